This is an optimization exercise on Yosys and OpenROAD, whose aim is small area, not a production implementation.
RTL that was checked went through simulation tests only; none was proved equivalent to the original.
Order is by start time. A run may have started before the one above it ended, and the first run may already hold edits.
Some runs may be left out. An edit can pass the tests and still lose a function that they never use.
No functional check of the RTL was part of runs 16 and 17.

==> flow/design.v <==
module video_uut (
    input  wire         clk_i           , 
    input  wire         cen_i           , 
    input  wire         rst_i           , 
    input  wire         vid_sel_i       , 
    input  wire [23:0]  vid_rgb_i       , 
    input  wire [1:0]   vh_blank_i      , 
    input  wire [2:0]   dvh_sync_i      , 
    output wire [2:0]   dvh_sync_o      , 
    output wire [23:0]  vid_rgb_o         
); 
reg HD, VD;   
wire HR, HF, VR, VF;   
reg [11:0] HCNT;   
reg [10:0] VCNT;   
assign HR = ~HD && vh_blank_i[0];   
assign HF = HD && ~vh_blank_i[0];   
assign VR = ~VD && vh_blank_i[1];   
assign VF = VD && ~vh_blank_i[1];   
reg [25:0] frame_counter;
localparam NUM_SNOWFLAKES = 12;
localparam SNOWFLAKE_SIZE = 16;   
reg [10:0] snowflake_x [0:NUM_SNOWFLAKES-1];   
reg [10:0] snowflake_y [0:NUM_SNOWFLAKES-1];   
reg [7:0]  snowflake_rot [0:NUM_SNOWFLAKES-1];   
reg [3:0]  snowflake_speed [0:NUM_SNOWFLAKES-1];   
localparam [23:0] COLOR_SNOWFLAKE = 24'hFF_FF_FF;   
localparam [23:0] COLOR_BG_DARK  = 24'h00_00_20;   
localparam [23:0] COLOR_BG       = 24'h00_00_40;   
localparam [23:0] COLOR_MAZE      = 24'h00_40_80;   
localparam [23:0] COLOR_LETTER_R      = 24'h00_00_FF;   
localparam [23:0] COLOR_LETTER_O      = 24'hFF_A5_00;   
localparam [23:0] COLOR_LETTER_S1     = 24'hFF_00_00;   
localparam [23:0] COLOR_LETTER_S2     = 24'h00_FF_00;   
localparam [23:0] COLOR_GHOST_BLUE   = 24'h00_80_FF;   
localparam [23:0] COLOR_GHOST_RED    = 24'hFF_00_00;   
localparam [23:0] COLOR_GHOST_PINK   = 24'hFF_B0_FF;   
localparam [23:0] COLOR_GHOST_GREEN  = 24'h00_FF_00;   
localparam [23:0] COLOR_GHOST_PURPLE = 24'h80_00_FF;   
localparam [23:0] COLOR_PACMAN    = 24'hFF_FF_00;   
reg [10:0] pixel_x, pixel_y;
reg [10:0] box_x, box_y;
reg        box_dir_x, box_dir_y;   
reg [23:0]  vid_rgb_d1;
reg [2:0]   dvh_sync_d1;
function [23:0] draw_snowflake;
    input [10:0] px, py;   
    input [10:0] sx, sy;   
    input [7:0]  rot;      
    reg [10:0] rel_x, rel_y;
    reg [10:0] abs_x, abs_y;
    begin
        if (px >= sx) begin
            rel_x = px - sx;
            abs_x = px - sx;
        end else begin
            rel_x = sx - px;
            abs_x = sx - px;
        end
        if (py >= sy) begin
            rel_y = py - sy;
            abs_y = py - sy;
        end else begin
            rel_y = sy - py;
            abs_y = sy - py;
        end
        if (abs_x > SNOWFLAKE_SIZE/2 || abs_y > SNOWFLAKE_SIZE/2) begin
            draw_snowflake = 24'h0;   
        end else begin
            if (abs_x < 2 && abs_y < 2) begin
                draw_snowflake = COLOR_SNOWFLAKE;
            end
            else if (abs_y < 2 && abs_x < SNOWFLAKE_SIZE/2) begin
                draw_snowflake = COLOR_SNOWFLAKE;
            end
            else if (abs_x < 2 && abs_y < SNOWFLAKE_SIZE/2) begin
                draw_snowflake = COLOR_SNOWFLAKE;
            end
            else if (abs_x == abs_y && abs_x < SNOWFLAKE_SIZE/2) begin
                draw_snowflake = COLOR_SNOWFLAKE;
            end
            else if ((abs_x + abs_y < 3) && (abs_x > 1 || abs_y > 1)) begin
                draw_snowflake = COLOR_SNOWFLAKE;
            end
            else begin
                draw_snowflake = 24'h0;   
            end
        end
    end
endfunction
wire [23:0] snowflake_color [0:NUM_SNOWFLAKES-1];
genvar i;
generate
    for (i = 0; i < NUM_SNOWFLAKES; i = i + 1) begin : gen_snowflakes
        assign snowflake_color[i] = draw_snowflake(HCNT, VCNT, snowflake_x[i], snowflake_y[i], snowflake_rot[i]);
    end
endgenerate
function [23:0] draw_maze;
    input [10:0] px, py;   
    input signed [10:0] offset_y;   
    reg [10:0] center_x, center_y;
    reg [10:0] letter_start_x;
    reg [10:0] letter_width, letter_height;
    reg [10:0] thickness_outer, thickness_inner, thickness_gap;
    reg [10:0] border_thickness;
    reg [10:0] corner_size;
    begin
        center_x = 960;   
        center_y = 540;   
        draw_maze = 24'h0;   
        border_thickness = 15;   
        corner_size = 30;   
        if (py < border_thickness && px >= corner_size && px < 1920 - corner_size) begin
            draw_maze = COLOR_MAZE;
        end
        if (py >= 1080 - border_thickness && px >= corner_size && px < 1920 - corner_size) begin
            draw_maze = COLOR_MAZE;
        end
        if (px < border_thickness && py >= corner_size && py < 1080 - corner_size) begin
            draw_maze = COLOR_MAZE;
        end
        if (px >= 1920 - border_thickness && py >= corner_size && py < 1080 - corner_size) begin
            draw_maze = COLOR_MAZE;
        end
        if (py >= border_thickness + 10 && py < border_thickness + 15 && px >= corner_size + 10 && px < 1920 - corner_size - 10) begin
            draw_maze = COLOR_MAZE;
        end
        if (py >= 1080 - border_thickness - 15 && py < 1080 - border_thickness - 10 && px >= corner_size + 10 && px < 1920 - corner_size - 10) begin
            draw_maze = COLOR_MAZE;
        end
        if (px >= border_thickness + 10 && px < border_thickness + 15 && py >= corner_size + 10 && py < 1080 - corner_size - 10) begin
            draw_maze = COLOR_MAZE;
        end
        if (px >= 1920 - border_thickness - 15 && px < 1920 - border_thickness - 10 && py >= corner_size + 10 && py < 1080 - corner_size - 10) begin
            draw_maze = COLOR_MAZE;
        end
        if ((px < corner_size && py < border_thickness) || (px < border_thickness && py < corner_size)) begin
            draw_maze = COLOR_MAZE;
        end
        if ((px >= border_thickness + 10 && px < corner_size + 10 && py >= border_thickness + 10 && py < border_thickness + 15) ||
            (px >= border_thickness + 10 && px < border_thickness + 15 && py >= border_thickness + 10 && py < corner_size + 10)) begin
            draw_maze = COLOR_MAZE;
        end
        if ((px >= 1920 - corner_size && py < border_thickness) || (px >= 1920 - border_thickness && py < corner_size)) begin
            draw_maze = COLOR_MAZE;
        end
        if ((px >= 1920 - corner_size - 10 && px < 1920 - border_thickness - 10 && py >= border_thickness + 10 && py < border_thickness + 15) ||
            (px >= 1920 - border_thickness - 15 && px < 1920 - border_thickness - 10 && py >= border_thickness + 10 && py < corner_size + 10)) begin
            draw_maze = COLOR_MAZE;
        end
        if ((px < corner_size && py >= 1080 - border_thickness) || (px < border_thickness && py >= 1080 - corner_size)) begin
            draw_maze = COLOR_MAZE;
        end
        if ((px >= border_thickness + 10 && px < corner_size + 10 && py >= 1080 - border_thickness - 15 && py < 1080 - border_thickness - 10) ||
            (px >= border_thickness + 10 && px < border_thickness + 15 && py >= 1080 - corner_size - 10 && py < 1080 - border_thickness - 10)) begin
            draw_maze = COLOR_MAZE;
        end
        if ((px >= 1920 - corner_size && py >= 1080 - border_thickness) || (px >= 1920 - border_thickness && py >= 1080 - corner_size)) begin
            draw_maze = COLOR_MAZE;
        end
        if ((px >= 1920 - corner_size - 10 && px < 1920 - border_thickness - 10 && py >= 1080 - border_thickness - 15 && py < 1080 - border_thickness - 10) ||
            (px >= 1920 - border_thickness - 15 && px < 1920 - border_thickness - 10 && py >= 1080 - corner_size - 10 && py < 1080 - border_thickness - 10)) begin
            draw_maze = COLOR_MAZE;
        end
        letter_start_x = 200;   
        letter_width = 350;   
        letter_height = 450;   
        thickness_outer = 16;   
        thickness_inner = 16;    
        thickness_gap = 20;      
        if (px >= letter_start_x && px < letter_start_x + letter_width && py >= center_y - letter_height/2 && py < center_y + letter_height/2) begin
            if (((px >= letter_start_x && px < letter_start_x + thickness_outer) ||  
                 (px >= letter_start_x + thickness_outer + thickness_gap && px < letter_start_x + thickness_outer + thickness_gap + thickness_inner)) &&
                (py >= center_y - letter_height/2 && py < center_y + letter_height/2)) begin
                draw_maze = COLOR_LETTER_R;
            end
            if (((py >= center_y - letter_height/2 && py < center_y - letter_height/2 + thickness_outer) ||  
                 (py >= center_y - letter_height/2 + thickness_outer + thickness_gap && py < center_y - letter_height/2 + thickness_outer + thickness_gap + thickness_inner)) &&
                (px >= letter_start_x && px < letter_start_x + letter_width)) begin
                draw_maze = COLOR_LETTER_R;
            end
            if (((px >= letter_start_x + letter_width - thickness_outer && px < letter_start_x + letter_width) ||  
                 (px >= letter_start_x + letter_width - thickness_outer - thickness_gap - thickness_inner && px < letter_start_x + letter_width - thickness_outer - thickness_gap)) &&
                (py >= center_y - letter_height/2 + thickness_outer && py < center_y)) begin
                draw_maze = COLOR_LETTER_R;
            end
            if (((py >= center_y && py < center_y + thickness_outer) ||  
                 (py >= center_y + thickness_outer + thickness_gap && py < center_y + thickness_outer + thickness_gap + thickness_inner)) &&
                (px >= letter_start_x && px < letter_start_x + letter_width)) begin
                draw_maze = COLOR_LETTER_R;
            end
            if (((px >= letter_start_x + letter_width - thickness_outer && px < letter_start_x + letter_width) ||  
                 (px >= letter_start_x + letter_width - thickness_outer - thickness_gap - thickness_inner && px < letter_start_x + letter_width - thickness_outer - thickness_gap)) &&
                (py >= center_y + thickness_outer && py < center_y + letter_height/2)) begin
                draw_maze = COLOR_LETTER_R;
            end
        end
        if (px >= letter_start_x + 430 && px < letter_start_x + 430 + letter_width && py >= center_y - letter_height/2 && py < center_y + letter_height/2) begin
            if (((px >= letter_start_x + 430 && px < letter_start_x + 430 + thickness_outer) ||  
                 (px >= letter_start_x + 430 + thickness_outer + thickness_gap && px < letter_start_x + 430 + thickness_outer + thickness_gap + thickness_inner)) &&
                (py >= center_y - letter_height/2 && py < center_y + letter_height/2)) begin
                draw_maze = COLOR_LETTER_O;
            end
            if (((px >= letter_start_x + 430 + letter_width - thickness_outer && px < letter_start_x + 430 + letter_width) ||  
                 (px >= letter_start_x + 430 + letter_width - thickness_outer - thickness_gap - thickness_inner && px < letter_start_x + 430 + letter_width - thickness_outer - thickness_gap)) &&
                (py >= center_y - letter_height/2 && py < center_y + letter_height/2)) begin
                draw_maze = COLOR_LETTER_O;
            end
            if (((py >= center_y - letter_height/2 && py < center_y - letter_height/2 + thickness_outer) ||  
                 (py >= center_y - letter_height/2 + thickness_outer + thickness_gap && py < center_y - letter_height/2 + thickness_outer + thickness_gap + thickness_inner)) &&
                (px >= letter_start_x + 430 + thickness_outer && px < letter_start_x + 430 + letter_width - thickness_outer)) begin
                draw_maze = COLOR_LETTER_O;
            end
            if (((py >= center_y + letter_height/2 - thickness_outer && py < center_y + letter_height/2) ||  
                 (py >= center_y + letter_height/2 - thickness_outer - thickness_gap - thickness_inner && py < center_y + letter_height/2 - thickness_outer - thickness_gap)) &&
                (px >= letter_start_x + 430 + thickness_outer && px < letter_start_x + 430 + letter_width - thickness_outer)) begin
                draw_maze = COLOR_LETTER_O;
            end
        end
        if (px >= letter_start_x + 860 && px < letter_start_x + 860 + letter_width && py >= center_y - letter_height/2 && py < center_y + letter_height/2) begin
            if (((px >= letter_start_x + 860 && px < letter_start_x + 860 + thickness_outer) ||  
                 (px >= letter_start_x + 860 + thickness_outer + thickness_gap && px < letter_start_x + 860 + thickness_outer + thickness_gap + thickness_inner)) &&
                (py >= center_y - letter_height/2 + thickness_outer && py < center_y)) begin
                draw_maze = COLOR_LETTER_S1;
            end
            if (((py >= center_y - letter_height/2 && py < center_y - letter_height/2 + thickness_outer) ||  
                 (py >= center_y - letter_height/2 + thickness_outer + thickness_gap && py < center_y - letter_height/2 + thickness_outer + thickness_gap + thickness_inner)) &&
                (px >= letter_start_x + 860 + thickness_outer && px < letter_start_x + 860 + letter_width - thickness_outer)) begin
                draw_maze = COLOR_LETTER_S1;
            end
            if (((px >= letter_start_x + 860 + letter_width - thickness_outer && px < letter_start_x + 860 + letter_width) ||  
                 (px >= letter_start_x + 860 + letter_width - thickness_outer - thickness_gap - thickness_inner && px < letter_start_x + 860 + letter_width - thickness_outer - thickness_gap)) &&
                (py >= center_y - letter_height/2 + thickness_outer && py < center_y - letter_height/2 + 60)) begin
                draw_maze = COLOR_LETTER_S1;
            end
            if (((py >= center_y && py < center_y + thickness_outer) ||  
                 (py >= center_y + thickness_outer + thickness_gap && py < center_y + thickness_outer + thickness_gap + thickness_inner)) &&
                (px >= letter_start_x + 860 && px < letter_start_x + 860 + letter_width)) begin
                draw_maze = COLOR_LETTER_S1;
            end
            if (((px >= letter_start_x + 860 + letter_width - thickness_outer && px < letter_start_x + 860 + letter_width) ||  
                 (px >= letter_start_x + 860 + letter_width - thickness_outer - thickness_gap - thickness_inner && px < letter_start_x + 860 + letter_width - thickness_outer - thickness_gap)) &&
                (py >= center_y + thickness_outer && py < center_y + letter_height/2)) begin
                draw_maze = COLOR_LETTER_S1;
            end
            if (((py >= center_y + letter_height/2 - thickness_outer && py < center_y + letter_height/2) ||  
                 (py >= center_y + letter_height/2 - thickness_outer - thickness_gap - thickness_inner && py < center_y + letter_height/2 - thickness_outer - thickness_gap)) &&
                (px >= letter_start_x + 860 && px < letter_start_x + 860 + letter_width - thickness_outer)) begin
                draw_maze = COLOR_LETTER_S1;
            end
        end
        if (px >= letter_start_x + 1290 && px < letter_start_x + 1290 + letter_width && py >= center_y - letter_height/2 && py < center_y + letter_height/2) begin
            if (((px >= letter_start_x + 1290 && px < letter_start_x + 1290 + thickness_outer) ||  
                 (px >= letter_start_x + 1290 + thickness_outer + thickness_gap && px < letter_start_x + 1290 + thickness_outer + thickness_gap + thickness_inner)) &&
                (py >= center_y - letter_height/2 + thickness_outer && py < center_y)) begin
                draw_maze = COLOR_LETTER_S2;
            end
            if (((py >= center_y - letter_height/2 && py < center_y - letter_height/2 + thickness_outer) ||  
                 (py >= center_y - letter_height/2 + thickness_outer + thickness_gap && py < center_y - letter_height/2 + thickness_outer + thickness_gap + thickness_inner)) &&
                (px >= letter_start_x + 1290 + thickness_outer && px < letter_start_x + 1290 + letter_width - thickness_outer)) begin
                draw_maze = COLOR_LETTER_S2;
            end
            if (((px >= letter_start_x + 1290 + letter_width - thickness_outer && px < letter_start_x + 1290 + letter_width) ||  
                 (px >= letter_start_x + 1290 + letter_width - thickness_outer - thickness_gap - thickness_inner && px < letter_start_x + 1290 + letter_width - thickness_outer - thickness_gap)) &&
                (py >= center_y - letter_height/2 + thickness_outer && py < center_y - letter_height/2 + 60)) begin
                draw_maze = COLOR_LETTER_S2;
            end
            if (((py >= center_y && py < center_y + thickness_outer) ||  
                 (py >= center_y + thickness_outer + thickness_gap && py < center_y + thickness_outer + thickness_gap + thickness_inner)) &&
                (px >= letter_start_x + 1290 && px < letter_start_x + 1290 + letter_width)) begin
                draw_maze = COLOR_LETTER_S2;
            end
            if (((px >= letter_start_x + 1290 + letter_width - thickness_outer && px < letter_start_x + 1290 + letter_width) ||  
                 (px >= letter_start_x + 1290 + letter_width - thickness_outer - thickness_gap - thickness_inner && px < letter_start_x + 1290 + letter_width - thickness_outer - thickness_gap)) &&
                (py >= center_y + thickness_outer && py < center_y + letter_height/2)) begin
                draw_maze = COLOR_LETTER_S2;
            end
            if (((py >= center_y + letter_height/2 - thickness_outer && py < center_y + letter_height/2) ||  
                 (py >= center_y + letter_height/2 - thickness_outer - thickness_gap - thickness_inner && py < center_y + letter_height/2 - thickness_outer - thickness_gap)) &&
                (px >= letter_start_x + 1290 && px < letter_start_x + 1290 + letter_width - thickness_outer)) begin
                draw_maze = COLOR_LETTER_S2;
            end
        end
    end
endfunction
function [23:0] draw_pacman;
    input [10:0] px, py;   
    input [10:0] pac_x, pac_y;   
    input [7:0]  mouth_angle;   
    reg signed [11:0] rel_x, rel_y;
    reg [10:0] abs_x, abs_y;
    reg [13:0] dist_sq;
    reg signed [11:0] mouth_slope;   
    begin
        rel_x = px - pac_x;
        rel_y = py - pac_y;
        if (rel_x >= 0) begin
            abs_x = rel_x;
        end else begin
            abs_x = -rel_x;
        end
        if (rel_y >= 0) begin
            abs_y = rel_y;
        end else begin
            abs_y = -rel_y;
        end
        dist_sq = rel_x * rel_x + rel_y * rel_y;
        if (dist_sq < 900) begin   
            if (rel_x > 0) begin
                if ((abs_y << 6) < (rel_x * mouth_angle)) begin   
                    draw_pacman = 24'h0;   
                end else begin
                    draw_pacman = COLOR_PACMAN;
                end
            end else begin
                draw_pacman = COLOR_PACMAN;
            end
        end else begin
            draw_pacman = 24'h0;   
        end
    end
endfunction
function [23:0] draw_ghost;
    input [10:0] px, py;   
    input [10:0] gx, gy;   
    input [23:0] ghost_color;   
    reg [10:0] rel_x, rel_y;
    reg [10:0] abs_x, abs_y;
    reg signed [10:0] signed_rel_x, signed_rel_y;
    reg [11:0] dist_sq;
    begin
        if (px >= gx) begin
            rel_x = px - gx;
            abs_x = px - gx;
            signed_rel_x = px - gx;
        end else begin
            rel_x = gx - px;
            abs_x = gx - px;
            signed_rel_x = -(gx - px);
        end
        if (py >= gy) begin
            rel_y = py - gy;
            abs_y = py - gy;
            signed_rel_y = py - gy;
        end else begin
            rel_y = gy - py;
            abs_y = gy - py;
            signed_rel_y = -(gy - py);
        end
        draw_ghost = 24'h0;   
        if (abs_x <= 20 && abs_y <= 25) begin
            if (signed_rel_y < -5) begin
                dist_sq = abs_x * abs_x + (signed_rel_y + 5) * (signed_rel_y + 5);
                if (dist_sq < 400) begin   
                    draw_ghost = ghost_color;
                end
            end
            else if (signed_rel_y >= -5 && signed_rel_y < 20) begin
                if (abs_x <= 20) begin
                    draw_ghost = ghost_color;
                end
            end
            else if (signed_rel_y >= 20 && signed_rel_y <= 25) begin
                if ((signed_rel_x >= -20 && signed_rel_x < -12 && signed_rel_y >= 20 && signed_rel_y < 22) ||
                    (signed_rel_x >= -12 && signed_rel_x < -4 && signed_rel_y >= 20 && signed_rel_y < 24) ||
                    (signed_rel_x >= -4 && signed_rel_x < 4 && signed_rel_y >= 20 && signed_rel_y < 25) ||
                    (signed_rel_x >= 4 && signed_rel_x < 12 && signed_rel_y >= 20 && signed_rel_y < 24) ||
                    (signed_rel_x >= 12 && signed_rel_x < 20 && signed_rel_y >= 20 && signed_rel_y < 22)) begin
                    draw_ghost = ghost_color;
                end
            end
            if (((signed_rel_x >= -12 && signed_rel_x <= -6) && (signed_rel_y >= -10 && signed_rel_y <= -4)) ||
                ((signed_rel_x >= 6 && signed_rel_x <= 12) && (signed_rel_y >= -10 && signed_rel_y <= -4))) begin
                draw_ghost = 24'hFF_FF_FF;   
            end
            if (((signed_rel_x >= -10 && signed_rel_x <= -8) && (signed_rel_y >= -8 && signed_rel_y <= -6)) ||
                ((signed_rel_x >= 8 && signed_rel_x <= 10) && (signed_rel_y >= -8 && signed_rel_y <= -6))) begin
                draw_ghost = 24'h00_00_00;   
            end
        end
    end
endfunction
wire [10:0] ghost_x [0:4];
wire [10:0] ghost_y_static;
wire [23:0] maze_color;
wire [23:0] ghost_color [0:4];
assign ghost_x[0] = 150;    
assign ghost_x[1] = 550;    
assign ghost_x[2] = 960;    
assign ghost_x[3] = 1180;   
assign ghost_x[4] = 1650;   
assign ghost_y_static = 150;   
assign maze_color = draw_maze(HCNT, VCNT, 0);   
assign ghost_color[0] = draw_ghost(HCNT, VCNT, ghost_x[0], ghost_y_static, COLOR_GHOST_PINK);    
assign ghost_color[1] = draw_ghost(HCNT, VCNT, ghost_x[1], ghost_y_static, COLOR_GHOST_RED);     
assign ghost_color[2] = draw_ghost(HCNT, VCNT, ghost_x[2], ghost_y_static, COLOR_GHOST_BLUE);    
assign ghost_color[3] = draw_ghost(HCNT, VCNT, ghost_x[3], ghost_y_static, COLOR_GHOST_GREEN);   
assign ghost_color[4] = draw_ghost(HCNT, VCNT, ghost_x[4], ghost_y_static, COLOR_GHOST_PURPLE);  
wire [10:0] pacman_x_static;
wire [10:0] pacman_y_static;
wire [7:0]  pacman_mouth_static;
wire [23:0] pacman_color_static;
assign pacman_x_static = 960;         
assign pacman_y_static = 250;         
assign pacman_mouth_static = 8'd45;   
assign pacman_color_static = draw_pacman(HCNT, VCNT, pacman_x_static, pacman_y_static, pacman_mouth_static);
function [23:0] draw_dots;
    input [10:0] px, py;   
    input [23:0] maze_pixel;   
    begin
        if (maze_pixel == 24'h0 &&   
            px >= 80 && px < 1840 &&   
            py >= 80 && py < 1000 &&
            (px % 50 >= 22 && px % 50 < 28) &&   
            (py % 50 >= 22 && py % 50 < 28)) begin   
            draw_dots = 24'hFF_FF_FF;   
        end else begin
            draw_dots = 24'h0;   
        end
    end
endfunction
wire [23:0] dot_color;
assign dot_color = draw_dots(HCNT, VCNT, maze_color);
integer j;
always @(posedge clk_i) begin
    if (rst_i) begin
        HD <= 1'b0;
        VD <= 1'b0;
        HCNT <= 12'd0;
        VCNT <= 11'd0;
        frame_counter <= 26'd0;
        for (j = 0; j < NUM_SNOWFLAKES; j = j + 1) begin
            snowflake_x[j] <= (j * 160) % 1920;   
            snowflake_y[j] <= (j * 90) % 1080;    
            snowflake_rot[j] <= j * 21;            
            snowflake_speed[j] <= (j % 8) + 1;     
        end
        vid_rgb_d1 <= 24'h00_00_00;
        dvh_sync_d1 <= 3'b000;
    end else if(cen_i) begin
        HD <= vh_blank_i[0];   
        VD <= vh_blank_i[1];   
        if (HF) begin   
            HCNT <= 12'd0;
        end else if (!vh_blank_i[0]) begin   
            HCNT <= HCNT + 1;
        end
        if (VF) begin   
            VCNT <= 11'd0;
            frame_counter <= frame_counter + 1;
            for (j = 0; j < NUM_SNOWFLAKES; j = j + 1) begin
                if (snowflake_y[j] + snowflake_speed[j] >= 1080) begin
                    snowflake_y[j] <= 11'd0;
                    snowflake_x[j] <= (snowflake_x[j] + 137) % 1920;   
                end else begin
                    snowflake_y[j] <= snowflake_y[j] + snowflake_speed[j];
                end
                snowflake_rot[j] <= snowflake_rot[j] + (j % 4) + 1;   
            end
        end else if (HR) begin   
            VCNT <= VCNT + 1;
        end
        vid_rgb_d1 <= 24'h00_00_00;   
        if (dot_color != 24'h0) begin
            vid_rgb_d1 <= dot_color;
        end
        if (maze_color != 24'h0) begin
            vid_rgb_d1 <= maze_color;
        end
        for (j = 0; j < 5; j = j + 1) begin
            if (ghost_color[j] != 24'h0) begin
                vid_rgb_d1 <= ghost_color[j];
            end
        end
        if (pacman_color_static != 24'h0) begin
            vid_rgb_d1 <= pacman_color_static;
        end
        for (j = 0; j < NUM_SNOWFLAKES; j = j + 1) begin
            if (snowflake_color[j] != 24'h0) begin
                vid_rgb_d1 <= snowflake_color[j];
            end
        end
        dvh_sync_d1 <= dvh_sync_i;
    end
end
assign dvh_sync_o  = dvh_sync_d1;
assign vid_rgb_o   = vid_rgb_d1;
endmodule
==> flow/run.sh <==
#!/bin/bash
# synth_recipe.tcl (not shown) runs the flow's synth.tcl, then flattens the netlist and writes it again
# the make line also repeats each setting of config.mk as NAME=value (left out here)
make -C /OpenROAD-flow-scripts/flow DESIGN_CONFIG=/design/flow/config.mk WORK_HOME=/design/flow/orfs CLKGATE_MAP_FILE= SYNTH_SCRIPT=/design/flow/synth_recipe.tcl finish
==> flow/config.mk <==
export PLATFORM = sky130hd
export DESIGN_NAME = video_uut
export DESIGN_NICKNAME = video_uut
export VERILOG_FILES = /design/flow/design.v
export SDC_FILE = /design/flow/constraint.sdc
export NUM_CORES = 4
export LEC_CHECK = 0
export CAP_MARGIN = 20
export CORE_MARGIN = 2
export CORE_UTILIZATION = 40
export SLEW_MARGIN = 20
==> flow/constraint.sdc <==
create_clock -name core_clock -period 13.0 [get_ports {clk_i}]
set_input_delay 2.6000 -clock core_clock [delete_from_list [all_inputs] [get_ports {clk_i}]]
set_output_delay 2.6000 -clock core_clock [all_outputs]
set_load 0.01 [all_outputs]
==> results of run 1 <==
worst max-delay path by stage:
stage	cells after the start	from	end
after floorplan	42	VCNT[1]	vid_rgb_d1[23]
after global placement	41	VCNT[1]	vid_rgb_d1[23]
after detailed placement	41	VCNT[1]	vid_rgb_d1[23]
after CTS	41	VCNT[1]	vid_rgb_d1[23]
after global routing	46	VCNT[1]	vid_rgb_d1[10]
final	44	VCNT[1]	vid_rgb_d1[10]
cell families after synthesis:
| kind of cell | after synthesis | synth area share |
|---|---|---|
| other cells | 1 | 0.0000546 |
| fa+ha+maj | 1392 | 0.300 |
| compound gates | 2460 | 0.232 |
| xor+xnor | 681 | 0.0872 |
| buf+inv | 1457 | 0.0814 |
| simple gates | 2550 | 0.178 |
| mux | 240 | 0.0361 |
| flops | 294 | 0.0857 |
layout by cell type (no fill, tap or decap), types with 84 or more instances in the layout:
master    instances
buf_4           150
o21ai_0         575
xor2_1          145
nor4_1           98
a31oi_1         124
ha_1            963
nand2_1         762
and2_1           84
a21o_1          249
nor3_1          173
nor2_1          684
nand4_1          85
mux2i_1         182
fa_1            427
a21oi_1         631
inv_1          1086
nor2b_1         107
dfxtp_1         272
nand3_1         196
xnor2_1         532
o21bai_1        112
timing repair:
action                                  4_1_cts  5_1_grt
gates resized for setup                       0        2
hold buffers                                  0        0
endpoints found under the setup margin        0        1
layout make-up:
cell class | count | area, sq um | share of cell area
clock buffer | 60 | 1180 | 0.0162
multi-input combinational | 7329 | 57300 | 0.785
antenna | 5 | 12.5 | 0.000171
sequential | 294 | 5950 | 0.0815
clock inverter | 14 | 135 | 0.00185
inverter | 1110 | 4170 | 0.0572
tap | 2233 | 2790 | 0.0383
timing repair buffer | 184 | 1470 | 0.0201
per-layer routing:
metal  vias up  part of all wire  wire length [um]
met1     31689              0.43            103000
met2      2361              0.45            107000
met3       520             0.071             16900
met4         8             0.043             10300
li1      31332                 -                 -
met5         -           0.00025                59
critical path: cells and delay by family (launching register included):
family | cells | cell delay, ns
flip-flops | 1 | 0.36
XOR/XNOR | 4 | 0.87
AO/OA/AOI/OAI | 11 | 3.24
adder cells (fa/ha/maj) | 12 | 4.90
buffers and inverters | 8 | 0.73
AND/OR/NAND/NOR | 9 | 1.78
per-stage QoR:
step                      cells   util
after floorplan            9080      -
after global placement    11150  0.418
after detailed placement  11150  0.418
after CTS                 11224  0.426
after global routing      11224  0.426
final                     11229  0.426
flip-flops by register name (all words and copies together), names as in the netlist:
| name | count |
|---|---|
| dvh_sync_d1 | 3 |
| VD | 1 |
| vid_rgb_d1 | 10 |
| VCNT | 11 |
| snowflake_y | 125 |
| HCNT | 11 |
| HD | 1 |
| snowflake_x | 132 |
==> run notes, run 1 <==
result of the run finished clean; number of register bits inferred by synthesis 294; die span in x 418 um; R2R Setup Slk 0.91 ns; max-cap violation count 0; type of the tightest min-delay check reg -> reg; CTS H-tree lvls 2; Starting Density 0.401; gp weighted congestion 0.959; number of fill cells in the layout 17481; RSZ-0062 raised after global routing no; crit path max-delay cell type o21ai_0; predominant post-synthesis flop cell dfxtp_1; maximum number of pins on one net before global-route repair 60; Worst EP required 13.45 ns; final-report hold violation count 0; mapped cell area 68700 sq um; crit-path max FO 14; vias per cell 5.87; Seq/Total Area, Yosys 0.0857; synthesized instance count 9075; ratio of cells with drive above 1 in the final layout 0.0497; Arrival @ worst endpoint 12.53 ns; met3 Use GR 0.0399; number of global-route vias before repair 63413; mean instance size in the synthesized netlist 7.57 sq um; clock network latency to the later pin of the worst-skew pair 0.62 ns; met1 track demand over resource in global routing 0.346; list of most frequent post-synthesis cells 1095 x inv_1, 963 x ha_1, 764 x nand2_1; layout overhead on the synthesized area 6.27%; sum of overflow across all layers after global routing 0; critical path endpoint category flip-flop; Max Clk Rate 82.7 MHz; Min-Delay Startpoint snowflake_x[10][10]; area of the core 171000 sq um; critical path type reg -> reg; number of synthesized flops with an enable pin 0; most frequent cell after synthesis inv_1; Yosys warning count 5; via count of the routed design 65910; setup bufs post-CTS 0; Num Clock Sinks 294; aggregate global-route resource usage 0.263; worst-case setup margin in the final layout 0.912 ns; most repeated library cell on the critical path fa_1; clock tree from TritonCTS done; library cell with the largest summed area after synthesis ha_1; # setup viols final 0; Post-Place Setup Slack 0.864 ns; post-placement cell area 71600 sq um; area of the die 175000 sq um; Initial DRT Pass Iterations 5; length in cells of the worst reg-to-reg path 44; Async SR Flop Fraction 0; maximum root-to-sink buffer count 3; final instance area 73000 sq um; worst-margin pin slew 1.13 ns; first-iteration detailed-routing DRC count 5918; global routing met2 resource utilization 0.431; Reg2Reg Capture Point vid_rgb_d1[10]; worst hold stages 2; Netlist cell types 128; max-slew violation count 0; TritonCTS Buffers 41; area share of the largest cell type after synthesis 0.175; final worst clock skew 0.0323 ns; # rows 152; minimum clock period after layout 12.09 ns; I/O Pins 60; relative slew slack 0.244; Largest stage delay, worst path 0.69 ns; cell at the root of the clock tree clkbuf_16; fin crit share 0.930; wire length per cell after detailed routing 21.2 um; Min-Delay Endpoint snowflake_x[10][10]; HPWL after DPL 181000 um; hold_ws 0.470 ns; post-route DRC violation count 0; routed wire length 238000 um; source of the worst register-to-register timing path VCNT[1]; main area contributors after synthesis ha_1 18%, fa_1 12%, dfxtp_1 8.6%; most utilized layer in the global route result met2; floorplan die height 418 um; number of antenna violations at the first check in global routing 16; total negative slack for setup checks 0 ns; startpoint type of the worst setup path flip-flop; Worst-path clk slew 0.06 ns; Final ANT Viol Nets 0; Final Net Count 10383; number of buffers inserted by port buffering 34; global-route wire length before repair 365000 um
Power of run 1 is not shown: the default activity estimate is doubtful for this run.
==> inputs of run 2 (changes only) <==
==> flow/design.v (replaced) <==
module video_uut (
    input  wire         clk_i           , 
    input  wire         cen_i           , 
    input  wire         rst_i           , 
    input  wire         vid_sel_i       , 
    input  wire [23:0]  vid_rgb_i       , 
    input  wire [1:0]   vh_blank_i      , 
    input  wire [2:0]   dvh_sync_i      , 
    output wire [2:0]   dvh_sync_o      , 
    output wire [23:0]  vid_rgb_o         
);
localparam [3:0] C_BLACK  = 4'd0;    
localparam [3:0] C_WHITE  = 4'd1;    
localparam [3:0] C_MAZE   = 4'd2;    
localparam [3:0] C_BLUE   = 4'd3;    
localparam [3:0] C_ORANGE = 4'd4;    
localparam [3:0] C_RED    = 4'd5;    
localparam [3:0] C_GREEN  = 4'd6;    
localparam [3:0] C_GBLUE  = 4'd7;    
localparam [3:0] C_PINK   = 4'd8;    
localparam [3:0] C_PURPLE = 4'd9;    
localparam [3:0] C_YELLOW = 4'd10;   
reg         HD, VD;
reg  [10:0] HCNT;      
reg  [10:0] VCNT;
wire HR = ~HD &  vh_blank_i[0];
wire HF =  HD & ~vh_blank_i[0];
wire VR = ~VD &  vh_blank_i[1];
wire VF =  VD & ~vh_blank_i[1];
wire [10:0] px = HCNT;
wire [10:0] py = VCNT;
localparam NSF = 12;
reg [10:0] sf_x [0:NSF-1];
reg [10:0] sf_y [0:NSF-1];
function automatic [10:0] sf_x0(input integer j); sf_x0 = (j * 160) % 1920; endfunction
function automatic [10:0] sf_y0(input integer j); sf_y0 = (j * 90) % 1080; endfunction
function automatic sf_hit(input [10:0] px, input [10:0] py, input [10:0] sx, input [10:0] sy);
    reg [11:0] ux, uy;
    reg [3:0]  tx, ty;
    reg [2:0]  ax, ay;
    begin
        ux = {1'b0, px} + 12'd7 - {1'b0, sx};
        uy = {1'b0, py} + 12'd7 - {1'b0, sy};
        tx = ux[3:0] - 4'd7;
        ty = uy[3:0] - 4'd7;
        ax = tx[3] ? -tx[2:0] : tx[2:0];
        ay = ty[3] ? -ty[2:0] : ty[2:0];
        sf_hit = (ux[11:4] == 8'd0) && (ux[3:0] != 4'd15) &&
                 (uy[11:4] == 8'd0) && (uy[3:0] != 4'd15) &&
                 (ax < 3'd2 || ay < 3'd2 || ax == ay);
    end
endfunction
wire [NSF-1:0] sf_on;
genvar gi;
generate
    for (gi = 0; gi < NSF; gi = gi + 1) begin : g_sf
        assign sf_on[gi] = sf_hit(px, py, sf_x[gi], sf_y[gi]);
    end
endgenerate
reg  [13:0] SX, SY;
localparam [13:0] SX0 = 14'd4096;    
localparam [13:0] SY0 = 14'd13348;   
wire [13:0] dist_sq = SX + SY;
wire signed [11:0] rel_x = {1'b0, px} - 12'd960;
wire signed [11:0] rel_y = {1'b0, py} - 12'd250;
wire [10:0] abs_y = rel_y[11] ? -rel_y : rel_y;
wire [11:0] mouth_r = rel_x * 8'd45;
wire pac_on = (dist_sq < 14'd900) &&
              !((rel_x > 0) && ({abs_y[5:0], 6'd0} < mouth_r));
wire g_row = (py >= 11'd125) && (py <= 11'd175);
wire g0 = (px >= 11'd130)  && (px <= 11'd170);
wire g1 = (px >= 11'd530)  && (px <= 11'd570);
wire g2 = (px >= 11'd940)  && (px <= 11'd980);
wire g3 = (px >= 11'd1160) && (px <= 11'd1200);
wire g4 = (px >= 11'd1650-11'd20) && (px <= 11'd1670);
wire [10:0] gx = g0 ? 11'd150 : g1 ? 11'd550 : g2 ? 11'd960 : g3 ? 11'd1180 : 11'd1650;
wire [3:0]  gcol = g0 ? C_PINK : g1 ? C_RED : g2 ? C_GBLUE : g3 ? C_GREEN : C_PURPLE;
wire signed [6:0] gdx = px[6:0] - gx[6:0];
wire signed [6:0] gdy = py[6:0] - 7'd22;        
wire [1:0] gshape;   
function automatic [1:0] ghost_shape(input signed [6:0] rx, input signed [6:0] ry);
    reg [6:0] ax;
    reg [11:0] d;
    reg [6:0] t;
    begin
        ax = rx[6] ? -rx : rx;
        t  = ry + 7'sd5;
        t  = t[6] ? -t : t;
        d  = ax * ax + t * t;
        ghost_shape = 2'd0;
        if (ry < -7'sd5) begin
            if (d < 12'd400) ghost_shape = 2'd1;
        end else if (ry < 7'sd20) begin
            ghost_shape = 2'd1;
        end else begin
            if ((rx >= -7'sd20 && rx < -7'sd12 && ry < 7'sd22) ||
                (rx >= -7'sd12 && rx < -7'sd4  && ry < 7'sd24) ||
                (rx >= -7'sd4  && rx <  7'sd4  && ry < 7'sd25) ||
                (rx >=  7'sd4  && rx <  7'sd12 && ry < 7'sd24) ||
                (rx >=  7'sd12 && rx <  7'sd20 && ry < 7'sd22))
                ghost_shape = 2'd1;
        end
        if (((rx >= -7'sd12 && rx <= -7'sd6) || (rx >= 7'sd6 && rx <= 7'sd12)) &&
            (ry >= -7'sd10 && ry <= -7'sd4))
            ghost_shape = 2'd2;
        if (((rx >= -7'sd10 && rx <= -7'sd8) || (rx >= 7'sd8 && rx <= 7'sd10)) &&
            (ry >= -7'sd8 && ry <= -7'sd6))
            ghost_shape = 2'd3;
    end
endfunction
assign gshape = (g_row && (g0 | g1 | g2 | g3 | g4)) ? ghost_shape(gdx, gdy) : 2'd0;
function [3:0] draw_maze;
    input [10:0] px, py;   
    input signed [10:0] offset_y;   
    reg [10:0] center_x, center_y;
    reg [10:0] letter_start_x;
    reg [10:0] letter_width, letter_height;
    reg [10:0] thickness_outer, thickness_inner, thickness_gap;
    reg [10:0] border_thickness;
    reg [10:0] corner_size;
    begin
        center_x = 960;   
        center_y = 540;   
        draw_maze = 4'd0;   
        border_thickness = 15;   
        corner_size = 30;   
        if (py < border_thickness && px >= corner_size && px < 1920 - corner_size) begin
            draw_maze = 4'd2;
        end
        if (py >= 1080 - border_thickness && px >= corner_size && px < 1920 - corner_size) begin
            draw_maze = 4'd2;
        end
        if (px < border_thickness && py >= corner_size && py < 1080 - corner_size) begin
            draw_maze = 4'd2;
        end
        if (px >= 1920 - border_thickness && py >= corner_size && py < 1080 - corner_size) begin
            draw_maze = 4'd2;
        end
        if (py >= border_thickness + 10 && py < border_thickness + 15 && px >= corner_size + 10 && px < 1920 - corner_size - 10) begin
            draw_maze = 4'd2;
        end
        if (py >= 1080 - border_thickness - 15 && py < 1080 - border_thickness - 10 && px >= corner_size + 10 && px < 1920 - corner_size - 10) begin
            draw_maze = 4'd2;
        end
        if (px >= border_thickness + 10 && px < border_thickness + 15 && py >= corner_size + 10 && py < 1080 - corner_size - 10) begin
            draw_maze = 4'd2;
        end
        if (px >= 1920 - border_thickness - 15 && px < 1920 - border_thickness - 10 && py >= corner_size + 10 && py < 1080 - corner_size - 10) begin
            draw_maze = 4'd2;
        end
        if ((px < corner_size && py < border_thickness) || (px < border_thickness && py < corner_size)) begin
            draw_maze = 4'd2;
        end
        if ((px >= border_thickness + 10 && px < corner_size + 10 && py >= border_thickness + 10 && py < border_thickness + 15) ||
            (px >= border_thickness + 10 && px < border_thickness + 15 && py >= border_thickness + 10 && py < corner_size + 10)) begin
            draw_maze = 4'd2;
        end
        if ((px >= 1920 - corner_size && py < border_thickness) || (px >= 1920 - border_thickness && py < corner_size)) begin
            draw_maze = 4'd2;
        end
        if ((px >= 1920 - corner_size - 10 && px < 1920 - border_thickness - 10 && py >= border_thickness + 10 && py < border_thickness + 15) ||
            (px >= 1920 - border_thickness - 15 && px < 1920 - border_thickness - 10 && py >= border_thickness + 10 && py < corner_size + 10)) begin
            draw_maze = 4'd2;
        end
        if ((px < corner_size && py >= 1080 - border_thickness) || (px < border_thickness && py >= 1080 - corner_size)) begin
            draw_maze = 4'd2;
        end
        if ((px >= border_thickness + 10 && px < corner_size + 10 && py >= 1080 - border_thickness - 15 && py < 1080 - border_thickness - 10) ||
            (px >= border_thickness + 10 && px < border_thickness + 15 && py >= 1080 - corner_size - 10 && py < 1080 - border_thickness - 10)) begin
            draw_maze = 4'd2;
        end
        if ((px >= 1920 - corner_size && py >= 1080 - border_thickness) || (px >= 1920 - border_thickness && py >= 1080 - corner_size)) begin
            draw_maze = 4'd2;
        end
        if ((px >= 1920 - corner_size - 10 && px < 1920 - border_thickness - 10 && py >= 1080 - border_thickness - 15 && py < 1080 - border_thickness - 10) ||
            (px >= 1920 - border_thickness - 15 && px < 1920 - border_thickness - 10 && py >= 1080 - corner_size - 10 && py < 1080 - border_thickness - 10)) begin
            draw_maze = 4'd2;
        end
        letter_start_x = 200;   
        letter_width = 350;   
        letter_height = 450;   
        thickness_outer = 16;   
        thickness_inner = 16;    
        thickness_gap = 20;      
        if (px >= letter_start_x && px < letter_start_x + letter_width && py >= center_y - letter_height/2 && py < center_y + letter_height/2) begin
            if (((px >= letter_start_x && px < letter_start_x + thickness_outer) ||  
                 (px >= letter_start_x + thickness_outer + thickness_gap && px < letter_start_x + thickness_outer + thickness_gap + thickness_inner)) &&
                (py >= center_y - letter_height/2 && py < center_y + letter_height/2)) begin
                draw_maze = 4'd3;
            end
            if (((py >= center_y - letter_height/2 && py < center_y - letter_height/2 + thickness_outer) ||  
                 (py >= center_y - letter_height/2 + thickness_outer + thickness_gap && py < center_y - letter_height/2 + thickness_outer + thickness_gap + thickness_inner)) &&
                (px >= letter_start_x && px < letter_start_x + letter_width)) begin
                draw_maze = 4'd3;
            end
            if (((px >= letter_start_x + letter_width - thickness_outer && px < letter_start_x + letter_width) ||  
                 (px >= letter_start_x + letter_width - thickness_outer - thickness_gap - thickness_inner && px < letter_start_x + letter_width - thickness_outer - thickness_gap)) &&
                (py >= center_y - letter_height/2 + thickness_outer && py < center_y)) begin
                draw_maze = 4'd3;
            end
            if (((py >= center_y && py < center_y + thickness_outer) ||  
                 (py >= center_y + thickness_outer + thickness_gap && py < center_y + thickness_outer + thickness_gap + thickness_inner)) &&
                (px >= letter_start_x && px < letter_start_x + letter_width)) begin
                draw_maze = 4'd3;
            end
            if (((px >= letter_start_x + letter_width - thickness_outer && px < letter_start_x + letter_width) ||  
                 (px >= letter_start_x + letter_width - thickness_outer - thickness_gap - thickness_inner && px < letter_start_x + letter_width - thickness_outer - thickness_gap)) &&
                (py >= center_y + thickness_outer && py < center_y + letter_height/2)) begin
                draw_maze = 4'd3;
            end
        end
        if (px >= letter_start_x + 430 && px < letter_start_x + 430 + letter_width && py >= center_y - letter_height/2 && py < center_y + letter_height/2) begin
            if (((px >= letter_start_x + 430 && px < letter_start_x + 430 + thickness_outer) ||  
                 (px >= letter_start_x + 430 + thickness_outer + thickness_gap && px < letter_start_x + 430 + thickness_outer + thickness_gap + thickness_inner)) &&
                (py >= center_y - letter_height/2 && py < center_y + letter_height/2)) begin
                draw_maze = 4'd4;
            end
            if (((px >= letter_start_x + 430 + letter_width - thickness_outer && px < letter_start_x + 430 + letter_width) ||  
                 (px >= letter_start_x + 430 + letter_width - thickness_outer - thickness_gap - thickness_inner && px < letter_start_x + 430 + letter_width - thickness_outer - thickness_gap)) &&
                (py >= center_y - letter_height/2 && py < center_y + letter_height/2)) begin
                draw_maze = 4'd4;
            end
            if (((py >= center_y - letter_height/2 && py < center_y - letter_height/2 + thickness_outer) ||  
                 (py >= center_y - letter_height/2 + thickness_outer + thickness_gap && py < center_y - letter_height/2 + thickness_outer + thickness_gap + thickness_inner)) &&
                (px >= letter_start_x + 430 + thickness_outer && px < letter_start_x + 430 + letter_width - thickness_outer)) begin
                draw_maze = 4'd4;
            end
            if (((py >= center_y + letter_height/2 - thickness_outer && py < center_y + letter_height/2) ||  
                 (py >= center_y + letter_height/2 - thickness_outer - thickness_gap - thickness_inner && py < center_y + letter_height/2 - thickness_outer - thickness_gap)) &&
                (px >= letter_start_x + 430 + thickness_outer && px < letter_start_x + 430 + letter_width - thickness_outer)) begin
                draw_maze = 4'd4;
            end
        end
        if (px >= letter_start_x + 860 && px < letter_start_x + 860 + letter_width && py >= center_y - letter_height/2 && py < center_y + letter_height/2) begin
            if (((px >= letter_start_x + 860 && px < letter_start_x + 860 + thickness_outer) ||  
                 (px >= letter_start_x + 860 + thickness_outer + thickness_gap && px < letter_start_x + 860 + thickness_outer + thickness_gap + thickness_inner)) &&
                (py >= center_y - letter_height/2 + thickness_outer && py < center_y)) begin
                draw_maze = 4'd5;
            end
            if (((py >= center_y - letter_height/2 && py < center_y - letter_height/2 + thickness_outer) ||  
                 (py >= center_y - letter_height/2 + thickness_outer + thickness_gap && py < center_y - letter_height/2 + thickness_outer + thickness_gap + thickness_inner)) &&
                (px >= letter_start_x + 860 + thickness_outer && px < letter_start_x + 860 + letter_width - thickness_outer)) begin
                draw_maze = 4'd5;
            end
            if (((px >= letter_start_x + 860 + letter_width - thickness_outer && px < letter_start_x + 860 + letter_width) ||  
                 (px >= letter_start_x + 860 + letter_width - thickness_outer - thickness_gap - thickness_inner && px < letter_start_x + 860 + letter_width - thickness_outer - thickness_gap)) &&
                (py >= center_y - letter_height/2 + thickness_outer && py < center_y - letter_height/2 + 60)) begin
                draw_maze = 4'd5;
            end
            if (((py >= center_y && py < center_y + thickness_outer) ||  
                 (py >= center_y + thickness_outer + thickness_gap && py < center_y + thickness_outer + thickness_gap + thickness_inner)) &&
                (px >= letter_start_x + 860 && px < letter_start_x + 860 + letter_width)) begin
                draw_maze = 4'd5;
            end
            if (((px >= letter_start_x + 860 + letter_width - thickness_outer && px < letter_start_x + 860 + letter_width) ||  
                 (px >= letter_start_x + 860 + letter_width - thickness_outer - thickness_gap - thickness_inner && px < letter_start_x + 860 + letter_width - thickness_outer - thickness_gap)) &&
                (py >= center_y + thickness_outer && py < center_y + letter_height/2)) begin
                draw_maze = 4'd5;
            end
            if (((py >= center_y + letter_height/2 - thickness_outer && py < center_y + letter_height/2) ||  
                 (py >= center_y + letter_height/2 - thickness_outer - thickness_gap - thickness_inner && py < center_y + letter_height/2 - thickness_outer - thickness_gap)) &&
                (px >= letter_start_x + 860 && px < letter_start_x + 860 + letter_width - thickness_outer)) begin
                draw_maze = 4'd5;
            end
        end
        if (px >= letter_start_x + 1290 && px < letter_start_x + 1290 + letter_width && py >= center_y - letter_height/2 && py < center_y + letter_height/2) begin
            if (((px >= letter_start_x + 1290 && px < letter_start_x + 1290 + thickness_outer) ||  
                 (px >= letter_start_x + 1290 + thickness_outer + thickness_gap && px < letter_start_x + 1290 + thickness_outer + thickness_gap + thickness_inner)) &&
                (py >= center_y - letter_height/2 + thickness_outer && py < center_y)) begin
                draw_maze = 4'd6;
            end
            if (((py >= center_y - letter_height/2 && py < center_y - letter_height/2 + thickness_outer) ||  
                 (py >= center_y - letter_height/2 + thickness_outer + thickness_gap && py < center_y - letter_height/2 + thickness_outer + thickness_gap + thickness_inner)) &&
                (px >= letter_start_x + 1290 + thickness_outer && px < letter_start_x + 1290 + letter_width - thickness_outer)) begin
                draw_maze = 4'd6;
            end
            if (((px >= letter_start_x + 1290 + letter_width - thickness_outer && px < letter_start_x + 1290 + letter_width) ||  
                 (px >= letter_start_x + 1290 + letter_width - thickness_outer - thickness_gap - thickness_inner && px < letter_start_x + 1290 + letter_width - thickness_outer - thickness_gap)) &&
                (py >= center_y - letter_height/2 + thickness_outer && py < center_y - letter_height/2 + 60)) begin
                draw_maze = 4'd6;
            end
            if (((py >= center_y && py < center_y + thickness_outer) ||  
                 (py >= center_y + thickness_outer + thickness_gap && py < center_y + thickness_outer + thickness_gap + thickness_inner)) &&
                (px >= letter_start_x + 1290 && px < letter_start_x + 1290 + letter_width)) begin
                draw_maze = 4'd6;
            end
            if (((px >= letter_start_x + 1290 + letter_width - thickness_outer && px < letter_start_x + 1290 + letter_width) ||  
                 (px >= letter_start_x + 1290 + letter_width - thickness_outer - thickness_gap - thickness_inner && px < letter_start_x + 1290 + letter_width - thickness_outer - thickness_gap)) &&
                (py >= center_y + thickness_outer && py < center_y + letter_height/2)) begin
                draw_maze = 4'd6;
            end
            if (((py >= center_y + letter_height/2 - thickness_outer && py < center_y + letter_height/2) ||  
                 (py >= center_y + letter_height/2 - thickness_outer - thickness_gap - thickness_inner && py < center_y + letter_height/2 - thickness_outer - thickness_gap)) &&
                (px >= letter_start_x + 1290 && px < letter_start_x + 1290 + letter_width - thickness_outer)) begin
                draw_maze = 4'd6;
            end
        end
    end
endfunction
wire [3:0] maze_c = draw_maze(px, py, 11'd0);
wire dot_on = (maze_c == 4'd0) &&
              px >= 80 && px < 1840 && py >= 80 && py < 1000 &&
              (px % 50 >= 22 && px % 50 < 28) && (py % 50 >= 22 && py % 50 < 28);
reg [3:0] pix_c;
always @* begin
    pix_c = C_BLACK;
    if (dot_on)               pix_c = C_WHITE;
    if (maze_c != 4'd0)       pix_c = maze_c;
    if (gshape == 2'd1)       pix_c = gcol;
    if (gshape == 2'd2)       pix_c = C_WHITE;
    if (pac_on)               pix_c = C_YELLOW;
    if (|sf_on)               pix_c = C_WHITE;
end
reg [3:0] col_q;
reg [2:0] dvh_sync_d1;
integer j;
always @(posedge clk_i) begin
    if (rst_i) begin
        HD <= 1'b0;
        VD <= 1'b0;
        HCNT <= 11'd0;
        VCNT <= 11'd0;
        SX <= SX0;
        SY <= SY0;
        for (j = 0; j < NSF; j = j + 1) begin
            sf_x[j] <= sf_x0(j);
            sf_y[j] <= sf_y0(j);
        end
        col_q <= C_BLACK;
        dvh_sync_d1 <= 3'b000;
    end else if (cen_i) begin
        HD <= vh_blank_i[0];
        VD <= vh_blank_i[1];
        if (HF || (!vh_blank_i[0] && HCNT == 11'd2047)) begin
            HCNT <= 11'd0;
            SX <= SX0;
        end else if (!vh_blank_i[0]) begin
            HCNT <= HCNT + 11'd1;
            SX <= SX + {2'b0, HCNT, 1'b0} - 14'd1919;
        end
        if (VF || (HR && VCNT == 11'd2047)) begin
            VCNT <= 11'd0;
            SY <= SY0;
        end else if (HR) begin
            VCNT <= VCNT + 11'd1;
            SY <= SY + {2'b0, VCNT, 1'b0} - 14'd499;
        end
        if (VF) begin
            for (j = 0; j < NSF; j = j + 1) begin
                if (sf_y[j] + ((j % 8) + 1) >= 1080) begin
                    sf_y[j] <= 11'd0;
                    sf_x[j] <= ({1'b0, sf_x[j]} + 12'd137 >= 12'd1920) ? sf_x[j] - 11'd1783 : sf_x[j] + 11'd137;
                end else begin
                    sf_y[j] <= sf_y[j] + ((j % 8) + 1);
                end
            end
        end
        col_q <= pix_c;
        dvh_sync_d1 <= dvh_sync_i;
    end
end
reg [23:0] rgb;
always @* begin
    case (col_q)
        C_WHITE:  rgb = 24'hFF_FF_FF;
        C_MAZE:   rgb = 24'h00_40_80;
        C_BLUE:   rgb = 24'h00_00_FF;
        C_ORANGE: rgb = 24'hFF_A5_00;
        C_RED:    rgb = 24'hFF_00_00;
        C_GREEN:  rgb = 24'h00_FF_00;
        C_GBLUE:  rgb = 24'h00_80_FF;
        C_PINK:   rgb = 24'hFF_B0_FF;
        C_PURPLE: rgb = 24'h80_00_FF;
        C_YELLOW: rgb = 24'hFF_FF_00;
        default:  rgb = 24'h00_00_00;
    endcase
end
assign dvh_sync_o = dvh_sync_d1;
assign vid_rgb_o  = rgb;
endmodule
--- a/flow/config.mk
+++ b/flow/config.mk
@@ -5,6 +5,7 @@
 export SDC_FILE = /design/flow/constraint.sdc
 export NUM_CORES = 4
 export LEC_CHECK = 0
+export ABC_AREA = 1
 export CAP_MARGIN = 20
 export CORE_MARGIN = 2
 export CORE_UTILIZATION = 40
==> run 2 against run 1 <==
  * Setup slack gained 0.32 ns
  * Die area down 40%
  * Register-to-register slack improved by 0.32 ns
  * Synthesized area fell by 41%
  * Via count decreased by 41%
  * Cell area decreased by 39%
  * Sequential share of layout area rose by 6.5 points
  * Still clean on timing, DRC and antenna
  * Critical path depth rose by 12
==> run notes, run 2 <==
result of the run finished clean; flip-flop count of the largest register after layout 132; max-cap violation count 0; # rows 117; clock network latency to the later pin of the worst-skew pair 0.65 ns; number of antenna violations at the first check in global routing 0; number of register bits inferred by synthesis 326; ratio of cells with drive above 1 in the final layout 0.0493; Num Clock Sinks 326; maximum number of pins on one net before global-route repair 101; xor/xnor share of the synthesized area 0.106; final-report hold violation count 0; relative slew slack 0.359; mean instance size in the synthesized netlist 6.63 sq um; area of the die 104000 sq um; final worst clock skew 0.0243 ns; global-route wire length before repair 193000 um; TritonCTS Buffers 43; number of synthesized flops with an enable pin 0; largest registers sf_x: 132 flops, sf_y: 125 flops; number of buffers inserted by port buffering 34; fin crit share 0.905; area of the core 101000 sq um; Final Net Count 6813; crit-path max FO 13; synthesized instance count 6143; startpoint type of the worst setup path flip-flop; sum of overflow across all layers after global routing 0; most repeated library cell on the critical path nand2_1; I/O Pins 60; max-slew violation count 0; Netlist cell types 67; routed wire length 122000 um; Diodes inserted 0; CTS hold repair buffers 0; first-iteration detailed-routing DRC count 2349; wire length per cell after detailed routing 16.1 um; commonest cells after routing, fill and taps aside 1050 x nand2_1, 1046 x inv_1, 566 x nor2_1; main area contributors after synthesis ha_1 16%, dfxtp_1 16%, nand2_1 9.7%; worst-margin pin slew 0.962 ns; gp weighted congestion 0.945; aggregate global-route resource usage 0.230; most frequent cell after synthesis nand2_1; most frequent standard cell in the layout excluding fill and tap cells nand2_1; mapped cell area 40700 sq um; die span in x 323 um; Initial DRT Pass Iterations 6; cell at the root of the clock tree clkbuf_16; maximum root-to-sink buffer count 3; simple-gate share of the synthesized area 0.250; floorplan die height 323 um; Top reg by flops sf_x; vias per cell 5.16; Worst-path clk slew 0.06 ns; via count of the routed design 39138; Max Clk Rate 85.0 MHz; mux contribution to synthesized area 0.000246; crit path max-delay cell type dfxtp_1; library cell with the largest summed area after synthesis ha_1; RSZ-0062 raised after global routing no; Seq/Total Area, Yosys 0.160; Starting Density 0.402; critical path type reg -> reg; Async SR Flop Fraction 0; Worst EP required 13.51 ns; # setup viols final 0; predominant post-synthesis flop cell dfxtp_1; HPWL after DPL 89700 um; number of fill cells in the layout 10606; setup bufs post-CTS 0; main combinational cell family by area after synthesis simple AND/OR/NAND/NOR gates; Largest stage delay, worst path 0.79 ns; area share of the largest cell type after synthesis 0.160; quantity of gates resized following cts 0; clock tree from TritonCTS done; critical path endpoint category flip-flop; Final ANT Viol Nets 0; Yosys warning count 3; fraction of the mapped netlist area in adder cells 0.200; Compound-Gate Fraction of Synth Area 0.172; minimum clock period after layout 11.77 ns; post-route DRC violation count 0; CTS H-tree lvls 2; total negative slack for setup checks 0 ns; type of the tightest min-delay check reg -> reg; Arrival @ worst endpoint 12.28 ns; layout overhead on the synthesized area 9.15%; number of global-route vias before repair 37221; list of most frequent post-synthesis cells 1050 x nand2_1, 1047 x inv_1, 567 x nor2_1
run 2: cell count changes in the layout (fill, tap and decap cells not counted), moves of 90 or more:
cell | before | now
xnor2_1 | 532 | 144
ha_1 | 963 | 520
nor2b_1 | 107 | 0
nand2_1 | 762 | 1050
xor2_1 | 145 | 336
fa_1 | 427 | 80
mux2i_1 | 182 | 1
a31oi_1 | 124 | 34
a21o_1 | 249 | 13
nor2_1 | 684 | 566
o21ai_0 | 575 | 322
run 2: path summary, 6_finish.rpt:
path                            cells past startpoint    start            end  slack [ns]
worst max-delay path                               56  HCNT[8]  vid_rgb_o[23]        1.23
worst min-delay path                                2       VD             VD        0.46
worst min register to register                      2       VD             VD        0.46
worst max register to register                     56  HCNT[8]  vid_rgb_o[23]        1.23
run 2: logic make-up after synthesis:
logic type / count (synthesis)
other cells: 2
fa+ha+maj: 602
mux: 1
xor+xnor: 493
flops: 326
compound gates: 1218
simple gates: 2318
buf+inv: 1183
run 2: critical path: cells and delay by family (launching register included):
family	cells	cell delay, ns
adder cells (fa/ha/maj)	9	3.75
AND/OR/NAND/NOR	21	2.91
AO/OA/AOI/OAI	14	2.77
buffers and inverters	9	1.05
flip-flops	1	0.79
XOR/XNOR	3	0.38
run 2: area by class of cell:
| class | count | area (sq um) | share of cell area |
|---|---|---|---|
| inverters | 1069 | 4020 | 0.0904 |
| well taps | 1368 | 1710 | 0.0385 |
| clock buffers | 56 | 1160 | 0.0262 |
| multi-input cells | 4638 | 29900 | 0.672 |
| repair buffers | 100 | 833 | 0.0187 |
| flip-flops and latches | 326 | 6530 | 0.147 |
| clock inverters | 23 | 343 | 0.00771 |
run 2: metal layers:
layer,vias to the layer above,part of all wire,global-route usage,wire length [um]
li1,20241,-,-,-
met1,17982,0.45,0.294,55200
met2,733,0.47,0.403,57300
met3,182,0.042,0.0227,5060
met4,0,0.033,0.0774,4070
met5,-,0,0,0
run 2: stage by stage:
step                      instance area, sq um  hold slack (ns)  setup slack (ns)   util  instances
after floorplan                          40800            0.435              2.68      -       6147
after global placement                   43000            0.446              1.38  0.423       7501
after detailed placement                 43000            0.452              1.35  0.423       7501
after CTS                                44500            0.459              1.33  0.438       7580
after global routing                     44500            0.471             0.332  0.438       7580
final                                    44500            0.455              1.23  0.438       7580
Power of run 2 is not shown: the default activity estimate is doubtful for this run.
==> inputs of run 3 (changes only) <==
--- a/flow/design.v
+++ b/flow/design.v
@@ -30,31 +30,72 @@
 wire [10:0] px = HCNT;
 wire [10:0] py = VCNT;
 localparam NSF = 12;
-reg [10:0] sf_x [0:NSF-1];
-reg [10:0] sf_y [0:NSF-1];
-function automatic [10:0] sf_x0(input integer j); sf_x0 = (j * 160) % 1920; endfunction
-function automatic [10:0] sf_y0(input integer j); sf_y0 = (j * 90) % 1080; endfunction
-function automatic sf_hit(input [10:0] px, input [10:0] py, input [10:0] sx, input [10:0] sy);
-    reg [11:0] ux, uy;
-    reg [3:0]  tx, ty;
-    reg [2:0]  ax, ay;
+function automatic [3:0] sf_win(input [11:0] u);
+    reg [3:0] t;
     begin
-        ux = {1'b0, px} + 12'd7 - {1'b0, sx};
-        uy = {1'b0, py} + 12'd7 - {1'b0, sy};
-        tx = ux[3:0] - 4'd7;
-        ty = uy[3:0] - 4'd7;
-        ax = tx[3] ? -tx[2:0] : tx[2:0];
-        ay = ty[3] ? -ty[2:0] : ty[2:0];
-        sf_hit = (ux[11:4] == 8'd0) && (ux[3:0] != 4'd15) &&
-                 (uy[11:4] == 8'd0) && (uy[3:0] != 4'd15) &&
-                 (ax < 3'd2 || ay < 3'd2 || ax == ay);
+        t = u[3:0] - 4'd7;
+        sf_win[3]   = (u[11:4] == 8'd0) && (u[3:0] != 4'd15);
+        sf_win[2:0] = t[3] ? -t[2:0] : t[2:0];
     end
 endfunction
+function automatic sf_pat(input [3:0] wx, input [3:0] wy);
+    sf_pat = wx[3] && wy[3] && (wx[2:0] < 3'd2 || wy[2:0] < 3'd2 || wx[2:0] == wy[2:0]);
+endfunction
+wire [11:0] px7 = {1'b0, px} + 12'd7;
+wire [11:0] py7 = {1'b0, py} + 12'd7;
 wire [NSF-1:0] sf_on;
+wire [11:0] sf_ux [0:NSF-1];
+wire [11:0] sf_uy [0:NSF-1];
+wire [10:0] sf_xv [0:NSF-1];
+wire [10:0] sf_yv [0:NSF-1];
 genvar gi;
 generate
     for (gi = 0; gi < NSF; gi = gi + 1) begin : g_sf
-        assign sf_on[gi] = sf_hit(px, py, sf_x[gi], sf_y[gi]);
+        localparam integer S  = (gi % 8) + 1;
+        localparam [10:0]  X0 = (gi * 160) % 1920;
+        localparam [10:0]  Y0 = (gi * 90) % 1080;
+        if (gi >= 8) begin : g_derived
+            wire [10:0] xb = sf_xv[gi-8];
+            wire [10:0] yb = sf_yv[gi-8];
+            wire c = (yb >= 11'd360);
+            wire w = c ? (xb >= 11'd503) : (xb >= 11'd640);
+            wire [11:0] uyb = sf_uy[gi-8];
+            wire [11:0] uxb = sf_ux[gi-8];
+            wire [11:0] uy_lo = uyb - 12'd720;
+            wire [11:0] uy_hi = (gi == 11 && yb[1]) ? uyb + 12'd362 : uyb + 12'd360;
+            wire [11:0] ux_00 = uxb - 12'd1280;
+            wire [11:0] ux_01 = uxb + 12'd640;
+            wire [11:0] ux_10 = uxb - 12'd1417;
+            wire [11:0] ux_11 = uxb + 12'd503;
+            wire [3:0] wy = c ? sf_win(uy_hi) : sf_win(uy_lo);
+            wire [3:0] wx = c ? (w ? sf_win(ux_11) : sf_win(ux_10)) : (w ? sf_win(ux_01) : sf_win(ux_00));
+            assign sf_on[gi] = sf_pat(wx, wy);
+            assign sf_ux[gi] = 12'd0;
+            assign sf_uy[gi] = 12'd0;
+            assign sf_xv[gi] = 11'd0;
+            assign sf_yv[gi] = 11'd0;
+        end else begin : g_stored
+            reg [10:0] x, y;
+            wire [10:0] yv = (S % 2 == 0 && Y0[0] == 1'b0) ? {y[10:1], 1'b0} : y;
+            always @(posedge clk_i) begin
+                if (rst_i) begin
+                    x <= X0;
+                    y <= Y0;
+                end else if (cen_i && VF) begin
+                    if (yv >= 11'd1080 - S) begin
+                        y <= 11'd0;
+                        x <= (x >= 11'd1783) ? x - 11'd1783 : x + 11'd137;
+                    end else begin
+                        y <= yv + S;
+                    end
+                end
+            end
+            assign sf_xv[gi] = x;
+            assign sf_yv[gi] = yv;
+            assign sf_ux[gi] = px7 - {1'b0, x};
+            assign sf_uy[gi] = py7 - {1'b0, yv};
+            assign sf_on[gi] = sf_pat(sf_win(sf_ux[gi]), sf_win(sf_uy[gi]));
+        end
     end
 endgenerate
 reg  [13:0] SX, SY;
@@ -313,7 +354,6 @@
 end
 reg [3:0] col_q;
 reg [2:0] dvh_sync_d1;
-integer j;
 always @(posedge clk_i) begin
     if (rst_i) begin
         HD <= 1'b0;
@@ -322,10 +362,6 @@
         VCNT <= 11'd0;
         SX <= SX0;
         SY <= SY0;
-        for (j = 0; j < NSF; j = j + 1) begin
-            sf_x[j] <= sf_x0(j);
-            sf_y[j] <= sf_y0(j);
-        end
         col_q <= C_BLACK;
         dvh_sync_d1 <= 3'b000;
     end else if (cen_i) begin
@@ -345,16 +381,6 @@
             VCNT <= VCNT + 11'd1;
             SY <= SY + {2'b0, VCNT, 1'b0} - 14'd499;
         end
-        if (VF) begin
-            for (j = 0; j < NSF; j = j + 1) begin
-                if (sf_y[j] + ((j % 8) + 1) >= 1080) begin
-                    sf_y[j] <= 11'd0;
-                    sf_x[j] <= ({1'b0, sf_x[j]} + 12'd137 >= 12'd1920) ? sf_x[j] - 11'd1783 : sf_x[j] + 11'd137;
-                end else begin
-                    sf_y[j] <= sf_y[j] + ((j % 8) + 1);
-                end
-            end
-        end
         col_q <= pix_c;
         dvh_sync_d1 <= dvh_sync_i;
     end
==> flow/flow/run.sh (new file) <==
#!/bin/bash
# The standard layout (standard.sh), with one change to synthesis: adders are
# left to ABC as plain logic (no full/half-adder cell extraction, no
# Kogge-Stone carry network), mapped with ABC's area script. Registers, their
# names and cell types are those of the standard synthesis.
set -euo pipefail
bash standard.sh ABC_AREA=1 ADDER_MAP_FILE= SYNTH_OPERATIONS_ARGS=-nofsm finish > make_finish.log 2>&1
==> flow/standard.sh (new file) <==
#!/bin/bash
# synth_recipe.tcl (not shown) runs the flow's synth.tcl, then flattens the netlist and writes it again
# the make line also repeats each setting of config.mk as NAME=value (left out here)
make -C /OpenROAD-flow-scripts/flow DESIGN_CONFIG=/design/flow/config.mk WORK_HOME=/design/flow/orfs CLKGATE_MAP_FILE= SYNTH_SCRIPT=/design/flow/synth_recipe.tcl "${@:-finish}"
removed: flow/run.sh
==> run 3 against run 2 <==
  * Die area is 33% lower
  * Register-to-register slack better by 4.0 ns
  * Synthesized cell count is 21% lower
  * Clock skew is 0.010 ns lower
  * Via count is 23% lower
  * Utilization is 0.25 points lower
  * Setup slack better by 4.0 ns
  * Cell area is 34% lower
==> run notes, run 3 <==
hold_ws 0.458 ns; floorplan die height 264 um; most repeated library cell on the critical path nand2_1; number of antenna violations at the first check in global routing 4; area of the die 69800 sq um; clock network latency to the later pin of the worst-skew pair 0.61 ns; Worst-path clk slew 0.06 ns; post-route DRC violation count 0; clock tree from TritonCTS done; Critical path origin HCNT[1]; number of register bits inferred by synthesis 240; area of the core 67000 sq um; worst-case setup margin in the final layout 5.24 ns; Arrival @ worst endpoint 8.30 ns; post-placement cell area 28200 sq um; area taken by flip-flops and latches 4810 sq um; area share of the largest cell type after synthesis 0.182; layout overhead on the synthesized area 7.97%; relative slew slack 0.275; gp weighted congestion 0.972; mapped cell area 27100 sq um; Min-Delay Startpoint VD; flip-flop count of the largest register after layout 88; setup bufs post-CTS 0; most frequent cell after synthesis nand2_1; first-iteration detailed-routing DRC count 2435; critical path endpoint category flip-flop; cell at the root of the clock tree clkbuf_16; commonest cells after routing, fill and taps aside 1314 x nand2_1, 717 x inv_1, 658 x nor2_1; via count of the routed design 30050; predominant post-synthesis flop cell dfxtp_1; Num Clock Sinks 240; largest registers g_sf.g_stored.x: 88 flops, g_sf.g_stored.y: 83 flops; quantity of gates resized following cts 0; # rows 95; result of the run finished clean; mean instance size in the synthesized netlist 5.57 sq um; Largest stage delay, worst path 0.72 ns; Async SR Flop Fraction 0; fin crit share 0.597; Max Clk Rate 129 MHz; Post-Place Setup Slack 5.48 ns; max-slew violation count 0; crit path max-delay cell type nand2_1; # setup viols final 0; critical path type reg -> reg; minimum clock period after layout 7.76 ns; Worst EP required 13.54 ns; Final ANT Viol Nets 0; vias per cell 5.22; routed wire length 92400 um; I/O Pins 60; area taken by multi-input logic gates 18800 sq um; Netlist cell types 83; list of most frequent post-synthesis cells 1314 x nand2_1, 718 x inv_1, 661 x nor2_1; global-route wire length before repair 144000 um; crit-path max FO 12; number of synthesized flops with an enable pin 0; Top reg by flops g_sf.g_stored.x; ratio of cells with drive above 1 in the final layout 0.0682; number of fill cells in the layout 7381; most frequent standard cell in the layout excluding fill and tap cells nand2_1; sum of overflow across all layers after global routing 0; final instance area 29200 sq um; source of the worst register-to-register timing path HCNT[1]; CTS H-tree lvls 1; type of the tightest min-delay check reg -> reg; maximum root-to-sink buffer count 3; die span in x 264 um; max-cap violation count 0; Initial DRT Pass Iterations 6; final-report hold violation count 0; wire length per cell after detailed routing 16.0 um; final worst clock skew 0.0140 ns; Yosys warning count 1; CTS hold repair buffers 0; synthesized instance count 4857; RSZ-0062 raised after global routing no; library cell with the largest summed area after synthesis nand2_1; aggregate global-route resource usage 0.257; total negative slack for setup checks 0 ns; Diodes inserted 0; startpoint type of the worst setup path flip-flop; number of global-route vias before repair 26685; Final Net Count 4893; number of buffers inserted by port buffering 34; worst-margin pin slew 1.09 ns; main area contributors after synthesis nand2_1 18%, dfxtp_1 18%, inv_1 10%; Seq/Total Area, Yosys 0.178; maximum number of pins on one net before global-route repair 43; TritonCTS Buffers 31; Starting Density 0.404; HPWL after DPL 68700 um
==> run 3: logic make-up after synthesis <==
logic type / after synthesis / share of synthesized area
and+or+nand+nor: 2678 / 0.429
buffers and inverters: 862 / 0.127
AOI/OAI and AO/OA: 811 / 0.178
xor gates and xnor gates: 261 / 0.0864
DFF: 240 / 0.178
adders and majority gates: 4 / 0.00148
muxes: 1 / 0.000416
==> run 3: routing by layer <==
metal	up-vias	global-route usage	routed length [um]
li1	15649	-	-
met1	13459	0.353	43300
met2	812	0.427	40900
met3	130	0.0265	5520
met4	0	0.0713	2740
met5	-	0	0
==> run 3: metrics by stage <==
| stage | instances | util |
|---|---|---|
| global placement | 5700 | 0.421 |
| global route | 5757 | 0.436 |
| finish | 5757 | 0.436 |
| CTS | 5757 | 0.436 |
| floorplan | 4857 | - |
| detailed placement | 5700 | 0.421 |
==> run 3: area by class of cell <==
type,count,area share
clock buffers,43,0.0301
clock inverters,14,0.00501
inverters,769,0.0994
multi-input cells,3755,0.645
flip-flops and latches,240,0.165
well taps,873,0.0374
repair buffers,63,0.0189
==> run 3: critical path: cells and delay by family, from the launching register on <==
family | cells | cell delay [ns]
AO/OA/AOI/OAI | 7 | 2.35
flip-flops | 1 | 0.68
AND/OR/NAND/NOR | 22 | 3.44
buffers and inverters | 5 | 1.18
==> run 3: worst paths after layout <==
| check | to | slack [ns] | depth (start not counted) |
|---|---|---|---|
| worst max-delay path | vid_rgb_o[11] | 5.24 | 34 |
| worst max register to register | vid_rgb_o[11] | 5.24 | 34 |
| worst min-delay path | VD | 0.46 | 2 |
| worst min register to register | VD | 0.46 | 2 |
Power of run 3 is not shown: the default activity estimate is doubtful for this run.
==> inputs of run 4 (changes only) <==
==> flow/flow/run.sh (replaced) <==
#!/bin/bash
# The standard layout (standard.sh) with a different combinational mapping in
# synthesis:
#  - adders are left to ABC as plain logic (no full/half-adder cell
#    extraction, no Kogge-Stone carry network);
#  - ABC runs flow/deep.abc (deepsyn restructuring, then area-recovering
#    mapping) instead of ORFS's abc script.
# flow/synth.tcl is synth_recipe.tcl with an abc wrapper that swaps the script;
# registers, their names and cell types are those of the standard synthesis.
set -euo pipefail
export MY_ABC_SCRIPT="$PWD/flow/deep.abc"
bash standard.sh SYNTH_SCRIPT="$PWD/flow/synth.tcl" ADDER_MAP_FILE= SYNTH_OPERATIONS_ARGS=-nofsm finish > make_finish.log 2>&1
==> flow/flow/deep.abc (new file) <==
strash
&get -n
&fraig -x
&deepsyn -T 100
&deepsyn -T 100
&put
strash
&get -n
&dch -f
&nf -R 1000
&put
==> flow/flow/synth.tcl (new file) <==
# synth_recipe.tcl with an abc wrapper: the ABC script is replaced by $MY_ABC_SCRIPT
proc synth {args} { yosys synth -nofsm -noshare {*}$args }
proc abc {args} {
  set out {}
  set skip 0
  foreach a $args {
    if {$skip} { set skip 0; continue }
    if {$a eq "-script"} { set skip 1; continue }
    lappend out $a
  }
  if {[info exists ::env(MY_ABC_SCRIPT)] && $::env(MY_ABC_SCRIPT) ne ""} {
    set out [linsert $out 0 -script $::env(MY_ABC_SCRIPT)]
  }
  yosys abc {*}$out
}
source $::env(SCRIPTS_DIR)/synth.tcl
# left out here: clear keep_hierarchy, flatten, clean up, hide names made inside functions, write 1_2_yosys.v
--- a/flow/config.mk
+++ b/flow/config.mk
@@ -5,7 +5,6 @@
 export SDC_FILE = /design/flow/constraint.sdc
 export NUM_CORES = 4
 export LEC_CHECK = 0
-export ABC_AREA = 1
 export CAP_MARGIN = 20
 export CORE_MARGIN = 2
 export CORE_UTILIZATION = 40
==> run 4 against run 3 <==
  * Non-clock buffer count increased by 26
  * Highest routed layer unchanged
  * Via count decreased by 27%
  * Fmax decreased by 12%
  * Wire length decreased by 23%
==> run notes, run 4 <==
wire length per cell after detailed routing 19.2 um; most frequent cell after synthesis nand2_1; Worst EP required 13.45 ns; number of buffers inserted by port buffering 34; Largest stage delay, worst path 0.67 ns; most frequent standard cell in the layout excluding fill and tap cells nand2_1; global-route wire length before repair 112000 um; fin crit share 0.681; commonest cells after routing, fill and taps aside 353 x nand2_1, 341 x nor2_1, 332 x a21oi_1; critical path type reg -> reg; synthesized instance count 2883; number of synthesized flops with an enable pin 0; Final ANT Viol Nets 0; Initial DRT Pass Iterations 6; number of fill cells in the layout 5041; area share of the largest cell type after synthesis 0.236; library cell with the largest summed area after synthesis dfxtp_1; Max Clk Rate 113 MHz; die span in x 230 um; Worst-path clk slew 0.06 ns; maximum root-to-sink buffer count 3; Critical Path End vid_rgb_o[13]; result of the run finished clean; Diodes inserted 0; source of the worst register-to-register timing path HCNT[6]; maximum number of pins on one net before global-route repair 50; gp weighted congestion 0.952; minimum clock period after layout 8.85 ns; RSZ-0062 raised after global routing no; HPWL after DPL 50300 um; area of the core 50200 sq um; clock tree from TritonCTS done; list of most frequent post-synthesis cells 353 x nand2_1, 341 x nor2_1, 332 x a21oi_1; main area contributors after synthesis dfxtp_1 24%, xnor2_1 12%, a21oi_1 8.2%; Final Net Count 3022; relative slew slack 0.269; most repeated library cell on the critical path nor2_1; vias per cell 5.95; TritonCTS Buffers 29; routed wire length 70900 um; worst-case setup margin in the final layout 4.15 ns; via count of the routed design 21902; Post-Place Setup Slack 4.45 ns; CTS hold repair buffers 0; Seq/Total Area, Yosys 0.236; post-route DRC violation count 0; number of register bits inferred by synthesis 240; Critical path origin HCNT[6]; worst-margin pin slew 1.09 ns; ratio of cells with drive above 1 in the final layout 0.0402; Reg2Reg Capture Point vid_rgb_o[13]; quantity of gates resized following cts 0; max-cap violation count 0; clock network latency to the later pin of the worst-skew pair 0.58 ns; total negative slack for setup checks 0 ns; Starting Density 0.406; max-slew violation count 0; length in cells of the worst reg-to-reg path 37; Yosys warning count 1; crit path max-delay cell type nor3_1; number of global-route vias before repair 20908; layout overhead on the synthesized area 12.4%; R2R Setup Slk 4.15 ns; Top reg by flops g_sf.g_stored.x; I/O Pins 60; setup bufs post-CTS 0; # setup viols final 0; mapped cell area 20400 sq um; crit-path max FO 28; number of antenna violations at the first check in global routing 0; final worst clock skew 0.0155 ns; cell at the root of the clock tree clkbuf_16; # rows 82; area of the die 52700 sq um; flip-flop count of the largest register after layout 88; Num Clock Sinks 240; Netlist cell types 68; type of the tightest min-delay check reg -> reg; first-iteration detailed-routing DRC count 1639; Async SR Flop Fraction 0; aggregate global-route resource usage 0.261; sum of overflow across all layers after global routing 0; Arrival @ worst endpoint 9.30 ns; mean instance size in the synthesized netlist 7.06 sq um; CTS H-tree lvls 1; floorplan die height 230 um; startpoint type of the worst setup path flip-flop; largest registers g_sf.g_stored.x: 88 flops, g_sf.g_stored.y: 83 flops; final-report hold violation count 0; predominant post-synthesis flop cell dfxtp_1; critical path endpoint category flip-flop
-- run 4: changes by cell type in the layout (fill, tap and decap cells not counted), moves of 44 or more --
cell      change
nand2_1     -961
xor2_1       -46
nor2_1      -317
and3_1       +56
nand2b_1     +48
inv_1       -717
xnor2_1     +214
or2_2        -57
a21oi_1     +109
nand3_1     -222
and2_0       +44
o21ai_0      -61
nand2_2      -53
-- run 4: metal layers --
layer / part of all wire / track usage / routed length [um] / up-vias
met2: 0.46 / 0.440 / 32700 / 737
met1: 0.43 / 0.330 / 30300 / 10321
met5: 0 / 0 / 0 / -
met4: 0.046 / 0.114 / 3230 / 0
met3: 0.065 / 0.0385 / 4640 / 184
li1: - / - / - / 10660
-- run 4: cell families (layout without fill, tap and decap cells) --
kind of cell / count (synthesis) / in the layout / share of synthesized area
muxes: 17 / 17 / 0.00854
DFF: 240 / 240 / 0.236
AOI/OAI and AO/OA: 862 / 862 / 0.254
buffers and inverters: 72 / 199 / 0.0159
adders and majority gates: 34 / 34 / 0.0167
xor gates and xnor gates: 433 / 433 / 0.186
and+or+nand+nor: 1225 / 1225 / 0.283
-- run 4: how the worst min path moves through the flow --
| stage | start | slack [ns] | depth (start not counted) | endpoint |
|---|---|---|---|---|
| floorplan | HD | 0.44 | 1 | HD |
| global placement | HD | 0.46 | 1 | HD |
| detailed placement | dvh_sync_d1[1] | 0.47 | 1 | dvh_sync_d1[1] |
| CTS | dvh_sync_d1[2] | 0.49 | 1 | dvh_sync_d1[2] |
| global route | HD | 0.51 | 1 | HD |
| finish | dvh_sync_d1[2] | 0.48 | 1 | dvh_sync_d1[2] |
-- run 4: layout make-up --
type,count,area [sq um],share of cell area
well taps,672,841,0.0367
multi-input cells,2571,15300,0.670
inverters,58,218,0.00951
flip-flops and latches,240,4810,0.210
repair buffers,89,752,0.0328
clock buffers,39,823,0.0360
clock inverters,13,125,0.00546
-- run 4: worst max-delay path, delay by kind of cell, from the launching register on --
| kind | cells | cell delay (ns) |
|---|---|---|
| compound gates | 14 | 3.86 |
| simple gates | 16 | 3.12 |
| xor+xnor | 4 | 0.86 |
| buf+inv | 3 | 0.56 |
| flops | 1 | 0.30 |
-- run 4: through the flow --
stage | instance area (sq um) | cells | hold slack (ns) | util
6_report | 22900 | 3682 | 0.485 | 0.456
4_1_cts | 22900 | 3682 | 0.487 | 0.456
3_3_place_gp | 21900 | 3629 | 0.461 | 0.437
5_1_grt | 22900 | 3682 | 0.509 | 0.456
2_1_floorplan | 20400 | 2883 | 0.442 | -
3_5_place_dp | 21900 | 3630 | 0.470 | 0.438
Power of run 4 is not shown: the default activity estimate is doubtful for this run.
==> inputs of run 5 (changes only) <==
--- a/flow/flow/run.sh
+++ b/flow/flow/run.sh
@@ -9,4 +9,4 @@
 # registers, their names and cell types are those of the standard synthesis.
 set -euo pipefail
 export MY_ABC_SCRIPT="$PWD/flow/deep.abc"
-bash standard.sh SYNTH_SCRIPT="$PWD/flow/synth.tcl" ADDER_MAP_FILE= SYNTH_OPERATIONS_ARGS=-nofsm finish > make_finish.log 2>&1
+bash standard.sh SYNTH_SCRIPT="$PWD/flow/synth.tcl" ADDER_MAP_FILE= SYNTH_OPERATIONS_ARGS=-nofsm CTS_ARGS="-sink_clustering_enable -repair_clock_nets -dont_use_dummy_load -sink_clustering_size 25 -sink_clustering_max_diameter 60" finish > make_finish.log 2>&1
==> run 5 against run 4 <==
  * Sequential cell count stayed put
  * Synthesized area is the same
  * Sequential share of layout area is 0.18 points higher
  * Wire length barely moved
  * Highest routed layer unchanged
  * Largest cell class unchanged
  * Still clean
  * Die area stayed put
  * Global-route usage about the same
  * Critical endpoint unchanged
  * First-iteration DRC count grew 6.1%
  * Setup slack worse by 0.044 ns
==> run notes, run 5 <==
Worst-path clk slew 0.07 ns; CP delay by family, top compound AO/OA/AOI/OAI gates; result of the run finished clean; Num Clock Sinks 240; setup bufs post-CTS 0; maximum number of pins on one net before global-route repair 50; CTS H-tree lvls 1; critical path endpoint category flip-flop; Largest stage delay, worst path 0.65 ns; synthesized instance count 2883; final-report hold violation count 0; area of the die 52700 sq um; Reg2Reg Capture Point vid_rgb_o[13]; Async SR Flop Fraction 0; sum of overflow across all layers after global routing 0; fin crit share 0.684; top layer reached by signal wires met4; source of the worst register-to-register timing path HCNT[6]; Final Net Count 3023; wire length the detailed router placed on met1 30300 um; list of most frequent post-synthesis cells 353 x nand2_1, 341 x nor2_1, 332 x a21oi_1; global-route wire length before repair 112000 um; R2R Setup Slk 4.11 ns; Max Clk Rate 112 MHz; main area contributors after synthesis dfxtp_1 24%, xnor2_1 12%, a21oi_1 8.2%; layout overhead on the synthesized area 11.5%; most frequent cell after synthesis nand2_1; crit path max-delay cell type nor3_1; TritonCTS Buffers 30; routed wire length 70900 um; relative slew slack 0.283; mapped cell area 20400 sq um; area share of the largest cell type after synthesis 0.236; post-route DRC violation count 0; clock tree from TritonCTS done; cell at the root of the clock tree clkbuf_16; vias per cell 5.99; crit-path max FO 28; Final ANT Viol Nets 0; flip-flop count of the largest register after layout 88; worst hold stages 1; minimum clock period after layout 8.89 ns; routed wl met3 4710 um; Top reg by flops g_sf.g_stored.x; CTS hold repair buffers 0; final worst clock skew 0.0457 ns; post-layout instance count excluding filler cells 3660; number of register bits inferred by synthesis 240; type of the tightest min-delay check reg -> reg; floorplan die height 230 um; critical path type reg -> reg; RSZ-0062 raised after global routing no; largest registers g_sf.g_stored.x: 88 flops, g_sf.g_stored.y: 83 flops; Arrival @ worst endpoint 9.34 ns; area of the core 50200 sq um; mean instance size in the synthesized netlist 7.06 sq um; # setup viols final 0; number of antenna violations at the first check in global routing 0; library cell with the largest summed area after synthesis dfxtp_1; number of buffers inserted by port buffering 34; Final Core Density 0.452; Starting Density 0.406; clock network latency to the later pin of the worst-skew pair 0.61 ns; total negative slack for setup checks 0 ns; I/O Pins 60; worst-margin pin slew 1.07 ns; met2 routed WL 32600 um; ratio of cells with drive above 1 in the final layout 0.0345; wire length per cell after detailed routing 19.4 um; number of global-route vias before repair 20781; first-iteration detailed-routing DRC count 1739; CP bufs+invs 3; maximum root-to-sink buffer count 3; most repeated library cell on the critical path nor2_1; via count of the routed design 21915; quantity of gates resized following cts 0; startpoint type of the worst setup path flip-flop; max-cap violation count 0; number of synthesized flops with an enable pin 0; commonest cells after routing, fill and taps aside 353 x nand2_1, 341 x nor2_1, 332 x a21oi_1; # rows 82; max-slew violation count 0; die span in x 230 um; Min-Delay Startpoint dvh_sync_d1[2]; Min-Delay Endpoint dvh_sync_d1[2]; Yosys warning count 1; most frequent standard cell in the layout excluding fill and tap cells nand2_1; Inst Count DP 3630; HPWL after DPL 50300 um; Worst EP required 13.45 ns; Seq/Total Area, Yosys 0.236; hold_ws 0.488 ns; predominant post-synthesis flop cell dfxtp_1; Diodes inserted 0; aggregate global-route resource usage 0.261; gp weighted congestion 0.952; Netlist cell types 68; length in cells of the worst reg-to-reg path 37; Initial DRT Pass Iterations 5
run 5: cell counts after synthesis:
No cell type changed its count.
run 5: area by class of cell:
type	instances	area [sq um]
fill	5047	27500
multi-input combinational	2571	15300
sequential	240	4810
tap	672	841
timing repair buffer	89	752
clock buffer	30	751
inverter	58	218
run 5: metal layers:
| layer | global-route usage | vias up |
|---|---|---|
| met4 | 0.118 | 0 |
| met1 | 0.331 | 10337 |
| met2 | 0.439 | 760 |
| li1 | - | 10646 |
| met5 | 0 | - |
| met3 | 0.0356 | 172 |
run 5: kinds of logic after synthesis:
family	Yosys count	synth area share
DFF	240	0.236
xor gates and xnor gates	433	0.186
AOI/OAI and AO/OA	862	0.254
buffers and inverters	72	0.0159
adders and majority gates	34	0.0167
muxes	17	0.00854
and+or+nand+nor	1225	0.283
run 5: worst register-to-register path, delay by kind of cell (launching register included):
| kind | cells | cell delay (ns) |
|---|---|---|
| and+or+nand+nor | 16 | 3.14 |
| xor gates and xnor gates | 4 | 0.86 |
| DFF | 1 | 0.30 |
| buffers and inverters | 3 | 0.56 |
| AOI/OAI and AO/OA | 14 | 3.91 |
run 5: how the worst max path moves through the flow:
stage / startpoint / endpoint / slack [ns] / cells past startpoint
after global routing: HCNT[6] / vid_rgb_o[10] / 3.49 / 37
after detailed placement: HCNT[6] / vid_rgb_o[10] / 4.45 / 37
after floorplan: HCNT[8] / vid_rgb_o[10] / 5.59 / 35
final: HCNT[6] / vid_rgb_o[13] / 4.11 / 37
after CTS: HCNT[6] / vid_rgb_o[10] / 4.38 / 37
after global placement: HCNT[6] / vid_rgb_o[10] / 4.49 / 37
run 5: metrics by stage:
step	cell area, sq um	setup WS, ns
2_1_floorplan	20400	5.59
3_3_place_gp	21900	4.49
3_5_place_dp	21900	4.45
4_1_cts	22700	4.38
5_1_grt	22700	3.49
6_report	22700	4.11
Power of run 5 is not shown: the default activity estimate is doubtful for this run.
==> inputs of run 6 (changes only) <==
--- a/flow/design.v
+++ b/flow/design.v
@@ -48,6 +48,7 @@
 wire [11:0] sf_uy [0:NSF-1];
 wire [10:0] sf_xv [0:NSF-1];
 wire [10:0] sf_yv [0:NSF-1];
+wire [10:0] sf_yg [0:NSF-1];    
 genvar gi;
 generate
     for (gi = 0; gi < NSF; gi = gi + 1) begin : g_sf
@@ -74,6 +75,38 @@
             assign sf_uy[gi] = 12'd0;
             assign sf_xv[gi] = 11'd0;
             assign sf_yv[gi] = 11'd0;
+            assign sf_yg[gi] = 11'd0;
+        end else if (gi == 1 || gi == 3 || gi == 5 || gi == 7) begin : g_double
+            localparam integer B  = (gi - 1) / 2;
+            localparam [11:0]  K  = (gi == 1 || gi == 5) ? 12'd90 : 12'd88;
+            localparam [10:0]  PH = (gi == 3) ? 11'd2 : (gi == 7) ? 11'd6 : 11'd0;
+            localparam [10:0]  WR = (gi == 3) ? 11'd1076 : 11'd1072;
+            wire [10:0] xb = sf_xv[B];
+            wire [10:0] yb = sf_yg[B];
+            wire [11:0] ys = {yb, 1'b0} + K;
+            wire [1:0]  e  = (ys >= 12'd2160) ? 2'd2 : (ys >= 12'd1080) ? 2'd1 : 2'd0;
+            wire [10:0] yg = (e == 2'd2) ? ys - 12'd2160 : (e == 2'd1) ? ys - 12'd1080 : ys;
+            wire [12:0] xs = {1'b0, xb, 1'b0} + 13'd160 + ((e == 2'd2) ? 13'd274 : (e == 2'd1) ? 13'd137 : 13'd0);
+            wire [10:0] xd = (xs >= 13'd3840) ? xs - 13'd3840 : (xs >= 13'd1920) ? xs - 13'd1920 : xs;
+            wire [10:0] yd;
+            if (PH != 0) begin : g_phase
+                reg p;
+                always @(posedge clk_i) begin
+                    if (rst_i)
+                        p <= 1'b1;
+                    else if (cen_i && VF && yd >= WR)
+                        p <= 1'b0;
+                end
+                assign yd = p ? yg + PH : yg;
+            end else begin : g_nophase
+                assign yd = yg;
+            end
+            assign sf_xv[gi] = xd;
+            assign sf_yv[gi] = yd;
+            assign sf_yg[gi] = yg;
+            assign sf_ux[gi] = px7 - {1'b0, xd};
+            assign sf_uy[gi] = py7 - {1'b0, yd};
+            assign sf_on[gi] = sf_pat(sf_win(sf_ux[gi]), sf_win(sf_uy[gi]));
         end else begin : g_stored
             reg [10:0] x, y;
             wire [10:0] yv = (S % 2 == 0 && Y0[0] == 1'b0) ? {y[10:1], 1'b0} : y;
@@ -92,20 +125,37 @@
             end
             assign sf_xv[gi] = x;
             assign sf_yv[gi] = yv;
+            assign sf_yg[gi] = yv;
             assign sf_ux[gi] = px7 - {1'b0, x};
             assign sf_uy[gi] = py7 - {1'b0, yv};
             assign sf_on[gi] = sf_pat(sf_win(sf_ux[gi]), sf_win(sf_uy[gi]));
         end
     end
 endgenerate
-reg  [13:0] SX, SY;
+reg  [13:6] SXh, SYh;
 localparam [13:0] SX0 = 14'd4096;    
 localparam [13:0] SY0 = 14'd13348;   
+function automatic [5:0] sq_lo(input [4:0] r);
+    reg [9:0] q;
+    begin
+        q = r * r;
+        sq_lo = q[5:0];
+    end
+endfunction
+wire [4:0]  ry5 = py[4:0] - 5'd26;    
+wire [13:0] SX = {SXh, sq_lo(px[4:0])};
+wire [13:0] SY = {SYh, sq_lo(ry5)};
+wire [13:0] SX_inc = SX + {2'b0, HCNT, 1'b0} - 14'd1919;
+wire [13:0] SY_inc = SY + {2'b0, VCNT, 1'b0} - 14'd499;
 wire [13:0] dist_sq = SX + SY;
 wire signed [11:0] rel_x = {1'b0, px} - 12'd960;
 wire signed [11:0] rel_y = {1'b0, py} - 12'd250;
 wire [10:0] abs_y = rel_y[11] ? -rel_y : rel_y;
-wire [11:0] mouth_r = rel_x * 8'd45;
+reg  [11:6] MRh;
+localparam [11:0] MR0 = 12'd1856;
+wire [11:0] mr_lo = {6'd0, px[5:0]} * 12'd45 + MR0;
+wire [11:0] mouth_r = {MRh, mr_lo[5:0]};
+wire [11:0] mouth_inc = mouth_r + 12'd45;
 wire pac_on = (dist_sq < 14'd900) &&
               !((rel_x > 0) && ({abs_y[5:0], 6'd0} < mouth_r));
 wire g_row = (py >= 11'd125) && (py <= 11'd175);
@@ -360,8 +410,9 @@
         VD <= 1'b0;
         HCNT <= 11'd0;
         VCNT <= 11'd0;
-        SX <= SX0;
-        SY <= SY0;
+        SXh <= SX0[13:6];
+        SYh <= SY0[13:6];
+        MRh <= MR0[11:6];
         col_q <= C_BLACK;
         dvh_sync_d1 <= 3'b000;
     end else if (cen_i) begin
@@ -369,17 +420,19 @@
         VD <= vh_blank_i[1];
         if (HF || (!vh_blank_i[0] && HCNT == 11'd2047)) begin
             HCNT <= 11'd0;
-            SX <= SX0;
+            SXh <= SX0[13:6];
+            MRh <= MR0[11:6];
         end else if (!vh_blank_i[0]) begin
             HCNT <= HCNT + 11'd1;
-            SX <= SX + {2'b0, HCNT, 1'b0} - 14'd1919;
+            SXh <= SX_inc[13:6];
+            MRh <= mouth_inc[11:6];
         end
         if (VF || (HR && VCNT == 11'd2047)) begin
             VCNT <= 11'd0;
-            SY <= SY0;
+            SYh <= SY0[13:6];
         end else if (HR) begin
             VCNT <= VCNT + 11'd1;
-            SY <= SY + {2'b0, VCNT, 1'b0} - 14'd499;
+            SYh <= SY_inc[13:6];
         end
         col_q <= pix_c;
         dvh_sync_d1 <= dvh_sync_i;
--- a/flow/flow/run.sh
+++ b/flow/flow/run.sh
@@ -9,4 +9,4 @@
 # registers, their names and cell types are those of the standard synthesis.
 set -euo pipefail
 export MY_ABC_SCRIPT="$PWD/flow/deep.abc"
-bash standard.sh SYNTH_SCRIPT="$PWD/flow/synth.tcl" ADDER_MAP_FILE= SYNTH_OPERATIONS_ARGS=-nofsm CTS_ARGS="-sink_clustering_enable -repair_clock_nets -dont_use_dummy_load -sink_clustering_size 25 -sink_clustering_max_diameter 60" finish > make_finish.log 2>&1
+bash standard.sh SYNTH_SCRIPT="$PWD/flow/synth.tcl" ADDER_MAP_FILE= SYNTH_OPERATIONS_ARGS=-nofsm CTS_ARGS="-sink_clustering_enable -repair_clock_nets -dont_use_dummy_load -sink_clustering_size 20 -sink_clustering_max_diameter 60 -buf_list {sky130_fd_sc_hd__clkbuf_8}" finish > make_finish.log 2>&1
==> run 6 against run 5 <==
  * Still clean
  * Fmax decreased by 26%
  * Via count down 5.6%
  * Sequential cell count decreased by 87
  * Non-clock buffer count is 24 higher
  * Register-to-register slack worse by 3.1 ns
  * Critical path depth increased by 28
  * Clock skew increased by 0.0038 ns
  * Die area down 11%
  * Cell area fell by 11%
  * Setup slack got worse by 3.1 ns
  * Clock-buffer cell count fell by 13
==> run notes, run 6 <==
wire length per cell after detailed routing 21.6 um; commonest cells after routing, fill and taps aside 380 x nor2_1, 306 x nand2_1, 294 x xnor2_1; synthesized instance count 2692; clock tree from TritonCTS done; predominant post-synthesis flop cell dfxtp_1; critical path endpoint category flip-flop; relative slew slack 0.309; CTS hold repair buffers 0; crit path max-delay cell type or4_1; cell at the root of the clock tree clkbuf_8; # rows 78; sum of overflow across all layers after global routing 0; Largest stage delay, worst path 0.55 ns; post-placement cell area 19800 sq um; mean instance size in the synthesized netlist 6.75 sq um; Num Clock Sinks 153; vias per cell 6.07; xor/xnor share of the synthesized area 0.210; crit-path max FO 12; number of buffers inserted by port buffering 34; CTS H-tree lvls 4; post-route DRC violation count 0; largest registers g_sf.genblk1.g_stored.x: 44 flops, g_sf.genblk1.g_stored.y: 44 flops; number of register bits inferred by synthesis 153; most frequent cell after synthesis nor2_1; Max Clk Rate 83.2 MHz; area share of the largest cell type after synthesis 0.168; fraction of the mapped netlist area in adder cells 0.0171; max-slew violation count 0; routed wire length 73700 um; maximum number of pins on one net before global-route repair 46; clock network latency to the later pin of the worst-skew pair 0.59 ns; Seq/Total Area, Yosys 0.168; Worst-path clk slew 0.09 ns; Compound-Gate Fraction of Synth Area 0.260; critical path type reg -> reg; layout overhead on the synthesized area 10.6%; number of global-route vias before repair 19256; Final Net Count 2843; aggregate global-route resource usage 0.310; mapped cell area 18200 sq um; number of fill cells in the layout 4709; most repeated library cell on the critical path nor2_1; Final ANT Viol Nets 0; area taken by flip-flops and latches 3060 sq um; main area contributors after synthesis dfxtp_1 17%, xnor2_1 14%, nor2_1 7.8%; worst-margin pin slew 1.02 ns; maximum root-to-sink buffer count 2; simple-gate share of the synthesized area 0.307; via count of the routed design 20696; area taken by multi-input logic gates 14900 sq um; I/O Pins 60; final-report hold violation count 0; list of most frequent post-synthesis cells 380 x nor2_1, 307 x nand2_1, 299 x xnor2_1; gp weighted congestion 0.947; Worst EP required 13.47 ns; final worst clock skew 0.0496 ns; main combinational cell family by area after synthesis simple AND/OR/NAND/NOR gates; number of synthesized flops with an enable pin 0; mux contribution to synthesized area 0.0186; area of the core 45100 sq um; Async SR Flop Fraction 0; minimum clock period after layout 12.02 ns; HPWL after DPL 55300 um; max-cap violation count 0; final instance area 20100 sq um; first-iteration detailed-routing DRC count 1924; TritonCTS Buffers 17; most frequent standard cell in the layout excluding fill and tap cells nor2_1; library cell with the largest summed area after synthesis dfxtp_1; Initial DRT Pass Iterations 6; floorplan die height 217 um; Starting Density 0.403; startpoint type of the worst setup path flip-flop; Arrival @ worst endpoint 12.48 ns; fin crit share 0.924; die span in x 217 um; # setup viols final 0; Netlist cell types 64; type of the tightest min-delay check reg -> reg; result of the run finished clean; Yosys warning count 1; global-route wire length before repair 113000 um; ratio of cells with drive above 1 in the final layout 0.0410; area of the die 47200 sq um; number of antenna violations at the first check in global routing 0
[run 6: repair_timing]
item / 4_1_cts / 5_1_grt
gates resized for setup: 0 / 16
endpoints found under the setup margin: 0 / 13
buffers inserted: 0 / 2
[run 6: worst paths after layout]
| check | slack, ns | cells after the start | start | endpoint |
|---|---|---|---|---|
| hold / removal | 0.48 | 1 | SXh[13] | SXh[13] |
| hold reg to reg | 0.48 | 1 | SXh[13] | SXh[13] |
| setup / recovery | 0.98 | 65 | g_sf[0].genblk1.g_stored.y[1] | vid_rgb_o[7] |
| setup reg to reg | 0.98 | 65 | g_sf[0].genblk1.g_stored.y[1] | vid_rgb_o[7] |
[run 6: logic make-up (layout without fill, tap and decap cells)]
family / Yosys count / after routing
simple gates: 1192 / 1192
compound gates: 770 / 770
xor+xnor: 435 / 435
flops: 153 / 153
buf+inv: 78 / 194
mux: 33 / 33
fa+ha+maj: 31 / 31
other cells: 0 / 1
[run 6: final cells by class]
type | instances | share of cell area
diodes | 1 | 0.000124
clock buffers | 17 | 0.0116
inverters | 64 | 0.0119
multi-input cells | 2461 | 0.740
flip-flops and latches | 153 | 0.152
well taps | 600 | 0.0373
repair buffers | 113 | 0.0462
[run 6: stage by stage]
step | std cells | util | TNS [ns] | hold WS (ns) | worst slack (ns)
floorplan | 2692 | - | 0 | 0.442 | 0.0551
global placement | 3389 | 0.439 | 0 | 0.461 | 0.687
detailed placement | 3389 | 0.439 | 0 | 0.475 | 0.532
CTS | 3406 | 0.444 | 0 | 0.487 | 0.412
global route | 3408 | 0.446 | -0.0437 | 0.546 | -0.0437
finish | 3409 | 0.446 | 0 | 0.478 | 0.984
[run 6: per-layer routing]
layer | routed length (um) | track usage
met1 | 31700 | 0.401
met2 | 32500 | 0.490
met3 | 5090 | 0.0467
met4 | 4420 | 0.177
met5 | 0 | 0
[run 6: critical path, delay by kind of cell, from the launching register on]
family                 cells  cell delay (ns)
multiplexers               3             0.91
AND/OR/NAND/NOR           30             5.02
XOR/XNOR                   6             1.23
AO/OA/AOI/OAI             20             3.54
flip-flops                 1             0.32
buffers and inverters      6             0.89
Power of run 6 is not shown: the default activity estimate is doubtful for this run.
==> inputs of run 7 (changes only) <==
--- a/flow/flow/run.sh
+++ b/flow/flow/run.sh
@@ -9,4 +9,4 @@
 # registers, their names and cell types are those of the standard synthesis.
 set -euo pipefail
 export MY_ABC_SCRIPT="$PWD/flow/deep.abc"
-bash standard.sh SYNTH_SCRIPT="$PWD/flow/synth.tcl" ADDER_MAP_FILE= SYNTH_OPERATIONS_ARGS=-nofsm CTS_ARGS="-sink_clustering_enable -repair_clock_nets -dont_use_dummy_load -sink_clustering_size 20 -sink_clustering_max_diameter 60 -buf_list {sky130_fd_sc_hd__clkbuf_8}" finish > make_finish.log 2>&1
+bash standard.sh SYNTH_SCRIPT="$PWD/flow/synth.tcl" ADDER_MAP_FILE= SYNTH_OPERATIONS_ARGS=-nofsm CTS_ARGS="-sink_clustering_enable -repair_clock_nets -dont_use_dummy_load -sink_clustering_size 16 -sink_clustering_max_diameter 60 -buf_list {sky130_fd_sc_hd__clkbuf_8}" finish > make_finish.log 2>&1
--- a/flow/config.mk
+++ b/flow/config.mk
@@ -8,4 +8,5 @@
 export CAP_MARGIN = 20
 export CORE_MARGIN = 2
 export CORE_UTILIZATION = 40
+export GPL_TIMING_DRIVEN = 0
 export SLEW_MARGIN = 20
==> run 7 against run 6 <==
  * Still clean
  * Global-route usage shrank 1.7 points
  * Wire length shrank 4.6%
  * Synthesized cell count is the same
  * Sequential share of layout area shrank 0.14 points
  * Cell area grew 1.5%
  * Sequential cell count is the same
  * Synthesized area is the same
  * Clock skew shrank 0.0088 ns
  * Utilization grew 0.68 points
  * Critical path depth shrank 5
  * Non-clock buffer count shrank 21
  * Critical path type unchanged
==> run notes, run 7 <==
result of the run finished clean; routed wl met3 5150 um; hold_ws 0.473 ns; global-route wire length before repair 107000 um; Max Clk Rate 79.9 MHz; most frequent standard cell in the layout excluding fill and tap cells nor2_1; Yosys warning count 1; TritonCTS Buffers 17; most repeated library cell on the critical path nand2_1; wire length the detailed router placed on met1 30500 um; Num Clock Sinks 153; maximum root-to-sink buffer count 2; layout overhead on the synthesized area 12.3%; cell at the root of the clock tree clkbuf_8; total negative slack for setup checks 0 ns; Async SR Flop Fraction 0; sum of overflow across all layers after global routing 0; startpoint type of the worst setup path flip-flop; largest registers g_sf.genblk1.g_stored.x: 44 flops, g_sf.genblk1.g_stored.y: 44 flops; wire length per cell after detailed routing 20.8 um; R2R Setup Slk 0.48 ns; Worst EP required 13.47 ns; gp weighted congestion 0.929; final worst clock skew 0.0408 ns; Post-Place Setup Slack -2.87 ns; worst-margin pin slew 1.19 ns; Netlist cell types 64; post-route DRC violation count 0; crit path max-delay cell type dfxtp_4; number of synthesized flops with an enable pin 0; HPWL after DPL 52800 um; final instance area 20400 sq um; main area contributors after synthesis dfxtp_1 17%, xnor2_1 14%, nor2_1 7.8%; Min-Delay Startpoint SXh[13]; commonest cells after routing, fill and taps aside 372 x nor2_1, 305 x nand2_1, 286 x xnor2_1; die span in x 217 um; via count of the routed design 20589; routed wire length 70300 um; Arrival @ worst endpoint 13.00 ns; synthesized instance count 2692; number of global-route vias before repair 18635; Reg2Reg Capture Point vid_rgb_o[11]; list of most frequent post-synthesis cells 380 x nor2_1, 307 x nand2_1, 299 x xnor2_1; worst hold stages 1; CTS H-tree lvls 4; top layer reached by signal wires met4; I/O Pins 60; maximum number of pins on one net before global-route repair 46; Final ANT Viol Nets 0; mapped cell area 18200 sq um; number of fill cells in the layout 4688; floorplan die height 217 um; ratio of cells with drive above 1 in the final layout 0.0527; post-placement cell area 19800 sq um; most frequent cell after synthesis nor2_1; # setup viols final 0; Final Net Count 2822; # rows 78; area of the die 47200 sq um; number of antenna violations at the first check in global routing 0; Initial DRT Pass Iterations 6; minimum clock period after layout 12.52 ns; Min-Delay Endpoint SXh[13]; vias per cell 6.08; Worst-path clk slew 0.09 ns; clock tree from TritonCTS done; fin crit share 0.963; crit-path max FO 14; length in cells of the worst reg-to-reg path 60; met2 routed WL 31600 um; CTS hold repair buffers 0; Starting Density 0.403; final-report hold violation count 0; source of the worst register-to-register timing path g_sf[0].genblk1.g_stored.y[0]; type of the tightest min-delay check reg -> reg; critical path type reg -> reg; predominant post-synthesis flop cell dfxtp_1; max-cap violation count 0; relative slew slack 0.202; library cell with the largest summed area after synthesis dfxtp_1; critical path endpoint category flip-flop; Largest stage delay, worst path 0.43 ns; mean instance size in the synthesized netlist 6.75 sq um; area share of the largest cell type after synthesis 0.168; max-slew violation count 0; clock network latency to the later pin of the worst-skew pair 0.58 ns; number of buffers inserted by port buffering 34; worst-case setup margin in the final layout 0.479 ns; Seq/Total Area, Yosys 0.168; aggregate global-route resource usage 0.292; number of register bits inferred by synthesis 153; area of the core 45100 sq um; first-iteration detailed-routing DRC count 1880
==> run 7: cell type report <==
type | count | area [sq um] | area share
clock buffers | 17 | 234 | 0.0115
multi-input cells | 2461 | 15100 | 0.741
diodes | 1 | 2.50 | 0.000123
plain buffers | 14 | 105 | 0.00515
well taps | 600 | 751 | 0.0368
inverters | 64 | 243 | 0.0119
repair buffers | 78 | 861 | 0.0422
flip-flops and latches | 153 | 3080 | 0.151
==> run 7: worst max path at each step <==
stage                                  startpoint       endpoint  cells past startpoint
floorplan           g_sf[0].genblk1.g_stored.y[0]  vid_rgb_o[10]                     59
global placement    g_sf[0].genblk1.g_stored.y[0]  vid_rgb_o[10]                     59
detailed placement  g_sf[0].genblk1.g_stored.y[0]   vid_rgb_o[7]                     62
CTS                 g_sf[0].genblk1.g_stored.y[1]   vid_rgb_o[7]                     63
global route        g_sf[0].genblk1.g_stored.y[0]   vid_rgb_o[7]                     64
finish              g_sf[0].genblk1.g_stored.y[0]  vid_rgb_o[11]                     60
==> run 7: kinds of logic (layout without fill, tap and decap cells) <==
kind of cell | count (synthesis) | count (layout) | synth area share
compound gates | 770 | 770 | 0.260
mux | 33 | 33 | 0.0186
fa+ha+maj | 31 | 31 | 0.0171
other cells | 0 | 1 | 0
flops | 153 | 153 | 0.168
simple gates | 1192 | 1192 | 0.307
xor+xnor | 435 | 435 | 0.210
buf+inv | 78 | 173 | 0.0190
==> run 7: metal layers <==
metal / vias up / global-route usage
met3: 158 / 0.0460
met1: 9698 / 0.386
met5: - / 0
met2: 817 / 0.469
met4: 0 / 0.128
li1: 9916 / -
==> run 7: timing repair <==
| action | in CTS | in global routing |
|---|---|---|
| buffers inserted | 6 | 13 |
| pin swaps | 3 | 7 |
| gates resized for setup | 32 | 29 |
| endpoints found under the setup margin | 14 | 14 |
==> run 7: critical path, delay by kind of cell (launching register included) <==
kind,cells,cell delay (ns)
and+or+nand+nor,28,5.27
AOI/OAI and AO/OA,21,4.12
muxes,2,0.62
DFF,1,0.43
xor gates and xnor gates,6,1.24
buffers and inverters,2,0.40
adders and majority gates,1,0.33
==> run 7: per-stage QoR <==
step | utilization | cells
global placement | 0.427 | 3326
CTS | 0.448 | 3374
global route | 0.453 | 3387
detailed placement | 0.439 | 3351
floorplan | - | 2692
finish | 0.453 | 3388
Power of run 7 is not shown: the default activity estimate is doubtful for this run.
==> inputs of run 8 (changes only) <==
--- a/flow/config.mk
+++ b/flow/config.mk
@@ -5,8 +5,8 @@
 export SDC_FILE = /design/flow/constraint.sdc
 export NUM_CORES = 4
 export LEC_CHECK = 0
-export CAP_MARGIN = 20
+export CAP_MARGIN = 0
 export CORE_MARGIN = 2
 export CORE_UTILIZATION = 40
 export GPL_TIMING_DRIVEN = 0
-export SLEW_MARGIN = 20
+export SLEW_MARGIN = 0
==> run 8 against run 7 <==
  * Now fails the layout checks on max-capacitance violations, max-slew violations
  * Sequential share of layout area increased by 0.053 points
  * Sequential cell count unchanged
  * Critical path depth is 1 lower
  * Critical path type unchanged
  * Largest cell class unchanged
  * Wire length hardly changed
==> run notes, run 8 <==
result of the run failed layout checks; Layout Check Fails max-capacitance violations, max-slew violations; type of the tightest min-delay check reg -> reg; crit path max-delay cell type dfxtp_4; Inst Count DP 3344; Diodes inserted 0; vias per cell 6.10; most repeated library cell on the critical path o21ai_0; mapped cell area 18200 sq um; # setup viols final 0; Worst-path clk slew 0.09 ns; number of register bits inferred by synthesis 153; synthesized instance count 2692; predominant post-synthesis flop cell dfxtp_1; Seq/Total Area, Yosys 0.168; max-slew violation count 7; number of global-route vias before repair 18747; area of the die 47200 sq um; wire length per cell after detailed routing 20.8 um; area of the core 45100 sq um; most frequent cell after synthesis nor2_1; Worst EP required 13.48 ns; critical path endpoint category flip-flop; post-layout instance count excluding filler cells 3379; HPWL after DPL 52600 um; max-cap violation count 1; routed wl met3 4770 um; Final ANT Viol Nets 0; largest registers g_sf.genblk1.g_stored.x: 44 flops, g_sf.genblk1.g_stored.y: 44 flops; mean instance size in the synthesized netlist 6.75 sq um; commonest cells after routing, fill and taps aside 372 x nor2_1, 305 x nand2_1, 286 x xnor2_1; aggregate global-route resource usage 0.293; ratio of cells with drive above 1 in the final layout 0.0439; Arrival @ worst endpoint 12.79 ns; post-route DRC violation count 0; maximum number of pins on one net before global-route repair 37; startpoint type of the worst setup path flip-flop; number of synthesized flops with an enable pin 0; Largest stage delay, worst path 0.43 ns; Final Net Count 2814; library cell with the largest summed area after synthesis dfxtp_1; sum of overflow across all layers after global routing 0; clock tree from TritonCTS done; first-iteration detailed-routing DRC count 1884; worst-margin pin slew 1.52 ns; cell at the root of the clock tree clkbuf_8; number of fill cells in the layout 4704; Num Clock Sinks 153; die span in x 217 um; routed wire length 70300 um; list of most frequent post-synthesis cells 380 x nor2_1, 307 x nand2_1, 299 x xnor2_1; number of antenna violations at the first check in global routing 0; floorplan die height 217 um; area share of the largest cell type after synthesis 0.168; most frequent standard cell in the layout excluding fill and tap cells nor2_1; layout overhead on the synthesized area 11.6%; final worst clock skew 0.0489 ns; global-route wire length before repair 108000 um; top layer reached by signal wires met4; critical path type reg -> reg; gp weighted congestion 0.929; maximum root-to-sink buffer count 2; Max Clk Rate 81.2 MHz; minimum clock period after layout 12.32 ns; Final Core Density 0.450; CTS hold repair buffers 0; # rows 78; crit-path max FO 14; Netlist cell types 64; final-report hold violation count 0; Async SR Flop Fraction 0; met2 routed WL 31400 um; clock network latency to the later pin of the worst-skew pair 0.59 ns; wire length the detailed router placed on met1 31000 um; number of buffers inserted by port buffering 34; TritonCTS Buffers 17; via count of the routed design 20598; Initial DRT Pass Iterations 6; main area contributors after synthesis dfxtp_1 17%, xnor2_1 14%, nor2_1 7.8%; Starting Density 0.403; I/O Pins 60; fin crit share 0.947; relative slew slack -0.0226; CTS H-tree lvls 4; Yosys warning count 1
[run 8: cell types whose count changed in the layout (fill, tap and decap cells not counted), sizes merged]
cell / delta
buf: -8
diode: -1
[run 8: routing by layer]
metal | up-vias | track usage
met3 | 172 | 0.0435
met2 | 787 | 0.469
met5 | - | 0
met4 | 0 | 0.133
li1 | 9881 | -
met1 | 9758 | 0.389
[run 8: worst paths after layout]
path	start	end	slack, ns	cells past startpoint
hold reg to reg	SXh[13]	SXh[13]	0.47	1
setup / recovery	g_sf[0].genblk1.g_stored.y[0]	vid_rgb_o[11]	0.68	59
setup reg to reg	g_sf[0].genblk1.g_stored.y[0]	vid_rgb_o[11]	0.68	59
hold / removal	SXh[13]	SXh[13]	0.47	1
[run 8: stage by stage]
stage | setup slack, ns | setup TNS (ns) | cell area [sq um] | hold WS, ns
2_1_floorplan | 0.0551 | 0 | 18200 | 0.442
3_3_place_gp | -3.84 | -47.86 | 19300 | 0.462
3_5_place_dp | -2.79 | -34.04 | 19700 | 0.462
4_1_cts | 0.0382 | 0 | 20100 | 0.475
5_1_grt | -0.0722 | -0.175 | 20300 | 0.503
6_report | 0.683 | 0 | 20300 | 0.474
[run 8: repair_timing]
action	in CTS	in global routing
setup endpoints to repair	14	14
buffers inserted	6	12
cloned	0	0
pin swaps	3	6
gates resized for setup	31	24
[run 8: cell families (layout without fill, tap and decap cells)]
family | after synthesis | count (layout) | synth area share
flip-flops | 153 | 153 | 0.168
buffers and inverters | 78 | 165 | 0.0190
XOR/XNOR | 435 | 435 | 0.210
multiplexers | 33 | 33 | 0.0186
AND/OR/NAND/NOR | 1192 | 1192 | 0.307
adder cells (fa/ha/maj) | 31 | 31 | 0.0171
AO/OA/AOI/OAI | 770 | 770 | 0.260
[run 8: cell type report]
cell class / count / area, sq um / share of cell area
plain buffers: 14 / 105 / 0.00518
clock buffers: 17 / 234 / 0.0115
inverters: 64 / 241 / 0.0119
multi-input cells: 2461 / 15100 / 0.744
flip-flops and latches: 153 / 3080 / 0.152
well taps: 600 / 751 / 0.0370
repair buffers: 70 / 791 / 0.0390
[run 8: critical path: cells and delay by family, from the launching register on]
family	cells	cell delay [ns]
AO/OA/AOI/OAI	21	4.27
XOR/XNOR	7	1.55
adder cells (fa/ha/maj)	1	0.33
buffers and inverters	3	0.54
flip-flops	1	0.43
multiplexers	2	0.60
AND/OR/NAND/NOR	25	4.47
Power of run 8 is not shown: the default activity estimate is doubtful for this run.
==> inputs of run 9 (changes only) <==
==> flow/flow/run.sh (replaced) <==
#!/bin/bash
# The standard layout (standard.sh) with a different clock tree (clkbuf_8 only,
# clusters of up to 20 sinks within 60 um, no dummy loads) and a different
# combinational mapping in
# synthesis:
#  - adders are left to ABC as plain logic (no full/half-adder cell
#    extraction, no Kogge-Stone carry network);
#  - ABC runs flow/deep.abc (deepsyn restructuring, then area-recovering
#    mapping) instead of ORFS's abc script.
# flow/synth.tcl is synth_recipe.tcl with an abc wrapper that swaps the script;
# registers, their names and cell types are those of the standard synthesis.
set -euo pipefail
export MY_ABC_SCRIPT="$PWD/flow/deep.abc"
bash standard.sh SYNTH_SCRIPT="$PWD/flow/synth.tcl" ADDER_MAP_FILE= SYNTH_OPERATIONS_ARGS=-nofsm CTS_ARGS="-sink_clustering_enable -repair_clock_nets -dont_use_dummy_load -sink_clustering_size 20 -sink_clustering_max_diameter 60 -buf_list {sky130_fd_sc_hd__clkbuf_8}" finish > make_finish.log 2>&1
==> flow/config.mk (replaced) <==
export PLATFORM = sky130hd
export DESIGN_NAME = video_uut
export DESIGN_NICKNAME = video_uut
export VERILOG_FILES = /design/flow/design.v
export SDC_FILE = /design/flow/constraint.sdc
export NUM_CORES = 4
export LEC_CHECK = 0
export CAP_MARGIN = 20
export CORE_MARGIN = 2
export CORE_UTILIZATION = 40
export SLEW_MARGIN = 20
==> run 9 against run 8 <==
  * The run now finishes clean
  * Sequential share of layout area up 0.085 points
  * Setup slack gained 0.30 ns
  * Via count is 0.48% higher
  * Synthesized cell count stayed put
  * Clock skew grew 0.00070 ns
  * Register-to-register slack improved by 0.30 ns
  * Critical path depth grew 6
  * Clock-buffer cell count unchanged
  * Fmax is 2.5% higher
  * Global-route usage increased by 1.6 points
  * Hold slack better by 0.0041 ns
  * Non-clock buffer count is 29 higher
  * Largest cell class unchanged
==> run notes, run 9 <==
most frequent cell after synthesis nor2_1; area of the die 47200 sq um; clock tree from TritonCTS done; ratio of cells with drive above 1 in the final layout 0.0410; Worst EP required 13.47 ns; most repeated library cell on the critical path nor2_1; Compound-Gate Fraction of Synth Area 0.260; area of the core 45100 sq um; list of most frequent post-synthesis cells 380 x nor2_1, 307 x nand2_1, 299 x xnor2_1; Netlist cell types 64; wire length per cell after detailed routing 21.6 um; routed wl met3 5090 um; synthesized instance count 2692; predominant post-synthesis flop cell dfxtp_1; Async SR Flop Fraction 0; maximum root-to-sink buffer count 2; Worst-path clk slew 0.09 ns; # setup viols final 0; Post-Place Setup Slack 0.532 ns; Max Clk Rate 83.2 MHz; post-route DRC violation count 0; routed wire length 73700 um; type of the tightest min-delay check reg -> reg; number of synthesized flops with an enable pin 0; max-cap violation count 0; global-route wire length before repair 113000 um; top layer reached by signal wires met4; number of global-route vias before repair 19256; gp weighted congestion 0.947; maximum number of pins on one net before global-route repair 46; max-slew violation count 0; Initial DRT Pass Iterations 6; I/O Pins 60; path length in cells of the critical path 65; clock network latency to the later pin of the worst-skew pair 0.59 ns; Num Clock Sinks 153; area share of the largest cell type after synthesis 0.168; critical path type reg -> reg; Final ANT Viol Nets 0; minimum clock period after layout 12.02 ns; Final Net Count 2843; startpoint type of the worst setup path flip-flop; CTS H-tree lvls 4; mux contribution to synthesized area 0.0186; mapped cell area 18200 sq um; Critical Path End vid_rgb_o[7]; Largest stage delay, worst path 0.55 ns; Reg2Reg Capture Point vid_rgb_o[7]; length in cells of the worst reg-to-reg path 65; wire length the detailed router placed on met1 31700 um; Yosys warning count 1; worst-case setup margin in the final layout 0.984 ns; largest registers g_sf.genblk1.g_stored.x: 44 flops, g_sf.genblk1.g_stored.y: 44 flops; source of the worst register-to-register timing path g_sf[0].genblk1.g_stored.y[1]; fraction of the mapped netlist area in adder cells 0.0171; mean instance size in the synthesized netlist 6.75 sq um; main combinational cell family by area after synthesis simple AND/OR/NAND/NOR gates; CP delay by family, top simple AND/OR/NAND/NOR gates; number of antenna violations at the first check in global routing 0; main area contributors after synthesis dfxtp_1 17%, xnor2_1 14%, nor2_1 7.8%; number of register bits inferred by synthesis 153; HPWL after DPL 55300 um; floorplan die height 217 um; via count of the routed design 20696; met2 routed WL 32500 um; vias per cell 6.07; Seq/Total Area, Yosys 0.168; CP bufs+invs 6; xor/xnor share of the synthesized area 0.210; TritonCTS Buffers 17; first-iteration detailed-routing DRC count 1924; worst-margin pin slew 1.02 ns; die span in x 217 um; layout overhead on the synthesized area 10.6%; simple-gate share of the synthesized area 0.307; aggregate global-route resource usage 0.310; sum of overflow across all layers after global routing 0; area taken by multi-input logic gates 14900 sq um; cell at the root of the clock tree clkbuf_8; most frequent standard cell in the layout excluding fill and tap cells nor2_1; final-report hold violation count 0; area taken by flip-flops and latches 3060 sq um; result of the run finished clean; fin crit share 0.924; Starting Density 0.403; # rows 78; Arrival @ worst endpoint 12.48 ns; crit-path max FO 12; library cell with the largest summed area after synthesis dfxtp_1; number of buffers inserted by port buffering 34; commonest cells after routing, fill and taps aside 380 x nor2_1, 306 x nand2_1, 294 x xnor2_1; relative slew slack 0.309; number of fill cells in the layout 4709; Critical path origin g_sf[0].genblk1.g_stored.y[1]; critical path endpoint category flip-flop; crit path max-delay cell type or4_1; R2R Setup Slk 0.98 ns; final worst clock skew 0.0496 ns
## run 9: cell count changes in the layout (fill, tap and decap cells not counted), sizes merged
cell	delta
buf	+29
diode	+1
inv	-1
clkinv	+1
## run 9: worst reg2reg max path, delay by kind of cell (launching register included)
| family | cells | cell delay [ns] |
|---|---|---|
| multiplexers | 3 | 0.92 |
| flip-flops | 1 | 0.32 |
| AO/OA/AOI/OAI | 20 | 3.54 |
| XOR/XNOR | 6 | 1.23 |
| buffers and inverters | 6 | 0.89 |
| AND/OR/NAND/NOR | 30 | 5.05 |
## run 9: logic make-up after synthesis
logic type | count (synthesis)
DFF | 153
muxes | 33
buffers and inverters | 78
AOI/OAI and AO/OA | 770
adders and majority gates | 31
and+or+nand+nor | 1192
xor gates and xnor gates | 435
## run 9: repair_timing
item	in CTS	in global routing
gates resized for setup	0	16
hold buffers	0	0
setup buffers	0	2
setup endpoints to repair	0	13
## run 9: per-layer routing
| layer | vias up | global-route usage |
|---|---|---|
| met5 | - | 0 |
| met4 | 0 | 0.177 |
| met3 | 189 | 0.0467 |
| met2 | 829 | 0.490 |
| met1 | 9743 | 0.401 |
| li1 | 9935 | - |
## run 9: cell type report
type | count | share of cell area
Antenna cell | 1 | 0.000124
Clock buffer | 17 | 0.0116
Tap cell | 600 | 0.0373
Sequential cell | 153 | 0.152
Inverter | 64 | 0.0119
Multi-Input combinational cell | 2461 | 0.740
Timing Repair Buffer | 113 | 0.0462
## run 9: worst min-delay path by stage
stage | to | depth (start not counted) | slack [ns] | startpoint
final | SXh[13] | 1 | 0.48 | SXh[13]
after global routing | SXh[13] | 1 | 0.55 | SXh[13]
after CTS | SXh[13] | 1 | 0.49 | SXh[13]
after floorplan | SXh[13] | 1 | 0.44 | SXh[13]
after global placement | SXh[13] | 1 | 0.46 | SXh[13]
after detailed placement | SXh[13] | 1 | 0.47 | SXh[13]
## run 9: through the flow
| stage | hold slack [ns] | cell area, sq um | setup TNS [ns] | std cells | util |
|---|---|---|---|---|---|
| 3_5_place_dp | 0.475 | 19800 | 0 | 3389 | 0.439 |
| 4_1_cts | 0.487 | 20000 | 0 | 3406 | 0.444 |
| 6_report | 0.478 | 20100 | 0 | 3409 | 0.446 |
| 3_3_place_gp | 0.461 | 19800 | 0 | 3389 | 0.439 |
| 5_1_grt | 0.546 | 20100 | -0.0437 | 3408 | 0.446 |
| 2_1_floorplan | 0.442 | 18200 | 0 | 2692 | - |
Power of run 9 is not shown: the default activity estimate is doubtful for this run.
==> inputs of run 10 (changes only) <==
--- a/flow/config.mk
+++ b/flow/config.mk
@@ -7,5 +7,5 @@
 export LEC_CHECK = 0
 export CAP_MARGIN = 20
 export CORE_MARGIN = 2
-export CORE_UTILIZATION = 40
+export CORE_UTILIZATION = 60
 export SLEW_MARGIN = 20
==> run 10 against run 9 <==
  * Critical endpoint unchanged
  * Critical path depth did not move
  * Final cell count fell by 6.4%
  * Synthesized cell count did not move
  * First-iteration DRC count rose by 23%
  * Still clean on timing, DRC and antenna
  * Non-clock buffer count fell by 8
  * Setup slack got worse by 0.012 ns
==> run notes, run 10 <==
result of the run finished clean; crit-path max FO 7; most repeated library cell on the critical path nand2_1; critical path endpoint category flip-flop; main area contributors after synthesis dfxtp_1 17%, xnor2_1 14%, nor2_1 7.8%; global-route wire length before repair 106000 um; Diodes inserted 0; Starting Density 0.612; die span in x 178 um; # rows 63; Worst EP required 13.40 ns; Seq/Total Area, Yosys 0.168; sum of overflow across all layers after global routing 0; wire length per cell after detailed routing 21.7 um; Yosys warning count 1; maximum root-to-sink buffer count 2; Num Clock Sinks 153; number of antenna violations at the first check in global routing 0; aggregate global-route resource usage 0.429; predominant post-synthesis flop cell dfxtp_1; number of global-route vias before repair 19409; startpoint type of the worst setup path flip-flop; HPWL after DPL 50600 um; Netlist cell types 64; Async SR Flop Fraction 0; first-iteration detailed-routing DRC count 2370; Max Clk Rate 83.1 MHz; most frequent cell after synthesis nor2_1; list of most frequent post-synthesis cells 380 x nor2_1, 307 x nand2_1, 299 x xnor2_1; ratio of cells with drive above 1 in the final layout 0.0400; type of the tightest min-delay check reg -> reg; max-slew violation count 0; number of buffers inserted by port buffering 34; # setup viols final 0; Final Core Density 0.666; Arrival @ worst endpoint 12.43 ns; via count of the routed design 21186; worst-margin pin slew 1.16 ns; TritonCTS Buffers 17; hold_ws 0.495 ns; library cell with the largest summed area after synthesis dfxtp_1; fin crit share 0.925; routed wire length 69200 um; clock network latency to the later pin of the worst-skew pair 0.53 ns; CTS H-tree lvls 4; critical path type reg -> reg; Worst-path clk slew 0.08 ns; final worst clock skew 0.0339 ns; synthesized instance count 2692; post-layout instance count excluding filler cells 3190; Final ANT Viol Nets 0; largest registers g_sf.genblk1.g_stored.x: 44 flops, g_sf.genblk1.g_stored.y: 44 flops; CTS hold repair buffers 0; Inst Count DP 3169; mean instance size in the synthesized netlist 6.75 sq um; mapped cell area 18200 sq um; minimum clock period after layout 12.03 ns; area of the die 31700 sq um; commonest cells after routing, fill and taps aside 378 x nor2_1, 307 x nand2_1, 294 x xnor2_1; gp weighted congestion 1.02; crit path max-delay cell type or4_1; layout overhead on the synthesized area 8.92%; area of the core 29700 sq um; relative slew slack 0.220; Final Net Count 2835; Largest stage delay, worst path 0.55 ns; floorplan die height 178 um; max-cap violation count 0; Initial DRT Pass Iterations 8; number of synthesized flops with an enable pin 0; number of fill cells in the layout 2681; maximum number of pins on one net before global-route repair 47; clock tree from TritonCTS done; I/O Pins 60; cell at the root of the clock tree clkbuf_8; area share of the largest cell type after synthesis 0.168; post-route DRC violation count 0; vias per cell 6.64; most frequent standard cell in the layout excluding fill and tap cells nor2_1; final-report hold violation count 0; number of register bits inferred by synthesis 153
[run 10: metrics by stage]
| stage | TNS, ns | worst slack (ns) | cell area [sq um] |
|---|---|---|---|
| after detailed placement | 0 | 0.406 | 19400 |
| after global routing | -0.379 | -0.122 | 19800 |
| after CTS | 0 | 0.317 | 19700 |
| after global placement | 0 | 0.670 | 19400 |
| final | 0 | 0.972 | 19800 |
| after floorplan | 0 | 0.0551 | 18200 |
[run 10: cells by family after synthesis]
family	count (synthesis)	share of synthesized area
and+or+nand+nor	1192	0.307
AOI/OAI and AO/OA	770	0.260
xor gates and xnor gates	435	0.210
DFF	153	0.168
buffers and inverters	78	0.0190
muxes	33	0.0186
adders and majority gates	31	0.0171
[run 10: cell type report]
class / count / area, sq um / share of cell area
clock buffer: 17 / 234 / 0.0118
inverter: 64 / 240 / 0.0121
multi-input combinational: 2461 / 14900 / 0.753
sequential: 153 / 3060 / 0.155
tap: 390 / 488 / 0.0246
timing repair buffer: 105 / 868 / 0.0438
[run 10: critical path: cells and delay by family (launching register included)]
kind / cells / cell delay (ns)
AOI/OAI and AO/OA: 20 / 3.45
xor gates and xnor gates: 7 / 1.44
buffers and inverters: 6 / 0.90
DFF: 1 / 0.31
muxes: 3 / 0.87
and+or+nand+nor: 29 / 4.93
[run 10: what timing repair did]
action                     in CTS  in global routing
buffers inserted                0                  4
setup endpoints to repair       0                 14
resized for setup               0                 24
[run 10: worst paths after layout]
path                                 startpoint            to  slack, ns  depth (start not counted)
setup / recovery  g_sf[0].genblk1.g_stored.y[1]  vid_rgb_o[7]       0.97                         65
hold / removal                               VD            VD       0.49                          2
setup reg to reg  g_sf[0].genblk1.g_stored.y[1]  vid_rgb_o[7]       0.97                         65
hold reg to reg                              VD            VD       0.49                          2
[run 10: metal layers]
layer,GRT usage,share of wire,vias to the layer above
met5,0,0,-
met2,0.648,0.42,1172
met1,0.535,0.39,9798
met3,0.0963,0.11,286
met4,0.317,0.078,0
li1,-,-,9930
Power of run 10 is not shown: the default activity estimate is doubtful for this run.
==> inputs of run 11 (changes only) <==
--- a/flow/flow/run.sh
+++ b/flow/flow/run.sh
@@ -11,4 +11,4 @@
 # registers, their names and cell types are those of the standard synthesis.
 set -euo pipefail
 export MY_ABC_SCRIPT="$PWD/flow/deep.abc"
-bash standard.sh SYNTH_SCRIPT="$PWD/flow/synth.tcl" ADDER_MAP_FILE= SYNTH_OPERATIONS_ARGS=-nofsm CTS_ARGS="-sink_clustering_enable -repair_clock_nets -dont_use_dummy_load -sink_clustering_size 20 -sink_clustering_max_diameter 60 -buf_list {sky130_fd_sc_hd__clkbuf_8}" finish > make_finish.log 2>&1
+bash standard.sh SYNTH_SCRIPT="$PWD/flow/synth.tcl" ADDER_MAP_FILE= SYNTH_OPERATIONS_ARGS=-nofsm BUFFER_PORTS_ARGS="-buffer_cell sky130_fd_sc_hd__buf_1" CTS_ARGS="-sink_clustering_enable -repair_clock_nets -dont_use_dummy_load -sink_clustering_size 20 -sink_clustering_max_diameter 60 -buf_list {sky130_fd_sc_hd__clkbuf_8}" finish > make_finish.log 2>&1
--- a/flow/config.mk
+++ b/flow/config.mk
@@ -7,5 +7,5 @@
 export LEC_CHECK = 0
 export CAP_MARGIN = 20
 export CORE_MARGIN = 2
-export CORE_UTILIZATION = 60
+export CORE_UTILIZATION = 40
 export SLEW_MARGIN = 20
==> run 11 against run 10 <==
  * Still clean on timing, DRC and antenna
  * Register-to-register slack improved by 0.12 ns
  * Synthesized cell count unchanged
  * Clock-buffer cell count unchanged
  * First-iteration DRC count shrank 15%
  * Clock skew up 0.032 ns
  * Final cell count is 6.6% higher
  * Wire length is 5.1% higher
  * Utilization decreased by 22 points
  * Non-clock buffer count is the same
  * Critical path depth fell by 2
==> run notes, run 11 <==
die span in x 217 um; main area contributors after synthesis dfxtp_1 17%, xnor2_1 14%, nor2_1 7.8%; post-placement cell area 19500 sq um; mean instance size in the synthesized netlist 6.75 sq um; Netlist cell types 64; number of antenna violations at the first check in global routing 1; CP bufs+invs 3; ratio of cells with drive above 1 in the final layout 0.0429; top layer reached by signal wires met4; number of global-route vias before repair 19057; mapped cell area 18200 sq um; cell at the root of the clock tree clkbuf_8; Max Clk Rate 84.0 MHz; Num Clock Sinks 153; max-cap violation count 0; via count of the routed design 20709; crit-path max FO 7; area of the die 47200 sq um; most frequent cell after synthesis nor2_1; post-layout instance count excluding filler cells 3401; type of the tightest min-delay check reg -> reg; critical path type reg -> reg; fin crit share 0.916; minimum clock period after layout 11.91 ns; list of most frequent post-synthesis cells 380 x nor2_1, 307 x nand2_1, 299 x xnor2_1; Initial DRT Pass Iterations 5; final-report hold violation count 0; aggregate global-route resource usage 0.304; synthesized instance count 2692; final worst clock skew 0.0655 ns; number of register bits inferred by synthesis 153; Async SR Flop Fraction 0; area share of the largest cell type after synthesis 0.168; critical path endpoint category flip-flop; maximum number of pins on one net before global-route repair 36; largest registers g_sf.genblk1.g_stored.x: 44 flops, g_sf.genblk1.g_stored.y: 44 flops; CTS hold repair buffers 0; Starting Density 0.403; most frequent standard cell in the layout excluding fill and tap cells nor2_1; post-route DRC violation count 0; CP delay by family, top simple AND/OR/NAND/NOR gates; area taken by flip-flops and latches 3060 sq um; clock network latency to the later pin of the worst-skew pair 0.56 ns; Final Net Count 2835; Yosys warning count 1; floorplan die height 217 um; vias per cell 6.09; gp weighted congestion 0.989; Inst Count DP 3381; area of the core 45100 sq um; maximum root-to-sink buffer count 2; wire length per cell after detailed routing 21.4 um; Worst EP required 13.41 ns; global-route wire length before repair 111000 um; # rows 78; TritonCTS Buffers 17; routed wl met3 5140 um; Worst-path clk slew 0.08 ns; layout overhead on the synthesized area 9.61%; met2 routed WL 32900 um; wire length the detailed router placed on met1 31900 um; commonest cells after routing, fill and taps aside 377 x nor2_1, 306 x nand2_1, 293 x xnor2_1; library cell with the largest summed area after synthesis dfxtp_1; final instance area 19900 sq um; crit path max-delay cell type or4_1; number of synthesized flops with an enable pin 0; result of the run finished clean; I/O Pins 60; total negative slack for setup checks 0 ns; number of buffers inserted by port buffering 34; startpoint type of the worst setup path flip-flop; Final ANT Viol Nets 0; CTS H-tree lvls 4; Largest stage delay, worst path 0.55 ns; Arrival @ worst endpoint 12.32 ns; number of fill cells in the layout 4761; HPWL after DPL 54400 um; sum of overflow across all layers after global routing 0; max-slew violation count 0; first-iteration detailed-routing DRC count 2019; routed wire length 72700 um; worst-margin pin slew 1.17 ns; Seq/Total Area, Yosys 0.168; # setup viols final 0; area taken by multi-input logic gates 15000 sq um; clock tree from TritonCTS done; hold_ws 0.474 ns; relative slew slack 0.215; predominant post-synthesis flop cell dfxtp_1
run 11: cell types whose count changed in the layout (fill, tap and decap cells not counted), sizes merged:
cell,change
buf,+32
clkbuf,+1
clkdlybuf4s50,-33
diode,+1
run 11: logic make-up (layout without fill, tap and decap cells):
kind of cell    count (synthesis)  after routing  synth area share
flops                         153            153             0.168
mux                            33             33            0.0186
buf+inv                        78            186            0.0190
fa+ha+maj                      31             31            0.0171
xor+xnor                      435            435             0.210
compound gates                770            770             0.260
simple gates                 1192           1192             0.307
other cells                     0              1                 0
run 11: cell type report:
| cell class | count | area share |
|---|---|---|
| inverter | 64 | 0.0121 |
| sequential | 153 | 0.154 |
| tap | 600 | 0.0377 |
| antenna | 1 | 0.000126 |
| multi-input combinational | 2461 | 0.751 |
| clock buffer | 17 | 0.0117 |
| timing repair buffer | 105 | 0.0332 |
run 11: final timing paths:
check	start	endpoint	slack (ns)	cells after the start
worst max-delay path	g_sf[0].genblk1.g_stored.y[1]	vid_rgb_o[7]	1.09	63
worst min-delay path	SXh[13]	SXh[13]	0.47	1
worst max register to register	g_sf[0].genblk1.g_stored.y[1]	vid_rgb_o[7]	1.09	63
worst min register to register	SXh[13]	SXh[13]	0.47	1
run 11: metal layers:
| metal | track usage | vias to the layer above |
|---|---|---|
| met2 | 0.490 | 796 |
| met3 | 0.0447 | 145 |
| met4 | 0.134 | 0 |
| met1 | 0.401 | 9855 |
| met5 | 0 | - |
| li1 | - | 9913 |
run 11: what timing repair did:
item                                   4_1_cts  5_1_grt
gates resized for setup                      3       27
endpoints found under the hold margin        0        0
buffers inserted                             0        2
setup endpoints to repair                    1       14
cloned                                       0        0
pin swaps                                    0        3
run 11: worst reg2reg max path: cells and delay by family, from the launching register on:
| family | cells | cell delay [ns] |
|---|---|---|
| compound gates | 21 | 3.84 |
| xor+xnor | 6 | 1.26 |
| buf+inv | 3 | 0.31 |
| flops | 1 | 0.31 |
| mux | 3 | 0.95 |
| simple gates | 30 | 5.13 |
run 11: metrics by stage:
step                utilization  setup WS [ns]
global route              0.442        -0.0685
detailed placement        0.433        -0.0146
CTS                       0.439          0.178
floorplan                     -         0.0551
finish                    0.442           1.09
global placement          0.433          0.386
Power of run 11 is not shown: the default activity estimate is doubtful for this run.
==> inputs of run 12 (changes only) <==
--- a/flow/flow/run.sh
+++ b/flow/flow/run.sh
@@ -11,4 +11,4 @@
 # registers, their names and cell types are those of the standard synthesis.
 set -euo pipefail
 export MY_ABC_SCRIPT="$PWD/flow/deep.abc"
-bash standard.sh SYNTH_SCRIPT="$PWD/flow/synth.tcl" ADDER_MAP_FILE= SYNTH_OPERATIONS_ARGS=-nofsm BUFFER_PORTS_ARGS="-buffer_cell sky130_fd_sc_hd__buf_1" CTS_ARGS="-sink_clustering_enable -repair_clock_nets -dont_use_dummy_load -sink_clustering_size 20 -sink_clustering_max_diameter 60 -buf_list {sky130_fd_sc_hd__clkbuf_8}" finish > make_finish.log 2>&1
+bash standard.sh SYNTH_SCRIPT="$PWD/flow/synth.tcl" ADDER_MAP_FILE= SYNTH_OPERATIONS_ARGS=-nofsm CTS_ARGS="-sink_clustering_enable -repair_clock_nets -dont_use_dummy_load -sink_clustering_size 20 -sink_clustering_max_diameter 60 -buf_list {sky130_fd_sc_hd__clkbuf_8}" finish > make_finish.log 2>&1
==> flow/config.mk (replaced) <==
export PLATFORM = sky130hd
export DESIGN_NAME = video_uut
export DESIGN_NICKNAME = video_uut
export VERILOG_FILES = /design/flow/design.v
export SDC_FILE = /design/flow/constraint.sdc
export NUM_CORES = 4
export LEC_CHECK = 0
export CAP_MARGIN = 10
export CORE_MARGIN = 2
export CORE_UTILIZATION = 60
export SLEW_MARGIN = 10
==> run 12 against run 11 <==
  * Wire length shrank 4.8%
  * Synthesized area is the same
  * Hold slack gained 0.021 ns
  * Final cell count shrank 6.2%
  * Synthesized cell count is the same
  * Non-clock buffer count is the same
  * Global-route usage grew 13 points
  * Utilization grew 22 points
==> run notes, run 12 <==
result of the run finished clean; fin crit share 0.925; top layer reached by signal wires met4; cell at the root of the clock tree clkbuf_8; Netlist cell types 64; final-report hold violation count 0; wire length the detailed router placed on met1 27100 um; area of the die 31700 sq um; clock network latency to the later pin of the worst-skew pair 0.53 ns; number of global-route vias before repair 19409; wire length per cell after detailed routing 21.7 um; sum of overflow across all layers after global routing 0; Min-Delay Startpoint VD; Initial DRT Pass Iterations 8; crit path max-delay cell type or4_1; Reg2Reg Capture Point vid_rgb_o[7]; main area contributors after synthesis dfxtp_1 17%, xnor2_1 14%, nor2_1 7.8%; mapped cell area 18200 sq um; area of the core 29700 sq um; library cell with the largest summed area after synthesis dfxtp_1; number of buffers inserted by port buffering 34; CTS H-tree lvls 4; vias per cell 6.64; synthesized instance count 2692; maximum number of pins on one net before global-route repair 47; # setup viols final 0; number of synthesized flops with an enable pin 0; Min-Delay Endpoint VD; die span in x 178 um; clock tree from TritonCTS done; most frequent cell after synthesis nor2_1; number of antenna violations at the first check in global routing 0; startpoint type of the worst setup path flip-flop; Final Net Count 2835; Final ANT Viol Nets 0; Diodes inserted 0; critical path type reg -> reg; number of register bits inferred by synthesis 153; Worst-path clk slew 0.08 ns; most repeated library cell on the critical path nand2_1; Arrival @ worst endpoint 12.43 ns; met2 routed WL 29300 um; Inst Count DP 3169; hold_ws 0.495 ns; post-layout instance count excluding filler cells 3190; Yosys warning count 1; relative slew slack 0.220; Worst EP required 13.40 ns; routed wl met3 7370 um; commonest cells after routing, fill and taps aside 378 x nor2_1, 307 x nand2_1, 294 x xnor2_1; final worst clock skew 0.0339 ns; worst hold stages 2; HPWL after DPL 50600 um; length in cells of the worst reg-to-reg path 65; max-slew violation count 0; Seq/Total Area, Yosys 0.168; via count of the routed design 21186; crit-path max FO 7; Max Clk Rate 83.1 MHz; # rows 63; type of the tightest min-delay check reg -> reg; floorplan die height 178 um; critical path endpoint category flip-flop; first-iteration detailed-routing DRC count 2370; largest registers g_sf.genblk1.g_stored.x: 44 flops, g_sf.genblk1.g_stored.y: 44 flops; Async SR Flop Fraction 0; predominant post-synthesis flop cell dfxtp_1; worst-margin pin slew 1.16 ns; post-route DRC violation count 0; Starting Density 0.612; area share of the largest cell type after synthesis 0.168; source of the worst register-to-register timing path g_sf[0].genblk1.g_stored.y[1]; gp weighted congestion 1.02; Largest stage delay, worst path 0.55 ns; most frequent standard cell in the layout excluding fill and tap cells nor2_1; routed wire length 69200 um; mean instance size in the synthesized netlist 6.75 sq um; I/O Pins 60; layout overhead on the synthesized area 8.92%; minimum clock period after layout 12.03 ns; Num Clock Sinks 153; ratio of cells with drive above 1 in the final layout 0.0400; TritonCTS Buffers 17; maximum root-to-sink buffer count 2; R2R Setup Slk 0.97 ns; list of most frequent post-synthesis cells 380 x nor2_1, 307 x nand2_1, 299 x xnor2_1; aggregate global-route resource usage 0.429; global-route wire length before repair 106000 um; max-cap violation count 0
## run 12: cell counts after synthesis
Identical to the previous run, type by type.
## run 12: worst max path at each step
stage                                              from       endpoint  cells past startpoint
after global placement    g_sf[0].genblk1.g_stored.y[1]  vid_rgb_o[10]                     61
after floorplan           g_sf[0].genblk1.g_stored.y[0]  vid_rgb_o[10]                     59
after CTS                 g_sf[0].genblk1.g_stored.y[1]   vid_rgb_o[7]                     63
after global routing      g_sf[0].genblk1.g_stored.y[1]   vid_rgb_o[7]                     66
after detailed placement  g_sf[0].genblk1.g_stored.y[1]   vid_rgb_o[7]                     63
final                     g_sf[0].genblk1.g_stored.y[1]   vid_rgb_o[7]                     65
## run 12: area by class of cell
cell class	instances	area, sq um
sequential	153	3060
inverter	64	240
fill	2681	9910
timing repair buffer	105	868
multi-input combinational	2461	14900
clock buffer	17	234
tap	390	488
## run 12: cell families (layout without fill, tap and decap cells)
group | Yosys count | after routing | share of synthesized area
and+or+nand+nor | 1192 | 1192 | 0.307
DFF | 153 | 153 | 0.168
muxes | 33 | 33 | 0.0186
xor gates and xnor gates | 435 | 435 | 0.210
AOI/OAI and AO/OA | 770 | 770 | 0.260
buffers and inverters | 78 | 186 | 0.0190
adders and majority gates | 31 | 31 | 0.0171
## run 12: repair_timing
action / 4_1_cts / 5_1_grt
setup endpoints to repair: 0 / 14
hold buffers: 0 / 0
buffers inserted: 0 / 4
gates resized for setup: 0 / 24
hold endpoints to repair: 0 / 0
## run 12: critical path, delay by kind of cell (launching register included)
| family | cells | cell delay (ns) |
|---|---|---|
| compound gates | 20 | 3.45 |
| flops | 1 | 0.31 |
| buf+inv | 6 | 0.90 |
| mux | 3 | 0.87 |
| simple gates | 29 | 4.93 |
| xor+xnor | 7 | 1.44 |
## run 12: layer usage
layer | vias up | global-route usage
met5 | - | 0
met4 | 0 | 0.317
met3 | 286 | 0.0963
met2 | 1172 | 0.648
met1 | 9798 | 0.535
li1 | 9930 | -
## run 12: per-stage QoR
| stage | setup slack, ns | setup TNS, ns | cell area, sq um | util |
|---|---|---|---|---|
| 2_1_floorplan | 0.0551 | 0 | 18200 | - |
| 3_3_place_gp | 0.670 | 0 | 19400 | 0.654 |
| 3_5_place_dp | 0.406 | 0 | 19400 | 0.654 |
| 4_1_cts | 0.317 | 0 | 19700 | 0.662 |
| 5_1_grt | -0.122 | -0.379 | 19800 | 0.666 |
| 6_report | 0.972 | 0 | 19800 | 0.666 |
Power of run 12 is not shown: the default activity estimate is doubtful for this run.
==> inputs of run 13 (changes only) <==
--- a/flow/flow/run.sh
+++ b/flow/flow/run.sh
@@ -11,4 +11,6 @@
 # registers, their names and cell types are those of the standard synthesis.
 set -euo pipefail
 export MY_ABC_SCRIPT="$PWD/flow/deep.abc"
-bash standard.sh SYNTH_SCRIPT="$PWD/flow/synth.tcl" ADDER_MAP_FILE= SYNTH_OPERATIONS_ARGS=-nofsm CTS_ARGS="-sink_clustering_enable -repair_clock_nets -dont_use_dummy_load -sink_clustering_size 20 -sink_clustering_max_diameter 60 -buf_list {sky130_fd_sc_hd__clkbuf_8}" finish > make_finish.log 2>&1
+# appended to the platform's own DONT_USE_CELLS by its "+="
+export DONT_USE_CELLS="sky130_fd_sc_hd__buf_4 sky130_fd_sc_hd__buf_6 sky130_fd_sc_hd__buf_8 sky130_fd_sc_hd__buf_12 sky130_fd_sc_hd__buf_16"
+bash standard.sh SYNTH_SCRIPT="$PWD/flow/synth.tcl" ADDER_MAP_FILE= SYNTH_OPERATIONS_ARGS=-nofsm MIN_BUF_CELL_AND_PORTS="sky130_fd_sc_hd__buf_2 A X" BUFFER_PORTS_ARGS="-buffer_cell sky130_fd_sc_hd__buf_1" CTS_ARGS="-sink_clustering_enable -repair_clock_nets -dont_use_dummy_load -sink_clustering_size 20 -sink_clustering_max_diameter 60 -buf_list {sky130_fd_sc_hd__clkbuf_8}" finish > make_finish.log 2>&1
--- a/flow/config.mk
+++ b/flow/config.mk
@@ -5,7 +5,7 @@
 export SDC_FILE = /design/flow/constraint.sdc
 export NUM_CORES = 4
 export LEC_CHECK = 0
-export CAP_MARGIN = 10
+export CAP_MARGIN = 20
 export CORE_MARGIN = 2
 export CORE_UTILIZATION = 60
-export SLEW_MARGIN = 10
+export SLEW_MARGIN = 20
==> run 13 against run 12 <==
  * Global-route usage is 0.79 points lower
  * Critical path depth is 6 lower
  * Via count about the same
  * Clock skew shrank 0.0014 ns
  * Sequential cell count unchanged
  * Utilization is 0.67 points lower
  * Cell area is 1.0% lower
  * Final cell count is essentially flat
==> run notes, run 13 <==
post-route DRC violation count 0; vias per cell 6.63; Min-Delay Endpoint VD; max-cap violation count 0; number of antenna violations at the first check in global routing 2; mapped cell area 18100 sq um; type of the tightest min-delay check reg -> reg; Largest stage delay, worst path 0.54 ns; Post-Place Setup Slack 0.405 ns; most frequent standard cell in the layout excluding fill and tap cells nor2_1; minimum clock period after layout 12.08 ns; cell at the root of the clock tree clkbuf_8; commonest cells after routing, fill and taps aside 379 x nor2_1, 306 x nand2_1, 292 x xnor2_1; Starting Density 0.611; post-layout instance count excluding filler cells 3192; # setup viols final 0; critical path type reg -> reg; largest registers g_sf.genblk1.g_stored.x: 44 flops, g_sf.genblk1.g_stored.y: 44 flops; Final ANT Viol Nets 0; Reg2Reg Capture Point vid_rgb_o[10]; first-iteration detailed-routing DRC count 2700; clock network latency to the later pin of the worst-skew pair 0.51 ns; predominant post-synthesis flop cell dfxtp_1; fin crit share 0.929; mean instance size in the synthesized netlist 6.74 sq um; main area contributors after synthesis dfxtp_1 17%, xnor2_1 14%, nor2_1 7.9%; met2 routed WL 28700 um; floorplan die height 178 um; length in cells of the worst reg-to-reg path 59; routed wire length 67400 um; Seq/Total Area, Yosys 0.169; top layer reached by signal wires met5; list of most frequent post-synthesis cells 380 x nor2_1, 307 x nand2_1, 299 x xnor2_1; # rows 63; worst-margin pin slew 1.05 ns; aggregate global-route resource usage 0.421; R2R Setup Slk 0.92 ns; sum of overflow across all layers after global routing 0; CTS hold repair buffers 0; Worst EP required 13.43 ns; library cell with the largest summed area after synthesis dfxtp_1; final-report hold violation count 0; clock tree from TritonCTS done; crit-path max FO 12; max-slew violation count 0; critical path endpoint category flip-flop; most repeated library cell on the critical path nor2_1; number of synthesized flops with an enable pin 0; gp weighted congestion 1.02; global-route wire length before repair 104000 um; I/O Pins 60; area of the die 31700 sq um; crit path max-delay cell type xnor2_1; wire length per cell after detailed routing 21.1 um; area of the core 29700 sq um; Num Clock Sinks 153; Async SR Flop Fraction 0; number of global-route vias before repair 19093; maximum number of pins on one net before global-route repair 47; Netlist cell types 64; synthesized instance count 2692; CTS H-tree lvls 4; Min-Delay Startpoint VD; Critical path origin g_sf[0].genblk1.g_stored.y[1]; most frequent cell after synthesis nor2_1; number of buffers inserted by port buffering 34; HPWL after DPL 50200 um; worst-case setup margin in the final layout 0.920 ns; wire length the detailed router placed on met1 26700 um; relative slew slack 0.300; startpoint type of the worst setup path flip-flop; Worst-path clk slew 0.09 ns; via count of the routed design 21176; result of the run finished clean; Final Net Count 2835; ratio of cells with drive above 1 in the final layout 0.0396; Final Core Density 0.660; die span in x 178 um; Arrival @ worst endpoint 12.51 ns; final worst clock skew 0.0325 ns; Initial DRT Pass Iterations 8; Yosys warning count 1; worst hold stages 2; source of the worst register-to-register timing path g_sf[0].genblk1.g_stored.y[1]; area share of the largest cell type after synthesis 0.169; routed wl met3 7410 um; Max Clk Rate 82.8 MHz; layout overhead on the synthesized area 8.04%; number of register bits inferred by synthesis 153; maximum root-to-sink buffer count 2; Inst Count DP 3172; TritonCTS Buffers 17
[run 13: routing by layer]
layer | up-vias | GRT usage
met5 | - | 0
met4 | 2 | 0.269
met3 | 279 | 0.0863
met2 | 1198 | 0.648
met1 | 9770 | 0.536
li1 | 9927 | -
[run 13: cell families (layout without fill, tap and decap cells)]
| logic type | after synthesis | count (layout) | synth area share |
|---|---|---|---|
| buffers and inverters | 78 | 186 | 0.0171 |
| XOR/XNOR | 435 | 435 | 0.210 |
| other | 0 | 2 | 0 |
| flip-flops | 153 | 153 | 0.169 |
| AO/OA/AOI/OAI | 770 | 770 | 0.261 |
| AND/OR/NAND/NOR | 1192 | 1192 | 0.308 |
| adder cells (fa/ha/maj) | 31 | 31 | 0.0171 |
| multiplexers | 33 | 33 | 0.0186 |
[run 13: layout make-up]
class | count | area [sq um]
Multi-Input combinational cell | 2461 | 14900
Fill cell | 2716 | 10100
Sequential cell | 153 | 3060
Timing Repair Buffer | 105 | 662
Tap cell | 390 | 488
Inverter | 64 | 240
Clock buffer | 17 | 234
Antenna cell | 2 | 5.00
[run 13: critical path: cells and delay by family, from the launching register on]
family          cells  cell delay, ns
mux                 2            0.48
compound gates     19            4.10
fa+ha+maj           1            0.34
simple gates       25            4.32
buf+inv             5            0.81
xor+xnor            7            1.59
flops               1            0.32
[run 13: what timing repair did]
item | CTS | global route
gates resized for setup | 0 | 22
setup endpoints to repair | 0 | 14
setup buffers | 0 | 1
endpoints found under the hold margin | 0 | 0
[run 13: per-stage QoR]
step                instance area (sq um)  TNS, ns  hold slack (ns)
CTS                                 19500        0            0.494
detailed placement                  19300        0            0.475
global route                        19600  -0.0374            0.529
finish                              19600        0            0.492
global placement                    19300        0            0.462
floorplan                           18100        0            0.442
[run 13: worst max-delay path by stage]
stage                     slack (ns)  cells after the start       endpoint
final                           0.92                     59  vid_rgb_o[10]
after global routing           -0.04                     65   vid_rgb_o[7]
after CTS                       0.34                     64  vid_rgb_o[11]
after detailed placement        0.41                     64  vid_rgb_o[11]
after global placement          0.81                     64  vid_rgb_o[11]
after floorplan                 0.06                     59  vid_rgb_o[10]
Power of run 13 is not shown: the default activity estimate is doubtful for this run.
==> inputs of run 14 (changes only) <==
==> flow/flow/run.sh (replaced) <==
#!/bin/bash
# The standard layout (standard.sh) with a different clock tree (clkbuf_8 only,
# clusters of up to 20 sinks within 60 um, no dummy loads) and a different
# combinational mapping in
# synthesis:
#  - adders are left to ABC as plain logic (no full/half-adder cell
#    extraction, no Kogge-Stone carry network);
#  - ABC runs flow/deep.abc (deepsyn restructuring, then area-recovering
#    mapping) instead of ORFS's abc script.
# flow/synth.tcl is synth_recipe.tcl with an abc wrapper that swaps the script;
# registers, their names and cell types are those of the standard synthesis.
set -euo pipefail
export MY_ABC_SCRIPT="$PWD/flow/deep.abc"
bash standard.sh SYNTH_SCRIPT="$PWD/flow/synth.tcl" ADDER_MAP_FILE= SYNTH_OPERATIONS_ARGS=-nofsm BUFFER_PORTS_ARGS="-buffer_cell sky130_fd_sc_hd__buf_1" CTS_ARGS="-sink_clustering_enable -repair_clock_nets -dont_use_dummy_load -sink_clustering_size 20 -sink_clustering_max_diameter 60 -buf_list {sky130_fd_sc_hd__clkbuf_8}" finish > make_finish.log 2>&1
==> run 14 against run 13 <==
  * Sequential cell count is the same
  * Cell area grew 0.57%
  * Wire length grew 0.43%
  * Utilization grew 0.37 points
  * Die area grew 0.19%
==> run notes, run 14 <==
result of the run finished clean; area of the die 31700 sq um; aggregate global-route resource usage 0.424; post-route DRC violation count 0; list of most frequent post-synthesis cells 380 x nor2_1, 307 x nand2_1, 299 x xnor2_1; Netlist cell types 64; Compound-Gate Fraction of Synth Area 0.260; fraction of the mapped netlist area in adder cells 0.0171; number of buffers inserted by port buffering 34; Final Net Count 2843; Worst-path clk slew 0.08 ns; global routing met2 resource utilization 0.652; Num Clock Sinks 153; most utilized layer in the global route result met2; number of antenna violations at the first check in global routing 0; Min-Delay Endpoint SXh[13]; commonest cells after routing, fill and taps aside 378 x nor2_1, 306 x nand2_1, 292 x xnor2_1; R2R Setup Slk 1.05 ns; mux contribution to synthesized area 0.0186; Diodes inserted 0; vias per cell 6.65; worst hold stages 1; relative slew slack 0.283; Starting Density 0.612; layout overhead on the synthesized area 8.44%; met3 Use GR 0.0725; length in cells of the worst reg-to-reg path 61; global-route wire length before repair 105000 um; HPWL after DPL 50100 um; Reg2Reg Capture Point vid_rgb_o[11]; CTS hold repair buffers 0; maximum root-to-sink buffer count 2; type of the tightest min-delay check reg -> reg; clock tree from TritonCTS done; max-cap violation count 0; synthesized instance count 2692; gp weighted congestion 1.05; final worst clock skew 0.0241 ns; met1 track demand over resource in global routing 0.539; final-report hold violation count 0; Final ANT Viol Nets 0; wire length per cell after detailed routing 21.2 um; xor/xnor share of the synthesized area 0.210; Worst EP required 13.40 ns; startpoint type of the worst setup path flip-flop; source of the worst register-to-register timing path g_sf[0].genblk1.g_stored.y[1]; Arrival @ worst endpoint 12.35 ns; worst-margin pin slew 1.07 ns; number of global-route vias before repair 19395; I/O Pins 60; TritonCTS Buffers 17; max-slew violation count 0; crit-path max FO 9; critical path type reg -> reg; floorplan die height 178 um; crit path max-delay cell type a2111oi_0; library cell with the largest summed area after synthesis dfxtp_1; Async SR Flop Fraction 0; Yosys warning count 1; clock network latency to the later pin of the worst-skew pair 0.49 ns; number of register bits inferred by synthesis 153; hold_ws 0.473 ns; sum of overflow across all layers after global routing 0; number of synthesized flops with an enable pin 0; number of fill cells in the layout 2743; most frequent cell after synthesis nor2_1; main combinational cell family by area after synthesis simple AND/OR/NAND/NOR gates; first-iteration detailed-routing DRC count 2558; # setup viols final 0; Min-Delay Startpoint SXh[13]; most frequent standard cell in the layout excluding fill and tap cells nor2_1; main area contributors after synthesis dfxtp_1 17%, xnor2_1 14%, nor2_1 7.8%; area of the core 29700 sq um; die span in x 178 um; mean instance size in the synthesized netlist 6.75 sq um; Seq/Total Area, Yosys 0.168; Initial DRT Pass Iterations 6; CTS H-tree lvls 4; ratio of cells with drive above 1 in the final layout 0.0449; maximum number of pins on one net before global-route repair 47; fin crit share 0.919; routed wire length 67700 um; simple-gate share of the synthesized area 0.307; Max Clk Rate 83.7 MHz; via count of the routed design 21282; # rows 63; cell at the root of the clock tree clkbuf_8; critical path endpoint category flip-flop; most repeated library cell on the critical path nor2_1; area share of the largest cell type after synthesis 0.168; largest registers g_sf.genblk1.g_stored.x: 44 flops, g_sf.genblk1.g_stored.y: 44 flops; minimum clock period after layout 11.95 ns; predominant post-synthesis flop cell dfxtp_1; Largest stage delay, worst path 0.49 ns; mapped cell area 18200 sq um
-- run 14: final cells by class --
| class | instances | area (sq um) | share of cell area |
|---|---|---|---|
| clock buffer | 17 | 234 | 0.0119 |
| inverter | 64 | 240 | 0.0122 |
| multi-input combinational | 2461 | 15000 | 0.759 |
| sequential | 153 | 3060 | 0.155 |
| tap | 390 | 488 | 0.0247 |
| timing repair buffer | 113 | 722 | 0.0366 |
-- run 14: stage by stage --
| step | setup WS [ns] | util | setup TNS (ns) | cell area [sq um] | std cells |
|---|---|---|---|---|---|
| floorplan | 0.0551 | - | 0 | 18200 | 2692 |
| global placement | 0.420 | 0.649 | 0 | 19300 | 3173 |
| detailed placement | -0.122 | 0.649 | -0.131 | 19300 | 3173 |
| CTS | 0.0467 | 0.657 | 0 | 19500 | 3190 |
| global route | -0.0528 | 0.664 | -0.120 | 19700 | 3198 |
| finish | 1.05 | 0.664 | 0 | 19700 | 3198 |
-- run 14: routing by layer --
| metal | wire [um] | part of all wire |
|---|---|---|
| met3 | 7180 | 0.11 |
| met4 | 5340 | 0.079 |
| met1 | 26400 | 0.39 |
| met2 | 28700 | 0.42 |
| met5 | 0 | 0 |
-- run 14: cells by family (layout without fill, tap and decap cells) --
logic type,Yosys count,after routing
compound gates,770,770
xor+xnor,435,435
fa+ha+maj,31,31
buf+inv,78,194
flops,153,153
mux,33,33
simple gates,1192,1192
-- run 14: timing repair --
item,in CTS,in global routing
pin swaps,0,4
gates resized for setup,1,28
setup endpoints to repair,2,14
setup buffers,0,8
endpoints found under the hold margin,0,0
gates cloned,0,0
-- run 14: how the worst max path moves through the flow --
stage | start | to | slack (ns) | cells past startpoint
2_1_floorplan | g_sf[0].genblk1.g_stored.y[0] | vid_rgb_o[10] | 0.06 | 59
3_3_place_gp | g_sf[0].genblk1.g_stored.y[1] | vid_rgb_o[10] | 0.42 | 62
3_5_place_dp | g_sf[0].genblk1.g_stored.y[1] | vid_rgb_o[10] | -0.12 | 62
4_1_cts | g_sf[0].genblk1.g_stored.y[1] | vid_rgb_o[10] | 0.05 | 62
5_1_grt | g_sf[0].genblk1.g_stored.y[1] | vid_rgb_o[7] | -0.05 | 65
6_report | g_sf[0].genblk1.g_stored.y[1] | vid_rgb_o[11] | 1.05 | 61
-- run 14: critical path, delay by kind of cell, from the launching register on --
family	cells	cell delay [ns]
AOI/OAI and AO/OA	22	4.42
xor gates and xnor gates	6	1.14
adders and majority gates	1	0.35
buffers and inverters	3	0.50
DFF	1	0.31
muxes	2	0.53
and+or+nand+nor	27	4.60
Power of run 14 is not shown: the default activity estimate is doubtful for this run.
==> inputs of run 15 (changes only) <==
--- a/flow/flow/run.sh
+++ b/flow/flow/run.sh
@@ -1,5 +1,6 @@
 #!/bin/bash
-# The standard layout (standard.sh) with a different clock tree (clkbuf_8 only,
+# The standard layout (standard.sh) with buf_1 port buffers, a different clock
+# tree (clkbuf_8 only,
 # clusters of up to 20 sinks within 60 um, no dummy loads) and a different
 # combinational mapping in
 # synthesis:
--- a/flow/config.mk
+++ b/flow/config.mk
@@ -7,5 +7,5 @@
 export LEC_CHECK = 0
 export CAP_MARGIN = 20
 export CORE_MARGIN = 2
-export CORE_UTILIZATION = 60
+export CORE_UTILIZATION = 40
 export SLEW_MARGIN = 20
==> run 15 against run 14 <==
  * Still clean on timing, DRC and antenna
  * Cell area is 1.1% higher
  * Wire length grew 7.4%
  * Utilization is 22 points lower
  * Non-clock buffer count fell by 8
  * Synthesized area unchanged
  * Critical path depth up 2
  * Sequential share of layout area shrank 0.16 points
  * Global-route usage decreased by 12 points
  * Clock skew up 0.041 ns
  * Hold slack is essentially flat
  * Final cell count is 6.3% higher
  * Clock-buffer cell count is the same
==> run notes, run 15 <==
hold_ws 0.474 ns; maximum root-to-sink buffer count 2; crit-path max FO 7; vias per cell 6.09; # setup viols final 0; aggregate global-route resource usage 0.304; post-placement cell area 19500 sq um; global-route wire length before repair 111000 um; # rows 78; TritonCTS Buffers 17; area of the die 47200 sq um; maximum number of pins on one net before global-route repair 36; ratio of cells with drive above 1 in the final layout 0.0429; worst hold stages 1; final instance area 19900 sq um; Seq/Total Area, Yosys 0.168; main area contributors after synthesis dfxtp_1 17%, xnor2_1 14%, nor2_1 7.8%; length in cells of the worst reg-to-reg path 63; wire length per cell after detailed routing 21.4 um; result of the run finished clean; predominant post-synthesis flop cell dfxtp_1; mean instance size in the synthesized netlist 6.75 sq um; layout overhead on the synthesized area 9.61%; max-slew violation count 0; area of the core 45100 sq um; Final ANT Viol Nets 0; Initial DRT Pass Iterations 5; final worst clock skew 0.0655 ns; Final Net Count 2835; most frequent standard cell in the layout excluding fill and tap cells nor2_1; critical path type reg -> reg; first-iteration detailed-routing DRC count 2019; gp weighted congestion 0.989; floorplan die height 217 um; die span in x 217 um; clock network latency to the later pin of the worst-skew pair 0.56 ns; fin crit share 0.916; max-cap violation count 0; commonest cells after routing, fill and taps aside 377 x nor2_1, 306 x nand2_1, 293 x xnor2_1; minimum clock period after layout 11.91 ns; number of register bits inferred by synthesis 153; type of the tightest min-delay check reg -> reg; worst-margin pin slew 1.17 ns; number of global-route vias before repair 19057; CTS H-tree lvls 4; most frequent cell after synthesis nor2_1; mapped cell area 18200 sq um; Async SR Flop Fraction 0; Starting Density 0.403; Arrival @ worst endpoint 12.32 ns; Num Clock Sinks 153; total negative slack for setup checks 0 ns; Largest stage delay, worst path 0.55 ns; area share of the largest cell type after synthesis 0.168; Final Core Density 0.442; Worst EP required 13.41 ns; critical path endpoint category flip-flop; Max Clk Rate 84.0 MHz; via count of the routed design 20709; cell at the root of the clock tree clkbuf_8; routed wire length 72700 um; number of synthesized flops with an enable pin 0; HPWL after DPL 54400 um; sum of overflow across all layers after global routing 0; post-route DRC violation count 0; synthesized instance count 2692; list of most frequent post-synthesis cells 380 x nor2_1, 307 x nand2_1, 299 x xnor2_1; library cell with the largest summed area after synthesis dfxtp_1; I/O Pins 60; startpoint type of the worst setup path flip-flop; Yosys warning count 1; crit path max-delay cell type or4_1; Netlist cell types 64; relative slew slack 0.215; number of buffers inserted by port buffering 34; largest registers g_sf.genblk1.g_stored.x: 44 flops, g_sf.genblk1.g_stored.y: 44 flops; final-report hold violation count 0; Worst-path clk slew 0.08 ns; number of antenna violations at the first check in global routing 1; clock tree from TritonCTS done
-- run 15: cell counts after synthesis --
No cell type changed its count.
-- run 15: through the flow --
stage	cells	setup slack, ns
after floorplan	2692	0.0551
after global placement	3381	0.386
after detailed placement	3381	-0.0146
after CTS	3398	0.178
after global routing	3401	-0.0685
final	3401	1.09
-- run 15: area by class of cell --
class	instances	area, sq um
diodes	1	2.50
inverters	64	240
clock buffers	17	234
flip-flops and latches	153	3060
fillers	4761	25200
repair buffers	105	662
well taps	600	751
multi-input cells	2461	15000
-- run 15: cells by family after synthesis --
logic type                 count (synthesis)  synth area share
and+or+nand+nor                         1192             0.307
adders and majority gates                 31            0.0171
buffers and inverters                     78            0.0190
xor gates and xnor gates                 435             0.210
muxes                                     33            0.0186
AOI/OAI and AO/OA                        770             0.260
DFF                                      153             0.168
-- run 15: what timing repair did --
action | in CTS | in global routing
gates resized for setup | 3 | 27
pin swaps | 0 | 3
setup endpoints to repair | 1 | 14
buffers inserted | 0 | 2
hold buffers | 0 | 0
endpoints found under the hold margin | 0 | 0
-- run 15: critical path, delay by kind of cell (launching register included) --
kind	cells	cell delay (ns)
multiplexers	3	0.95
AO/OA/AOI/OAI	21	3.83
flip-flops	1	0.31
AND/OR/NAND/NOR	30	5.13
XOR/XNOR	6	1.25
buffers and inverters	3	0.31
-- run 15: metal layers --
| layer | up-vias | part of all wire | GRT usage |
|---|---|---|---|
| li1 | 9913 | - | - |
| met1 | 9855 | 0.44 | 0.401 |
| met2 | 796 | 0.45 | 0.490 |
| met3 | 145 | 0.071 | 0.0447 |
| met4 | 0 | 0.038 | 0.134 |
| met5 | - | 0 | 0 |
-- run 15: final timing paths --
path / slack, ns / to / start
min reg2reg: 0.47 / SXh[13] / SXh[13]
max: 1.09 / vid_rgb_o[7] / g_sf[0].genblk1.g_stored.y[1]
max reg2reg: 1.09 / vid_rgb_o[7] / g_sf[0].genblk1.g_stored.y[1]
min: 0.47 / SXh[13] / SXh[13]
Power of run 15 is not shown: the default activity estimate is doubtful for this run.
==> inputs of run 16 (changes only) <==
--- a/flow/design.v
+++ b/flow/design.v
@@ -76,8 +76,8 @@
             assign sf_xv[gi] = 11'd0;
             assign sf_yv[gi] = 11'd0;
             assign sf_yg[gi] = 11'd0;
-        end else if (gi == 1 || gi == 3 || gi == 5 || gi == 7) begin : g_double
-            localparam integer B  = (gi - 1) / 2;
+        end else if (gi == 1 || gi == 5 || gi == 7) begin : g_double
+            localparam integer B  = (gi == 7) ? 3 : (gi - 1) / 2;
             localparam [11:0]  K  = (gi == 1 || gi == 5) ? 12'd90 : 12'd88;
             localparam [10:0]  PH = (gi == 3) ? 11'd2 : (gi == 7) ? 11'd6 : 11'd0;
             localparam [10:0]  WR = (gi == 3) ? 11'd1076 : 11'd1072;
@@ -125,7 +125,7 @@
             end
             assign sf_xv[gi] = x;
             assign sf_yv[gi] = yv;
-            assign sf_yg[gi] = yv;
+            assign sf_yg[gi] = (gi == 3) ? {yv[10:2], 2'b00} : yv;
             assign sf_ux[gi] = px7 - {1'b0, x};
             assign sf_uy[gi] = py7 - {1'b0, yv};
             assign sf_on[gi] = sf_pat(sf_win(sf_ux[gi]), sf_win(sf_uy[gi]));
--- a/flow/flow/run.sh
+++ b/flow/flow/run.sh
@@ -1,6 +1,5 @@
 #!/bin/bash
-# The standard layout (standard.sh) with buf_1 port buffers, a different clock
-# tree (clkbuf_8 only,
+# The standard layout (standard.sh) with a different clock tree (clkbuf_8 only,
 # clusters of up to 20 sinks within 60 um, no dummy loads) and a different
 # combinational mapping in
 # synthesis:
==> run 16 against run 15 <==
  * Sequential cell count up 20
  * Non-clock buffer count down 18
  * Die area up 2.4%
  * Fmax up 13%
  * Synthesized area up 2.5%
  * Clock skew down 0.019 ns
  * Utilization down 0.75 points
  * Largest cell class unchanged
  * Highest routed layer unchanged
==> run notes, run 16 <==
library cell with the largest summed area after synthesis dfxtp_1; list of most frequent post-synthesis cells 332 x nor2_1, 306 x nand2_1, 295 x xnor2_1; CTS H-tree lvls 4; vias per cell 6.07; Arrival @ worst endpoint 10.99 ns; clock network latency to the later pin of the worst-skew pair 0.56 ns; # rows 79; die span in x 220 um; number of global-route vias before repair 18793; aggregate global-route resource usage 0.282; final instance area 20100 sq um; critical path type reg -> reg; maximum number of pins on one net before global-route repair 48; max-slew violation count 0; first-iteration detailed-routing DRC count 1890; most frequent standard cell in the layout excluding fill and tap cells nor2_1; number of synthesized flops with an enable pin 0; Final Net Count 2824; relative slew slack 0.317; startpoint type of the worst setup path flip-flop; Largest stage delay, worst path 0.80 ns; Diodes inserted 0; post-route DRC violation count 0; main area contributors after synthesis dfxtp_1 19%, xnor2_1 14%, a21oi_1 6.9%; critical path endpoint category flip-flop; mean instance size in the synthesized netlist 6.90 sq um; layout overhead on the synthesized area 7.88%; result of the run finished clean; Final ANT Viol Nets 0; Max Clk Rate 94.6 MHz; area share of the largest cell type after synthesis 0.186; number of buffers inserted by port buffering 34; most repeated library cell on the critical path nor2_1; post-placement cell area 19900 sq um; worst-case setup margin in the final layout 2.43 ns; crit path max-delay cell type nor3_1; mapped cell area 18600 sq um; area of the core 46300 sq um; R2R Setup Slk 2.43 ns; number of antenna violations at the first check in global routing 0; Critical path origin HCNT[6]; flip-flop count of the largest register after layout 55; CTS hold repair buffers 0; commonest cells after routing, fill and taps aside 332 x nor2_1, 306 x nand2_1, 290 x xnor2_1; number of register bits inferred by synthesis 173; via count of the routed design 20626; Worst-path clk slew 0.11 ns; Post-Place Setup Slack 2.69 ns; worst-margin pin slew 1.02 ns; crit-path max FO 28; source of the worst register-to-register timing path HCNT[6]; largest registers g_sf.genblk1.g_stored.x: 55 flops, g_sf.genblk1.g_stored.y: 54 flops; global-route wire length before repair 106000 um; cell at the root of the clock tree clkbuf_8; max-cap violation count 0; Yosys warning count 1; RSZ-0062 raised after global routing no; area of the die 48300 sq um; predominant post-synthesis flop cell dfxtp_1; routed wire length 68400 um; fin crit share 0.813; # setup viols final 0; length in cells of the worst reg-to-reg path 43; type of the tightest min-delay check reg -> reg; Starting Density 0.403; final-report hold violation count 0; Critical Path End vid_rgb_o[13]; most frequent cell after synthesis nor2_1; quantity of gates resized following cts 0; setup bufs post-CTS 0; floorplan die height 220 um; minimum clock period after layout 10.57 ns; maximum root-to-sink buffer count 2; Seq/Total Area, Yosys 0.186; final worst clock skew 0.0462 ns; Netlist cell types 67; Initial DRT Pass Iterations 6; HPWL after DPL 49800 um; Worst EP required 13.42 ns; sum of overflow across all layers after global routing 0; wire length per cell after detailed routing 20.1 um; ratio of cells with drive above 1 in the final layout 0.0283; gp weighted congestion 0.945; Num Clock Sinks 173; area taken by multi-input logic gates 14900 sq um; Reg2Reg Capture Point vid_rgb_o[13]; Async SR Flop Fraction 0; TritonCTS Buffers 17; total negative slack for setup checks 0 ns; area taken by flip-flops and latches 3460 sq um; Top reg by flops g_sf.genblk1.g_stored.x; I/O Pins 60; clock tree from TritonCTS done; number of fill cells in the layout 4853; synthesized instance count 2699
[run 16: cell count changes in the layout (fill, tap and decap cells not counted), moves of 9 or more]
cell	change
o2111ai_1	+12
a21oi_1	+23
nor2_1	-45
xor2_1	+11
buf_4	-18
dfxtp_1	+21
a21o_1	-14
nor3_1	+12
o22ai_1	-9
a211oi_1	-9
maj3_1	+13
[run 16: layout make-up]
| type | count | area share |
|---|---|---|
| flip-flops and latches | 173 | 0.172 |
| clock buffers | 17 | 0.0116 |
| multi-input cells | 2446 | 0.740 |
| repair buffers | 87 | 0.0262 |
| well taps | 607 | 0.0378 |
| inverters | 66 | 0.0123 |
[run 16: per-stage QoR]
| stage | util | hold slack [ns] | cells |
|---|---|---|---|
| final | 0.435 | 0.492 | 3396 |
| after global routing | 0.435 | 0.531 | 3396 |
| after CTS | 0.434 | 0.497 | 3396 |
| after detailed placement | 0.429 | 0.481 | 3379 |
| after global placement | 0.429 | 0.467 | 3379 |
| after floorplan | - | 0.441 | 2699 |
[run 16: logic make-up after synthesis]
kind of cell / after synthesis / synth area share
XOR/XNOR: 437 / 0.205
flip-flops: 173 / 0.186
adder cells (fa/ha/maj): 44 / 0.0236
multiplexers: 25 / 0.0136
buffers and inverters: 80 / 0.0189
AO/OA/AOI/OAI: 777 / 0.255
AND/OR/NAND/NOR: 1163 / 0.297
[run 16: worst min-delay path by stage]
stage	start	to	slack, ns	depth (start not counted)
6_report	VD	VD	0.49	2
5_1_grt	MRh[11]	MRh[11]	0.53	1
4_1_cts	VD	VD	0.50	2
3_5_place_dp	VD	VD	0.48	2
3_3_place_gp	VD	VD	0.47	2
2_1_floorplan	HD	HD	0.44	1
[run 16: layer usage]
layer  wire length [um]  vias up  global-route usage
met5                  0        -                   0
met4               2460        0               0.112
met3               4440      119              0.0433
met2              31300      711               0.463
met1              30200     9854               0.369
li1                   -     9942                   -
[run 16: critical path: cells and delay by family, from the launching register on]
kind	cells	cell delay, ns
adders and majority gates	4	1.55
DFF	1	0.31
and+or+nand+nor	20	3.94
buffers and inverters	3	0.47
muxes	1	0.26
AOI/OAI and AO/OA	12	3.17
xor gates and xnor gates	3	0.71
Power of run 16 is not shown: the default activity estimate is doubtful for this run.
==> inputs of run 17 (changes only) <==
--- a/flow/design.v
+++ b/flow/design.v
@@ -76,18 +76,30 @@
             assign sf_xv[gi] = 11'd0;
             assign sf_yv[gi] = 11'd0;
             assign sf_yg[gi] = 11'd0;
-        end else if (gi == 1 || gi == 5 || gi == 7) begin : g_double
-            localparam integer B  = (gi == 7) ? 3 : (gi - 1) / 2;
+        end else if (gi == 1 || gi == 3 || gi == 5 || gi == 7) begin : g_double
+            localparam integer B  = (gi - 1) / 2;
             localparam [11:0]  K  = (gi == 1 || gi == 5) ? 12'd90 : 12'd88;
             localparam [10:0]  PH = (gi == 3) ? 11'd2 : (gi == 7) ? 11'd6 : 11'd0;
             localparam [10:0]  WR = (gi == 3) ? 11'd1076 : 11'd1072;
             wire [10:0] xb = sf_xv[B];
             wire [10:0] yb = sf_yg[B];
-            wire [11:0] ys = {yb, 1'b0} + K;
-            wire [1:0]  e  = (ys >= 12'd2160) ? 2'd2 : (ys >= 12'd1080) ? 2'd1 : 2'd0;
-            wire [10:0] yg = (e == 2'd2) ? ys - 12'd2160 : (e == 2'd1) ? ys - 12'd1080 : ys;
-            wire [12:0] xs = {1'b0, xb, 1'b0} + 13'd160 + ((e == 2'd2) ? 13'd274 : (e == 2'd1) ? 13'd137 : 13'd0);
-            wire [10:0] xd = (xs >= 13'd3840) ? xs - 13'd3840 : (xs >= 13'd1920) ? xs - 13'd1920 : xs;
+            localparam integer KI = (gi == 1 || gi == 5) ? 90 : 88;
+            localparam [10:0] TY1 = (1080 - KI + 1) / 2;      
+            localparam [10:0] TY2 = (2160 - KI + 1) / 2;      
+            wire [1:0]  e  = (yb >= TY2) ? 2'd2 : (yb >= TY1) ? 2'd1 : 2'd0;
+            wire [11:0] yk = (e == 2'd2) ? K - 12'd2160 : (e == 2'd1) ? K - 12'd1080 : K;
+            wire [11:0] ys = {yb, 1'b0} + yk;
+            wire [10:0] yg = ys[10:0];
+            localparam [10:0] TX10 = (1760 + 1) / 2,        TX20 = (3680 + 1) / 2;
+            localparam [10:0] TX11 = (1760 - 137 + 1) / 2,  TX21 = (3680 - 137 + 1) / 2;
+            localparam [10:0] TX12 = (1760 - 274 + 1) / 2,  TX22 = (3680 - 274 + 1) / 2;
+            wire [10:0] tx1 = (e == 2'd2) ? TX12 : (e == 2'd1) ? TX11 : TX10;
+            wire [10:0] tx2 = (e == 2'd2) ? TX22 : (e == 2'd1) ? TX21 : TX20;
+            wire [1:0]  m  = (xb >= tx2) ? 2'd2 : (xb >= tx1) ? 2'd1 : 2'd0;
+            wire [12:0] xk = 13'd160 + ((e == 2'd2) ? 13'd274 : (e == 2'd1) ? 13'd137 : 13'd0)
+                                     - ((m == 2'd2) ? 13'd3840 : (m == 2'd1) ? 13'd1920 : 13'd0);
+            wire [12:0] xs = {1'b0, xb, 1'b0} + xk;
+            wire [10:0] xd = xs[10:0];
             wire [10:0] yd;
             if (PH != 0) begin : g_phase
                 reg p;
@@ -125,7 +137,7 @@
             end
             assign sf_xv[gi] = x;
             assign sf_yv[gi] = yv;
-            assign sf_yg[gi] = (gi == 3) ? {yv[10:2], 2'b00} : yv;
+            assign sf_yg[gi] = yv;
             assign sf_ux[gi] = px7 - {1'b0, x};
             assign sf_uy[gi] = py7 - {1'b0, yv};
             assign sf_on[gi] = sf_pat(sf_win(sf_ux[gi]), sf_win(sf_uy[gi]));
==> run 17 against run 16 <==
  * Non-clock buffer count rose by 25
  * First-iteration DRC count increased by 16%
  * Still clean on timing, DRC and antenna
  * Die area shrank 1.5%
  * Sequential cell count is 20 lower
  * Fmax decreased by 11%
  * Critical path type unchanged
  * Critical path depth grew 20
  * Highest routed layer unchanged
  * Utilization is 0.81 points higher
  * Hold slack worse by 0.0072 ns
  * Clock-buffer cell count stayed put
==> run notes, run 17 <==
number of antenna violations at the first check in global routing 0; critical path endpoint category flip-flop; CTS hold repair buffers 0; type of the tightest min-delay check reg -> reg; via count of the routed design 21255; cell at the root of the clock tree clkbuf_8; commonest cells after routing, fill and taps aside 390 x nor2_1, 337 x nand2_1, 300 x xnor2_1; critical path type reg -> reg; final worst clock skew 0.0421 ns; Post-Place Setup Slack 0.506 ns; wire length the detailed router placed on met1 32200 um; # rows 78; met2 routed WL 33000 um; startpoint type of the worst setup path flip-flop; result of the run finished clean; aggregate global-route resource usage 0.311; ratio of cells with drive above 1 in the final layout 0.0389; crit path max-delay cell type dfxtp_1; Final Net Count 2913; number of synthesized flops with an enable pin 0; Worst EP required 13.45 ns; routed wl met3 5600 um; Initial DRT Pass Iterations 6; source of the worst register-to-register timing path g_sf[0].genblk1.g_stored.y[1]; relative slew slack 0.219; post-route DRC violation count 0; worst-case setup margin in the final layout 1.15 ns; Async SR Flop Fraction 0; layout overhead on the synthesized area 9.23%; most frequent standard cell in the layout excluding fill and tap cells nor2_1; first-iteration detailed-routing DRC count 2195; Diodes inserted 0; Worst-path clk slew 0.10 ns; Arrival @ worst endpoint 12.30 ns; sum of overflow across all layers after global routing 0; vias per cell 6.11; global-route wire length before repair 113000 um; TritonCTS Buffers 17; clock network latency to the later pin of the worst-skew pair 0.57 ns; number of global-route vias before repair 19516; max-cap violation count 0; crit-path max FO 17; CTS H-tree lvls 4; post-placement cell area 19700 sq um; final-report hold violation count 0; clock tree from TritonCTS done; Reg2Reg Capture Point vid_rgb_o[11]; minimum clock period after layout 11.85 ns; worst-margin pin slew 1.17 ns; final instance area 20000 sq um; library cell with the largest summed area after synthesis dfxtp_1; Num Clock Sinks 153; wire length per cell after detailed routing 21.5 um; maximum root-to-sink buffer count 2; area share of the largest cell type after synthesis 0.167; Final ANT Viol Nets 0; Largest stage delay, worst path 0.48 ns; Min-Delay Startpoint VD; Starting Density 0.405; number of buffers inserted by port buffering 34; area of the core 45300 sq um; predominant post-synthesis flop cell dfxtp_1; Max Clk Rate 84.4 MHz; maximum number of pins on one net before global-route repair 34; # setup viols final 0; synthesized instance count 2763; most repeated library cell on the critical path nor2_1; main area contributors after synthesis dfxtp_1 17%, xnor2_1 15%, nor2_1 8.0%; routed wire length 74900 um; floorplan die height 218 um; die span in x 218 um; gp weighted congestion 0.981; number of fill cells in the layout 4865; mapped cell area 18400 sq um; list of most frequent post-synthesis cells 390 x nor2_1, 337 x nand2_1, 306 x xnor2_1; Min-Delay Endpoint VD; HPWL after DPL 56500 um; I/O Pins 60; Yosys warning count 1; number of register bits inferred by synthesis 153; mean instance size in the synthesized netlist 6.64 sq um; R2R Setup Slk 1.15 ns; largest registers g_sf.genblk1.g_stored.x: 44 flops, g_sf.genblk1.g_stored.y: 44 flops; most frequent cell after synthesis nor2_1; area of the die 47600 sq um; fin crit share 0.912; length in cells of the worst reg-to-reg path 63; max-slew violation count 0; top layer reached by signal wires met4; Netlist cell types 65; Seq/Total Area, Yosys 0.167; worst hold stages 1
-- run 17: changes by cell type in the layout (fill, tap and decap cells not counted), sizes merged, moves of 12 or more --
cell	delta
o22ai	+12
nand2	+31
nor2	+58
o21ai	+30
xor2	-17
clkinv	+14
dfxtp	-20
buf	+25
nor2b	-13
a21oi	+14
-- run 17: kinds of logic after synthesis --
family | share of synthesized area
AOI/OAI and AO/OA | 0.272
xor gates and xnor gates | 0.206
adders and majority gates | 0.0191
buffers and inverters | 0.0221
DFF | 0.167
muxes | 0.0132
and+or+nand+nor | 0.301
-- run 17: worst max path at each step --
stage	startpoint	to	slack, ns	cells past startpoint
2_1_floorplan	g_sf[0].genblk1.g_stored.y[0]	vid_rgb_o[12]	1.14	61
6_report	g_sf[0].genblk1.g_stored.y[1]	vid_rgb_o[11]	1.15	63
4_1_cts	g_sf[0].genblk1.g_stored.y[7]	vid_rgb_o[11]	0.49	61
3_5_place_dp	g_sf[0].genblk1.g_stored.y[7]	vid_rgb_o[11]	0.51	61
5_1_grt	g_sf[0].genblk1.g_stored.y[1]	vid_rgb_o[11]	-0.05	63
3_3_place_gp	g_sf[0].genblk1.g_stored.y[7]	vid_rgb_o[12]	0.87	62
-- run 17: cell type report --
type	count	area (sq um)	area share
multi-input cells	2516	15000	0.747
flip-flops and latches	153	3060	0.153
well taps	600	751	0.0375
repair buffers	112	714	0.0356
inverters	80	300	0.0150
clock buffers	17	234	0.0117
-- run 17: layer usage --
| metal | vias to the layer above | track usage |
|---|---|---|
| met2 | 898 | 0.489 |
| met1 | 9987 | 0.406 |
| met3 | 190 | 0.0447 |
| met5 | - | 0 |
| li1 | 10180 | - |
| met4 | 0 | 0.175 |
-- run 17: critical path: cells and delay by family (launching register included) --
kind	cells	cell delay (ns)
and+or+nand+nor	27	3.66
xor gates and xnor gates	5	1.22
AOI/OAI and AO/OA	25	4.80
buffers and inverters	4	0.81
adders and majority gates	1	0.44
DFF	1	0.48
muxes	1	0.29
-- run 17: metrics by stage --
stage	utilization	hold slack, ns	cells	TNS (ns)
floorplan	-	0.435	2763	0
global placement	0.436	0.450	3460	0
detailed placement	0.436	0.459	3460	0
CTS	0.441	0.484	3477	0
global route	0.443	0.506	3478	-0.0926
finish	0.443	0.485	3478	0
-- run 17: timing repair --
item | CTS | global route
setup buffers | 0 | 1
endpoints found under the setup margin | 0 | 14
gates resized for setup | 0 | 13
Power of run 17 is not shown: the default activity estimate is doubtful for this run.
==> inputs of run 18 (changes only) <==
--- a/flow/design.v
+++ b/flow/design.v
@@ -83,23 +83,11 @@
             localparam [10:0]  WR = (gi == 3) ? 11'd1076 : 11'd1072;
             wire [10:0] xb = sf_xv[B];
             wire [10:0] yb = sf_yg[B];
-            localparam integer KI = (gi == 1 || gi == 5) ? 90 : 88;
-            localparam [10:0] TY1 = (1080 - KI + 1) / 2;      
-            localparam [10:0] TY2 = (2160 - KI + 1) / 2;      
-            wire [1:0]  e  = (yb >= TY2) ? 2'd2 : (yb >= TY1) ? 2'd1 : 2'd0;
-            wire [11:0] yk = (e == 2'd2) ? K - 12'd2160 : (e == 2'd1) ? K - 12'd1080 : K;
-            wire [11:0] ys = {yb, 1'b0} + yk;
-            wire [10:0] yg = ys[10:0];
-            localparam [10:0] TX10 = (1760 + 1) / 2,        TX20 = (3680 + 1) / 2;
-            localparam [10:0] TX11 = (1760 - 137 + 1) / 2,  TX21 = (3680 - 137 + 1) / 2;
-            localparam [10:0] TX12 = (1760 - 274 + 1) / 2,  TX22 = (3680 - 274 + 1) / 2;
-            wire [10:0] tx1 = (e == 2'd2) ? TX12 : (e == 2'd1) ? TX11 : TX10;
-            wire [10:0] tx2 = (e == 2'd2) ? TX22 : (e == 2'd1) ? TX21 : TX20;
-            wire [1:0]  m  = (xb >= tx2) ? 2'd2 : (xb >= tx1) ? 2'd1 : 2'd0;
-            wire [12:0] xk = 13'd160 + ((e == 2'd2) ? 13'd274 : (e == 2'd1) ? 13'd137 : 13'd0)
-                                     - ((m == 2'd2) ? 13'd3840 : (m == 2'd1) ? 13'd1920 : 13'd0);
-            wire [12:0] xs = {1'b0, xb, 1'b0} + xk;
-            wire [10:0] xd = xs[10:0];
+            wire [11:0] ys = {yb, 1'b0} + K;
+            wire [1:0]  e  = (ys >= 12'd2160) ? 2'd2 : (ys >= 12'd1080) ? 2'd1 : 2'd0;
+            wire [10:0] yg = (e == 2'd2) ? ys - 12'd2160 : (e == 2'd1) ? ys - 12'd1080 : ys;
+            wire [12:0] xs = {1'b0, xb, 1'b0} + 13'd160 + ((e == 2'd2) ? 13'd274 : (e == 2'd1) ? 13'd137 : 13'd0);
+            wire [10:0] xd = (xs >= 13'd3840) ? xs - 13'd3840 : (xs >= 13'd1920) ? xs - 13'd1920 : xs;
             wire [10:0] yd;
             if (PH != 0) begin : g_phase
                 reg p;
--- a/flow/config.mk
+++ b/flow/config.mk
@@ -8,4 +8,5 @@
 export CAP_MARGIN = 20
 export CORE_MARGIN = 2
 export CORE_UTILIZATION = 40
+export GPL_TIMING_DRIVEN = 0
 export SLEW_MARGIN = 20
==> run 18 against run 17 <==
  * Register-to-register slack worse by 0.55 ns
  * Utilization up 0.74 points
  * Critical path depth is 4 lower
  * Cell area rose by 1.2%
  * Die area is 0.89% lower
  * Final cell count decreased by 2.5%
  * Fmax down 4.4%
  * Sequential share of layout area down 0.099 points
  * Critical path type unchanged
==> run notes, run 18 <==
fin crit share 0.954; crit-path max FO 9; die span in x 217 um; relative slew slack 0.254; commonest cells after routing, fill and taps aside 372 x nor2_1, 306 x nand2_1, 286 x xnor2_1; Yosys warning count 1; critical path endpoint category flip-flop; maximum number of pins on one net before global-route repair 34; area taken by flip-flops and latches 3080 sq um; area share of the largest cell type after synthesis 0.168; Critical Path End vid_rgb_o[7]; final-report hold violation count 0; result of the run finished clean; cell at the root of the clock tree clkbuf_8; HPWL after DPL 53600 um; final instance area 20300 sq um; Max Clk Rate 80.6 MHz; I/O Pins 60; number of global-route vias before repair 19008; R2R Setup Slk 0.60 ns; predominant post-synthesis flop cell dfxtp_1; vias per cell 6.02; number of antenna violations at the first check in global routing 0; max-cap violation count 0; via count of the routed design 20418; number of synthesized flops with an enable pin 0; clock tree from TritonCTS done; sum of overflow across all layers after global routing 0; startpoint type of the worst setup path flip-flop; total negative slack for setup checks 0 ns; global-route wire length before repair 109000 um; routed wire length 71300 um; type of the tightest min-delay check reg -> reg; main area contributors after synthesis dfxtp_1 17%, xnor2_1 14%, nor2_1 7.8%; post-placement cell area 19600 sq um; # rows 78; TritonCTS Buffers 17; floorplan die height 217 um; final worst clock skew 0.0432 ns; most frequent standard cell in the layout excluding fill and tap cells nor2_1; Critical path origin g_sf[0].genblk1.g_stored.y[1]; # setup viols final 0; number of fill cells in the layout 4711; critical path type reg -> reg; most frequent cell after synthesis nor2_1; worst-margin pin slew 1.12 ns; library cell with the largest summed area after synthesis dfxtp_1; length in cells of the worst reg-to-reg path 59; Initial DRT Pass Iterations 7; mapped cell area 18200 sq um; Largest stage delay, worst path 0.43 ns; number of register bits inferred by synthesis 153; Worst-path clk slew 0.09 ns; clock network latency to the later pin of the worst-skew pair 0.57 ns; Final Net Count 2825; post-route DRC violation count 0; synthesized instance count 2692; Final ANT Viol Nets 0; Reg2Reg Capture Point vid_rgb_o[7]; mean instance size in the synthesized netlist 6.75 sq um; largest registers g_sf.genblk1.g_stored.x: 44 flops, g_sf.genblk1.g_stored.y: 44 flops; Starting Density 0.403; area of the die 47200 sq um; Seq/Total Area, Yosys 0.168; Arrival @ worst endpoint 12.83 ns; Async SR Flop Fraction 0; Worst EP required 13.44 ns; aggregate global-route resource usage 0.298; layout overhead on the synthesized area 11.6%; crit path max-delay cell type or3_1; maximum root-to-sink buffer count 2; hold_ws 0.483 ns; gp weighted congestion 0.959; list of most frequent post-synthesis cells 380 x nor2_1, 307 x nand2_1, 299 x xnor2_1; max-slew violation count 0; number of buffers inserted by port buffering 34; area of the core 45100 sq um; most repeated library cell on the critical path nand2_1; Netlist cell types 64; ratio of cells with drive above 1 in the final layout 0.0541; Num Clock Sinks 153; wire length per cell after detailed routing 21.0 um; minimum clock period after layout 12.40 ns; first-iteration detailed-routing DRC count 1674; area taken by multi-input logic gates 15200 sq um; CTS H-tree lvls 4; source of the worst register-to-register timing path g_sf[0].genblk1.g_stored.y[1]
## run 18: cell count changes after synthesis, moves of 7 or more
cell,previous run,this run
xnor2_1,306,299
xor2_1,125,136
nor3_1,105,98
nor2_1,390,380
a21oi_1,272,238
nand2b_1,50,58
clkinv_1,80,64
o21ai_0,245,207
nand3_1,74,81
a21o_1,19,26
or2_0,21,30
nand2_1,337,307
nor4_1,21,31
a22oi_1,12,21
## run 18: per-layer routing
layer	global-route usage	up-vias	wire length, um	share of wire
li1	-	9912	-	-
met1	0.381	9620	31000	0.43
met2	0.476	717	31800	0.45
met3	0.0549	169	4910	0.069
met4	0.155	0	3570	0.050
met5	0	-	0	0
## run 18: kinds of logic after synthesis
| logic type | count (synthesis) | share of synthesized area |
|---|---|---|
| AND/OR/NAND/NOR | 1192 | 0.307 |
| AO/OA/AOI/OAI | 770 | 0.260 |
| flip-flops | 153 | 0.168 |
| multiplexers | 33 | 0.0186 |
| XOR/XNOR | 435 | 0.210 |
| buffers and inverters | 78 | 0.0190 |
| adder cells (fa/ha/maj) | 31 | 0.0171 |
## run 18: area by class of cell
class                           instances  share of cell area
Antenna cell                            2            0.000247
Buffer                                 14             0.00518
Clock buffer                           17              0.0115
Inverter                               64              0.0120
Multi-Input combinational cell       2461               0.749
Sequential cell                       153               0.152
Tap cell                              600              0.0370
Timing Repair Buffer                   81              0.0331
## run 18: how the worst min path moves through the flow
stage                     startpoint      end  slack (ns)  depth (start not counted)
after global routing         SXh[13]  SXh[13]        0.51                          1
after floorplan              SXh[13]  SXh[13]        0.44                          1
final                        SXh[13]  SXh[13]        0.48                          1
after global placement       SXh[13]  SXh[13]        0.46                          1
after detailed placement          VD       VD        0.47                          2
after CTS                    SXh[13]  SXh[13]        0.49                          1
## run 18: per-stage QoR
stage | utilization | worst slack, ns | cells
after floorplan | - | 0.0551 | 2692
after global placement | 0.423 | -3.90 | 3326
after detailed placement | 0.434 | -2.58 | 3351
after CTS | 0.443 | 0.0441 | 3372
after global routing | 0.450 | -0.225 | 3390
final | 0.450 | 0.600 | 3392
## run 18: what timing repair did
action,CTS,global route
hold buffers,0,0
setup buffers,4,17
setup endpoints to repair,14,14
gates resized for setup,32,31
pin swaps,3,8
## run 18: critical path: cells and delay by family (launching register included)
family                     cells  cell delay, ns
AOI/OAI and AO/OA             22            4.39
muxes                          2            0.56
buffers and inverters          3            0.44
adders and majority gates      1            0.34
xor gates and xnor gates       7            1.57
DFF                            1            0.42
and+or+nand+nor               24            4.57
Power of run 18 is not shown: the default activity estimate is doubtful for this run.
==> inputs of run 19 (changes only) <==
--- a/flow/design.v
+++ b/flow/design.v
@@ -438,22 +438,26 @@
         dvh_sync_d1 <= dvh_sync_i;
     end
 end
-reg [23:0] rgb;
-always @* begin
-    case (col_q)
-        C_WHITE:  rgb = 24'hFF_FF_FF;
-        C_MAZE:   rgb = 24'h00_40_80;
-        C_BLUE:   rgb = 24'h00_00_FF;
-        C_ORANGE: rgb = 24'hFF_A5_00;
-        C_RED:    rgb = 24'hFF_00_00;
-        C_GREEN:  rgb = 24'h00_FF_00;
-        C_GBLUE:  rgb = 24'h00_80_FF;
-        C_PINK:   rgb = 24'hFF_B0_FF;
-        C_PURPLE: rgb = 24'h80_00_FF;
-        C_YELLOW: rgb = 24'hFF_FF_00;
-        default:  rgb = 24'h00_00_00;
-    endcase
-end
+wire k_white  = (col_q == C_WHITE);
+wire k_maze   = (col_q == C_MAZE);
+wire k_blue   = (col_q == C_BLUE);
+wire k_orange = (col_q == C_ORANGE);
+wire k_red    = (col_q == C_RED);
+wire k_green  = (col_q == C_GREEN);
+wire k_gblue  = (col_q == C_GBLUE);
+wire k_pink   = (col_q == C_PINK);
+wire k_purple = (col_q == C_PURPLE);
+wire k_yellow = (col_q == C_YELLOW);
+wire r_hi  = k_white | k_orange | k_red | k_pink | k_purple | k_yellow;   
+wire r_lo  = k_white | k_orange | k_red | k_pink | k_yellow;              
+wire [7:0] g = ({8{k_white | k_green | k_yellow}} & 8'hFF) |
+               ({8{k_maze}}   & 8'h40) |
+               ({8{k_orange}} & 8'hA5) |
+               ({8{k_gblue}}  & 8'h80) |
+               ({8{k_pink}}   & 8'hB0);
+wire b_hi  = k_white | k_maze | k_blue | k_gblue | k_pink | k_purple;     
+wire b_lo  = k_white | k_blue | k_gblue | k_pink | k_purple;              
+wire [23:0] rgb = {r_hi, {7{r_lo}}, g, b_hi, {7{b_lo}}};
 assign dvh_sync_o = dvh_sync_d1;
 assign vid_rgb_o  = rgb;
 endmodule
--- a/flow/flow/run.sh
+++ b/flow/flow/run.sh
@@ -1,5 +1,6 @@
 #!/bin/bash
-# The standard layout (standard.sh) with a different clock tree (clkbuf_8 only,
+# The standard layout (standard.sh) with buf_1 port buffers, a different clock
+# tree (clkbuf_8 only,
 # clusters of up to 20 sinks within 60 um, no dummy loads) and a different
 # combinational mapping in
 # synthesis:
--- a/flow/config.mk
+++ b/flow/config.mk
@@ -8,5 +8,4 @@
 export CAP_MARGIN = 20
 export CORE_MARGIN = 2
 export CORE_UTILIZATION = 40
-export GPL_TIMING_DRIVEN = 0
 export SLEW_MARGIN = 20
==> run 19 against run 18 <==
  * Still clean on timing, DRC and antenna
  * Wire length grew 0.50%
  * Fmax increased by 4.3%
  * Synthesized area down 0.50%
  * Global-route usage rose by 0.31 points
  * Via count grew 2.9%
  * Utilization decreased by 0.68 points
  * Synthesized cell count rose by 0.74%
  * First-iteration DRC count increased by 15%
  * Die area is 0.49% lower
  * Critical endpoint is now col_q[2]
==> run notes, run 19 <==
post-layout instance count excluding filler cells 3410; max-slew violation count 0; final-report hold violation count 0; result of the run finished clean; number of buffers inserted by port buffering 34; wire length per cell after detailed routing 21.0 um; Final Net Count 2852; # rows 77; RSZ-0062 raised after global routing no; Worst-path clk slew 0.07 ns; Max Clk Rate 84.1 MHz; vias per cell 6.16; startpoint type of the worst setup path flip-flop; ratio of cells with drive above 1 in the final layout 0.0366; most frequent cell after synthesis nor2_1; met3 Use GR 0.0533; critical path endpoint category flip-flop; Worst EP required 13.43 ns; Async SR Flop Fraction 0; Starting Density 0.407; R2R Setup Slk 1.11 ns; relative slew slack 0.286; type of the tightest min-delay check reg -> reg; number of global-route vias before repair 19320; Seq/Total Area, Yosys 0.158; Final ANT Viol Nets 0; CP bufs+invs 4; crit-path max FO 13; main area contributors after synthesis dfxtp_1 16%, xnor2_1 15%, nor2_1 7.6%; CP delay by family, top compound AO/OA/AOI/OAI gates; aggregate global-route resource usage 0.301; predominant post-synthesis flop cell dfxtp_1; cell at the root of the clock tree clkbuf_8; clock tree from TritonCTS done; via count of the routed design 21004; worst-margin pin slew 1.06 ns; Yosys warning count 1; gp weighted congestion 1.02; total negative slack for setup checks 0 ns; largest registers g_sf.genblk1.g_stored.x: 44 flops, g_sf.genblk1.g_stored.y: 44 flops; # setup viols final 0; routed wire length 71700 um; maximum number of pins on one net before global-route repair 41; layout overhead on the synthesized area 8.80%; clock network latency to the later pin of the worst-skew pair 0.55 ns; CTS H-tree lvls 4; post-route DRC violation count 0; Critical path origin g_sf[0].genblk1.g_stored.y[0]; Largest stage delay, worst path 0.59 ns; commonest cells after routing, fill and taps aside 364 x nor2_1, 325 x nand2_1, 295 x xnor2_1; Num Clock Sinks 143; crit path max-delay cell type xnor2_1; critical path type reg -> reg; HPWL after DPL 53600 um; source of the worst register-to-register timing path g_sf[0].genblk1.g_stored.y[0]; mean instance size in the synthesized netlist 6.67 sq um; synthesized instance count 2712; number of register bits inferred by synthesis 143; area of the die 47000 sq um; area share of the largest cell type after synthesis 0.158; I/O Pins 60; fin crit share 0.914; maximum root-to-sink buffer count 2; Netlist cell types 70; mapped cell area 18100 sq um; die span in x 217 um; sum of overflow across all layers after global routing 0; area of the core 44400 sq um; Arrival @ worst endpoint 12.32 ns; number of synthesized flops with an enable pin 0; max-cap violation count 0; met1 track demand over resource in global routing 0.394; first-iteration detailed-routing DRC count 1929; Initial DRT Pass Iterations 7; most frequent standard cell in the layout excluding fill and tap cells nor2_1; final worst clock skew 0.0346 ns; most utilized layer in the global route result met2; minimum clock period after layout 11.89 ns; global-route wire length before repair 110000 um; Min-Delay Startpoint dvh_sync_d1[0]; list of most frequent post-synthesis cells 364 x nor2_1, 325 x nand2_1, 300 x xnor2_1; number of antenna violations at the first check in global routing 0; global routing met2 resource utilization 0.471; library cell with the largest summed area after synthesis dfxtp_1; floorplan die height 217 um; TritonCTS Buffers 17; most repeated library cell on the critical path nor2_1; Inst Count DP 3391
[run 19: cell count changes after synthesis, moves of 14 or more]
cell	before	now
xor2_1	136	112
a21oi_1	238	264
nand2_1	307	325
o21ai_0	207	228
nor2_1	380	364
nand3_1	81	95
[run 19: logic make-up after synthesis]
group / Yosys count / share of synthesized area
AO/OA/AOI/OAI: 840 / 0.287
XOR/XNOR: 412 / 0.199
adder cells (fa/ha/maj): 30 / 0.0166
buffers and inverters: 82 / 0.0207
flip-flops: 143 / 0.158
multiplexers: 31 / 0.0176
AND/OR/NAND/NOR: 1174 / 0.301
[run 19: path summary, 6_finish.rpt]
| path | to | depth (start not counted) |
|---|---|---|
| max reg2reg | col_q[2] | 54 |
| max | col_q[2] | 54 |
| min | dvh_sync_d1[0] | 1 |
| min reg2reg | dvh_sync_d1[0] | 1 |
[run 19: final cells by class]
cell class                 instances  area (sq um)
fill                            4699         24700
multi-input combinational       2487         14900
sequential                       143          2860
tap                              592           741
timing repair buffer             106           669
inverter                          64           240
clock buffer                      17           234
antenna                            1          2.50
[run 19: timing repair]
item	CTS	global route
setup endpoints to repair	0	4
buffers inserted	0	1
hold buffers	0	0
resized for setup	0	4
[run 19: through the flow]
step	setup slack, ns	instance area [sq um]	hold WS, ns	util
3_5_place_dp	0.665	19400	0.465	0.437
2_1_floorplan	0.846	18100	0.449	-
6_report	1.11	19700	0.481	0.443
5_1_grt	0.0887	19700	0.499	0.443
3_3_place_gp	0.994	19400	0.461	0.437
4_1_cts	0.626	19700	0.483	0.443
[run 19: worst register-to-register path: cells and delay by family, from the launching register on]
kind / cells / cell delay [ns]
mux: 2 / 0.58
xor+xnor: 4 / 1.24
compound gates: 23 / 5.22
simple gates: 21 / 3.80
flops: 1 / 0.30
buf+inv: 4 / 0.68
[run 19: routing by layer]
metal  part of all wire  wire (um)
met1               0.43      30600
met2               0.44      31300
met3              0.082       5900
met4              0.053       3800
met5                  0          0
Power of run 19 is not shown: the default activity estimate is doubtful for this run.
==> inputs of run 20 (changes only) <==
--- a/flow/flow/run.sh
+++ b/flow/flow/run.sh
@@ -12,4 +12,4 @@
 # registers, their names and cell types are those of the standard synthesis.
 set -euo pipefail
 export MY_ABC_SCRIPT="$PWD/flow/deep.abc"
-bash standard.sh SYNTH_SCRIPT="$PWD/flow/synth.tcl" ADDER_MAP_FILE= SYNTH_OPERATIONS_ARGS=-nofsm BUFFER_PORTS_ARGS="-buffer_cell sky130_fd_sc_hd__buf_1" CTS_ARGS="-sink_clustering_enable -repair_clock_nets -dont_use_dummy_load -sink_clustering_size 20 -sink_clustering_max_diameter 60 -buf_list {sky130_fd_sc_hd__clkbuf_8}" finish > make_finish.log 2>&1
+bash standard.sh SYNTH_SCRIPT="$PWD/flow/synth.tcl" ADDER_MAP_FILE= SYNTH_OPERATIONS_ARGS=-nofsm GPL_KEEP_OVERFLOW=0 BUFFER_PORTS_ARGS="-buffer_cell sky130_fd_sc_hd__buf_1" CTS_ARGS="-sink_clustering_enable -repair_clock_nets -dont_use_dummy_load -sink_clustering_size 20 -sink_clustering_max_diameter 60 -buf_list {sky130_fd_sc_hd__clkbuf_8}" finish > make_finish.log 2>&1
==> run 20 against run 19 <==
  * Synthesized cell count unchanged
  * Global-route usage up 0.060 points
  * Still clean on timing, DRC and antenna
  * First-iteration DRC count up 4.6%
  * Clock-buffer cell count unchanged
  * Synthesized area unchanged
  * Critical endpoint unchanged
  * Die area unchanged
  * Register-to-register slack worse by 0.11 ns
  * Sequential share of layout area up 0.082 points
  * Setup slack worse by 0.11 ns
  * Clock skew up 0.0013 ns
  * Non-clock buffer count down 47
  * Final cell count down 1.4%
==> run notes, run 20 <==
crit path max-delay cell type xnor2_1; synthesized instance count 2712; critical path type reg -> reg; mean instance size in the synthesized netlist 6.67 sq um; number of register bits inferred by synthesis 143; max-slew violation count 0; Critical path origin g_sf[0].genblk1.g_stored.y[0]; Starting Density 0.407; max-cap violation count 0; # rows 77; Yosys warning count 1; most frequent standard cell in the layout excluding fill and tap cells nor2_1; mapped cell area 18100 sq um; vias per cell 6.20; number of global-route vias before repair 19435; post-placement cell area 19300 sq um; sum of overflow across all layers after global routing 0; maximum number of pins on one net before global-route repair 35; HPWL after DPL 53800 um; wire length per cell after detailed routing 21.3 um; relative slew slack 0.201; number of synthesized flops with an enable pin 0; number of buffers inserted by port buffering 34; TritonCTS Buffers 17; Post-Place Setup Slack -1.51 ns; first-iteration detailed-routing DRC count 2017; gp weighted congestion 0.982; commonest cells after routing, fill and taps aside 359 x nor2_1, 324 x nand2_1, 293 x xnor2_1; area share of the largest cell type after synthesis 0.158; ratio of cells with drive above 1 in the final layout 0.0336; Max Clk Rate 83.4 MHz; list of most frequent post-synthesis cells 364 x nor2_1, 325 x nand2_1, 300 x xnor2_1; post-route DRC violation count 0; Num Clock Sinks 143; largest registers g_sf.genblk1.g_stored.x: 44 flops, g_sf.genblk1.g_stored.y: 44 flops; routed wire length 71500 um; Netlist cell types 70; type of the tightest min-delay check reg -> reg; die span in x 217 um; clock tree from TritonCTS done; worst-margin pin slew 1.20 ns; final instance area 19700 sq um; layout overhead on the synthesized area 8.85%; result of the run finished clean; predominant post-synthesis flop cell dfxtp_1; CTS hold repair buffers 0; Worst EP required 13.45 ns; library cell with the largest summed area after synthesis dfxtp_1; main area contributors after synthesis dfxtp_1 16%, xnor2_1 15%, nor2_1 7.6%; R2R Setup Slk 1.01 ns; aggregate global-route resource usage 0.301; # setup viols final 0; cell at the root of the clock tree clkbuf_8; Final ANT Viol Nets 0; area of the core 44400 sq um; minimum clock period after layout 11.99 ns; most repeated library cell on the critical path nor2_1; number of antenna violations at the first check in global routing 1; maximum root-to-sink buffer count 2; I/O Pins 60; crit-path max FO 13; Initial DRT Pass Iterations 6; Min-Delay Startpoint dvh_sync_d1[0]; area of the die 47000 sq um; via count of the routed design 20846; startpoint type of the worst setup path flip-flop; total negative slack for setup checks 0 ns; CTS H-tree lvls 4; Final Net Count 2805; floorplan die height 217 um; worst-case setup margin in the final layout 1.01 ns; final-report hold violation count 0; number of fill cells in the layout 4681; Worst-path clk slew 0.08 ns; Arrival @ worst endpoint 12.44 ns; Async SR Flop Fraction 0; global-route wire length before repair 110000 um; final worst clock skew 0.0359 ns; fin crit share 0.923; most frequent cell after synthesis nor2_1; source of the worst register-to-register timing path g_sf[0].genblk1.g_stored.y[0]; Seq/Total Area, Yosys 0.158; critical path endpoint category flip-flop; clock network latency to the later pin of the worst-skew pair 0.58 ns; Largest stage delay, worst path 0.51 ns; hold_ws 0.474 ns
## run 20: area by class of cell
type	instances	area, sq um	area share
multi-input cells	2487	15100	0.767
repair buffers	59	479	0.0243
inverters	64	245	0.0125
flip-flops and latches	143	2880	0.146
well taps	592	741	0.0376
diodes	1	2.50	0.000127
clock buffers	17	234	0.0119
## run 20: what timing repair did
item,4_1_cts,5_1_grt
endpoints found under the hold margin,0,0
setup buffers,1,4
pin swaps,1,3
endpoints found under the setup margin,4,4
gates resized for setup,10,15
## run 20: critical path: cells and delay by family, from the launching register on
family | cells | cell delay (ns)
and+or+nand+nor | 24 | 3.97
buffers and inverters | 3 | 0.51
muxes | 2 | 0.76
AOI/OAI and AO/OA | 21 | 4.55
DFF | 1 | 0.47
adders and majority gates | 1 | 0.37
xor gates and xnor gates | 4 | 1.23
## run 20: kinds of logic after synthesis
| group | count (synthesis) | share of synthesized area |
|---|---|---|
| adder cells (fa/ha/maj) | 30 | 0.0166 |
| AO/OA/AOI/OAI | 840 | 0.287 |
| buffers and inverters | 82 | 0.0207 |
| XOR/XNOR | 412 | 0.199 |
| AND/OR/NAND/NOR | 1174 | 0.301 |
| multiplexers | 31 | 0.0176 |
| flip-flops | 143 | 0.158 |
## run 20: routing by layer
layer	GRT usage	vias up	wire length (um)
li1	-	9973	-
met1	0.383	9865	30500
met2	0.479	822	31400
met3	0.0602	186	5760
met4	0.163	0	3830
met5	0	-	0
## run 20: path summary, 6_finish.rpt
path,to,cells after the start
worst max-delay path,col_q[2],55
worst min-delay path,dvh_sync_d1[0],1
worst max register to register,col_q[2],55
worst min register to register,dvh_sync_d1[0],1
## run 20: through the flow
step	utilization	instances
after global placement	0.424	3320
after global routing	0.443	3363
after detailed placement	0.435	3340
after floorplan	-	2712
after CTS	0.441	3358
final	0.443	3363
Power of run 20 is not shown: the default activity estimate is doubtful for this run.
==> inputs of run 21 (changes only) <==
--- a/flow/flow/run.sh
+++ b/flow/flow/run.sh
@@ -3,7 +3,9 @@
 # tree (clkbuf_8 only,
 # clusters of up to 20 sinks within 60 um, no dummy loads) and a different
 # combinational mapping in
-# synthesis:
+# synthesis, and timing-driven global placement that keeps none of its trial
+# repairs (GPL_KEEP_OVERFLOW=0; the later repair steps fix what is needed).
+# Synthesis:
 #  - adders are left to ABC as plain logic (no full/half-adder cell
 #    extraction, no Kogge-Stone carry network);
 #  - ABC runs flow/deep.abc (deepsyn restructuring, then area-recovering
==> run 21 against run 20 <==
  * Critical path type unchanged
  * Die area unchanged
  * Clock-buffer cell count unchanged
  * Utilization unchanged
  * Fmax unchanged
  * Wire length unchanged
  * Synthesized cell count unchanged
  * Final cell count unchanged
  * Register-to-register slack about the same
  * Via count unchanged
  * Cell area unchanged
  * First-iteration DRC count unchanged
  * Setup slack unchanged
==> run notes, run 21 <==
result of the run finished clean; largest registers g_sf.genblk1.g_stored.x: 44 flops, g_sf.genblk1.g_stored.y: 44 flops; maximum number of pins on one net before global-route repair 35; number of register bits inferred by synthesis 143; list of most frequent post-synthesis cells 364 x nor2_1, 325 x nand2_1, 300 x xnor2_1; crit path max-delay cell type xnor2_1; most repeated library cell on the critical path nor2_1; layout overhead on the synthesized area 8.85%; Worst-path clk slew 0.08 ns; most frequent standard cell in the layout excluding fill and tap cells nor2_1; worst-margin pin slew 1.20 ns; Starting Density 0.407; HPWL after DPL 53800 um; mean instance size in the synthesized netlist 6.67 sq um; predominant post-synthesis flop cell dfxtp_1; critical path endpoint category flip-flop; max-cap violation count 0; Compound-Gate Fraction of Synth Area 0.287; gp weighted congestion 0.982; vias per cell 6.20; simple-gate share of the synthesized area 0.301; xor/xnor share of the synthesized area 0.199; main area contributors after synthesis dfxtp_1 16%, xnor2_1 15%, nor2_1 7.6%; Largest stage delay, worst path 0.51 ns; number of buffers inserted by port buffering 34; # rows 77; first-iteration detailed-routing DRC count 2017; number of global-route vias before repair 19435; Seq/Total Area, Yosys 0.158; Arrival @ worst endpoint 12.44 ns; Initial DRT Pass Iterations 6; maximum root-to-sink buffer count 2; final worst clock skew 0.0359 ns; main combinational cell family by area after synthesis simple AND/OR/NAND/NOR gates; critical path type reg -> reg; fin crit share 0.923; max-slew violation count 0; routed wire length 71500 um; TritonCTS Buffers 17; relative slew slack 0.201; area of the core 44400 sq um; mux contribution to synthesized area 0.0176; CTS hold repair buffers 0; startpoint type of the worst setup path flip-flop; type of the tightest min-delay check reg -> reg; Final ANT Viol Nets 0; number of fill cells in the layout 4681; clock network latency to the later pin of the worst-skew pair 0.58 ns; area taken by multi-input logic gates 15100 sq um; floorplan die height 217 um; area of the die 47000 sq um; mapped cell area 18100 sq um; die span in x 217 um; Async SR Flop Fraction 0; clock tree from TritonCTS done; synthesized instance count 2712; CTS H-tree lvls 4; area taken by flip-flops and latches 2880 sq um; most frequent cell after synthesis nor2_1; post-route DRC violation count 0; Final Net Count 2805; library cell with the largest summed area after synthesis dfxtp_1; Yosys warning count 1; I/O Pins 60; number of antenna violations at the first check in global routing 1; area share of the largest cell type after synthesis 0.158; via count of the routed design 20846; Netlist cell types 70; total negative slack for setup checks 0 ns; Max Clk Rate 83.4 MHz; commonest cells after routing, fill and taps aside 359 x nor2_1, 324 x nand2_1, 293 x xnor2_1; cell at the root of the clock tree clkbuf_8; Num Clock Sinks 143; sum of overflow across all layers after global routing 0; ratio of cells with drive above 1 in the final layout 0.0336; crit-path max FO 13; fraction of the mapped netlist area in adder cells 0.0166; wire length per cell after detailed routing 21.3 um; global-route wire length before repair 110000 um; minimum clock period after layout 11.99 ns; final-report hold violation count 0; # setup viols final 0; aggregate global-route resource usage 0.301; Worst EP required 13.45 ns; number of synthesized flops with an enable pin 0
## run 21: cell counts after synthesis
Identical to the previous run, type by type.
## run 21: final cells by class
class	instances	share of cell area
Sequential cell	143	0.146
Multi-Input combinational cell	2487	0.767
Timing Repair Buffer	59	0.0243
Clock buffer	17	0.0119
Tap cell	592	0.0376
Inverter	64	0.0125
Antenna cell	1	0.000127
## run 21: critical path, delay by kind of cell (launching register included)
family	cells	cell delay (ns)
DFF	1	0.47
and+or+nand+nor	24	3.97
adders and majority gates	1	0.37
xor gates and xnor gates	4	1.23
AOI/OAI and AO/OA	21	4.55
buffers and inverters	3	0.51
muxes	2	0.76
## run 21: cells by family (layout without fill, tap and decap cells)
| kind of cell | count (synthesis) | in the layout |
|---|---|---|
| AND/OR/NAND/NOR | 1174 | 1174 |
| AO/OA/AOI/OAI | 840 | 840 |
| XOR/XNOR | 412 | 412 |
| flip-flops | 143 | 143 |
| buffers and inverters | 82 | 140 |
| multiplexers | 31 | 31 |
| adder cells (fa/ha/maj) | 30 | 30 |
| other | 0 | 1 |
## run 21: what timing repair did
action,4_1_cts,5_1_grt
buffers inserted,1,4
hold endpoints to repair,0,0
pin swaps,1,3
cloned,0,0
setup endpoints to repair,4,4
resized for setup,10,15
## run 21: final timing paths
kind	startpoint	to	slack [ns]	cells past startpoint
setup / recovery	g_sf[0].genblk1.g_stored.y[0]	col_q[2]	1.01	55
hold / removal	dvh_sync_d1[0]	dvh_sync_d1[0]	0.47	1
setup reg to reg	g_sf[0].genblk1.g_stored.y[0]	col_q[2]	1.01	55
hold reg to reg	dvh_sync_d1[0]	dvh_sync_d1[0]	0.47	1
## run 21: per-stage QoR
step                      setup WS, ns  cell area, sq um  hold slack, ns  utilization  instances
final                             1.01             19700           0.474        0.443       3363
after global routing           -0.0572             19700           0.503        0.443       3363
after global placement           -2.54             18800           0.460        0.424       3320
after floorplan                  0.846             18100           0.449            -       2712
after detailed placement         -1.51             19300           0.466        0.435       3340
after CTS                       0.0923             19600           0.482        0.441       3358
## run 21: per-layer routing
metal | vias up | part of all wire | global-route usage
li1 | 9973 | - | -
met1 | 9865 | 0.43 | 0.383
met2 | 822 | 0.44 | 0.479
met3 | 186 | 0.080 | 0.0602
met4 | 0 | 0.053 | 0.163
met5 | - | 0 | 0
Power of run 21 is not shown: the default activity estimate is doubtful for this run.
==> inputs of run 22 (changes only) <==
==> flow/flow/run.sh (replaced) <==
#!/bin/bash
# The standard layout (standard.sh) with buf_1 port buffers, a different clock
# tree (clkbuf_8 only,
# clusters of up to 20 sinks within 60 um, no dummy loads) and a different
# combinational mapping in
# synthesis:
#  - adders are left to ABC as plain logic (no full/half-adder cell
#    extraction, no Kogge-Stone carry network);
#  - ABC runs flow/deep.abc (deepsyn restructuring, then area-recovering
#    mapping) instead of ORFS's abc script.
# flow/synth.tcl is synth_recipe.tcl with an abc wrapper that swaps the script;
# registers, their names and cell types are those of the standard synthesis.
set -euo pipefail
export MY_ABC_SCRIPT="$PWD/flow/deep.abc"
bash standard.sh SYNTH_SCRIPT="$PWD/flow/synth.tcl" ADDER_MAP_FILE= SYNTH_OPERATIONS_ARGS=-nofsm GPL_KEEP_OVERFLOW=0 BUFFER_PORTS_ARGS="-buffer_cell sky130_fd_sc_hd__buf_1" CTS_ARGS="-sink_clustering_enable -repair_clock_nets -dont_use_dummy_load -sink_clustering_size 30 -sink_clustering_max_diameter 80 -buf_list {sky130_fd_sc_hd__clkbuf_8}" finish > make_finish.log 2>&1
==> run 22 against run 21 <==
  * Register-to-register slack barely moved
  * Cell area is the same
  * Synthesized cell count stayed put
  * Die area is the same
  * Synthesized area is the same
  * Utilization stayed put
  * Final cell count unchanged
  * Setup slack unchanged
  * Fmax did not move
  * Wire length is the same
  * Via count did not move
  * Clock-buffer cell count unchanged
  * Critical endpoint unchanged
==> run notes, run 22 <==
relative slew slack 0.201; max-cap violation count 0; fraction of the mapped netlist area in adder cells 0.0166; mux contribution to synthesized area 0.0176; Async SR Flop Fraction 0; type of the tightest min-delay check reg -> reg; mean instance size in the synthesized netlist 6.67 sq um; simple-gate share of the synthesized area 0.301; CP bufs+invs 3; final worst clock skew 0.0359 ns; TritonCTS Buffers 17; Max Clk Rate 83.4 MHz; layout overhead on the synthesized area 8.85%; post-route DRC violation count 0; critical path endpoint category flip-flop; critical path type reg -> reg; worst-margin pin slew 1.20 ns; Final Net Count 2805; via count of the routed design 20846; floorplan die height 217 um; post-placement cell area 19300 sq um; Initial DRT Pass Iterations 6; main combinational cell family by area after synthesis simple AND/OR/NAND/NOR gates; predominant post-synthesis flop cell dfxtp_1; fin crit share 0.923; wire length per cell after detailed routing 21.3 um; most frequent standard cell in the layout excluding fill and tap cells nor2_1; xor/xnor share of the synthesized area 0.199; Yosys warning count 1; gp weighted congestion 0.982; Largest stage delay, worst path 0.51 ns; Netlist cell types 70; # setup viols final 0; largest registers g_sf.genblk1.g_stored.x: 44 flops, g_sf.genblk1.g_stored.y: 44 flops; area share of the largest cell type after synthesis 0.158; clock tree from TritonCTS done; synthesized instance count 2712; Num Clock Sinks 143; minimum clock period after layout 11.99 ns; number of buffers inserted by port buffering 34; area of the core 44400 sq um; ratio of cells with drive above 1 in the final layout 0.0336; commonest cells after routing, fill and taps aside 359 x nor2_1, 324 x nand2_1, 293 x xnor2_1; final instance area 19700 sq um; worst-case setup margin in the final layout 1.01 ns; library cell with the largest summed area after synthesis dfxtp_1; number of global-route vias before repair 19435; number of fill cells in the layout 4681; # rows 77; maximum root-to-sink buffer count 2; Starting Density 0.407; sum of overflow across all layers after global routing 0; area of the die 47000 sq um; result of the run finished clean; startpoint type of the worst setup path flip-flop; Final ANT Viol Nets 0; crit-path max FO 13; number of antenna violations at the first check in global routing 1; number of register bits inferred by synthesis 143; Arrival @ worst endpoint 12.44 ns; area taken by flip-flops and latches 2880 sq um; final-report hold violation count 0; list of most frequent post-synthesis cells 364 x nor2_1, 325 x nand2_1, 300 x xnor2_1; crit path max-delay cell type xnor2_1; routed wire length 71500 um; most frequent cell after synthesis nor2_1; CTS H-tree lvls 4; HPWL after DPL 53800 um; Worst EP required 13.45 ns; maximum number of pins on one net before global-route repair 35; die span in x 217 um; cell at the root of the clock tree clkbuf_8; vias per cell 6.20; number of synthesized flops with an enable pin 0; global-route wire length before repair 110000 um; mapped cell area 18100 sq um; main area contributors after synthesis dfxtp_1 16%, xnor2_1 15%, nor2_1 7.6%; CTS hold repair buffers 0; CP delay by family, top compound AO/OA/AOI/OAI gates; max-slew violation count 0; first-iteration detailed-routing DRC count 2017; aggregate global-route resource usage 0.301; most repeated library cell on the critical path nor2_1; Seq/Total Area, Yosys 0.158; I/O Pins 60; Compound-Gate Fraction of Synth Area 0.287; Post-Place Setup Slack -1.51 ns; clock network latency to the later pin of the worst-skew pair 0.58 ns; area taken by multi-input logic gates 15100 sq um; Worst-path clk slew 0.08 ns; total negative slack for setup checks 0 ns
[run 22: cell counts after synthesis]
Identical to the previous run, type by type.
[run 22: logic make-up (layout without fill, tap and decap cells)]
group	count (synthesis)	count (layout)
xor+xnor	412	412
other cells	0	1
mux	31	31
simple gates	1174	1174
flops	143	143
fa+ha+maj	30	30
buf+inv	82	140
compound gates	840	840
[run 22: worst paths after layout]
kind	from	endpoint	slack [ns]	cells past startpoint
setup reg to reg	g_sf[0].genblk1.g_stored.y[0]	col_q[2]	1.01	55
setup / recovery	g_sf[0].genblk1.g_stored.y[0]	col_q[2]	1.01	55
hold reg to reg	dvh_sync_d1[0]	dvh_sync_d1[0]	0.47	1
hold / removal	dvh_sync_d1[0]	dvh_sync_d1[0]	0.47	1
[run 22: area by class of cell]
class / count / share of cell area
Tap cell: 592 / 0.0376
Antenna cell: 1 / 0.000127
Timing Repair Buffer: 59 / 0.0243
Clock buffer: 17 / 0.0119
Inverter: 64 / 0.0125
Sequential cell: 143 / 0.146
Multi-Input combinational cell: 2487 / 0.767
[run 22: stage by stage]
stage,hold WS (ns),instances,utilization
6_report,0.474,3363,0.443
5_1_grt,0.503,3363,0.443
4_1_cts,0.482,3358,0.441
3_5_place_dp,0.466,3340,0.435
3_3_place_gp,0.460,3320,0.424
2_1_floorplan,0.449,2712,-
[run 22: worst register-to-register path: cells and delay by family (launching register included)]
| family | cells | cell delay, ns |
|---|---|---|
| muxes | 2 | 0.76 |
| and+or+nand+nor | 24 | 3.98 |
| DFF | 1 | 0.47 |
| AOI/OAI and AO/OA | 21 | 4.57 |
| adders and majority gates | 1 | 0.37 |
| buffers and inverters | 3 | 0.51 |
| xor gates and xnor gates | 4 | 1.23 |
[run 22: timing repair]
item | 4_1_cts | 5_1_grt
setup endpoints to repair | 4 | 4
buffers inserted | 1 | 4
pin swaps | 1 | 3
resized for setup | 10 | 15
[run 22: per-layer routing]
layer	vias up	global-route usage	wire length [um]
li1	9973	-	-
met1	9865	0.383	30500
met2	822	0.479	31400
met3	186	0.0602	5760
met4	0	0.163	3830
met5	-	0	0
Power of run 22 is not shown: the default activity estimate is doubtful for this run.
==> inputs of run 23 (changes only) <==
==> flow/flow/run.sh (replaced) <==
#!/bin/bash
# The standard layout (standard.sh) with buf_1 port buffers, a different clock
# tree (clkbuf_8 only,
# clusters of up to 20 sinks within 60 um, no dummy loads) and a different
# combinational mapping in
# synthesis:
#  - adders are left to ABC as plain logic (no full/half-adder cell
#    extraction, no Kogge-Stone carry network);
#  - ABC runs flow/deep.abc (deepsyn restructuring, then ABC's area-oriented
#    mapper amap) instead of ORFS's abc script.
# flow/synth.tcl is synth_recipe.tcl with an abc wrapper that swaps the script;
# registers, their names and cell types are those of the standard synthesis.
set -euo pipefail
export MY_ABC_SCRIPT="$PWD/flow/deep.abc"
bash standard.sh SYNTH_SCRIPT="$PWD/flow/synth.tcl" ADDER_MAP_FILE= SYNTH_OPERATIONS_ARGS=-nofsm BUFFER_PORTS_ARGS="-buffer_cell sky130_fd_sc_hd__buf_1" CTS_ARGS="-sink_clustering_enable -repair_clock_nets -dont_use_dummy_load -sink_clustering_size 20 -sink_clustering_max_diameter 60 -buf_list {sky130_fd_sc_hd__clkbuf_8}" finish > make_finish.log 2>&1
==> flow/flow/deep.abc (replaced) <==
strash
&get -n
&fraig -x
&deepsyn -T 100
&deepsyn -T 100
&put
strash
dch -f
amap
==> run 23 against run 22 <==
  * Register-to-register slack better by 0.34 ns
  * First-iteration DRC count up 29%
  * Via count up 15%
  * Global-route usage up 4.9 points
  * Sequential share of layout area up 0.26 points
  * Fmax up 2.9%
  * Cell area down 2.3%
  * Hold slack worse by 0.012 ns
  * Wire length up 13%
  * Synthesized cell count up 14%
  * Die area down 2.9%
  * Sequential cell count unchanged
  * Critical path type unchanged
  * Largest cell class unchanged
  * Highest routed layer unchanged
==> run notes, run 23 <==
result of the run finished clean; Compound-Gate Fraction of Synth Area 0.419; main area contributors after synthesis dfxtp_1 16%, nor2_1 15%, o21ai_0 10%; xor/xnor share of the synthesized area 0.00200; minimum clock period after layout 11.66 ns; list of most frequent post-synthesis cells 721 x nor2_1, 420 x clkinv_1, 349 x o21ai_0; startpoint type of the worst setup path flip-flop; total negative slack for setup checks 0 ns; layout overhead on the synthesized area 9.62%; CTS H-tree lvls 4; number of buffers inserted by port buffering 34; number of global-route vias before repair 20929; Max Clk Rate 85.8 MHz; path length in cells of the critical path 66; critical path type reg -> reg; # setup viols final 0; final-report hold violation count 0; number of fill cells in the layout 4780; Netlist cell types 58; number of register bits inferred by synthesis 143; Diodes inserted 0; worst-case setup margin in the final layout 1.34 ns; worst-margin pin slew 1.20 ns; library cell with the largest summed area after synthesis dfxtp_1; area share of the largest cell type after synthesis 0.163; wire length per cell after detailed routing 21.3 um; I/O Pins 60; largest registers g_sf.genblk1.g_stored.x: 44 flops, g_sf.genblk1.g_stored.y: 44 flops; Initial DRT Pass Iterations 9; main combinational cell family by area after synthesis compound AO/OA/AOI/OAI gates; via count of the routed design 23906; clock tree from TritonCTS done; fin crit share 0.897; Arrival @ worst endpoint 12.10 ns; global-route wire length before repair 121000 um; routed wire length 81200 um; CTS hold repair buffers 0; most frequent cell after synthesis nor2_1; maximum number of pins on one net before global-route repair 31; vias per cell 6.28; Final ANT Viol Nets 0; Worst EP required 13.45 ns; CP delay by family, top compound AO/OA/AOI/OAI gates; Yosys warning count 1; post-placement cell area 18900 sq um; type of the tightest min-delay check reg -> reg; Starting Density 0.407; TritonCTS Buffers 17; max-cap violation count 0; commonest cells after routing, fill and taps aside 715 x nor2_1, 420 x clkinv_1, 339 x o21ai_0; final worst clock skew 0.0304 ns; relative slew slack 0.191; number of antenna violations at the first check in global routing 0; cell at the root of the clock tree clkbuf_8; Final Net Count 3254; number of synthesized flops with an enable pin 0; sum of overflow across all layers after global routing 0; CP bufs+invs 13; HPWL after DPL 63000 um; Async SR Flop Fraction 0; mapped cell area 17600 sq um; floorplan die height 213 um; area of the die 45600 sq um; clock network latency to the later pin of the worst-skew pair 0.58 ns; ratio of cells with drive above 1 in the final layout 0.0385; post-route DRC violation count 0; Largest stage delay, worst path 0.50 ns; synthesized instance count 3100; fraction of the mapped netlist area in adder cells 0; crit path max-delay cell type or4_1; max-slew violation count 0; final instance area 19200 sq um; gp weighted congestion 1.04; die span in x 213 um; area of the core 43200 sq um; # rows 76; most repeated library cell on the critical path clkinv_1; simple-gate share of the synthesized area 0.319; maximum root-to-sink buffer count 2; Post-Place Setup Slack 0.773 ns; Seq/Total Area, Yosys 0.163; mean instance size in the synthesized netlist 5.66 sq um; aggregate global-route resource usage 0.351; first-iteration detailed-routing DRC count 2599; worst hold stages 1; crit-path max FO 7; mux contribution to synthesized area 0; predominant post-synthesis flop cell dfxtp_1; most frequent standard cell in the layout excluding fill and tap cells nor2_1; Worst-path clk slew 0.08 ns; Num Clock Sinks 143; length in cells of the worst reg-to-reg path 66; critical path endpoint category flip-flop
[run 23: final cells by class]
type	instances	area, sq um	share of cell area
Sequential cell	143	2860	0.149
Clock buffer	17	234	0.0122
Inverter	420	1580	0.0819
Multi-Input combinational cell	2519	13100	0.679
Tap cell	585	732	0.0380
Timing Repair Buffer	120	774	0.0402
[run 23: path summary, 6_finish.rpt]
path | startpoint | endpoint | slack [ns]
setup / recovery | g_sf[0].genblk1.g_stored.y[7] | col_q[0] | 1.34
hold / removal | dvh_sync_d1[0] | dvh_sync_d1[0] | 0.46
setup reg to reg | g_sf[0].genblk1.g_stored.y[7] | col_q[0] | 1.34
hold reg to reg | dvh_sync_d1[0] | dvh_sync_d1[0] | 0.46
[run 23: cells by family (layout without fill, tap and decap cells)]
logic type,count (synthesis),after routing
compound gates,1183,1183
xor+xnor,4,4
buf+inv,438,557
flops,143,143
simple gates,1332,1332
[run 23: what timing repair did]
item,in CTS,in global routing
setup buffers,0,2
endpoints found under the setup margin,0,4
resized for setup,0,27
[run 23: metrics by stage]
stage | util | instances | hold WS [ns]
after floorplan | - | 3100 | 0.439
after global placement | 0.438 | 3785 | 0.443
after detailed placement | 0.438 | 3785 | 0.452
after CTS | 0.443 | 3802 | 0.466
after global routing | 0.446 | 3804 | 0.474
final | 0.446 | 3804 | 0.462
[run 23: layer usage]
| layer | track usage | vias to the layer above | wire (um) |
|---|---|---|---|
| li1 | - | 11462 | - |
| met1 | 0.463 | 10846 | 33800 |
| met2 | 0.525 | 1329 | 33700 |
| met3 | 0.0767 | 269 | 8620 |
| met4 | 0.203 | 0 | 5050 |
| met5 | 0 | - | 0 |
Power of run 23 is not shown: the default activity estimate is doubtful for this run.
==> inputs of run 24 (changes only) <==
--- a/flow/design.v
+++ b/flow/design.v
@@ -9,17 +9,17 @@
     output wire [2:0]   dvh_sync_o      , 
     output wire [23:0]  vid_rgb_o         
 );
-localparam [3:0] C_BLACK  = 4'd0;    
-localparam [3:0] C_WHITE  = 4'd1;    
-localparam [3:0] C_MAZE   = 4'd2;    
-localparam [3:0] C_BLUE   = 4'd3;    
-localparam [3:0] C_ORANGE = 4'd4;    
-localparam [3:0] C_RED    = 4'd5;    
-localparam [3:0] C_GREEN  = 4'd6;    
-localparam [3:0] C_GBLUE  = 4'd7;    
-localparam [3:0] C_PINK   = 4'd8;    
-localparam [3:0] C_PURPLE = 4'd9;    
-localparam [3:0] C_YELLOW = 4'd10;   
+localparam [3:0] C_BLACK  = 4'b0000;   
+localparam [3:0] C_WHITE  = 4'b1111;   
+localparam [3:0] C_MAZE   = 4'b0011;   
+localparam [3:0] C_BLUE   = 4'b0001;   
+localparam [3:0] C_ORANGE = 4'b1100;   
+localparam [3:0] C_RED    = 4'b1000;   
+localparam [3:0] C_GREEN  = 4'b0110;   
+localparam [3:0] C_GBLUE  = 4'b0101;   
+localparam [3:0] C_PINK   = 4'b1101;   
+localparam [3:0] C_PURPLE = 4'b1001;   
+localparam [3:0] C_YELLOW = 4'b1110;   
 reg         HD, VD;
 reg  [10:0] HCNT;      
 reg  [10:0] VCNT;
@@ -216,56 +216,56 @@
         border_thickness = 15;   
         corner_size = 30;   
         if (py < border_thickness && px >= corner_size && px < 1920 - corner_size) begin
-            draw_maze = 4'd2;
+            draw_maze = C_MAZE;
         end
         if (py >= 1080 - border_thickness && px >= corner_size && px < 1920 - corner_size) begin
-            draw_maze = 4'd2;
+            draw_maze = C_MAZE;
         end
         if (px < border_thickness && py >= corner_size && py < 1080 - corner_size) begin
-            draw_maze = 4'd2;
+            draw_maze = C_MAZE;
         end
         if (px >= 1920 - border_thickness && py >= corner_size && py < 1080 - corner_size) begin
-            draw_maze = 4'd2;
+            draw_maze = C_MAZE;
         end
         if (py >= border_thickness + 10 && py < border_thickness + 15 && px >= corner_size + 10 && px < 1920 - corner_size - 10) begin
-            draw_maze = 4'd2;
+            draw_maze = C_MAZE;
         end
         if (py >= 1080 - border_thickness - 15 && py < 1080 - border_thickness - 10 && px >= corner_size + 10 && px < 1920 - corner_size - 10) begin
-            draw_maze = 4'd2;
+            draw_maze = C_MAZE;
         end
         if (px >= border_thickness + 10 && px < border_thickness + 15 && py >= corner_size + 10 && py < 1080 - corner_size - 10) begin
-            draw_maze = 4'd2;
+            draw_maze = C_MAZE;
         end
         if (px >= 1920 - border_thickness - 15 && px < 1920 - border_thickness - 10 && py >= corner_size + 10 && py < 1080 - corner_size - 10) begin
-            draw_maze = 4'd2;
+            draw_maze = C_MAZE;
         end
         if ((px < corner_size && py < border_thickness) || (px < border_thickness && py < corner_size)) begin
-            draw_maze = 4'd2;
+            draw_maze = C_MAZE;
         end
         if ((px >= border_thickness + 10 && px < corner_size + 10 && py >= border_thickness + 10 && py < border_thickness + 15) ||
             (px >= border_thickness + 10 && px < border_thickness + 15 && py >= border_thickness + 10 && py < corner_size + 10)) begin
-            draw_maze = 4'd2;
+            draw_maze = C_MAZE;
         end
         if ((px >= 1920 - corner_size && py < border_thickness) || (px >= 1920 - border_thickness && py < corner_size)) begin
-            draw_maze = 4'd2;
+            draw_maze = C_MAZE;
         end
         if ((px >= 1920 - corner_size - 10 && px < 1920 - border_thickness - 10 && py >= border_thickness + 10 && py < border_thickness + 15) ||
             (px >= 1920 - border_thickness - 15 && px < 1920 - border_thickness - 10 && py >= border_thickness + 10 && py < corner_size + 10)) begin
-            draw_maze = 4'd2;
+            draw_maze = C_MAZE;
         end
         if ((px < corner_size && py >= 1080 - border_thickness) || (px < border_thickness && py >= 1080 - corner_size)) begin
-            draw_maze = 4'd2;
+            draw_maze = C_MAZE;
         end
         if ((px >= border_thickness + 10 && px < corner_size + 10 && py >= 1080 - border_thickness - 15 && py < 1080 - border_thickness - 10) ||
             (px >= border_thickness + 10 && px < border_thickness + 15 && py >= 1080 - corner_size - 10 && py < 1080 - border_thickness - 10)) begin
-            draw_maze = 4'd2;
+            draw_maze = C_MAZE;
         end
         if ((px >= 1920 - corner_size && py >= 1080 - border_thickness) || (px >= 1920 - border_thickness && py >= 1080 - corner_size)) begin
-            draw_maze = 4'd2;
+            draw_maze = C_MAZE;
         end
         if ((px >= 1920 - corner_size - 10 && px < 1920 - border_thickness - 10 && py >= 1080 - border_thickness - 15 && py < 1080 - border_thickness - 10) ||
             (px >= 1920 - border_thickness - 15 && px < 1920 - border_thickness - 10 && py >= 1080 - corner_size - 10 && py < 1080 - border_thickness - 10)) begin
-            draw_maze = 4'd2;
+            draw_maze = C_MAZE;
         end
         letter_start_x = 200;   
         letter_width = 350;   
@@ -277,113 +277,113 @@
             if (((px >= letter_start_x && px < letter_start_x + thickness_outer) ||  
                  (px >= letter_start_x + thickness_outer + thickness_gap && px < letter_start_x + thickness_outer + thickness_gap + thickness_inner)) &&
                 (py >= center_y - letter_height/2 && py < center_y + letter_height/2)) begin
-                draw_maze = 4'd3;
+                draw_maze = C_BLUE;
             end
             if (((py >= center_y - letter_height/2 && py < center_y - letter_height/2 + thickness_outer) ||  
                  (py >= center_y - letter_height/2 + thickness_outer + thickness_gap && py < center_y - letter_height/2 + thickness_outer + thickness_gap + thickness_inner)) &&
                 (px >= letter_start_x && px < letter_start_x + letter_width)) begin
-                draw_maze = 4'd3;
+                draw_maze = C_BLUE;
             end
             if (((px >= letter_start_x + letter_width - thickness_outer && px < letter_start_x + letter_width) ||  
                  (px >= letter_start_x + letter_width - thickness_outer - thickness_gap - thickness_inner && px < letter_start_x + letter_width - thickness_outer - thickness_gap)) &&
                 (py >= center_y - letter_height/2 + thickness_outer && py < center_y)) begin
-                draw_maze = 4'd3;
+                draw_maze = C_BLUE;
             end
             if (((py >= center_y && py < center_y + thickness_outer) ||  
                  (py >= center_y + thickness_outer + thickness_gap && py < center_y + thickness_outer + thickness_gap + thickness_inner)) &&
                 (px >= letter_start_x && px < letter_start_x + letter_width)) begin
-                draw_maze = 4'd3;
+                draw_maze = C_BLUE;
             end
             if (((px >= letter_start_x + letter_width - thickness_outer && px < letter_start_x + letter_width) ||  
                  (px >= letter_start_x + letter_width - thickness_outer - thickness_gap - thickness_inner && px < letter_start_x + letter_width - thickness_outer - thickness_gap)) &&
                 (py >= center_y + thickness_outer && py < center_y + letter_height/2)) begin
-                draw_maze = 4'd3;
+                draw_maze = C_BLUE;
             end
         end
         if (px >= letter_start_x + 430 && px < letter_start_x + 430 + letter_width && py >= center_y - letter_height/2 && py < center_y + letter_height/2) begin
             if (((px >= letter_start_x + 430 && px < letter_start_x + 430 + thickness_outer) ||  
                  (px >= letter_start_x + 430 + thickness_outer + thickness_gap && px < letter_start_x + 430 + thickness_outer + thickness_gap + thickness_inner)) &&
                 (py >= center_y - letter_height/2 && py < center_y + letter_height/2)) begin
-                draw_maze = 4'd4;
+                draw_maze = C_ORANGE;
             end
             if (((px >= letter_start_x + 430 + letter_width - thickness_outer && px < letter_start_x + 430 + letter_width) ||  
                  (px >= letter_start_x + 430 + letter_width - thickness_outer - thickness_gap - thickness_inner && px < letter_start_x + 430 + letter_width - thickness_outer - thickness_gap)) &&
                 (py >= center_y - letter_height/2 && py < center_y + letter_height/2)) begin
-                draw_maze = 4'd4;
+                draw_maze = C_ORANGE;
             end
             if (((py >= center_y - letter_height/2 && py < center_y - letter_height/2 + thickness_outer) ||  
                  (py >= center_y - letter_height/2 + thickness_outer + thickness_gap && py < center_y - letter_height/2 + thickness_outer + thickness_gap + thickness_inner)) &&
                 (px >= letter_start_x + 430 + thickness_outer && px < letter_start_x + 430 + letter_width - thickness_outer)) begin
-                draw_maze = 4'd4;
+                draw_maze = C_ORANGE;
             end
             if (((py >= center_y + letter_height/2 - thickness_outer && py < center_y + letter_height/2) ||  
                  (py >= center_y + letter_height/2 - thickness_outer - thickness_gap - thickness_inner && py < center_y + letter_height/2 - thickness_outer - thickness_gap)) &&
                 (px >= letter_start_x + 430 + thickness_outer && px < letter_start_x + 430 + letter_width - thickness_outer)) begin
-                draw_maze = 4'd4;
+                draw_maze = C_ORANGE;
             end
         end
         if (px >= letter_start_x + 860 && px < letter_start_x + 860 + letter_width && py >= center_y - letter_height/2 && py < center_y + letter_height/2) begin
             if (((px >= letter_start_x + 860 && px < letter_start_x + 860 + thickness_outer) ||  
                  (px >= letter_start_x + 860 + thickness_outer + thickness_gap && px < letter_start_x + 860 + thickness_outer + thickness_gap + thickness_inner)) &&
                 (py >= center_y - letter_height/2 + thickness_outer && py < center_y)) begin
-                draw_maze = 4'd5;
+                draw_maze = C_RED;
             end
             if (((py >= center_y - letter_height/2 && py < center_y - letter_height/2 + thickness_outer) ||  
                  (py >= center_y - letter_height/2 + thickness_outer + thickness_gap && py < center_y - letter_height/2 + thickness_outer + thickness_gap + thickness_inner)) &&
                 (px >= letter_start_x + 860 + thickness_outer && px < letter_start_x + 860 + letter_width - thickness_outer)) begin
-                draw_maze = 4'd5;
+                draw_maze = C_RED;
             end
             if (((px >= letter_start_x + 860 + letter_width - thickness_outer && px < letter_start_x + 860 + letter_width) ||  
                  (px >= letter_start_x + 860 + letter_width - thickness_outer - thickness_gap - thickness_inner && px < letter_start_x + 860 + letter_width - thickness_outer - thickness_gap)) &&
                 (py >= center_y - letter_height/2 + thickness_outer && py < center_y - letter_height/2 + 60)) begin
-                draw_maze = 4'd5;
+                draw_maze = C_RED;
             end
             if (((py >= center_y && py < center_y + thickness_outer) ||  
                  (py >= center_y + thickness_outer + thickness_gap && py < center_y + thickness_outer + thickness_gap + thickness_inner)) &&
                 (px >= letter_start_x + 860 && px < letter_start_x + 860 + letter_width)) begin
-                draw_maze = 4'd5;
+                draw_maze = C_RED;
             end
             if (((px >= letter_start_x + 860 + letter_width - thickness_outer && px < letter_start_x + 860 + letter_width) ||  
                  (px >= letter_start_x + 860 + letter_width - thickness_outer - thickness_gap - thickness_inner && px < letter_start_x + 860 + letter_width - thickness_outer - thickness_gap)) &&
                 (py >= center_y + thickness_outer && py < center_y + letter_height/2)) begin
-                draw_maze = 4'd5;
+                draw_maze = C_RED;
             end
             if (((py >= center_y + letter_height/2 - thickness_outer && py < center_y + letter_height/2) ||  
                  (py >= center_y + letter_height/2 - thickness_outer - thickness_gap - thickness_inner && py < center_y + letter_height/2 - thickness_outer - thickness_gap)) &&
                 (px >= letter_start_x + 860 && px < letter_start_x + 860 + letter_width - thickness_outer)) begin
-                draw_maze = 4'd5;
+                draw_maze = C_RED;
             end
         end
         if (px >= letter_start_x + 1290 && px < letter_start_x + 1290 + letter_width && py >= center_y - letter_height/2 && py < center_y + letter_height/2) begin
             if (((px >= letter_start_x + 1290 && px < letter_start_x + 1290 + thickness_outer) ||  
                  (px >= letter_start_x + 1290 + thickness_outer + thickness_gap && px < letter_start_x + 1290 + thickness_outer + thickness_gap + thickness_inner)) &&
                 (py >= center_y - letter_height/2 + thickness_outer && py < center_y)) begin
-                draw_maze = 4'd6;
+                draw_maze = C_GREEN;
             end
             if (((py >= center_y - letter_height/2 && py < center_y - letter_height/2 + thickness_outer) ||  
                  (py >= center_y - letter_height/2 + thickness_outer + thickness_gap && py < center_y - letter_height/2 + thickness_outer + thickness_gap + thickness_inner)) &&
                 (px >= letter_start_x + 1290 + thickness_outer && px < letter_start_x + 1290 + letter_width - thickness_outer)) begin
-                draw_maze = 4'd6;
+                draw_maze = C_GREEN;
             end
             if (((px >= letter_start_x + 1290 + letter_width - thickness_outer && px < letter_start_x + 1290 + letter_width) ||  
                  (px >= letter_start_x + 1290 + letter_width - thickness_outer - thickness_gap - thickness_inner && px < letter_start_x + 1290 + letter_width - thickness_outer - thickness_gap)) &&
                 (py >= center_y - letter_height/2 + thickness_outer && py < center_y - letter_height/2 + 60)) begin
-                draw_maze = 4'd6;
+                draw_maze = C_GREEN;
             end
             if (((py >= center_y && py < center_y + thickness_outer) ||  
                  (py >= center_y + thickness_outer + thickness_gap && py < center_y + thickness_outer + thickness_gap + thickness_inner)) &&
                 (px >= letter_start_x + 1290 && px < letter_start_x + 1290 + letter_width)) begin
-                draw_maze = 4'd6;
+                draw_maze = C_GREEN;
             end
             if (((px >= letter_start_x + 1290 + letter_width - thickness_outer && px < letter_start_x + 1290 + letter_width) ||  
                  (px >= letter_start_x + 1290 + letter_width - thickness_outer - thickness_gap - thickness_inner && px < letter_start_x + 1290 + letter_width - thickness_outer - thickness_gap)) &&
                 (py >= center_y + thickness_outer && py < center_y + letter_height/2)) begin
-                draw_maze = 4'd6;
+                draw_maze = C_GREEN;
             end
             if (((py >= center_y + letter_height/2 - thickness_outer && py < center_y + letter_height/2) ||  
                  (py >= center_y + letter_height/2 - thickness_outer - thickness_gap - thickness_inner && py < center_y + letter_height/2 - thickness_outer - thickness_gap)) &&
                 (px >= letter_start_x + 1290 && px < letter_start_x + 1290 + letter_width - thickness_outer)) begin
-                draw_maze = 4'd6;
+                draw_maze = C_GREEN;
             end
         end
     end
@@ -438,26 +438,16 @@
         dvh_sync_d1 <= dvh_sync_i;
     end
 end
-wire k_white  = (col_q == C_WHITE);
-wire k_maze   = (col_q == C_MAZE);
-wire k_blue   = (col_q == C_BLUE);
-wire k_orange = (col_q == C_ORANGE);
-wire k_red    = (col_q == C_RED);
-wire k_green  = (col_q == C_GREEN);
-wire k_gblue  = (col_q == C_GBLUE);
-wire k_pink   = (col_q == C_PINK);
-wire k_purple = (col_q == C_PURPLE);
-wire k_yellow = (col_q == C_YELLOW);
-wire r_hi  = k_white | k_orange | k_red | k_pink | k_purple | k_yellow;   
-wire r_lo  = k_white | k_orange | k_red | k_pink | k_yellow;              
-wire [7:0] g = ({8{k_white | k_green | k_yellow}} & 8'hFF) |
-               ({8{k_maze}}   & 8'h40) |
-               ({8{k_orange}} & 8'hA5) |
-               ({8{k_gblue}}  & 8'h80) |
-               ({8{k_pink}}   & 8'hB0);
-wire b_hi  = k_white | k_maze | k_blue | k_gblue | k_pink | k_purple;     
-wire b_lo  = k_white | k_blue | k_gblue | k_pink | k_purple;              
-wire [23:0] rgb = {r_hi, {7{r_lo}}, g, b_hi, {7{b_lo}}};
+wire c3 = col_q[3], c2 = col_q[2], c1 = col_q[1], c0 = col_q[0];
+wire r_lo = c3 & (c2 | ~c0);                  
+wire o_g5 = c2 & (c3 | c1);
+wire o_g4 = c2 & (c1 | (c3 & c0));
+wire o_g3 = c2 & c1;                          
+wire o_g2 = c2 & (c1 | (c3 & ~c0));           
+wire b_lo = c0 & (~c1 | c2);                  
+wire [23:0] rgb = {c3, {7{r_lo}},
+                   c2, c1, o_g5, o_g4, o_g3, o_g2, o_g3, o_g2,
+                   c0, {7{b_lo}}};
 assign dvh_sync_o = dvh_sync_d1;
 assign vid_rgb_o  = rgb;
 endmodule
==> flow/flow/run.sh (replaced) <==
#!/bin/bash
# The standard layout (standard.sh) with buf_1 port buffers, a different clock
# tree (clkbuf_8 only,
# clusters of up to 20 sinks within 60 um, no dummy loads) and a different
# combinational mapping in
# synthesis, and timing-driven global placement that keeps none of its trial
# repairs (GPL_KEEP_OVERFLOW=0; the later repair steps fix what is needed).
# Synthesis:
#  - adders are left to ABC as plain logic (no full/half-adder cell
#    extraction, no Kogge-Stone carry network);
#  - ABC runs flow/deep.abc (deepsyn restructuring, then ABC's area-oriented
#    mapper amap) instead of ORFS's abc script.
# flow/synth.tcl is synth_recipe.tcl with an abc wrapper that swaps the script;
# registers, their names and cell types are those of the standard synthesis.
set -euo pipefail
export MY_ABC_SCRIPT="$PWD/flow/deep.abc"
bash standard.sh SYNTH_SCRIPT="$PWD/flow/synth.tcl" ADDER_MAP_FILE= SYNTH_OPERATIONS_ARGS=-nofsm GPL_KEEP_OVERFLOW=0 BUFFER_PORTS_ARGS="-buffer_cell sky130_fd_sc_hd__buf_1" CTS_ARGS="-sink_clustering_enable -repair_clock_nets -dont_use_dummy_load -sink_clustering_size 20 -sink_clustering_max_diameter 60 -buf_list {sky130_fd_sc_hd__clkbuf_8}" finish > make_finish.log 2>&1
==> flow/flow/deep.abc (replaced) <==
strash
&get -n
&fraig -x
&deepsyn -T 100
&deepsyn -T 100
&put
strash
dch -f
amap -m -F 3 -A 10
strash
dch -f
amap -m -F 3 -A 10
==> run 24 against run 23 <==
  * Largest cell class unchanged
  * Critical path type unchanged
  * Cell area is 1.6% lower
  * Via count fell by 1.7%
  * Wire length is 3.1% lower
  * Clock-buffer cell count unchanged
  * Highest routed layer unchanged
  * Global-route usage fell by 0.48 points
  * Utilization shrank 0.53 points
==> run notes, run 24 <==
minimum clock period after layout 11.71 ns; Critical path origin g_sf[0].genblk1.g_stored.y[0]; hold_ws 0.470 ns; R2R Setup Slk 1.29 ns; worst hold stages 1; HPWL after DPL 59700 um; Reg2Reg Capture Point col_q[1]; sum of overflow across all layers after global routing 0; area taken by multi-input logic gates 13100 sq um; maximum root-to-sink buffer count 2; cell at the root of the clock tree clkbuf_8; Netlist cell types 57; post-route DRC violation count 0; area taken by flip-flops and latches 2870 sq um; floorplan die height 213 um; crit-path max FO 10; number of register bits inferred by synthesis 143; commonest cells after routing, fill and taps aside 682 x nor2_1, 392 x clkinv_1, 372 x o21ai_0; Largest stage delay, worst path 0.57 ns; Worst EP required 13.52 ns; maximum number of pins on one net before global-route repair 36; Num Clock Sinks 143; Diodes inserted 0; Min-Delay Endpoint MRh[11]; die span in x 213 um; fin crit share 0.901; main combinational cell family by area after synthesis compound AO/OA/AOI/OAI gates; most frequent standard cell in the layout excluding fill and tap cells nor2_1; mean instance size in the synthesized netlist 5.68 sq um; vias per cell 6.34; clock tree from TritonCTS done; critical path endpoint category flip-flop; ratio of cells with drive above 1 in the final layout 0.0343; max-slew violation count 0; number of buffers inserted by port buffering 34; CTS hold repair buffers 0; number of synthesized flops with an enable pin 0; I/O Pins 60; max-cap violation count 0; predominant post-synthesis flop cell dfxtp_1; Max Clk Rate 85.4 MHz; source of the worst register-to-register timing path g_sf[0].genblk1.g_stored.y[0]; Min-Delay Startpoint MRh[11]; total negative slack for setup checks 0 ns; TritonCTS Buffers 17; mapped cell area 17400 sq um; fraction of the mapped netlist area in adder cells 0; xor/xnor share of the synthesized area 0.00151; main area contributors after synthesis dfxtp_1 16%, nor2_1 15%, o21ai_0 11%; layout overhead on the synthesized area 8.69%; Worst-path clk slew 0.09 ns; via count of the routed design 23502; list of most frequent post-synthesis cells 691 x nor2_1, 402 x clkinv_1, 391 x o21ai_0; aggregate global-route resource usage 0.346; # rows 76; area of the die 45200 sq um; # setup viols final 0; CP bufs+invs 14; simple-gate share of the synthesized area 0.292; type of the tightest min-delay check reg -> reg; number of antenna violations at the first check in global routing 0; result of the run finished clean; final-report hold violation count 0; Compound-Gate Fraction of Synth Area 0.445; number of fill cells in the layout 4763; CP delay by family, top compound AO/OA/AOI/OAI gates; mux contribution to synthesized area 0; crit path max-delay cell type or4_1; gp weighted congestion 1.02; clock network latency to the later pin of the worst-skew pair 0.58 ns; wire length per cell after detailed routing 21.2 um; number of global-route vias before repair 20898; Final ANT Viol Nets 0; global-route wire length before repair 119000 um; most repeated library cell on the critical path nor2_1; Seq/Total Area, Yosys 0.164; first-iteration detailed-routing DRC count 2435; CTS H-tree lvls 4; length in cells of the worst reg-to-reg path 67; synthesized instance count 3066; critical path type reg -> reg; area share of the largest cell type after synthesis 0.164; Yosys warning count 1; Arrival @ worst endpoint 12.23 ns; routed wire length 78700 um; library cell with the largest summed area after synthesis dfxtp_1; largest registers g_sf.genblk1.g_stored.x: 44 flops, g_sf.genblk1.g_stored.y: 44 flops; worst-margin pin slew 1.23 ns; startpoint type of the worst setup path flip-flop; relative slew slack 0.174; Async SR Flop Fraction 0; area of the core 43000 sq um; most frequent cell after synthesis nor2_1; Final Net Count 3158; Initial DRT Pass Iterations 11; Starting Density 0.405; final worst clock skew 0.0315 ns
[run 24: per-layer routing]
layer	routed length (um)	track usage	part of all wire
met1	32100	0.430	0.41
met2	34000	0.546	0.43
met3	7250	0.0684	0.092
met4	5400	0.224	0.069
met5	0	0	0
[run 24: per-stage QoR]
stage	setup WS (ns)	instances	util	area, sq um
2_1_floorplan	1.66	3066	-	17400
3_3_place_gp	-3.00	3661	0.421	18100
3_5_place_dp	-3.00	3676	0.427	18300
4_1_cts	0.00169	3697	0.435	18700
5_1_grt	-0.0538	3708	0.440	18900
6_report	1.29	3708	0.440	18900
[run 24: what timing repair did]
action                     in CTS  in global routing
setup endpoints to repair       5                  4
resized for setup              26                 40
hold endpoints to repair        0                  0
pin swaps                       2                  5
buffers inserted                4                 11
cloned                          0                  0
[run 24: logic make-up after synthesis]
logic type	Yosys count
AO/OA/AOI/OAI	1278
XOR/XNOR	3
buffers and inverters	426
flip-flops	143
AND/OR/NAND/NOR	1216
[run 24: area by class of cell]
type | instances | share of cell area
clock buffer | 17 | 0.0124
inverter | 402 | 0.0808
multi-input combinational | 2497 | 0.694
sequential | 143 | 0.152
tap | 585 | 0.0387
timing repair buffer | 64 | 0.0230
[run 24: worst max path at each step]
stage	slack, ns	to	depth (start not counted)
CTS	0.002	col_q[3]	66
detailed placement	-3.00	col_q[1]	66
floorplan	1.66	col_q[1]	66
global placement	-3.00	col_q[1]	66
global route	-0.05	col_q[1]	67
finish	1.29	col_q[1]	67
Power of run 24 is not shown: the default activity estimate is doubtful for this run.
==> inputs of run 25 (changes only) <==
==> flow/flow/run.sh (replaced) <==
#!/bin/bash
# The standard layout (standard.sh) with buf_1 port buffers, a different clock
# tree (clkbuf_8 only,
# clusters of up to 20 sinks within 60 um, no dummy loads) and a different
# combinational mapping in
# synthesis:
#  - adders are left to ABC as plain logic (no full/half-adder cell
#    extraction, no Kogge-Stone carry network);
#  - ABC runs flow/deep.abc (deepsyn restructuring, then ABC's area-oriented
#    mapper amap) instead of ORFS's abc script.
# flow/synth.tcl is synth_recipe.tcl with an abc wrapper that swaps the script;
# registers, their names and cell types are those of the standard synthesis.
set -euo pipefail
export MY_ABC_SCRIPT="$PWD/flow/deep.abc"
bash standard.sh SYNTH_SCRIPT="$PWD/flow/synth.tcl" ADDER_MAP_FILE= SYNTH_OPERATIONS_ARGS=-nofsm BUFFER_PORTS_ARGS="-buffer_cell sky130_fd_sc_hd__buf_1" CTS_ARGS="-sink_clustering_enable -repair_clock_nets -dont_use_dummy_load -sink_clustering_size 20 -sink_clustering_max_diameter 60 -buf_list {sky130_fd_sc_hd__clkbuf_8}" finish > make_finish.log 2>&1
==> run 25 against run 24 <==
  * Fmax down 1.1%
  * Wire length down 0.20%
  * Via count up 0.83%
  * Cell area up 0.34%
  * First-iteration DRC count up 11%
  * Clock skew up 0.0040 ns
  * Highest routed layer unchanged
  * Register-to-register slack worse by 0.13 ns
  * Utilization up 0.15 points
==> run notes, run 25 <==
clock network latency to the later pin of the worst-skew pair 0.58 ns; relative slew slack 0.271; cell at the root of the clock tree clkbuf_8; list of most frequent post-synthesis cells 691 x nor2_1, 402 x clkinv_1, 391 x o21ai_0; number of antenna violations at the first check in global routing 0; floorplan die height 213 um; via count of the routed design 23697; final-report hold violation count 0; Worst EP required 13.51 ns; Seq/Total Area, Yosys 0.164; simple-gate share of the synthesized area 0.292; CTS H-tree lvls 4; maximum root-to-sink buffer count 2; main area contributors after synthesis dfxtp_1 16%, nor2_1 15%, o21ai_0 11%; most frequent cell after synthesis nor2_1; Final ANT Viol Nets 0; # setup viols final 0; mapped cell area 17400 sq um; Async SR Flop Fraction 0; Max Clk Rate 84.5 MHz; HPWL after DPL 59300 um; type of the tightest min-delay check reg -> reg; CTS hold repair buffers 0; Netlist cell types 57; wire length per cell after detailed routing 20.9 um; Critical path origin g_sf[0].genblk1.g_stored.y[1]; global-route wire length before repair 120000 um; critical path endpoint category flip-flop; Post-Place Setup Slack 1.08 ns; sum of overflow across all layers after global routing 0; max-cap violation count 0; Final Net Count 3210; worst-margin pin slew 1.08 ns; fin crit share 0.911; area of the die 45200 sq um; result of the run finished clean; source of the worst register-to-register timing path g_sf[0].genblk1.g_stored.y[1]; critical path type reg -> reg; number of synthesized flops with an enable pin 0; clock tree from TritonCTS done; Worst-path clk slew 0.10 ns; routed wire length 78500 um; fraction of the mapped netlist area in adder cells 0; number of register bits inferred by synthesis 143; most frequent standard cell in the layout excluding fill and tap cells nor2_1; CP bufs+invs 19; startpoint type of the worst setup path flip-flop; crit-path max FO 8; die span in x 213 um; Starting Density 0.405; library cell with the largest summed area after synthesis dfxtp_1; final worst clock skew 0.0355 ns; mux contribution to synthesized area 0; number of buffers inserted by port buffering 34; most repeated library cell on the critical path nor2_1; mean instance size in the synthesized netlist 5.68 sq um; Diodes inserted 0; I/O Pins 60; commonest cells after routing, fill and taps aside 689 x nor2_1, 402 x clkinv_1, 381 x o21ai_0; Initial DRT Pass Iterations 6; xor/xnor share of the synthesized area 0.00151; crit path max-delay cell type or4_1; Yosys warning count 1; number of global-route vias before repair 21265; Num Clock Sinks 143; Min-Delay Startpoint MRh[11]; area share of the largest cell type after synthesis 0.164; TritonCTS Buffers 17; Largest stage delay, worst path 0.55 ns; # rows 76; predominant post-synthesis flop cell dfxtp_1; max-slew violation count 0; Arrival @ worst endpoint 12.35 ns; maximum number of pins on one net before global-route repair 40; worst-case setup margin in the final layout 1.16 ns; aggregate global-route resource usage 0.346; minimum clock period after layout 11.84 ns; area of the core 43000 sq um; synthesized instance count 3066; vias per cell 6.30; main combinational cell family by area after synthesis compound AO/OA/AOI/OAI gates; layout overhead on the synthesized area 9.06%; largest registers g_sf.genblk1.g_stored.x: 44 flops, g_sf.genblk1.g_stored.y: 44 flops; CP delay by family, top simple AND/OR/NAND/NOR gates; ratio of cells with drive above 1 in the final layout 0.0350; first-iteration detailed-routing DRC count 2708; gp weighted congestion 1.03; Compound-Gate Fraction of Synth Area 0.445; post-route DRC violation count 0
[run 25: timing repair]
| action | 4_1_cts | 5_1_grt |
|---|---|---|
| resized for setup | 0 | 19 |
| endpoints found under the setup margin | 0 | 4 |
| setup buffers | 0 | 1 |
[run 25: layer usage]
layer,GRT usage,share of wire,up-vias
li1,-,-,11414
met5,0,0,-
met3,0.0624,0.097,315
met2,0.531,0.42,1285
met4,0.246,0.075,0
met1,0.438,0.41,10683
[run 25: cells by family (layout without fill, tap and decap cells)]
group | after synthesis | count (layout)
XOR/XNOR | 3 | 3
buffers and inverters | 426 | 535
flip-flops | 143 | 143
AO/OA/AOI/OAI | 1278 | 1278
AND/OR/NAND/NOR | 1216 | 1216
[run 25: path summary, 6_finish.rpt]
check                           endpoint  slack [ns]  depth (start not counted)
worst max-delay path            col_q[1]        1.16                         69
worst min register to register   MRh[11]        0.47                          1
worst min-delay path             MRh[11]        0.47                          1
worst max register to register  col_q[1]        1.16                         69
[run 25: area by class of cell]
| class | count | area [sq um] |
|---|---|---|
| well taps | 585 | 732 |
| fillers | 4687 | 24000 |
| flip-flops and latches | 143 | 2860 |
| clock buffers | 17 | 234 |
| repair buffers | 116 | 744 |
| inverters | 402 | 1510 |
| multi-input cells | 2497 | 12900 |
[run 25: stage by stage]
step | hold slack (ns) | setup TNS (ns) | utilization | instance area, sq um | std cells
final | 0.470 | 0 | 0.442 | 19000 | 3760
after global routing | 0.505 | -0.0111 | 0.442 | 19000 | 3760
after global placement | 0.451 | 0 | 0.435 | 18700 | 3742
after detailed placement | 0.456 | 0 | 0.435 | 18700 | 3742
after floorplan | 0.431 | 0 | - | 17400 | 3066
after CTS | 0.470 | 0 | 0.441 | 18900 | 3759
Power of run 25 is not shown: the default activity estimate is doubtful for this run.

re-timing with driven ports:
Ports are ideal in the flow. The routed layouts listed here were re-timed in OpenROAD.
Step 1 assumes that a clkbuf_16 drives the clock port and a buf_2 every other input.
Step 2 adds t to the input delays and takes it off the output delays; t is the mean of the earliest and latest rising clock arrival at the registers after step 1. Input paths then give back, and output paths get back, about the clock's delay inside the block.
Three values: no drivers, after step 1, after step 2; two values: the first two.
| run | shift t [ns] | setup WS [ns] | slew at the worst register clock pin (ns) | cell pins on the clock port's net |
|---|---|---|---|---|
| run 1 | 0.691 | 0.912 / 0.912 / 0.912 | 0.07 / 0.07 | 1 |
| run 2 | 0.700 | 1.229 / 1.229 / 1.229 | 0.07 / 0.07 | 1 |
| run 3 | 0.668 | 5.242 / 5.242 / 5.242 | 0.06 / 0.06 | 1 |
| run 4 | 0.630 | 4.153 / 4.153 / 4.153 | 0.06 / 0.06 | 1 |
| run 5 | 0.637 | 4.109 / 4.109 / 4.109 | 0.07 / 0.07 | 1 |
| run 6 | 0.619 | 0.984 / 0.984 / 0.984 | 0.12 / 0.12 | 1 |
| run 7 | 0.605 | 0.479 / 0.479 / 0.479 | 0.11 / 0.11 | 1 |
| run 8 | 0.625 | 0.683 / 0.683 / 0.683 | 0.12 / 0.12 | 1 |
| run 9 | 0.619 | 0.984 / 0.984 / 0.984 | 0.12 / 0.12 | 1 |
| run 10 | 0.566 | 0.972 / 0.972 / 0.972 | 0.10 / 0.10 | 1 |
| run 11 | 0.588 | 1.094 / 1.094 / 1.094 | 0.11 / 0.11 | 1 |
| run 12 | 0.566 | 0.972 / 0.972 / 0.972 | 0.10 / 0.10 | 1 |
| run 13 | 0.544 | 0.920 / 0.920 / 0.920 | 0.09 / 0.09 | 1 |
| run 14 | 0.534 | 1.049 / 1.049 / 1.049 | 0.09 / 0.09 | 1 |
| run 15 | 0.588 | 1.094 / 1.094 / 1.094 | 0.11 / 0.11 | 1 |
| run 16 | 0.590 | 2.433 / 2.433 / 2.433 | 0.11 / 0.11 | 1 |
| run 17 | 0.607 | 1.149 / 1.149 / 1.149 | 0.11 / 0.11 | 1 |
| run 18 | 0.611 | 0.600 / 0.600 / 0.600 | 0.11 / 0.11 | 1 |
| run 19 | 0.591 | 1.113 / 1.113 / 1.113 | 0.09 / 0.09 | 1 |
| run 20 | 0.621 | 1.005 / 1.005 / 1.005 | 0.10 / 0.10 | 1 |
| run 21 | 0.621 | 1.005 / 1.005 / 1.005 | 0.10 / 0.10 | 1 |
| run 22 | 0.621 | 1.005 / 1.005 / 1.005 | 0.10 / 0.10 | 1 |
| run 23 | 0.619 | 1.344 / 1.344 / 1.344 | 0.09 / 0.09 | 1 |
| run 24 | 0.621 | 1.293 / 1.293 / 1.293 | 0.10 / 0.10 | 1 |
| run 25 | 0.617 | 1.161 / 1.161 / 1.161 | 0.10 / 0.10 | 1 |
